This design comes from an exercise in tuning for small area on the open sky130 flow, not from production work. Function was checked by simulation only, so behaviour that the tests miss may differ from the original. Runs are listed by start time; runs that overlapped did not see each other's results, and the first one shown may already differ from the original design. Not every run is shown, and edits may drop behaviour that the tests do not exercise. The flow treats the clock pin as an ideal source, which a real chip does not have. Power is estimated from default activity; no workload was simulated.

File: design/flow/config.mk
export PLATFORM = sky130hd
export DESIGN_NAME = project_top_milestone_3
export DESIGN_NICKNAME = project_top_milestone_3
export VERILOG_FILES = /design/flow/design.v
export SDC_FILE = /design/flow/constraint.sdc
export NUM_CORES = 4
export LEC_CHECK = 0
export CAP_MARGIN = 20
export CORE_MARGIN = 2
export CORE_UTILIZATION = 40
export SLEW_MARGIN = 20
File: design/flow/constraint.sdc
create_clock -name core_clock -period 20.0 [get_ports {clk}]
set_input_delay 4.0000 -clock core_clock [delete_from_list [all_inputs] [get_ports {clk}]]
set_output_delay 4.0000 -clock core_clock [all_outputs]
set_load 0.01 [all_outputs]
File: design/flow/design.v
module vgaSync(clk, rst, hsync, vsync, video_on, p_tick, pixel_x, pixel_y);
input clk, rst;
output hsync, vsync, video_on, p_tick;
output [9:0] pixel_x, pixel_y;
parameter HD = 640;  
parameter HF = 48;  
parameter HB = 16;  
parameter HR = 96;  
parameter VD = 480;  
parameter VF = 10;  
parameter VB = 33;  
parameter VR = 2;  
reg mod2;
wire mod2Next;
reg [9:0] h_count, h_countNext;
reg [9:0] v_count, v_countNext;
reg v_sync, h_sync;
wire v_syncNext, h_syncNext;
wire h_end, v_end, pixel_tick;
always @(posedge clk) begin
		mod2 <= mod2Next;
		v_count <= v_countNext;
		h_count <= h_countNext;
		v_sync <= v_syncNext;
		h_sync <= h_syncNext;
end
assign mod2Next = rst ? 0 : ~mod2;
assign pixel_tick = mod2;
assign h_end = (h_count == (HD+HF+HB+HR-1));
assign v_end = (v_count == (VD+VF+VB+VR-1));
always @(*) begin
	h_countNext = h_count;
	if(rst)
		h_countNext = 0;
	else if(pixel_tick)  
		if(h_end)
			h_countNext = 0;
		else
			h_countNext = h_count + 1;
end
always @(*) begin
	v_countNext = v_count;
	if(rst)
		v_countNext = 0;
	else if(pixel_tick & h_end)
		if(v_end)
			v_countNext = 0;
		else
			v_countNext = v_count + 1;
end
assign h_syncNext = rst ? 0 : (h_count >= (HD+HB) && h_count <= (HD+HB+HR-1));
assign v_syncNext = rst ? 0 : (v_count >= (VD+VB) && v_count <= (VD+VB+VR-1));
assign video_on = (h_count < HD) && (v_count < VD);
assign hsync = h_sync;
assign vsync = v_sync;
assign p_tick = mod2;
assign pixel_x = h_count;
assign pixel_y = v_count;
endmodule
module pixelGeneration(clk, rst, push, pixel_x, pixel_y, video_on, rgb);
input clk, rst;
input [2:0] push;
input [9:0] pixel_x, pixel_y;
input video_on;
output reg [2:0] rgb;
wire ball_on, border_circle, handle_on ,refr_tick;
reg handle_pixel;
localparam MAX_X = 640;
localparam MAX_Y = 480;
localparam ROD_L = 16;
localparam BALL_RADIUS = 16;
localparam BIG_BALL_RADIUS = 27;
localparam BALL_VEL = 5;
reg [1:0] state, stateNext;
wire [17:0] expanded_x, expanded_y;
wire [9:0] ball_x_left, ball_x_right, ball_y_top, ball_y_bottom;
reg [9:0] ball_y_cent, ball_y_cent_next, diffX, diffY;
reg [9:0] ball_x_cent, ball_x_cent_next;
reg direction_y, direction_x, direction_yNext, direction_xNext;
reg [1:0] quadrant, quadrant_next;
reg [7:0] angle, angle_next;
wire [7:0] tan;
LUT_TAN lut(angle, tan);
always @(posedge clk) begin
	if(rst) begin
		ball_y_cent <= 240;
		ball_x_cent <= 320;
		direction_y <= 0;  
		direction_x <= 0;  
		quadrant <= 0;
		angle <= 0;
		state <= 0;
	end
	else begin
		ball_y_cent <= ball_y_cent_next;
		ball_x_cent <= ball_x_cent_next;
		direction_y <= direction_yNext;
		direction_x <= direction_xNext;
		quadrant <= quadrant_next;
		angle <= angle_next;
		state <= stateNext;
	end
end
assign refr_tick = (pixel_y == 481) && (pixel_x == 0);
assign ball_y_top = ball_y_cent - BALL_RADIUS + 1;
assign ball_x_left = ball_x_cent - BALL_RADIUS + 1;
assign ball_y_bottom = ball_y_cent + BALL_RADIUS - 1;
assign ball_x_right = ball_x_cent + BALL_RADIUS - 1;
always @(*) begin
	rgb = 3'b000;
	if(video_on) begin
		if(handle_on)
			rgb = 3'b000;
		else begin 
			if(ball_on)
				rgb = 3'b011;
			else	
				rgb = 3'b110;
		end
	end
end
assign ball_on = ((BALL_RADIUS * BALL_RADIUS) > ((pixel_x - ball_x_cent)*(pixel_x - ball_x_cent))
									+ ((pixel_y - ball_y_cent)*(pixel_y - ball_y_cent)));
assign border_circle = ((BIG_BALL_RADIUS * BIG_BALL_RADIUS) > ((pixel_x - ball_x_cent)*(pixel_x - ball_x_cent))
									+ ((pixel_y - ball_y_cent)*(pixel_y - ball_y_cent))); 									
assign handle_on = handle_pixel && border_circle;
assign expanded_x = diffX*tan;  
assign expanded_y = diffY*tan;  
always @(*) begin
	ball_y_cent_next = ball_y_cent;
	ball_x_cent_next = ball_x_cent;
	direction_xNext = direction_x;
	direction_yNext = direction_y;
	quadrant_next = quadrant;
	angle_next = angle;
	stateNext = state;
	handle_pixel = 1'b0;
	diffX = 10'd0;
	diffY = 10'd0;
	if(ball_x_right >= (MAX_X-8))
		direction_xNext = 1;  
	else if (0 >= ball_x_left)
		direction_xNext = 0;  
	if (ball_y_bottom >= MAX_Y)
		direction_yNext = 0;  
	else if (5 >= ball_y_top)
		direction_yNext = 1;  
	if(refr_tick) begin		
		if (push[0] && (~direction_x)) begin
			ball_x_cent_next = ball_x_cent + BALL_VEL;  
		end 
		else if (push[0] && (direction_x)) begin
			if(ball_x_left < BALL_VEL) begin
				ball_x_cent_next = BALL_RADIUS - 1 ;  
			end
			else begin  
				ball_x_cent_next = ball_x_cent - BALL_VEL; 
			end
		end
		else if (push[1] && (direction_y)) begin
			ball_y_cent_next = ball_y_cent + BALL_VEL;  
		end
		else if (push[1] && (~direction_y)) begin
			ball_y_cent_next = ball_y_cent - BALL_VEL;  
		end
		if(push[2]) begin
			if(state == 0)begin
				if(angle < 23)
					angle_next = angle + 1;
				else
					stateNext = state + 1;
			end
			else if(state == 1) begin		
				if(angle > 0)
					angle_next = angle - 1;
				else begin
					stateNext = state + 1;
					quadrant_next = quadrant + 1;
				end
			end
			else if(state == 2)begin
				if(angle < 23)
					angle_next = angle + 1;
				else
					stateNext = state + 1;
			end
			else if(state == 3) begin		
				if(angle > 0)
					angle_next = angle - 1;
				else begin
					stateNext = state + 1;
					quadrant_next = quadrant + 1;
				end
			end
		end
	end	 
	case(quadrant)
		0:begin 
			diffX = pixel_x-ball_x_cent;
			diffY = ball_y_cent-pixel_y;
			if ((state == 0) || (state == 3)) begin	
				handle_pixel =
					(expanded_x[17:7]-1 == diffY)
				|| (expanded_x[17:7] == diffY)
				|| (expanded_x[17:7]+1 == diffY);
			end
			else if ((state == 1) || (state == 2))begin
				handle_pixel =
					(expanded_y[17:7]-1 == diffX)
				|| (expanded_y[17:7] == diffX)
				|| (expanded_y[17:7]+1 == diffX);
			end
		end
		1:begin
			diffX = ball_x_cent-pixel_x;
			diffY = ball_y_cent-pixel_y;
			if ((state == 0) || (state == 3)) begin	
				handle_pixel =
					(expanded_x[17:7]-1 == diffY)
				|| (expanded_x[17:7] == diffY)
				|| (expanded_x[17:7]+1 == diffY);
			end
			else if ((state == 1) || (state == 2))begin
				handle_pixel =
					(expanded_y[17:7]-1 == diffX)
				|| (expanded_y[17:7] == diffX)
				|| (expanded_y[17:7]+1 == diffX);
			end
		end
		2:begin
			diffX = ball_x_cent-pixel_x;
			diffY = pixel_y-ball_y_cent;
			if ((state == 0) || (state == 3)) begin	
				handle_pixel =
					(expanded_x[17:7]-1 == diffY)
				|| (expanded_x[17:7] == diffY)
				|| (expanded_x[17:7]+1 == diffY);
			end
			else if ((state == 1) || (state == 2))begin
				handle_pixel =
					(expanded_y[17:7]-1 == diffX)
				|| (expanded_y[17:7] == diffX)
				|| (expanded_y[17:7]+1 == diffX);
			end	
		end
		3:begin
			diffX = pixel_x-ball_x_cent;
			diffY = pixel_y-ball_y_cent;
			if ((state == 0) || (state == 3)) begin	
				handle_pixel =
					(expanded_x[17:7]-1 == diffY)
				|| (expanded_x[17:7] == diffY)
				|| (expanded_x[17:7]+1 == diffY);
			end
			else if ((state == 1) || (state == 2))begin
				handle_pixel =
					(expanded_y[17:7]-1 == diffX)
				|| (expanded_y[17:7] == diffX)
				|| (expanded_y[17:7]+1 == diffX);
			end	
		end
	endcase
	if(refr_tick) begin		
		if (push[0] && (~direction_x)) begin
			ball_x_cent_next = ball_x_cent + BALL_VEL;  
		end 
		else if (push[0] && (direction_x)) begin
			if(ball_x_left < BALL_VEL) begin
				ball_x_cent_next = BALL_RADIUS - 1 ;  
			end
			else begin  
				ball_x_cent_next = ball_x_cent - BALL_VEL; 
			end
		end
		else if (push[1] && (direction_y)) begin
			ball_y_cent_next = ball_y_cent + BALL_VEL;  
		end
		else if (push[1] && (~direction_y)) begin
			ball_y_cent_next = ball_y_cent - BALL_VEL;  
		end
	end
end
endmodule
module LUT_TAN (angle, tan_scale);
input [7:0] angle;
output reg [7:0] tan_scale;
always @(*)
   case(angle)
       0: tan_scale = 4;   
       1: tan_scale = 7;   
       2: tan_scale = 11;   
       3: tan_scale = 14;  
       4: tan_scale = 18;  
       5: tan_scale = 21;  
       6: tan_scale = 25;  
       7: tan_scale = 29;  
       8: tan_scale = 33;   
       9: tan_scale = 36;   
       10: tan_scale = 40;   
       11: tan_scale = 45;   
       12: tan_scale = 49;   
       13: tan_scale = 53;   
       14: tan_scale = 58;   
       15: tan_scale = 63;   
       16: tan_scale = 67;   
       17: tan_scale = 73;   
       18: tan_scale = 78;   
       19: tan_scale = 84;   
       20: tan_scale = 90;   
       21: tan_scale = 97;   
       22: tan_scale = 100;  
       default: tan_scale = 100; 
    endcase
endmodule
module project_top_milestone_3(clk, rst, push, hsync, vsync, rgb);
input clk, rst;
input [2:0] push; 
output hsync, vsync;
output [2:0] rgb;
wire video_on;
wire [9:0] pixel_x, pixel_y;
vgaSync vgaSync(.clk(clk), .rst(rst), .hsync(hsync), .vsync(vsync), .video_on(video_on), .p_tick(), .pixel_x(pixel_x), .pixel_y(pixel_y));
pixelGeneration pixelGeneration(.clk(clk), .rst(rst), .push(push), .pixel_x(pixel_x), .pixel_y(pixel_y), .video_on(video_on), .rgb(rgb));
endmodule
File: design/flow/run.sh
#!/bin/bash
# synth_recipe.tcl (not shown) runs the flow's synth.tcl, then flattens the netlist and writes it again
# the make line also repeats each setting of config.mk as NAME=value (left out here)
make -C /OpenROAD-flow-scripts/flow DESIGN_CONFIG=/design/flow/config.mk WORK_HOME=/design/flow/orfs CLKGATE_MAP_FILE= SYNTH_SCRIPT=/design/flow/synth_recipe.tcl finish
==> impl_metrics.ini, run 1 <==
[route]
routedWlPerCell_um = 17.9
vias = 23535
drt_pre_antenna_iters = 5
vias_per_cell = 5.11
first_iter_violations = 1455
drc = 0
drtAntennaViolNets = 0
drt-total-wl_um = 82500

[place]
portBuffers = 9
dp_slack_ns = 2.91
place_hpwl_um = 71500
gp_congestion = 0.954
place_area_um2 = 32600

[clocking]
postCtsResizedCells = 0
htreeDepth = 3
path_clk_slew_ns = 0.06
clkLatencyLatePin_ns = 0.34
numCtsBuffers = 9
cts_hold_buf = 0
cts_sinks = 64
post_cts.repair.setup_buffers = 0
cts_tree = yes
root_buffer = clkbuf_16
clk_path_buf_depth = 2

[yosys]
synthArstFlopShare_pct = 0
seq_area_frac_synth_pct = 4.10
synth_top_family_by_area = adder cells
synth_compound_area_share_pct = 10.4
dominantRegCellSynth = dfxtp_1
yosysWarnings = 3
synth_fa_ha_area_share_pct = 53.0
synth-xor-area-share_pct = 6.67
synth_nets = 4569
synth_seq_cells = 64
syn_avg_cell_area_um2 = 8.70
synth_edf_count = 0
yosysUniqueCellTypes = 102
syn-cell-area_um2 = 31300
syn_inst = 3593
muxShareOfSynthArea_pct = 0.973
synth_simple_gate_area_share_pct = 13.3

[worst_setup_path]
critical-path-slowest-cell = o21ai_0
crit_fanout = 13
startpoint_type = flip-flop
cp_common_cell = fa_1
cp.arrival_ns = 13.32
max_stage_delay_ns = 0.84
timing_worst_setup_path_type = reg -> out
worst_ep_required_time_ns = 16.00
end_kind = primary output

[die]
fp.dieH_um = 284
core-area_um2 = 77500
io_pins = 10
fp.dieW_um = 284
start_util_pct = 40.3
num_rows = 102
die-area_um2 = 80400

[run_status]
status = complete, no violations

[global_route]
grt.overflow.total = 0
grt_pass1_vias = 24092
grt_start_max_net_pins = 37
track_usage_pct = 20.8
antenna_found_initial = 0
grt_pass1_wl_um = 134000

[timing]
rsz0062_at_grt = no
final_hold_viol_count = 0
worst_pin_slew_ns = 1.18
setup-violations-final = 0
maxSlewViolCount = 0
fin_setup_tns_ns = 0
slew_headroom_pct = 21.1
setup_slack_ns = 2.68
fmax_mhz = 57.7
period_needed_ns = 17.32
period_share_pct = 86.6
finClkSkew_ns = 0.00921

[hold_path]
hp-class = reg -> reg

[finish]
nets = 4538
area_growth_pct = 5.34
fin_util_pct = 42.5
drive_above_1_share_pct = 3.73
fin_area_um2 = 32900

[job]
cap_violations = 0
## worst paths after layout
path	endpoint	cells past startpoint	slack, ns	start
setup / recovery	rgb[2]	41	2.68	vgaSync.v_count[0]
hold reg to reg	pixelGeneration.angle[7]	2	0.49	pixelGeneration.angle[7]
hold / removal	pixelGeneration.angle[7]	2	0.49	pixelGeneration.angle[7]
setup reg to reg	flip-flop	14	16.28	vgaSync.v_count[5]
## layer usage
metal	vias up	wire length [um]	GRT usage, %
met5	-	0	0
met4	0	997	2.94
met3	51	4280	2.55
met2	511	37800	33.8
met1	11713	39400	30.5
li1	11260	-	-
## kinds of logic (layout without fill, tap and decap cells)
| kind of cell | after synthesis | count (layout) |
|---|---|---|
| fa+ha+maj | 971 | 971 |
| buf+inv | 952 | 925 |
| simple gates | 859 | 859 |
| compound gates | 484 | 484 |
| xor+xnor | 233 | 233 |
| flops | 64 | 64 |
| mux | 30 | 30 |
| other cells | 0 | 1 |
## synth_stat cells, drive strengths merged (6+ instances only)
master   instances  area [um^2]
nand3           49          245
xor2            45          402
xnor2          186         1640
ha             382         4780
nor2           350         1310
dfxtp           64         1280
a21oi          143          719
inv            856         3210
nor2b           21          131
o31ai           16          134
a2111oi         13          140
buf             18          103
nand4           28          181
o22ai            9         56.3
fa             589        11800
nor4            28          188
o31a             6         52.6
a31oi           25          156
or4              8         63.8
or3             21          136
o21a            24          180
o21bai          11         82.6
nand2b          29          181
and3            24          150
and4             7         61.3
nand2          158          593
o211ai          25          193
nor3            49          262
clkbuf          73          274
mux2i           27          270
a21boi           6         45.0
nor3b           10         75.1
or2             34          215
o21ai           85          425
a211oi          26          220
and2            21          136
a21o            34          255
nand3b           7         52.6
## worst max-delay path: cells and delay by family, from the launching register on
kind                     cells  cell delay (ns)
buffers and inverters       11             2.28
flip-flops                   1             0.41
AND/OR/NAND/NOR              7             1.34
adder cells (fa/ha/maj)     13             6.13
AO/OA/AOI/OAI               10             2.79
## layout make-up
cell class	count	area (um^2)
antenna	1	2.50
clock buffer	12	256
clock inverter	3	65.1
fill	7711	44500
inverter	861	3230
multi-input combinational	2577	26400
sequential	64	1280
tap	1040	1300
timing repair buffer	49	390
## cells in the final DEF, fill, tap and decap left out, types with 32 or more instances in the layout
cell | synthesis | final
xnor2_1 | 185 | 184
ha_1 | 382 | 382
buf_4 | 1 | 40
a21oi_1 | 142 | 141
nor3_1 | 47 | 47
o21ai_0 | 84 | 84
inv_1 | 852 | 852
xor2_1 | 44 | 43
or2_2 | 32 | 32
fa_1 | 589 | 589
dfxtp_1 | 64 | 64
nor2_1 | 350 | 350
a21o_1 | 34 | 34
nand3_1 | 49 | 49
nand2_1 | 158 | 157
## through the flow
| stage | hold WS, ns | std cells |
|---|---|---|
| final | 0.494 | 4607 |
| after global routing | 0.519 | 4606 |
| after CTS | 0.500 | 4606 |
| after detailed placement | 0.493 | 4591 |
| after global placement | 0.475 | 4591 |
| after floorplan | 0.459 | 3593 |
Power of run 1 is not shown: the default activity estimate is doubtful for this run.
==> run 2: changes to the inputs <==
==> design/flow/design.v (replaced) <==
module vgaSync(clk, rst, hsync, vsync, video_on, pix_adv, line_adv, pixel_x, pixel_y);
input clk, rst;
output hsync, vsync, video_on, pix_adv, line_adv;
output [9:0] pixel_x, pixel_y;
reg [10:0] hc;
reg [9:0] vc;
wire [11:0] hcy;
wire [10:0] hinc;
assign hcy[0] = 1'b1;
wire [10:0] vcy;
wire [9:0] vinc;
genvar i;
generate
	for (i = 0; i < 11; i = i + 1) begin : h_inc
		assign hinc[i] = hc[i] ^ hcy[i];
		assign hcy[i + 1] = hc[i] & hcy[i];
	end
	for (i = 0; i < 10; i = i + 1) begin : v_inc
		assign vinc[i] = vc[i] ^ vcy[i];
		assign vcy[i + 1] = vc[i] & vcy[i];
	end
endgenerate
assign line_adv = hcy[11];
assign vcy[0] = line_adv;
assign pix_adv = hc[0];
wire h_jump = hc[10] & ~hc[9] & hcy[8];
wire v_jump = ~vc[9] & vc[8] & vc[7] & vc[6] & vcy[5];
always @(posedge clk) begin
	if (rst) begin
		hc <= 11'd0;
		vc <= 10'd0;
	end else begin
		hc <= h_jump ? 11'd1728 : hinc;
		vc <= v_jump ? 10'd979 : vinc;
	end
end
assign hsync = (hc >= 11'd1761) && (hc <= 11'd1952);
wire line_start = (hc == 11'd0);
assign vsync = (vc == 10'd1013) || (!line_start && vc == 10'd1012) || (line_start && vc == 10'd1014);
assign video_on = ~(hc[10] & hc[9]) & ~vc[9];
assign pixel_x = hc[10:1];
assign pixel_y = vc;
endmodule
module pixelGeneration(clk, rst, push, pixel_x, pixel_y, pix_adv, line_adv, video_on, rgb);
input clk, rst;
input [2:0] push;
input [9:0] pixel_x, pixel_y;
input pix_adv, line_adv, video_on;
output [2:0] rgb;
reg [9:0] kx;
reg [8:0] ly;
reg dir_x, dir_y;        
reg [4:0] k;
reg [2:0] sq;            
reg [11:0] acc;
genvar i;
wire refr_tick = (pixel_y == 10'd980) && (pixel_x == 10'd0);
wire at_right  = ~|kx[9:6] & ~(kx[5] & kx[4] & kx[3]);    
wire at_left   = kx[9] & kx[7] & kx[4];                   
wire at_bottom = ~|ly[8:4];                               
wire at_top    = ly[8] & ly[7] & ly[6] & (ly[4] | ly[3]);  
wire mx = refr_tick & push[0] & ~(dir_x & at_left);
wire my = refr_tick & ~push[0] & push[1];
wire [9:0] dkx = {{7{mx & ~dir_x}}, mx & dir_x, mx & ~dir_x, mx};
wire [8:0] dly = {{6{my & dir_y}}, my & ~dir_y, my & dir_y, my};
wire [10:0] kcy;
wire [9:0] ksum;
wire [9:0] lcy;
wire [8:0] lsum;
assign kcy[0] = 1'b0;
assign lcy[0] = 1'b0;
generate
	for (i = 0; i < 10; i = i + 1) begin : k_add
		assign ksum[i] = kx[i] ^ dkx[i] ^ kcy[i];
		assign kcy[i + 1] = (kx[i] & dkx[i]) | (kx[i] & kcy[i]) | (dkx[i] & kcy[i]);
	end
	for (i = 0; i < 9; i = i + 1) begin : l_add
		assign lsum[i] = ly[i] ^ dly[i] ^ lcy[i];
		assign lcy[i + 1] = (ly[i] & dly[i]) | (ly[i] & lcy[i]) | (dly[i] & lcy[i]);
	end
endgenerate
wire ma = refr_tick & push[2];
wire k_wrap = k[4] & k[2] & k[1] & k[0];      
wire [5:0] kacy;
wire [4:0] kinc;
assign kacy[0] = ma;
wire [3:0] scy;
wire [2:0] sinc;
assign scy[0] = ma & k_wrap;
generate
	for (i = 0; i < 5; i = i + 1) begin : a_inc
		assign kinc[i] = k[i] ^ kacy[i];
		assign kacy[i + 1] = k[i] & kacy[i];
	end
	for (i = 0; i < 3; i = i + 1) begin : s_inc
		assign sinc[i] = sq[i] ^ scy[i];
		assign scy[i + 1] = sq[i] & scy[i];
	end
endgenerate
always @(posedge clk) begin
	if (rst) begin
		kx <= 10'd352;
		ly <= 9'd240;
		dir_x <= 1'b0;
		dir_y <= 1'b0;
		k <= 5'd0;
		sq <= 3'd0;
	end else begin
		kx <= ksum;
		ly <= lsum;
		dir_x <= at_right | (dir_x & ~at_left);
		dir_y <= ~at_bottom & (at_top | dir_y);
		k <= (ma & k_wrap) ? 5'd0 : kinc;
		sq <= sinc;
	end
end
wire s0 = sq[0];
wire [1:0] quadrant = sq[2:1];
wire [9:0] t, s;
wire [10:0] tcy, scy2;
assign tcy[0] = 1'b0;
assign scy2[0] = 1'b0;
wire [9:0] lyx = {1'b0, ly};
generate
	for (i = 0; i < 10; i = i + 1) begin : t_add
		assign t[i] = pixel_x[i] ^ kx[i] ^ tcy[i];
		assign tcy[i + 1] = (pixel_x[i] & kx[i]) | (pixel_x[i] & tcy[i]) | (kx[i] & tcy[i]);
		assign s[i] = pixel_y[i] ^ lyx[i] ^ scy2[i];
		assign scy2[i + 1] = (pixel_y[i] & lyx[i]) | (pixel_y[i] & scy2[i]) | (lyx[i] & scy2[i]);
	end
endgenerate
wire wt = (t[9:6] == 4'd10);
wire ws = (s[9:6] == 4'd7);
wire [4:0] a = t[5] ? t[4:0] : 5'd0 - t[4:0];
wire [4:0] b = s[5] ? s[4:0] : 5'd0 - s[4:0];
wire in_win = wt & ws & (|t[5:0]) & (|s[5:0]);
wire ball_in, border_in;
circleTest circleTest(.a(a), .b(b), .ball_on(ball_in), .border(border_in));
wire ball_on = in_win & ball_in;
wire border = in_win & border_in;
wire [6:0] tan;
tanLut tanLut(.s0(s0), .k(k), .tan(tan));
wire u_pos = ~(quadrant[0] ^ quadrant[1]);    
wire v_pos = quadrant[1];                     
wire ok_u = u_pos ? t[5] : (~t[5] | ~|t[4:0]);
wire ok_v = v_pos ? s[5] : (~s[5] | ~|s[4:0]);
wire xmode = ~(quadrant[0] ^ s0);             
wire d_pos = xmode ? u_pos : v_pos;
wire d_win = xmode ? wt : ws;
wire d_hi = xmode ? t[5] : s[5];
wire d_en = xmode ? pix_adv : line_adv;
wire d_step = d_win & (~d_pos | d_hi);
wire d_add = d_en & d_step;
wire d_load = d_en & ~d_step;
wire [6:0] dtan = tan & {7{d_add}};
wire [12:0] acy;
wire [11:0] asum;
assign acy[0] = 1'b0;
generate
	for (i = 0; i < 12; i = i + 1) begin : acc_add
		if (i < 7) begin : full
			assign asum[i] = acc[i] ^ dtan[i] ^ acy[i];
			assign acy[i + 1] = (acc[i] & dtan[i]) | (acc[i] & acy[i]) | (dtan[i] & acy[i]);
		end else begin : half
			assign asum[i] = acc[i] ^ acy[i];
			assign acy[i + 1] = acc[i] & acy[i];
		end
	end
endgenerate
wire [11:0] d_hold = d_pos ? 12'd0 : {~tan, 5'b11111};
always @(posedge clk)
	acc <= d_load ? d_hold : asum;
wire [4:0] r = xmode ? b : a;
wire [4:0] rn = r ^ {5{d_pos}};               
wire [5:0] ncy;
wire [4:0] diff;
assign ncy[0] = 1'b1;
generate
	for (i = 0; i < 5; i = i + 1) begin : n_sub
		assign diff[i] = acc[7 + i] ^ rn[i] ^ ncy[i];
		assign ncy[i + 1] = (acc[7 + i] & rn[i]) | (acc[7 + i] & ncy[i]) | (rn[i] & ncy[i]);
	end
endgenerate
wire near = ~|diff[4:1] | (&diff);
wire handle_on = border & ok_u & ok_v & near;
assign rgb = video_on ? (handle_on ? 3'b000 : (ball_on ? 3'b011 : 3'b110)) : 3'b000;
endmodule
module circleTest(a, b, ball_on, border);
input [4:0] a, b;
output ball_on, border;
function [1023:0] disc;
	input integer rr;
	integer i;
	begin
		for (i = 0; i < 1024; i = i + 1)
			disc[i] = ((i / 32) * (i / 32) + (i % 32) * (i % 32)) < rr;
	end
endfunction
localparam [1023:0] BALL = disc(16 * 16);
localparam [1023:0] BORDER = disc(27 * 27);
assign ball_on = BALL[{a, b}];
assign border = BORDER[{a, b}];
endmodule
module tanLut(s0, k, tan);
input s0;
input [4:0] k;
output [6:0] tan;
function [447:0] table_of;
	input dummy;
	integer j, ang;
	reg [6:0] v;
	begin
		table_of = 448'd0;
		for (j = 0; j < 64; j = j + 1) begin
			ang = (j >= 32) ? 23 - (j % 32) : (j % 32);
			case (ang)
				0: v = 4;   1: v = 7;   2: v = 11;  3: v = 14;  4: v = 18;  5: v = 21;
				6: v = 25;  7: v = 29;  8: v = 33;  9: v = 36;  10: v = 40; 11: v = 45;
				12: v = 49; 13: v = 53; 14: v = 58; 15: v = 63; 16: v = 67; 17: v = 73;
				18: v = 78; 19: v = 84; 20: v = 90; 21: v = 97; default: v = 100;
			endcase
			table_of[j * 7 +: 7] = v;
		end
	end
endfunction
localparam [447:0] TAN = table_of(1'b0);
assign tan = TAN[{s0, k} * 7 +: 7];
endmodule
module project_top_milestone_3(clk, rst, push, hsync, vsync, rgb);
input clk, rst;
input [2:0] push;
output hsync, vsync;
output [2:0] rgb;
wire video_on, pix_adv, line_adv;
wire [9:0] pixel_x, pixel_y;
vgaSync vgaSync(.clk(clk), .rst(rst), .hsync(hsync), .vsync(vsync), .video_on(video_on),
                .pix_adv(pix_adv), .line_adv(line_adv), .pixel_x(pixel_x), .pixel_y(pixel_y));
pixelGeneration pixelGeneration(.clk(clk), .rst(rst), .push(push), .pixel_x(pixel_x),
                .pixel_y(pixel_y), .pix_adv(pix_adv), .line_adv(line_adv), .video_on(video_on),
                .rgb(rgb));
endmodule
==> impl_metrics.ini, run 2 <==
[worst_setup_path]
worst_ep_required_time_ns = 16.00
timing_worst_setup_path_type = reg -> out
cp.arrival_ns = 7.55
end_kind = primary output
startpoint_type = flip-flop
crit_fanout = 17

[timing]
maxSlewViolCount = 0
period_needed_ns = 11.55
slew_headroom_pct = 34.7
fin_setup_tns_ns = 0
final_hold_viol_count = 0
rsz0062_at_grt = no
setup-violations-final = 0
finClkSkew_ns = 0.00669
period_share_pct = 57.7
fmax_mhz = 86.6
worst_pin_slew_ns = 0.976

[clocking]
cts_tree = yes
postCtsResizedCells = 0
clkLatencyLatePin_ns = 0.34
cts_hold_buf = 0
post_cts.repair.setup_buffers = 0
path_clk_slew_ns = 0.05
cts_sinks = 62
root_buffer = clkbuf_16
numCtsBuffers = 9
htreeDepth = 3
clk_path_buf_depth = 2

[place]
dp.cells = 715
place_area_um2 = 5170
place_hpwl_um = 7800
portBuffers = 9
gp_congestion = 0.894

[yosys]
dominantRegCellSynth = dfxtp_1
synth_nets = 654
synth_area_leaders = dfxtp_1, fa_1, ha_1
yosysTopAreaCellShare_pct = 25.0
yosysUniqueCellTypes = 61
yosys-top-cells-count = dfxtp_1, nor2_1, inv_1
syn-cell-area_um2 = 4970
yosysMostFrequentCell = dfxtp_1
synth_edf_count = 0
synth_area_leader_cell = dfxtp_1
syn_inst = 562
synth_seq_cells = 62
syn_avg_cell_area_um2 = 8.85
yosysWarnings = 2
seq_area_frac_synth_pct = 25.0
synthArstFlopShare_pct = 0

[die]
fp.dieW_um = 115
start_util_pct = 41.2
fp.dieH_um = 115
die-area_um2 = 13300
core-area_um2 = 12100
io_pins = 10
num_rows = 40

[route]
routedWlPerCell_um = 14.0
first_iter_violations = 238
vias_per_cell = 5.02
vias = 3670
drc = 0
drt-total-wl_um = 10200
drtAntennaViolNets = 0
drt_pre_antenna_iters = 4

[finish]
layout_common_cells = dfxtp_1, nor2_1, inv_1, ha_1
n_antenna_cell = 0
nets = 650
fin_area_um2 = 5500
drive_above_1_share_pct = 5.51
fin_util_pct = 45.6
fin_cells = 731
largestRegisters = pixelGeneration.acc x12, vgaSync.hc x11
area_growth_pct = 10.5
top_register = pixelGeneration.acc
largest_reg_flops = 12
final_common_cell = dfxtp_1

[global_route]
grt_pass1_wl_um = 17600
grt_pass1_vias = 3744
grt.overflow.total = 0
antenna_found_initial = 0
grt_start_max_net_pins = 41
track_usage_pct = 17.2

[hold_path]
hp-class = reg -> reg

[power]
p_per_area_nw_per_um2 = 55.8
p_total_mw = 0.307
ir_worst_vdd_mv = 0.0560
p_leak_nw = 2.25

[job]
cap_violations = 0

[run_status]
status = complete, no violations
## run 2: changes by cell type in the layout (fill, tap and decap cells not counted), sizes merged, moves of 38 or more
cell   delta
xnor2   -165
ha      -335
a21oi   -114
inv     -800
nand2   -118
fa      -549
nand3    -41
xor2     -38
o21ai    -63
nor2    -293
buf      -39
## run 2: final cells by class
class                   instances  area [um^2]
well taps                     168          210
clock inverters                 4         70.1
flip-flops and latches         62         1240
repair buffers                 10         97.6
fillers                      1179         6570
multi-input cells             419         3420
inverters                      56          210
clock buffers                  12          246
## run 2: cells by family after synthesis
logic type | Yosys count | share of synthesized area, %
multiplexers | 7 | 1.99
flip-flops | 62 | 25.0
AND/OR/NAND/NOR | 201 | 20.6
adder cells (fa/ha/maj) | 87 | 27.9
XOR/XNOR | 30 | 5.86
AO/OA/AOI/OAI | 94 | 12.3
buffers and inverters | 81 | 6.42
## run 2: worst max-delay path: stages (launching register included)
cell,delay (ns)
dfxtp_1,0.38
ha_1,0.16
inv_1,0.05
fa_1,0.45
fa_1,0.47
fa_1,0.47
fa_1,0.47
fa_1,0.87
nand2_1,0.14
o21ai_0,0.19
mux2i_1,0.15
xnor2_1,0.19
fa_1,0.48
fa_1,0.44
fa_1,0.42
xnor2_1,0.18
xnor3_1,0.25
and3_1,0.16
or3_1,0.32
a211oi_2,0.18
o211ai_1,0.14
and3b_1,0.20
clkdlybuf4s50_1,0.47
## run 2: path summary, 6_finish.rpt
kind | slack (ns) | from | endpoint | depth (start not counted)
max reg2reg | 10.92 | vgaSync.vc[0] | pixelGeneration.acc[10] | 31
min | 0.51 | pixelGeneration.dir_x | pixelGeneration.dir_x | 2
min reg2reg | 0.51 | pixelGeneration.dir_x | pixelGeneration.dir_x | 2
max | 8.45 | vgaSync.hc[1] | rgb[2] | 22
## run 2: layer usage
metal	GRT usage (%)	part of all wire [%]
met3	4.24	2.6
met1	20.8	45
met2	29.0	49
met4	7.47	2.9
met5	0	0
## run 2: report_power, final
part	total [mW]	leakage (nW)	switching (mW)	internal (mW)
combinational	0.0124	1.60	0.00742	0.00493
sequential	0.126	0.501	0.00102	0.125
clock	0.169	0.157	0.0569	0.112
total	0.307	2.25	0.0654	0.242
## run 2: metrics by stage
step	hold slack, ns	worst slack, ns
global placement	0.481	8.95
global route	0.530	7.98
CTS	0.507	8.38
finish	0.507	8.45
detailed placement	0.499	8.78
floorplan	0.466	9.54
==> run 3: changes to the inputs <==
--- a/design/flow/design.v
+++ b/design/flow/design.v
@@ -50,8 +50,9 @@
 reg [9:0] kx;
 reg [8:0] ly;
 reg dir_x, dir_y;        
-reg [4:0] k;
-reg [2:0] sq;            
+reg [4:0] angle;
+reg s0;                  
+reg [1:0] quadrant;
 reg [11:0] acc;
 genvar i;
 wire refr_tick = (pixel_y == 10'd980) && (pixel_x == 10'd0);
@@ -80,42 +81,39 @@
 	end
 endgenerate
 wire ma = refr_tick & push[2];
-wire k_wrap = k[4] & k[2] & k[1] & k[0];      
-wire [5:0] kacy;
-wire [4:0] kinc;
-assign kacy[0] = ma;
-wire [3:0] scy;
-wire [2:0] sinc;
-assign scy[0] = ma & k_wrap;
-generate
-	for (i = 0; i < 5; i = i + 1) begin : a_inc
-		assign kinc[i] = k[i] ^ kacy[i];
-		assign kacy[i + 1] = k[i] & kacy[i];
-	end
-	for (i = 0; i < 3; i = i + 1) begin : s_inc
-		assign sinc[i] = sq[i] ^ scy[i];
-		assign scy[i + 1] = sq[i] & scy[i];
-	end
-endgenerate
+wire a_end = s0 ? ~|angle : (angle[4] & angle[2] & angle[1] & angle[0]);
+wire ma_step = ma & ~a_end;
+wire ma_turn = ma & a_end;
+wire [4:0] dang = {{4{ma_step & s0}}, ma_step};
+wire [5:0] angcy;
+wire [4:0] anginc;
+assign angcy[0] = 1'b0;
+generate
+	for (i = 0; i < 5; i = i + 1) begin : a_add
+		assign anginc[i] = angle[i] ^ dang[i] ^ angcy[i];
+		assign angcy[i + 1] = (angle[i] & dang[i]) | (angle[i] & angcy[i]) | (dang[i] & angcy[i]);
+	end
+endgenerate
+wire q_step = ma_turn & s0;
 always @(posedge clk) begin
 	if (rst) begin
 		kx <= 10'd352;
 		ly <= 9'd240;
 		dir_x <= 1'b0;
 		dir_y <= 1'b0;
-		k <= 5'd0;
-		sq <= 3'd0;
+		angle <= 5'd0;
+		s0 <= 1'b0;
+		quadrant <= 2'd0;
 	end else begin
 		kx <= ksum;
 		ly <= lsum;
 		dir_x <= at_right | (dir_x & ~at_left);
 		dir_y <= ~at_bottom & (at_top | dir_y);
-		k <= (ma & k_wrap) ? 5'd0 : kinc;
-		sq <= sinc;
+		angle <= anginc;
+		s0 <= s0 ^ ma_turn;
+		quadrant <= {quadrant[1] ^ (quadrant[0] & q_step), quadrant[0] ^ q_step};
 	end
 end
-wire s0 = sq[0];
-wire [1:0] quadrant = sq[2:1];
 wire [9:0] t, s;
 wire [10:0] tcy, scy2;
 assign tcy[0] = 1'b0;
@@ -139,7 +137,7 @@
 wire ball_on = in_win & ball_in;
 wire border = in_win & border_in;
 wire [6:0] tan;
-tanLut tanLut(.s0(s0), .k(k), .tan(tan));
+tanLut tanLut(.angle(angle), .tan(tan));
 wire u_pos = ~(quadrant[0] ^ quadrant[1]);    
 wire v_pos = quadrant[1];                     
 wire ok_u = u_pos ? t[5] : (~t[5] | ~|t[4:0]);
@@ -201,30 +199,15 @@
 assign ball_on = BALL[{a, b}];
 assign border = BORDER[{a, b}];
 endmodule
-module tanLut(s0, k, tan);
-input s0;
-input [4:0] k;
+module tanLut(angle, tan);
+input [4:0] angle;
 output [6:0] tan;
-function [447:0] table_of;
-	input dummy;
-	integer j, ang;
-	reg [6:0] v;
-	begin
-		table_of = 448'd0;
-		for (j = 0; j < 64; j = j + 1) begin
-			ang = (j >= 32) ? 23 - (j % 32) : (j % 32);
-			case (ang)
-				0: v = 4;   1: v = 7;   2: v = 11;  3: v = 14;  4: v = 18;  5: v = 21;
-				6: v = 25;  7: v = 29;  8: v = 33;  9: v = 36;  10: v = 40; 11: v = 45;
-				12: v = 49; 13: v = 53; 14: v = 58; 15: v = 63; 16: v = 67; 17: v = 73;
-				18: v = 78; 19: v = 84; 20: v = 90; 21: v = 97; default: v = 100;
-			endcase
-			table_of[j * 7 +: 7] = v;
-		end
-	end
-endfunction
-localparam [447:0] TAN = table_of(1'b0);
-assign tan = TAN[{s0, k} * 7 +: 7];
+localparam [223:0] TAN = {
+	7'd63,  7'd58,  7'd53,  7'd49,  7'd45,  7'd40,  7'd36,  7'd33,
+	7'd100, 7'd100, 7'd97,  7'd90,  7'd84,  7'd78,  7'd73,  7'd67,
+	7'd63,  7'd58,  7'd53,  7'd49,  7'd45,  7'd40,  7'd36,  7'd33,
+	7'd29,  7'd25,  7'd21,  7'd18,  7'd14,  7'd11,  7'd7,   7'd4};
+assign tan = TAN[angle * 7 +: 7];
 endmodule
 module project_top_milestone_3(clk, rst, push, hsync, vsync, rgb);
 input clk, rst;
==> impl_metrics.ini, run 3 <==
[run_status]
status = complete, no violations

[route]
routedWlPerCell_um = 13.5
first_iter_violations = 104
vias_per_cell = 5.10
drc = 0
drtAntennaViolNets = 0
drt-total-wl_um = 8850
drt_pre_antenna_iters = 5
vias = 3355

[power]
p_total_mw = 0.309
p_per_area_nw_per_um2 = 60.2
pwr-share-comb_pct = 3.2
ir_worst_vdd_mv = 0.0296
internal_power_mw = 0.247
p_seq_share_pct = 40.5
p_clk_share_pct = 56.3
swShare_pct = 20.0
p_leak_nw = 2.18
power_switching_mw = 0.0619

[yosys]
dominantRegCellSynth = dfxtp_1
synth_nets = 596
synth_seq_cells = 62
yosysMostFrequentCell = dfxtp_1
synth_area_leaders = dfxtp_1, fa_1, ha_1
yosysWarnings = 2
yosys-top-cells-count = dfxtp_1, inv_1, nor2_1
synth_area_leader_cell = dfxtp_1
seq_area_frac_synth_pct = 27.1
syn_inst = 506
synthArstFlopShare_pct = 0
synth_edf_count = 0
syn_avg_cell_area_um2 = 9.06
yosysTopAreaCellShare_pct = 27.1
syn-cell-area_um2 = 4580
yosysUniqueCellTypes = 53

[die]
fp.dieH_um = 111
io_pins = 10
num_rows = 39
die-area_um2 = 12300
start_util_pct = 40.5
core-area_um2 = 11300
fp.dieW_um = 111

[clocking]
postCtsResizedCells = 0
clk_path_buf_depth = 2
root_buffer = clkbuf_16
post_cts.repair.setup_buffers = 0
cts_sinks = 62
clkLatencyLatePin_ns = 0.33
path_clk_slew_ns = 0.05
numCtsBuffers = 9
htreeDepth = 3
cts_tree = yes
cts_hold_buf = 0

[global_route]
grt.overflow.total = 0
grt_pass1_wl_um = 15700
grt_pass1_vias = 3384
track_usage_pct = 15.6
grt_start_max_net_pins = 44
antenna_found_initial = 0

[finish]
drive_above_1_share_pct = 5.83
largestRegisters = pixelGeneration.acc x12, vgaSync.hc x11
top_register = pixelGeneration.acc
area_growth_pct = 12.1
n_antenna_cell = 0
final_common_cell = dfxtp_1
layout_common_cells = dfxtp_1, inv_1, nor2_1, fa_1, ha_1
fillers = 1078
nets = 600
fin_util_pct = 45.4
largest_reg_flops = 12

[worst_setup_path]
end_kind = primary output
cp.arrival_ns = 7.27
cp_common_cell = fa_1
max_stage_delay_ns = 0.86
worst_ep_required_time_ns = 16.00
crit_fanout = 16
reg2reg_depth = 32
path_cells = ha_1, inv_1, fa_1, fa_1, fa_1, fa_1, fa_1, nor2_1, a21oi_1, mux2i_1, xor2_1, fa_1, fa_1, fa_1, xor2_1, xnor2_1, xnor2_1, mux2i_1, o41ai_2, a21oi_1, clkdlybuf4s50_1
startpoint_type = flip-flop
timing_worst_setup_path_type = reg -> out
critical-path-slowest-cell = fa_1

[hold_path]
hold_depth = 1
hp-class = reg -> reg

[timing]
worst_pin_slew_ns = 0.948
finClkSkew_ns = 0.00407
fmax_mhz = 88.8
final_hold_viol_count = 0
rsz0062_at_grt = no
maxSlewViolCount = 0
setup-violations-final = 0
fin_setup_tns_ns = 0
period_needed_ns = 11.27
slew_headroom_pct = 36.6
period_share_pct = 56.3

[job]
cap_violations = 0

[place]
gp_congestion = 0.828
portBuffers = 9
place_hpwl_um = 6890
-- run 3: final cells by class --
cell class	instances	area [um^2]	area share, %
Clock buffer	13	270	5.26
Inverter	57	214	4.17
Multi-Input combinational cell	368	3050	59.5
Clock inverter	3	65.1	1.27
Sequential cell	62	1240	24.2
Timing Repair Buffer	12	113	2.19
Tap cell	143	179	3.48
-- run 3: metal layers --
metal	vias to the layer above	wire, um	GRT usage [%]
met5	-	0	0
met4	0	170	6.26
met1	1583	4290	20.9
li1	1692	-	-
met2	67	4040	24.7
met3	13	348	3.55
-- run 3: worst paths after layout --
path | to | from | slack [ns]
min | vgaSync.hc[0] | vgaSync.hc[0] | 0.50
max | rgb[0] | vgaSync.vc[0] | 8.73
min reg2reg | vgaSync.hc[0] | vgaSync.hc[0] | 0.50
max reg2reg | pixelGeneration.acc[11] | vgaSync.vc[0] | 11.05
-- run 3: power groups by stage --
stage               Sequential [mW]  Clock (mW)  Combinational (mW)
floorplan                     0.127           0             0.00734
global placement              0.128           0             0.00985
detailed placement            0.128           0             0.00992
CTS                           0.125       0.179              0.0100
global route                  0.125       0.184              0.0115
finish                        0.125       0.174             0.00992
-- run 3: worst max-delay path, delay by kind of cell, from the launching register on --
| kind | cells | cell delay, ns |
|---|---|---|
| multiplexers | 2 | 0.24 |
| XOR/XNOR | 4 | 0.70 |
| AO/OA/AOI/OAI | 3 | 0.79 |
| buffers and inverters | 2 | 0.55 |
| adder cells (fa/ha/maj) | 9 | 4.15 |
| AND/OR/NAND/NOR | 1 | 0.14 |
| flip-flops | 1 | 0.35 |
-- run 3: logic make-up after synthesis --
kind of cell               synth area share, %
xor gates and xnor gates                  5.35
buffers and inverters                     6.25
DFF                                       27.1
and+or+nand+nor                           18.8
muxes                                     1.31
AOI/OAI and AO/OA                         10.9
adders and majority gates                 30.3
-- run 3: metrics by stage --
| stage | hold WS (ns) | worst slack (ns) | std cells | instance area, um^2 |
|---|---|---|---|---|
| floorplan | 0.456 | 9.99 | 506 | 4580 |
| global placement | 0.477 | 9.24 | 641 | 4790 |
| detailed placement | 0.491 | 9.05 | 641 | 4790 |
| CTS | 0.499 | 8.68 | 657 | 5130 |
| global route | 0.532 | 8.35 | 658 | 5140 |
| finish | 0.501 | 8.73 | 658 | 5140 |
==> run 4: changes to the inputs <==
--- a/design/flow/config.mk
+++ b/design/flow/config.mk
@@ -8,4 +8,7 @@
 export CAP_MARGIN = 20
 export CORE_MARGIN = 2
 export CORE_UTILIZATION = 40
+export CTS_BUF_LIST = sky130_fd_sc_hd__clkbuf_8
+export CTS_CLUSTER_DIAMETER = 200
+export CTS_CLUSTER_SIZE = 32
 export SLEW_MARGIN = 20
==> impl_metrics.ini, run 4 <==
[run_status]
status = complete, no violations

[route]
first_iter_violations = 97
vias_per_cell = 5.03
vias = 3305
drtAntennaViolNets = 0
drc = 0
routedWlPerCell_um = 13.5
drt-total-wl_um = 8860
drt_pre_antenna_iters = 4

[worst_setup_path]
r2r_setup_slack_ns = 11.04
path_cells = ha_1, inv_1, fa_1, fa_1, fa_1, fa_1, fa_1, nor2_1, a21oi_1, mux2i_1, xor2_1, fa_1, fa_1, fa_1, xor2_1, xnor2_1, xnor2_1, mux2i_1, o41ai_2, a21oi_1, clkdlybuf4s50_1
crit_fanout = 16
worst_r2r_endpoint = pixelGeneration.acc[11]
worst_ep_required_time_ns = 16.00
max_stage_delay_ns = 0.86
reg2reg_depth = 32
startpoint_type = flip-flop
timing_worst_setup_path_type = reg -> out
end_kind = primary output
cp_common_cell = fa_1
critical-path-slowest-cell = fa_1
rr_startpoint = vgaSync.vc[0]
cp.arrival_ns = 7.29

[job]
cap_violations = 0

[clocking]
htreeDepth = 3
clk_path_buf_depth = 2
clkLatencyLatePin_ns = 0.35
cts_tree = yes
post_cts.repair.setup_buffers = 0
cts_hold_buf = 0
root_buffer = clkbuf_8
postCtsResizedCells = 0
cts_sinks = 62
path_clk_slew_ns = 0.07
numCtsBuffers = 9

[timing]
period_share_pct = 56.4
final_hold_viol_count = 0
period_needed_ns = 11.29
fmax_mhz = 88.6
rsz0062_at_grt = no
worst_pin_slew_ns = 0.941
maxSlewViolCount = 0
setup_slack_ns = 8.71
slew_headroom_pct = 37.1
fin_setup_tns_ns = 0
setup-violations-final = 0
finClkSkew_ns = 0.00925

[global_route]
grt_pass1_wl_um = 15600
grt.overflow.total = 0
antenna_found_initial = 0
grt_start_max_net_pins = 44
grt_pass1_vias = 3404
track_usage_pct = 15.7

[yosys]
synth-xor-area-share_pct = 5.35
synth_compound_area_share_pct = 10.9
yosysWarnings = 2
synth_fa_ha_area_share_pct = 30.3
synth_area_leaders = dfxtp_1, fa_1, ha_1
syn_inst = 506
seq_area_frac_synth_pct = 27.1
synth_nets = 596
yosysUniqueCellTypes = 53
yosys-top-cells-count = dfxtp_1, inv_1, nor2_1
synth_simple_gate_area_share_pct = 18.8
synthArstFlopShare_pct = 0
syn_avg_cell_area_um2 = 9.06
yosysMostFrequentCell = dfxtp_1
dominantRegCellSynth = dfxtp_1
synth_top_family_by_area = adder cells
yosysTopAreaCellShare_pct = 27.1
muxShareOfSynthArea_pct = 1.31
synth_area_leader_cell = dfxtp_1
syn-cell-area_um2 = 4580
synth_seq_cells = 62
synth_edf_count = 0

[place]
place_hpwl_um = 6890
portBuffers = 9
dp_slack_ns = 9.05
dp.cells = 641
gp_congestion = 0.828

[finish]
fin_cells = 657
largest_reg_flops = 12
layout_common_cells = dfxtp_1, inv_1, nor2_1, fa_1, ha_1
fillers = 1090
largestRegisters = pixelGeneration.acc x12, vgaSync.hc x11
area_growth_pct = 9.78
drive_above_1_share_pct = 5.84
top_register = pixelGeneration.acc
n_antenna_cell = 0
final_common_cell = dfxtp_1
nets = 599

[die]
start_util_pct = 40.5
fp.dieW_um = 111
io_pins = 10
die-area_um2 = 12300
core-area_um2 = 11300
fp.dieH_um = 111
num_rows = 39

[hold_path]
worstHoldStart = vgaSync.hc[0]
hold_depth = 1
hp-class = reg -> reg
holdPathEnd = vgaSync.hc[0]

[power]
p_leak_nw = 2.14
p_per_area_nw_per_um2 = 52.7
ir_worst_vdd_mv = 0.0330
p_total_mw = 0.265
[run 4: changes by cell type in the layout (fill, tap and decap cells not counted)]
cell and change:
clkbuf_8 +9, inv_1 +1, buf_4 -1, nor2_1 -1, nor2_2 +1, clkbuf_1 -1
clkbuf_16 -9
[run 4: power breakdown]
part           internal (mW)  total (mW)  switching, mW
registers              0.124       0.125       0.000856
clock network         0.0797       0.130         0.0505
logic                0.00384     0.00989        0.00605
[run 4: critical path, delay by kind of cell, from the launching register on]
family	cells	cell delay (ns)
adders and majority gates	9	4.15
AOI/OAI and AO/OA	3	0.78
xor gates and xnor gates	4	0.70
buffers and inverters	2	0.55
DFF	1	0.36
muxes	2	0.25
and+or+nand+nor	1	0.14
[run 4: area by class of cell]
class / instances / area [um^2] / area share [%]
inverters: 57 / 214 / 4.25
flip-flops and latches: 62 / 1240 / 24.7
repair buffers: 11 / 105 / 2.09
clock inverters: 4 / 68.8 / 1.37
well taps: 143 / 179 / 3.56
multi-input cells: 368 / 3060 / 60.8
clock buffers: 12 / 165 / 3.28
[run 4: cells by family after synthesis]
logic type | after synthesis
compound gates | 78
xor+xnor | 28
fa+ha+maj | 85
buf+inv | 76
flops | 62
mux | 6
simple gates | 171
[run 4: per-layer routing]
layer / global-route usage [%] / routed length [um] / up-vias
li1: - / - / 1686
met1: 20.8 / 4330 / 1558
met2: 24.5 / 4000 / 49
met3: 3.61 / 327 / 12
met4: 7.08 / 195 / 0
met5: 0 / 0 / -
[run 4: how the worst max path moves through the flow]
stage | start | end | slack (ns) | depth (start not counted)
finish | vgaSync.vc[0] | rgb[0] | 8.71 | 21
global route | vgaSync.vc[0] | rgb[0] | 8.32 | 21
CTS | vgaSync.vc[0] | rgb[0] | 8.65 | 21
detailed placement | vgaSync.vc[0] | rgb[0] | 9.05 | 21
global placement | vgaSync.vc[0] | rgb[0] | 9.24 | 21
floorplan | vgaSync.vc[0] | rgb[0] | 9.99 | 20
[run 4: per-stage QoR]
stage / cell area (um^2) / hold WS [ns] / utilization (%)
CTS: 5030 / 0.501 / 44.4
global placement: 4790 / 0.477 / 42.3
detailed placement: 4790 / 0.491 / 42.3
floorplan: 4580 / 0.456 / -
global route: 5030 / 0.532 / 44.4
finish: 5030 / 0.503 / 44.4
==> run 5: changes to the inputs <==
--- a/design/flow/config.mk
+++ b/design/flow/config.mk
@@ -8,7 +8,7 @@
 export CAP_MARGIN = 20
 export CORE_MARGIN = 2
 export CORE_UTILIZATION = 40
-export CTS_BUF_LIST = sky130_fd_sc_hd__clkbuf_8
+export CTS_BUF_LIST = sky130_fd_sc_hd__clkbuf_4
 export CTS_CLUSTER_DIAMETER = 200
-export CTS_CLUSTER_SIZE = 32
+export CTS_CLUSTER_SIZE = 30
 export SLEW_MARGIN = 20
==> impl_metrics.ini, run 5 <==
[clocking]
postCtsResizedCells = 0
cts_sinks = 62
htreeDepth = 3
clk_path_buf_depth = 2
cts_tree = yes
numCtsBuffers = 9
cts_hold_buf = 0
clkLatencyLatePin_ns = 0.42
post_cts.repair.setup_buffers = 0
path_clk_slew_ns = 0.10
root_buffer = clkbuf_4

[finish]
layout_common_cells = dfxtp_1, inv_1, nor2_1, fa_1, ha_1
nets = 600
largestRegisters = pixelGeneration.acc x12, vgaSync.hc x11
final_common_cell = dfxtp_1
largest_reg_flops = 12
area_growth_pct = 8.14
drive_above_1_share_pct = 5.44
top_register = pixelGeneration.acc

[timing]
period_share_pct = 57.0
whs_ns = 0.507
fmax_mhz = 87.8
maxSlewViolCount = 0
setup_slack_ns = 8.61
worst_pin_slew_ns = 0.952
period_needed_ns = 11.39
finClkSkew_ns = 0.0149
fin_setup_tns_ns = 0
slew_headroom_pct = 36.3
final_hold_viol_count = 0
rsz0062_at_grt = no
setup-violations-final = 0

[route]
routedWlPerCell_um = 13.4
vias = 3340
drt-total-wl_um = 8840
first_iter_violations = 110
drc = 0
vias_per_cell = 5.07
drtAntennaViolNets = 0
drt_pre_antenna_iters = 5

[hold_path]
hold_depth = 1
hp-class = reg -> reg

[power]
p_leak_nw = 2.10
ir_worst_vdd_mv = 0.0279
p_per_area_nw_per_um2 = 47.0

[job]
cap_violations = 0

[global_route]
grt_start_max_net_pins = 44
grt_pass1_wl_um = 15600
grt.overflow.total = 0
track_usage_pct = 15.6
grt_pass1_vias = 3394
antenna_found_initial = 1

[yosys]
yosysTopAreaCellShare_pct = 27.1
synth_area_leader_cell = dfxtp_1
synthArstFlopShare_pct = 0
syn_inst = 506
yosysMostFrequentCell = dfxtp_1
yosysUniqueCellTypes = 53
synth_nets = 596
yosys-top-cells-count = dfxtp_1, inv_1, nor2_1
synth_edf_count = 0
seq_area_frac_synth_pct = 27.1
syn-cell-area_um2 = 4580
synth_seq_cells = 62
syn_avg_cell_area_um2 = 9.06
yosysWarnings = 2
synth_area_leaders = dfxtp_1, fa_1, ha_1
dominantRegCellSynth = dfxtp_1

[place]
gp_congestion = 0.828
portBuffers = 9
dp_slack_ns = 9.05
place_hpwl_um = 6890

[run_status]
status = complete, no violations

[worst_setup_path]
worst_ep_required_time_ns = 16.00
crit_fanout = 16
timing_worst_setup_path_type = reg -> out
end_kind = primary output
startpoint_type = flip-flop
cp.arrival_ns = 7.39
reg2reg_depth = 32

[die]
io_pins = 10
fp.dieW_um = 111
fp.dieH_um = 111
die-area_um2 = 12300
num_rows = 39
start_util_pct = 40.5
core-area_um2 = 11300
[run 5: cell families after synthesis]
family / count (synthesis) / synth area share [%]
simple gates: 171 / 18.8
fa+ha+maj: 85 / 30.3
compound gates: 78 / 10.9
buf+inv: 76 / 6.25
flops: 62 / 27.1
xor+xnor: 28 / 5.35
mux: 6 / 1.31
[run 5: final timing paths]
path	startpoint	end	slack (ns)
max	vgaSync.vc[0]	rgb[0]	8.61
min	vgaSync.hc[0]	vgaSync.hc[0]	0.51
max reg2reg	vgaSync.vc[0]	pixelGeneration.acc[11]	11.03
min reg2reg	vgaSync.hc[0]	vgaSync.hc[0]	0.51
[run 5: worst max-delay path, cell delays in order (launching register included)]
cell and delay, ns:
dfxtp_1 0.37, ha_1 0.16, inv_1 0.06, fa_1 0.44, fa_1 0.46, fa_1 0.46, fa_1 0.46, fa_1 0.87
nor2_1 0.14, a21oi_1 0.27, mux2i_1 0.14, xor2_1 0.20, fa_1 0.46, fa_1 0.43, fa_1 0.42, xor2_1 0.17
xnor2_1 0.18, xnor2_1 0.15, mux2i_1 0.11, o41ai_2 0.40, a21oi_1 0.12, clkdlybuf4s50_1 0.49
[run 5: layout make-up]
class	count	area (um^2)
diodes	1	2.50
fillers	1107	6370
flip-flops and latches	62	1240
inverters	57	214
repair buffers	12	113
clock inverters	6	76.3
clock buffers	10	75.1
multi-input cells	368	3050
well taps	143	179
[run 5: routing by layer]
metal	wire (um)	vias up	GRT usage, %	share of wire (%)
li1	-	1693	-	-
met1	4390	1574	20.8	50
met2	4010	60	24.6	45
met3	298	13	3.28	3.4
met4	145	0	6.34	1.6
met5	0	-	0	0
[run 5: through the flow]
stage,cell area (um^2),total power [mW],utilization (%),std cells
6_report,4950,0.233,43.8,659
5_1_grt,4950,0.244,43.8,659
3_3_place_gp,4790,0.137,42.3,641
2_1_floorplan,4580,0.135,-,506
4_1_cts,4940,0.236,43.7,657
3_5_place_dp,4790,0.138,42.3,641
[run 5: report_power, final]
group          switching [mW]  internal (mW)  total (mW)
sequential           0.000855          0.124       0.125
combinational         0.00608        0.00384     0.00993
clock                  0.0472         0.0507      0.0979
==> run 6: changes to the inputs <==
--- a/design/flow/config.mk
+++ b/design/flow/config.mk
@@ -8,7 +8,6 @@
 export CAP_MARGIN = 20
 export CORE_MARGIN = 2
 export CORE_UTILIZATION = 40
-export CTS_BUF_LIST = sky130_fd_sc_hd__clkbuf_4
-export CTS_CLUSTER_DIAMETER = 200
-export CTS_CLUSTER_SIZE = 30
+export CTS_BUF_LIST = sky130_fd_sc_hd__clkbuf_4 sky130_fd_sc_hd__clkbuf_8
+export CTS_CLUSTER_SIZE = 20
 export SLEW_MARGIN = 20
==> impl_metrics.ini, run 6 <==
[route]
routedWlPerCell_um = 13.5
drt-total-wl_um = 8860
vias_per_cell = 5.03
vias = 3305
first_iter_violations = 97
drc = 0
drtAntennaViolNets = 0
drt_pre_antenna_iters = 4

[yosys]
syn_avg_cell_area_um2 = 9.06
yosys-top-cells-count = dfxtp_1, inv_1, nor2_1
seq_area_frac_synth_pct = 27.1
yosysWarnings = 2
syn_inst = 506
synth_area_leaders = dfxtp_1, fa_1, ha_1
yosysTopAreaCellShare_pct = 27.1
yosysUniqueCellTypes = 53
syn-cell-area_um2 = 4580
synthArstFlopShare_pct = 0
synth_nets = 596
synth_edf_count = 0
yosysMostFrequentCell = dfxtp_1
dominantRegCellSynth = dfxtp_1
synth_area_leader_cell = dfxtp_1
synth_seq_cells = 62

[die]
num_rows = 39
start_util_pct = 40.5
io_pins = 10
core-area_um2 = 11300
fp.dieH_um = 111
fp.dieW_um = 111
die-area_um2 = 12300

[global_route]
track_usage_pct = 15.7
antenna_found_initial = 0
grt_start_max_net_pins = 44
grt_pass1_vias = 3404
grt_pass1_wl_um = 15600
grt.overflow.total = 0

[finish]
ff_latch_area_um2 = 1240
drive_above_1_share_pct = 6.03
largest_reg_flops = 12
top_register = pixelGeneration.acc
nets = 599
fin_cells = 657
multi_input_area_um2 = 3060
area_growth_pct = 9.86
layout_common_cells = dfxtp_1, inv_1, nor2_1, fa_1, ha_1
fillers = 1090
final_common_cell = dfxtp_1
n_antenna_cell = 0
largestRegisters = pixelGeneration.acc x12, vgaSync.hc x11

[timing]
final_hold_viol_count = 0
period_needed_ns = 11.29
rsz0062_at_grt = no
whs_ns = 0.503
fin_setup_tns_ns = 0
setup_slack_ns = 8.71
fmax_mhz = 88.6
setup-violations-final = 0
maxSlewViolCount = 0
period_share_pct = 56.4
worst_pin_slew_ns = 0.941
slew_headroom_pct = 37.1
finClkSkew_ns = 0.00903

[clocking]
root_buffer = clkbuf_8
path_clk_slew_ns = 0.07
postCtsResizedCells = 0
post_cts.repair.setup_buffers = 0
numCtsBuffers = 9
cts_tree = yes
clkLatencyLatePin_ns = 0.35
htreeDepth = 3
clk_path_buf_depth = 2
cts_sinks = 62
cts_hold_buf = 0

[worst_setup_path]
cp.arrival_ns = 7.29
crit_fanout = 16
timing_worst_setup_path_type = reg -> out
end_kind = primary output
cp_common_cell = fa_1
startpoint_type = flip-flop
critical-path-slowest-cell = fa_1
worst_ep_required_time_ns = 16.00
max_stage_delay_ns = 0.86
path_cells = ha_1, inv_1, fa_1, fa_1, fa_1, fa_1, fa_1, nor2_1, a21oi_1, mux2i_1, xor2_1, fa_1, fa_1, fa_1, xor2_1, xnor2_1, xnor2_1, mux2i_1, o41ai_2, a21oi_1, clkdlybuf4s50_1

[job]
cap_violations = 0

[power]
internal_power_mw = 0.210
swShare_pct = 21.5
p_seq_share_pct = 46.8
power_switching_mw = 0.0574
ir_worst_vdd_mv = 0.0330
pwr-share-comb_pct = 3.7
p_clk_share_pct = 49.5
p_per_area_nw_per_um2 = 53.0
p_leak_nw = 2.14

[place]
place_hpwl_um = 6890
gp_congestion = 0.828
dp.cells = 641
portBuffers = 9
dp_slack_ns = 9.05

[run_status]
status = complete, no violations

[hold_path]
hp-class = reg -> reg
==> run 6: worst paths after layout <==
check	start	end	slack, ns	cells after the start
worst max-delay path	vgaSync.vc[0]	rgb[0]	8.71	21
worst max register to register	vgaSync.vc[0]	pixelGeneration.acc[11]	11.04	32
worst min-delay path	vgaSync.hc[0]	vgaSync.hc[0]	0.50	1
worst min register to register	vgaSync.hc[0]	vgaSync.hc[0]	0.50	1
==> run 6: cells by family after synthesis <==
kind of cell,after synthesis,synth area share [%]
buffers and inverters,76,6.25
and+or+nand+nor,171,18.8
AOI/OAI and AO/OA,78,10.9
DFF,62,27.1
xor gates and xnor gates,28,5.35
muxes,6,1.31
adders and majority gates,85,30.3
==> run 6: routing by layer <==
metal  GRT usage (%)  share of wire, %
met2            24.5                45
met5               0                 0
met1            20.8                49
met3            3.61               3.7
met4            7.08               2.2
==> run 6: stage by stage <==
step / power, mW / util (%) / area, um^2
floorplan: 0.135 / - / 4580
global placement: 0.137 / 42.3 / 4790
detailed placement: 0.138 / 42.3 / 4790
CTS: 0.271 / 44.4 / 5030
global route: 0.278 / 44.5 / 5030
finish: 0.267 / 44.5 / 5030
==> run 6: area by class of cell <==
| type | instances | share of cell area, % |
|---|---|---|
| clock buffers | 13 | 3.43 |
| clock inverters | 3 | 1.29 |
| inverters | 57 | 4.25 |
| multi-input cells | 368 | 60.7 |
| flip-flops and latches | 62 | 24.7 |
| well taps | 143 | 3.55 |
| repair buffers | 11 | 2.09 |
==> run 6: critical path, delay by kind of cell (launching register included) <==
kind	cells	cell delay, ns
XOR/XNOR	4	0.70
adder cells (fa/ha/maj)	9	4.15
AO/OA/AOI/OAI	3	0.78
buffers and inverters	2	0.55
multiplexers	2	0.25
flip-flops	1	0.36
AND/OR/NAND/NOR	1	0.14
==> run 6: power groups by stage <==
stage          Clock (mW)  Combinational, mW  Sequential, mW
2_1_floorplan           0            0.00734           0.127
3_3_place_gp            0            0.00985           0.128
3_5_place_dp            0            0.00992           0.128
4_1_cts             0.136             0.0100           0.125
5_1_grt             0.141             0.0115           0.125
6_report            0.132            0.00989           0.125
==> run 7: changes to the inputs <==
--- a/design/flow/config.mk
+++ b/design/flow/config.mk
@@ -8,6 +8,5 @@
 export CAP_MARGIN = 20
 export CORE_MARGIN = 2
 export CORE_UTILIZATION = 40
-export CTS_BUF_LIST = sky130_fd_sc_hd__clkbuf_4 sky130_fd_sc_hd__clkbuf_8
-export CTS_CLUSTER_SIZE = 20
+export CTS_BUF_LIST = sky130_fd_sc_hd__clkbuf_4
 export SLEW_MARGIN = 20
==> impl_metrics.ini, run 7 <==
[run_status]
status = complete, no violations

[timing]
final_hold_viol_count = 0
fin_setup_tns_ns = 0
fmax_mhz = 87.8
worst_pin_slew_ns = 0.952
slew_headroom_pct = 36.3
maxSlewViolCount = 0
finClkSkew_ns = 0.0149
period_share_pct = 57.0
whs_ns = 0.507
period_needed_ns = 11.39
rsz0062_at_grt = no
setup-violations-final = 0

[yosys]
yosysUniqueCellTypes = 53
synth_seq_cells = 62
synth_top_family_by_area = adder cells
syn-cell-area_um2 = 4580
synth_nets = 596
synth_compound_area_share_pct = 10.9
syn_inst = 506
yosys-top-cells-count = dfxtp_1, inv_1, nor2_1
synth_simple_gate_area_share_pct = 18.8
synth_area_leaders = dfxtp_1, fa_1, ha_1
yosysMostFrequentCell = dfxtp_1
yosysWarnings = 2
synth_fa_ha_area_share_pct = 30.3
synth_area_leader_cell = dfxtp_1
synth-xor-area-share_pct = 5.35
dominantRegCellSynth = dfxtp_1
muxShareOfSynthArea_pct = 1.31
seq_area_frac_synth_pct = 27.1
yosysTopAreaCellShare_pct = 27.1
synthArstFlopShare_pct = 0
syn_avg_cell_area_um2 = 9.06
synth_edf_count = 0

[route]
met1_length_um = 4390
routedWlPerCell_um = 13.4
drtAntennaViolNets = 0
drc = 0
top_layer = met4
drt_pre_antenna_iters = 5
vias_per_cell = 5.07
wl_met2_um = 4010
vias = 3340
drt-total-wl_um = 8840
wl_met3_um = 298
first_iter_violations = 110

[finish]
final_common_cell = dfxtp_1
largest_reg_flops = 12
multi_input_area_um2 = 3050
top_register = pixelGeneration.acc
fin_area_um2 = 4950
nets = 600
drive_above_1_share_pct = 5.44
ff_latch_area_um2 = 1240
largestRegisters = pixelGeneration.acc x12, vgaSync.hc x11
fillers = 1107
area_growth_pct = 8.14
layout_common_cells = dfxtp_1, inv_1, nor2_1, fa_1, ha_1

[die]
start_util_pct = 40.5
fp.dieH_um = 111
io_pins = 10
fp.dieW_um = 111
core-area_um2 = 11300
die-area_um2 = 12300
num_rows = 39

[clocking]
clk_path_buf_depth = 2
postCtsResizedCells = 0
cts_tree = yes
cts_sinks = 62
clkLatencyLatePin_ns = 0.42
root_buffer = clkbuf_4
numCtsBuffers = 9
cts_hold_buf = 0
path_clk_slew_ns = 0.10
htreeDepth = 3
post_cts.repair.setup_buffers = 0

[worst_setup_path]
max_stage_delay_ns = 0.87
cp_common_cell = fa_1
crit_fanout = 16
startpoint_type = flip-flop
end_kind = primary output
path_cells = ha_1, inv_1, fa_1, fa_1, fa_1, fa_1, fa_1, nor2_1, a21oi_1, mux2i_1, xor2_1, fa_1, fa_1, fa_1, xor2_1, xnor2_1, xnor2_1, mux2i_1, o41ai_2, a21oi_1, clkdlybuf4s50_1
timing_worst_setup_path_type = reg -> out
worst_ep_required_time_ns = 16.00
critical-path-slowest-cell = fa_1
cp.arrival_ns = 7.39

[power]
p_total_mw = 0.233
p_leak_nw = 2.10
p_per_area_nw_per_um2 = 47.0
ir_worst_vdd_mv = 0.0279

[place]
portBuffers = 9
place_area_um2 = 4790
place_hpwl_um = 6890
gp_congestion = 0.828

[global_route]
grt.overflow.total = 0
grt_start_max_net_pins = 44
antenna_found_initial = 1
track_usage_pct = 15.6
grt_pass1_wl_um = 15600
grt_pass1_vias = 3394

[hold_path]
hp-class = reg -> reg

[job]
cap_violations = 0
-- run 7: cell counts after synthesis --
Identical to the previous run, type by type.
-- run 7: power by group --
part | internal [mW] | switching, mW
registers | 0.124 | 0.000855
logic | 0.00384 | 0.00608
clock network | 0.0507 | 0.0472
-- run 7: worst max-delay path, delay by kind of cell (launching register included) --
| family | cells | cell delay (ns) |
|---|---|---|
| DFF | 1 | 0.37 |
| buffers and inverters | 2 | 0.55 |
| muxes | 2 | 0.25 |
| adders and majority gates | 9 | 4.16 |
| and+or+nand+nor | 1 | 0.14 |
| AOI/OAI and AO/OA | 3 | 0.79 |
| xor gates and xnor gates | 4 | 0.70 |
-- run 7: layer usage --
| metal | up-vias | GRT usage, % |
|---|---|---|
| met2 | 60 | 24.6 |
| met5 | - | 0 |
| met3 | 13 | 3.28 |
| li1 | 1693 | - |
| met4 | 0 | 6.34 |
| met1 | 1574 | 20.8 |
-- run 7: logic make-up (layout without fill, tap and decap cells) --
| logic type | Yosys count | after routing |
|---|---|---|
| multiplexers | 6 | 6 |
| other | 0 | 1 |
| buffers and inverters | 76 | 85 |
| AND/OR/NAND/NOR | 171 | 171 |
| XOR/XNOR | 28 | 28 |
| adder cells (fa/ha/maj) | 85 | 85 |
| flip-flops | 62 | 62 |
| AO/OA/AOI/OAI | 78 | 78 |
-- run 7: path summary, 6_finish.rpt --
kind,end,cells after the start,startpoint,slack (ns)
setup / recovery,rgb[0],21,vgaSync.vc[0],8.61
setup reg to reg,pixelGeneration.acc[11],32,vgaSync.vc[0],11.03
hold / removal,vgaSync.hc[0],1,vgaSync.hc[0],0.51
hold reg to reg,vgaSync.hc[0],1,vgaSync.hc[0],0.51
-- run 7: area by class of cell --
class	instances	area share, %
diodes	1	0.0505
clock buffers	10	1.52
clock inverters	6	1.54
inverters	57	4.32
multi-input cells	368	61.6
flip-flops and latches	62	25.1
well taps	143	3.61
repair buffers	12	2.27
-- run 7: through the flow --
step / instances / util [%] / setup WS [ns]
3_5_place_dp: 641 / 42.3 / 9.05
3_3_place_gp: 641 / 42.3 / 9.24
6_report: 659 / 43.8 / 8.61
2_1_floorplan: 506 / - / 9.99
5_1_grt: 659 / 43.8 / 8.22
4_1_cts: 657 / 43.7 / 8.55
==> run 8: changes to the inputs <==
==> design/flow/flow/run.sh (new file) <==
#!/bin/bash
# Layout flow: the standard flow (standard.sh), with three changes:
#  - after the standard synthesis, the combinational logic is re-mapped by ABC
#    with an area-oriented script (flip-flops, adders and tie cells are kept as
#    synthesized), and the result is proven equivalent to the standard netlist;
#  - the port buffers are buf_1 cells;
#  - clock tree synthesis uses clkbuf_4 buffers and inserts no dummy loads.
# Each tool's output goes to a log file of its own in this folder.
set -euo pipefail
HERE=$(cd "$(dirname "$0")" && pwd)
WD=$(pwd)
LIB=$FLOW_HOME/platforms/$FLOW_PLATFORM/lib/sky130_fd_sc_hd__tt_025C_1v80.lib
RES=$WD/orfs/results/$FLOW_PLATFORM/project_top_milestone_3/base

bash standard.sh synth > "$WD/1_synth_standard.log" 2>&1
cp "$RES/1_2_yosys.v" "$WD/synth_standard.v"

bash "$HERE/reopt.sh" "$WD/synth_standard.v" "$WD/synth_reopt.v" "$LIB" "$WD/reopt" > "$WD/2_reopt.log" 2>&1
(cd "$WD/reopt" && bash "$HERE/equiv.sh" "$WD/synth_standard.v" "$WD/synth_reopt.v" "$LIB") > "$WD/3_equiv.log" 2>&1

cp "$WD/synth_reopt.v" "$RES/1_2_yosys.v"
rm -f "$RES/1_synth.odb" "$RES/1_synth.sdc"

export BUFFER_PORTS_ARGS="-buffer_cell sky130_fd_sc_hd__buf_1"
export CTS_ARGS="-sink_clustering_enable -repair_clock_nets -buf_list sky130_fd_sc_hd__clkbuf_4 -dont_use_dummy_load"
bash standard.sh finish > "$WD/4_layout.log" 2>&1
==> design/flow/flow/equiv.sh (new file) <==
#!/bin/bash
# equiv.sh GOLD_NETLIST GATE_NETLIST LIB : proves the two mapped netlists equivalent
# (flip-flops paired by name), reading the cells from the liberty file.
set -euo pipefail
cat > equiv.ys <<EOY
read_liberty -ignore_miss_func $3
read_verilog $1
rename $FLOW_TOP gold
read_verilog $2
rename $FLOW_TOP gate
hierarchy -check
flatten gold gate
opt_clean
equiv_make gold gate equiv
hierarchy -top equiv
equiv_simple -seq 2
equiv_induct
equiv_status -assert
EOY
yosys -s equiv.ys
==> design/flow/flow/gen_cells.py (new file) <==
#!/usr/bin/env python3
# Writes Verilog models of the liberty's cells for re-mapping a netlist:
# single-output combinational cells as logic, every other cell as an empty blackbox.
import re, sys
lib = open(sys.argv[1]).read()
comb, boxes = [], []
for body in re.split(r'\n\s*cell\s*\(', lib)[1:]:
    name = re.match(r'\s*"?(\w+)"?', body).group(1)
    pins = []
    for m in re.finditer(r'\n\s*pin\s*\(\s*"?(\w+)"?\s*\)\s*\{', body):
        seg = body[m.end():m.end() + 6000]
        d = re.search(r'direction\s*:\s*"?(\w+)"?', seg).group(1)
        head = seg.split('timing')[0].split('internal_power')[0]
        f = re.search(r'function\s*:\s*"([^"]*)"', head)
        if m.group(1) not in [p[0] for p in pins]:
            pins.append((m.group(1), d, f.group(1) if f else None))
    ins = [p for p, d, f in pins if d == 'input']
    outs = [(p, f) for p, d, f in pins if d == 'output']
    seq = re.search(r'\b(ff|latch|statetable)\s*\(', body) is not None
    ports = ins + [p for p, _ in outs]
    if not ports:
        continue
    if not seq and len(outs) == 1 and outs[0][1]:
        o, f = outs[0]
        e = f.replace('!', '~').replace('+', '|').replace('*', '&')
        e = re.sub(r'(\w)\s+(?=[\w(~])', r'\1 & ', e)
        e = re.sub(r'\)\s+(?=[\w(~])', r') & ', e)
        comb.append('module %s(%s);\n%s output %s;\n assign %s = %s;\nendmodule\n' % (
            name, ', '.join(ports), ''.join(' input %s;\n' % p for p in ins), o, o, e))
    else:
        decl = ''.join(' input %s;\n' % p for p in ins) + ''.join(' output %s;\n' % p for p, _ in outs)
        decl += ''.join(' inout %s;\n' % p for p, d, f in pins if d == 'inout')
        allp = ports + [p for p, d, f in pins if d == 'inout']
        boxes.append('(* blackbox *)\nmodule %s(%s);\n%sendmodule\n' % (name, ', '.join(allp), decl))
open(sys.argv[2], 'w').write(''.join(comb))
open(sys.argv[3], 'w').write(''.join(boxes))
==> design/flow/flow/reopt.abc (new file) <==
strash
&get -n
&st
&dch -f
&nf -R 1000
&put
mfs2 -a
strash
&get -n
&dch -f
&nf -R 1000
&put
topo
==> design/flow/flow/reopt.sh (new file) <==
#!/bin/bash
# reopt.sh IN_NETLIST OUT_NETLIST LIB WORKDIR
# Re-maps the combinational logic of a mapped netlist with ABC; flip-flops and
# multi-output cells (full/half adders, tie cells) are kept as they are.
set -euo pipefail
IN=$1; OUT=$2; LIB=$3; W=$4
HERE=$(cd "$(dirname "$0")" && pwd)
mkdir -p "$W"
python3 "$HERE/gen_cells.py" "$LIB" "$W/comb.v" "$W/boxes.v"
DU=""
for c in $(python3 - "$LIB" <<'PY'
import re, sys
names = re.findall(r'\n\s*cell\s*\(\s*"?(\w+)"?', open(sys.argv[1]).read())
bad = re.compile(r'lpflow|probe|clkbuf|clkinv|clkdly|dlygate|dlymetal|dlxb|dlxt|dlrt|_16$|_12$|_8$|buf_6|conb|einv|ebuf|bufbuf|bufinv|fill|tap|decap|diode|macro')
print(' '.join(n for n in names if bad.search(n)))
PY
); do DU="$DU -dont_use $c"; done
cat > "$W/reopt.ys" <<EOY
read_verilog $W/comb.v
read_verilog $W/boxes.v
read_verilog $IN
hierarchy -top $FLOW_TOP
flatten
techmap
opt -purge
abc -liberty $LIB $DU -script $HERE/reopt.abc
read_liberty -lib -ignore_redef $LIB
opt_clean -purge
hilomap -singleton -hicell sky130_fd_sc_hd__conb_1 HI -locell sky130_fd_sc_hd__conb_1 LO
insbuf -buf sky130_fd_sc_hd__buf_1 A X
splitnets
opt_clean -purge
check -assert -mapped
tee -o $W/reopt_stat.txt stat -liberty $LIB
write_verilog -noattr -nohex -nodec $OUT
EOY
yosys -s "$W/reopt.ys"
==> design/flow/standard.sh (new file) <==
#!/bin/bash
# synth_recipe.tcl (not shown) runs the flow's synth.tcl, then flattens the netlist and writes it again
# the make line also repeats each setting of config.mk as NAME=value (left out here)
make -C /OpenROAD-flow-scripts/flow DESIGN_CONFIG=/design/flow/config.mk WORK_HOME=/design/flow/orfs CLKGATE_MAP_FILE= SYNTH_SCRIPT=/design/flow/synth_recipe.tcl "${@:-finish}"
removed: design/flow/run.sh
==> impl_metrics.ini, run 8 <==
[run_status]
status = complete, no violations

[route]
drc = 0
vias = 3184
drtAntennaViolNets = 0
vias_per_cell = 5.05
first_iter_violations = 138
routedWlPerCell_um = 13.3
drt-total-wl_um = 8360
drt_pre_antenna_iters = 4

[finish]
area_growth_pct = 6.08
largest_reg_flops = 12
top_register = pixelGeneration.acc
drive_above_1_share_pct = 2.04
layout_common_cells = dfxtp_1, inv_1, nor2_1, fa_1, ha_1
largestRegisters = pixelGeneration.acc x12, vgaSync.hc x11
final_common_cell = dfxtp_1
nets = 582
n_antenna_cell = 0
fin_util_pct = 43.3
fin_area_um2 = 4650

[die]
fp.dieW_um = 109
fp.dieH_um = 109
die-area_um2 = 11800
core-area_um2 = 10700
start_util_pct = 40.8
io_pins = 10
num_rows = 38

[worst_setup_path]
rr_startpoint = vgaSync.vc[0]
startpoint_type = flip-flop
worst_ep_required_time_ns = 16.00
r2r_setup_slack_ns = 10.99
worst_r2r_endpoint = pixelGeneration.acc[11]
cp.arrival_ns = 7.15
reg2reg_depth = 31
end_kind = primary output
crit_fanout = 9
timing_worst_setup_path_type = reg -> out

[power]
p_per_area_nw_per_um2 = 41.8
ir_worst_vdd_mv = 0.0263
p_leak_nw = 1.93
p_total_mw = 0.194

[place]
gp_congestion = 0.848
portBuffers = 9
place_area_um2 = 4580
place_hpwl_um = 6680

[yosys]
yosysWarnings = 2
syn_inst = 475
synth_nets = 565
syn_avg_cell_area_um2 = 9.23
syn-cell-area_um2 = 4390

[clocking]
post_cts.repair.setup_buffers = 0
cts_hold_buf = 0
clk_path_buf_depth = 2
cts_sinks = 62
postCtsResizedCells = 0
cts_tree = yes
numCtsBuffers = 9
root_buffer = clkbuf_4
htreeDepth = 3
clkLatencyLatePin_ns = 0.42
path_clk_slew_ns = 0.09

[timing]
whs_ns = 0.507
fmax_mhz = 89.6
worst_pin_slew_ns = 1.03
maxSlewViolCount = 0
rsz0062_at_grt = no
slew_headroom_pct = 31.2
period_share_pct = 55.8
final_hold_viol_count = 0
fin_setup_tns_ns = 0
period_needed_ns = 11.15
setup-violations-final = 0
finClkSkew_ns = 0.0402

[hold_path]
holdPathEnd = pixelGeneration.dir_x
hold_depth = 2
hp-class = reg -> reg
worstHoldStart = pixelGeneration.dir_x

[global_route]
grt.overflow.total = 0
antenna_found_initial = 0
grt_start_max_net_pins = 46
use_met1_pct = 21.2
gr-max-usage-layer = met2
grt_pass1_wl_um = 14900
grt_util_met2_pct = 26.5
grt_pass1_vias = 3271
track_usage_pct = 16.1
met3_usage_pct = 3.23

[job]
cap_violations = 0
==> run 8: area by class of cell <==
cell class	count	area [um^2]
Multi-Input combinational cell	353	2920
Clock buffer	9	67.6
Timing Repair Buffer	9	35.0
Sequential cell	62	1240
Inverter	57	214
Tap cell	140	175
Fill cell	1099	6090
==> run 8: per-stage QoR <==
stage,std cells,worst slack [ns]
floorplan,475,9.80
CTS,630,8.84
finish,630,8.85
global route,630,8.37
global placement,621,9.48
detailed placement,621,9.27
==> run 8: worst max path at each step <==
stage | slack, ns | cells past startpoint | start | end
floorplan | 9.80 | 22 | vgaSync.hc[1] | rgb[0]
global placement | 9.48 | 22 | vgaSync.hc[1] | rgb[0]
detailed placement | 9.27 | 22 | vgaSync.hc[1] | rgb[0]
CTS | 8.84 | 22 | vgaSync.hc[1] | rgb[0]
global route | 8.37 | 22 | vgaSync.hc[1] | rgb[0]
finish | 8.85 | 22 | vgaSync.hc[1] | rgb[0]
==> run 8: power breakdown <==
part           switching (mW)  internal [mW]  leakage, nW
logic                 0.00557        0.00255         1.39
registers            0.000681          0.124        0.500
clock network          0.0409         0.0209       0.0414
==> run 8: critical path, stage by stage (launching register included) <==
cell and delay [ns]:
dfxtp_1 0.44, ha_1 0.19, inv_1 0.06, fa_1 0.44, fa_1 0.46, fa_1 0.46
fa_1 0.46, fa_1 0.61, o21ai_0 0.50, mux2i_1 0.18, xnor2_1 0.19, fa_1 0.45
fa_1 0.43, fa_1 0.41, xnor2_1 0.15, xnor2_1 0.14, xnor2_1 0.22, o31a_1 0.16
nor3_1 0.05, o21ai_0 0.10, a21oi_1 0.12, nor4_1 0.32, buf_1 0.19
==> run 8: per-layer routing <==
| layer | vias to the layer above | part of all wire (%) |
|---|---|---|
| met5 | - | 0 |
| li1 | 1624 | - |
| met1 | 1518 | 50 |
| met3 | 9 | 2.2 |
| met4 | 0 | 1.3 |
| met2 | 33 | 47 |
==> run 9: changes to the inputs <==
--- a/design/flow/flow/run.sh
+++ b/design/flow/flow/run.sh
@@ -4,7 +4,8 @@
 #    with an area-oriented script (flip-flops, adders and tie cells are kept as
 #    synthesized), and the result is proven equivalent to the standard netlist;
 #  - the port buffers are buf_1 cells;
-#  - clock tree synthesis uses clkbuf_4 buffers and inserts no dummy loads.
+#  - clock tree synthesis uses clkbuf_4 buffers and inserts no dummy loads; clock
+#    buffers whose sinks see a slow clock edge are then upsized to clkbuf_8.
 # Each tool's output goes to a log file of its own in this folder.
 set -euo pipefail
 HERE=$(cd "$(dirname "$0")" && pwd)
@@ -22,5 +23,6 @@
 rm -f "$RES/1_synth.odb" "$RES/1_synth.sdc"
 
 export BUFFER_PORTS_ARGS="-buffer_cell sky130_fd_sc_hd__buf_1"
+export POST_CTS_TCL="$HERE/post_cts.tcl"
 export CTS_ARGS="-sink_clustering_enable -repair_clock_nets -buf_list sky130_fd_sc_hd__clkbuf_4 -dont_use_dummy_load"
 bash standard.sh finish > "$WD/4_layout.log" 2>&1
==> design/flow/flow/post_cts.tcl (new file) <==
# Upsize clock buffers whose sinks see a slow clock edge, then re-legalize.
estimate_parasitics -placement
set changed 0
foreach inst [get_cells -hierarchical clkbuf_*] {
  set name [get_full_name $inst]
  set ref [get_property $inst ref_name]
  if { $ref != "sky130_fd_sc_hd__clkbuf_4" } { continue }
  set worst 0
  foreach pin [get_pins -of_objects [get_nets -of_objects [get_pins $name/X]]] {
    if { [get_property $pin direction] == "input" } {
      set s [get_property $pin slew_max]
      if { $s > $worst } { set worst $s }
    }
  }
  if { $worst > 0.095 } {
    puts "upsizing $name (worst sink slew $worst)"
    replace_cell $name sky130_fd_sc_hd__clkbuf_8
    incr changed
  }
}
if { $changed > 0 } {
  detailed_placement
  check_placement -verbose
  estimate_parasitics -placement
}
--- a/design/flow/config.mk
+++ b/design/flow/config.mk
@@ -7,6 +7,6 @@
 export LEC_CHECK = 0
 export CAP_MARGIN = 20
 export CORE_MARGIN = 2
-export CORE_UTILIZATION = 40
+export CORE_UTILIZATION = 60
 export CTS_BUF_LIST = sky130_fd_sc_hd__clkbuf_4
 export SLEW_MARGIN = 20
==> impl_metrics.ini, run 9 <==
[place]
dp_slack_ns = 9.31
place_area_um2 = 4530
portBuffers = 9
place_hpwl_um = 6540
dp.cells = 580
gp_congestion = 0.902

[route]
vias = 3220
first_iter_violations = 190
routedWlPerCell_um = 14.2
drc = 0
drt-total-wl_um = 8350
drt_pre_antenna_iters = 4
drtAntennaViolNets = 0
vias_per_cell = 5.47

[yosys]
syn-cell-area_um2 = 4390
syn_avg_cell_area_um2 = 9.23
syn_inst = 475
yosysWarnings = 2
synth_nets = 565

[clocking]
path_clk_slew_ns = 0.07
cts_sinks = 62
clkLatencyLatePin_ns = 0.34
cts_tree = yes

[timing]
worst_pin_slew_ns = 0.930
final_hold_viol_count = 0
setup_slack_ns = 8.97
fin_setup_tns_ns = 0
slew_headroom_pct = 37.8
rsz0062_at_grt = no
finClkSkew_ns = 0.0233
fmax_mhz = 90.7
period_share_pct = 55.1
period_needed_ns = 11.03
maxSlewViolCount = 0
whs_ns = 0.504
setup-violations-final = 0

[run_status]
status = complete, no violations

[global_route]
grt_pass1_vias = 3034
track_usage_pct = 23.6
antenna_found_initial = 0
grt_pass1_wl_um = 14300
grt.overflow.total = 0
grt_start_max_net_pins = 46

[worst_setup_path]
path_cells = ha_1, inv_1, fa_1, fa_1, fa_1, fa_1, fa_1, o21ai_0, mux2i_1, xnor2_1, fa_1, fa_1, fa_1, xnor2_1, xnor2_1, xnor2_1, o31a_1, nor3_1, o21ai_0, a21oi_1, nor4_1, buf_1
timing_worst_setup_path_type = reg -> out
startpoint_type = flip-flop
path_delay_family = adder cells
crit_fanout = 9
r2r_setup_slack_ns = 11.15
rr_startpoint = vgaSync.vc[0]
cp_common_cell = fa_1
path_buf_inv = 2
cp.arrival_ns = 7.03
worst_r2r_endpoint = pixelGeneration.acc[11]
max_stage_delay_ns = 0.62
critical-path-slowest-cell = fa_1
reg2reg_depth = 31
end_kind = primary output
worst_ep_required_time_ns = 16.00

[finish]
largestRegisters = pixelGeneration.acc x12, vgaSync.hc x11
fin_area_um2 = 4630
final_common_cell = dfxtp_1
largest_reg_flops = 12
drive_above_1_share_pct = 2.04
fillers = 611
top_register = pixelGeneration.acc
fin_cells = 589
ff_latch_area_um2 = 1240
n_antenna_cell = 0
layout_common_cells = dfxtp_1, inv_1, nor2_1, fa_1, ha_1
area_growth_pct = 5.62
nets = 582
multi_input_area_um2 = 2920

[die]
fp.dieH_um = 89.5
core-area_um2 = 7180
num_rows = 31
fp.dieW_um = 89.5
start_util_pct = 61.1
io_pins = 10
die-area_um2 = 8010

[job]
cap_violations = 0

[hold_path]
hp-class = reg -> reg
hold_depth = 2
worstHoldStart = pixelGeneration.dir_x
holdPathEnd = pixelGeneration.dir_x

[power]
p_leak_nw = 1.94
p_per_area_nw_per_um2 = 44.5
ir_worst_vdd_mv = 0.0355
## run 9: tightest hold or removal path: stages, from the launching register on
cell,delay (ns)
dfxtp_1,0.32
nand2_1,0.08
a21oi_1,0.06
## run 9: worst max path at each step
stage | endpoint | cells past startpoint | slack (ns) | from
global placement | rgb[0] | 22 | 9.52 | vgaSync.hc[1]
global route | rgb[0] | 22 | 8.43 | vgaSync.hc[1]
floorplan | rgb[0] | 22 | 9.80 | vgaSync.hc[1]
finish | rgb[0] | 22 | 8.97 | vgaSync.hc[1]
detailed placement | rgb[0] | 22 | 9.31 | vgaSync.hc[1]
## run 9: area by class of cell
type | instances | share of cell area (%)
Multi-Input combinational cell | 353 | 63.0
Sequential cell | 62 | 26.8
Inverter | 57 | 4.62
Tap cell | 99 | 2.67
Clock buffer | 9 | 2.13
Timing Repair Buffer | 9 | 0.756
## run 9: per-stage QoR
step / util [%] / total power, mW
2_1_floorplan: - / 0.132
3_3_place_gp: 63.2 / 0.135
3_5_place_dp: 63.2 / 0.135
5_1_grt: 64.6 / 0.215
6_report: 64.6 / 0.206
## run 9: routing by layer
metal	vias to the layer above	GRT usage (%)	share of wire, %
met5	-	0	0
met4	0	6.92	1.5
met3	11	4.89	3.1
met2	44	37.2	46
met1	1552	32.9	49
li1	1613	-	-
## run 9: power by group
group	internal, mW	leakage (nW)	switching, mW
Clock	0.0317	0.0544	0.0416
Combinational	0.00257	1.39	0.00557
Sequential	0.124	0.500	0.000649
==> run 10: changes to the inputs <==
--- a/design/flow/config.mk
+++ b/design/flow/config.mk
@@ -7,6 +7,6 @@
 export LEC_CHECK = 0
 export CAP_MARGIN = 20
 export CORE_MARGIN = 2
-export CORE_UTILIZATION = 60
+export CORE_UTILIZATION = 75
 export CTS_BUF_LIST = sky130_fd_sc_hd__clkbuf_4
 export SLEW_MARGIN = 20
==> impl_metrics.ini, run 10 <==
[finish]
area_growth_pct = 4.56
largest_reg_flops = 12
final_common_cell = dfxtp_1
top_register = pixelGeneration.acc
drive_above_1_share_pct = 2.04
n_antenna_cell = 0
largestRegisters = pixelGeneration.acc x12, vgaSync.hc x11
nets = 582
fillers = 363
layout_common_cells = dfxtp_1, inv_1, nor2_1, fa_1, ha_1

[yosys]
syn-cell-area_um2 = 4390
syn_avg_cell_area_um2 = 9.23
syn_inst = 475
synth_nets = 565
yosysWarnings = 2

[die]
io_pins = 10
die-area_um2 = 6470
fp.dieH_um = 80.5
start_util_pct = 78.7
num_rows = 27
core-area_um2 = 5570
fp.dieW_um = 80.5

[clocking]
path_clk_slew_ns = 0.09
cts_sinks = 62
cts_tree = yes
clkLatencyLatePin_ns = 0.35

[place]
dp_slack_ns = 9.29
place_hpwl_um = 7130
portBuffers = 9
gp_congestion = 0.941

[timing]
maxSlewViolCount = 0
whs_ns = 0.506
finClkSkew_ns = 0.0352
slew_headroom_pct = 35.2
fmax_mhz = 90.2
fin_setup_tns_ns = 0
setup-violations-final = 0
rsz0062_at_grt = no
setup_slack_ns = 8.91
period_share_pct = 55.4
period_needed_ns = 11.09
worst_pin_slew_ns = 0.970
final_hold_viol_count = 0

[route]
vias = 3319
routedWlPerCell_um = 16.1
first_iter_violations = 167
vias_per_cell = 5.91
drtAntennaViolNets = 0
drt-total-wl_um = 9070
drt_pre_antenna_iters = 6
drc = 0

[global_route]
use_met1_pct = 39.4
grt_pass1_wl_um = 15400
grt_util_met2_pct = 54.6
grt_pass1_vias = 3378
grt_start_max_net_pins = 46
met3_usage_pct = 4.72
antenna_found_initial = 0
track_usage_pct = 31.3
grt.overflow.total = 0
gr-max-usage-layer = met2

[job]
cap_violations = 0

[power]
p_per_area_nw_per_um2 = 44.3
p_total_mw = 0.203
ir_worst_vdd_mv = 0.0397
p_leak_nw = 1.94

[worst_setup_path]
worst_ep_required_time_ns = 16.00
timing_worst_setup_path_type = reg -> out
end_kind = primary output
startpoint_type = flip-flop
cp.arrival_ns = 7.09
crit_fanout = 9

[run_status]
status = complete, no violations

[hold_path]
hp-class = reg -> reg
run 10: area by class of cell:
type	instances	area (um^2)	share of cell area, %
multi-input cells	353	2920	63.7
flip-flops and latches	62	1240	27.1
inverters	57	214	4.67
well taps	72	90.1	1.96
clock buffers	9	86.3	1.88
repair buffers	9	35.0	0.764
run 10: final timing paths:
| kind | start | end | slack (ns) | cells past startpoint |
|---|---|---|---|---|
| max | vgaSync.hc[1] | rgb[0] | 8.91 | 22 |
| min | vgaSync.hc[0] | vgaSync.hc[0] | 0.51 | 1 |
| max reg2reg | vgaSync.vc[0] | pixelGeneration.acc[11] | 10.86 | 31 |
| min reg2reg | vgaSync.hc[0] | vgaSync.hc[0] | 0.51 | 1 |
run 10: critical path, stage by stage, from the launching register on:
cell	delay (ns)
dfxtp_1	0.42
ha_1	0.18
inv_1	0.05
fa_1	0.45
fa_1	0.46
fa_1	0.47
fa_1	0.46
fa_1	0.63
o21ai_0	0.50
mux2i_1	0.19
xnor2_1	0.19
fa_1	0.47
fa_1	0.44
fa_1	0.43
xnor2_1	0.19
xnor2_1	0.10
xnor2_1	0.23
o31a_1	0.16
nor3_1	0.04
o21ai_0	0.10
a21oi_1	0.12
nor4_1	0.29
buf_1	0.18
run 10: metrics by stage:
stage	area [um^2]	utilization (%)	cells
finish	4590	82.3	562
global route	4590	82.3	562
detailed placement	4500	80.7	553
global placement	4500	80.7	553
floorplan	4390	-	475
run 10: where the power goes:
| part | switching (mW) | internal (mW) | leakage (nW) |
|---|---|---|---|
| Combinational | 0.00574 | 0.00263 | 1.39 |
| Clock | 0.0428 | 0.0275 | 0.0492 |
| Sequential | 0.000612 | 0.124 | 0.500 |
run 10: routing by layer:
layer / vias up / routed length, um
met5: - / 0
met4: 0 / 194
met3: 21 / 414
met2: 81 / 4440
met1: 1597 / 4020
li1: 1620 / -
==> run 11: changes to the inputs <==
--- a/design/flow/config.mk
+++ b/design/flow/config.mk
@@ -7,6 +7,6 @@
 export LEC_CHECK = 0
 export CAP_MARGIN = 20
 export CORE_MARGIN = 2
-export CORE_UTILIZATION = 75
+export CORE_UTILIZATION = 40
 export CTS_BUF_LIST = sky130_fd_sc_hd__clkbuf_4
 export SLEW_MARGIN = 20
==> impl_metrics.ini, run 11 <==
[run_status]
status = complete, no violations

[place]
gp_congestion = 0.848
dp_slack_ns = 9.27
place_hpwl_um = 6680
portBuffers = 9

[finish]
final_common_cell = dfxtp_1
nets = 582
n_antenna_cell = 0
top_register = pixelGeneration.acc
layout_common_cells = dfxtp_1, inv_1, nor2_1, fa_1, ha_1
largest_reg_flops = 12
largestRegisters = pixelGeneration.acc x12, vgaSync.hc x11
drive_above_1_share_pct = 2.04
area_growth_pct = 6.51

[route]
first_iter_violations = 109
drt-total-wl_um = 8380
drtAntennaViolNets = 0
vias_per_cell = 5.05
drt_pre_antenna_iters = 4
routedWlPerCell_um = 13.3
vias = 3181
drc = 0

[worst_setup_path]
worst_r2r_endpoint = pixelGeneration.acc[11]
cp_common_cell = fa_1
cp.arrival_ns = 7.12
crit_fanout = 9
worst_ep_required_time_ns = 16.00
path_buf_inv = 2
reg2reg_depth = 31
max_stage_delay_ns = 0.62
timing_worst_setup_path_type = reg -> out
r2r_setup_slack_ns = 11.00
critical-path-slowest-cell = fa_1
path_cells = ha_1, inv_1, fa_1, fa_1, fa_1, fa_1, fa_1, o21ai_0, mux2i_1, xnor2_1, fa_1, fa_1, fa_1, xnor2_1, xnor2_1, xnor2_1, o31a_1, nor3_1, o21ai_0, a21oi_1, nor4_1, buf_1
rr_startpoint = vgaSync.vc[0]
path_delay_family = adder cells
end_kind = primary output
startpoint_type = flip-flop

[hold_path]
hold_depth = 2
holdPathEnd = pixelGeneration.dir_x
worstHoldStart = pixelGeneration.dir_x
hp-class = reg -> reg

[global_route]
antenna_found_initial = 0
grt_start_max_net_pins = 46
grt_pass1_wl_um = 15000
grt.overflow.total = 0
grt_pass1_vias = 3281
track_usage_pct = 16.1

[die]
core-area_um2 = 10700
die-area_um2 = 11800
io_pins = 10
fp.dieH_um = 109
num_rows = 38
fp.dieW_um = 109
start_util_pct = 40.8

[clocking]
cts_sinks = 62
cts_tree = yes
clkLatencyLatePin_ns = 0.35
path_clk_slew_ns = 0.09

[timing]
setup_slack_ns = 8.88
whs_ns = 0.506
period_needed_ns = 11.12
fin_setup_tns_ns = 0
setup-violations-final = 0
maxSlewViolCount = 0
worst_pin_slew_ns = 1.03
slew_headroom_pct = 31.1
period_share_pct = 55.6
finClkSkew_ns = 0.0199
rsz0062_at_grt = no
final_hold_viol_count = 0
fmax_mhz = 90.0

[power]
p_leak_nw = 1.94
p_total_mw = 0.202
p_per_area_nw_per_um2 = 43.2
ir_worst_vdd_mv = 0.0186

[yosys]
yosysWarnings = 2
synth_nets = 565
syn_inst = 475
syn-cell-area_um2 = 4390
syn_avg_cell_area_um2 = 9.23

[job]
cap_violations = 0
## run 11: cell counts in the layout (fill, tap and decap cells not counted)
Identical to the previous run, type by type.
## run 11: worst register-to-register path, delay by kind of cell (launching register included)
kind | cells | cell delay [ns]
XOR/XNOR | 2 | 0.28
AND/OR/NAND/NOR | 4 | 0.58
flip-flops | 1 | 0.38
AO/OA/AOI/OAI | 2 | 0.22
buffers and inverters | 3 | 0.20
adder cells (fa/ha/maj) | 20 | 7.23
## run 11: how the worst max path moves through the flow
stage               endpoint  cells past startpoint  slack [ns]          start
floorplan             rgb[0]                     22        9.80  vgaSync.hc[1]
global placement      rgb[0]                     22        9.48  vgaSync.hc[1]
detailed placement    rgb[0]                     22        9.27  vgaSync.hc[1]
global route          rgb[0]                     22        8.43  vgaSync.hc[1]
finish                rgb[0]                     22        8.88  vgaSync.hc[1]
## run 11: layout make-up
class                   instances  area, um^2
inverters                      57         214
fillers                      1101        6070
flip-flops and latches         62        1240
repair buffers                  9        35.0
well taps                     140         175
clock buffers                   9        86.3
multi-input cells             353        2920
## run 11: where the power goes
| part | total [mW] | switching (mW) | internal (mW) |
|---|---|---|---|
| sequential | 0.125 | 0.000681 | 0.124 |
| clock | 0.0692 | 0.0417 | 0.0275 |
| combinational | 0.00811 | 0.00556 | 0.00254 |
## run 11: layer usage
layer,wire (um),part of all wire [%],global-route usage [%],vias to the layer above
met5,0,0,0,-
met4,157,1.9,6.41,0
met3,153,1.8,2.69,14
met2,3880,46,26.5,31
met1,4180,50,21.2,1516
li1,-,-,-,1620
## run 11: per-stage QoR
stage	util, %	std cells	instance area, um^2
after floorplan	-	475	4390
after detailed placement	42.7	621	4580
after global placement	42.7	621	4580
after global routing	43.5	630	4670
final	43.5	630	4670
==> run 12: changes to the inputs <==
==> design/flow/flow/run.sh (replaced) <==
#!/bin/bash
# Layout flow: the standard flow (standard.sh), with these changes:
#  - after the standard synthesis, the combinational logic is re-mapped by ABC
#    with area-oriented scripts; flip-flops, adders and tie cells stay as
#    synthesized. Full adders whose inputs mostly come through inverters are
#    turned to the opposite polarity (a full adder is self-dual) before the
#    last re-mapping. The smaller of two re-mappings is kept, and it is proven
#    equivalent to the standard netlist;
#  - the port buffers are buf_1 cells;
#  - clock tree synthesis uses clkbuf_4 buffers and inserts no dummy loads; clock
#    buffers whose sinks see a slow clock edge are then upsized to clkbuf_8.
# Each tool's output goes to a log file of its own in this folder.
set -euo pipefail
HERE=$(cd "$(dirname "$0")" && pwd)
WD=$(pwd)
LIB=$FLOW_HOME/platforms/$FLOW_PLATFORM/lib/sky130_fd_sc_hd__tt_025C_1v80.lib
RES=$WD/orfs/results/$FLOW_PLATFORM/project_top_milestone_3/base

bash standard.sh synth > "$WD/1_synth_standard.log" 2>&1
cp "$RES/1_2_yosys.v" "$WD/synth_standard.v"

bash "$HERE/reopt.sh" "$WD/synth_standard.v" "$WD/synth_reopt1.v" "$LIB" "$WD/reopt1" "$HERE/reopt_fast.abc" > "$WD/2_reopt1.log" 2>&1
python3 "$HERE/fa_polarity.py" "$WD/synth_reopt1.v" "$WD/synth_fapol.v" > "$WD/3_fa_polarity.log" 2>&1
bash "$HERE/reopt.sh" "$WD/synth_fapol.v" "$WD/synth_reopt_fast.v" "$LIB" "$WD/reopt_fast" "$HERE/reopt_fast.abc" > "$WD/4_reopt_fast.log" 2>&1
bash "$HERE/reopt.sh" "$WD/synth_fapol.v" "$WD/synth_reopt_deep.v" "$LIB" "$WD/reopt_deep" "$HERE/reopt_deep.abc" > "$WD/5_reopt_deep.log" 2>&1

area() { grep "Chip area" "$1" | awk '{print $NF}'; }
best="$WD/synth_reopt_fast.v"
if awk -v a="$(area "$WD/reopt_deep/reopt_stat.txt")" -v b="$(area "$WD/reopt_fast/reopt_stat.txt")" 'BEGIN { exit !(a < b) }'; then
  best="$WD/synth_reopt_deep.v"
fi
cp "$best" "$WD/synth_final.v"
(cd "$WD/reopt1" && bash "$HERE/equiv.sh" "$WD/synth_standard.v" "$WD/synth_final.v" "$LIB") > "$WD/6_equiv.log" 2>&1

cp "$WD/synth_final.v" "$RES/1_2_yosys.v"
rm -f "$RES/1_synth.odb" "$RES/1_synth.sdc"

export BUFFER_PORTS_ARGS="-buffer_cell sky130_fd_sc_hd__buf_1"
export POST_CTS_TCL="$HERE/post_cts.tcl"
export CTS_ARGS="-sink_clustering_enable -repair_clock_nets -buf_list sky130_fd_sc_hd__clkbuf_4 -dont_use_dummy_load"
bash standard.sh finish > "$WD/7_layout.log" 2>&1
--- a/design/flow/flow/equiv.sh
+++ b/design/flow/flow/equiv.sh
@@ -10,7 +10,8 @@
 rename $FLOW_TOP gate
 hierarchy -check
 flatten gold gate
-opt_clean
+rename -hide w:_*
+opt_clean -purge
 equiv_make gold gate equiv
 hierarchy -top equiv
 equiv_simple -seq 2
==> design/flow/flow/fa_polarity.py (new file) <==
#!/usr/bin/env python3
# fa_polarity.py IN.v OUT.v : flips full adders to the opposite polarity where that
# saves inverters. A full adder is self-dual, FA(~a,~b,~c) = ~FA(a,b,c), so a cell
# whose inputs mostly come through inverters can take the uninverted signals and
# hand out complemented sums and carries instead.
import re, sys
from collections import defaultdict

src = open(sys.argv[1]).read()
cell_re = re.compile(r'^(\s*)(sky130_fd_sc_hd__\w+)\s+(\\\S+|\w+)\s*\((.*?)\);\n', re.S | re.M)
pin_re = re.compile(r'\.(\w+)\(\s*(\\\S+ |[\w\[\]]+)\s*\)')

cells = {}
order = []
for m in cell_re.finditer(src):
    typ, name, body = m.group(2), m.group(3), m.group(4)
    pins = {p: n.strip() for p, n in pin_re.findall(body)}
    cells[name] = [typ, pins]
    order.append(name)
head = src[:cell_re.search(src).start()]
tail_start = src.rindex('endmodule')

OUTS = {'Y', 'X', 'Q', 'SUM', 'COUT', 'HI', 'LO'}
def is_inv(t): return re.match(r'sky130_fd_sc_hd__(clk)?inv_\d+$', t) is not None
def is_fa(t): return t == 'sky130_fd_sc_hd__fa_1' or re.match(r'sky130_fd_sc_hd__fa_\d+$', t)

def index():
    drv, loads = {}, defaultdict(list)
    for n, (t, pins) in cells.items():
        for p, net in pins.items():
            if p in OUTS: drv[net] = (n, p)
            else: loads[net].append((n, p))
    return drv, loads

ports = set()
for m in re.finditer(r'^\s*(input|output)\s+(\[[^\]]*\]\s*)?(.*?);', head, re.M):
    for x in m.group(3).split(','):
        ports.add(x.strip())
def is_port(net):
    return net.split('[')[0].strip() in ports or net in ports

newid = [0]
def fresh():
    newid[0] += 1
    return '_fapol_%d_' % newid[0]

def inv_driver(net, drv):
    d = drv.get(net)
    if d and is_inv(cells[d[0]][0]): return d[0]
    return None

def complement_of(x, drv, loads):
    # an existing net holding ~x, if any
    i = inv_driver(x, drv)
    if i and i in cells: return cells[i][1]['A']
    for n, p in loads.get(x, []):
        if n in cells and is_inv(cells[n][0]): return cells[n][1]['Y']
    return None

def delta(f, drv, loads):
    t, pins = cells[f]
    d = 0
    for p in ('A', 'B', 'CIN'):
        x = pins[p]
        i = inv_driver(x, drv)
        if i:
            if len(loads[x]) == 1 and not is_port(x): d -= 1
        elif complement_of(x, drv, loads) is None:
            d += 1
    for p in ('SUM', 'COUT'):
        n = pins.get(p)
        if n is None or is_port(n): 
            if n is not None and is_port(n): d += 1
            continue
        ls = loads.get(n, [])
        if not ls: continue
        invs = [l for l in ls if is_inv(cells[l[0]][0])]
        d -= len(invs)
        if len(invs) < len(ls): d += 1
    return d

def flip(f, drv, loads):
    t, pins = cells[f]
    newpins = dict(pins)
    for p in ('A', 'B', 'CIN'):
        x = pins[p]
        i = inv_driver(x, drv)
        if i:
            newpins[p] = cells[i][1]['A']
            if len(loads[x]) == 1 and not is_port(x):
                del cells[i]
        else:
            c = complement_of(x, drv, loads)
            if c is None:
                c = fresh()
                cells[fresh()] = ['sky130_fd_sc_hd__inv_1', {'A': x, 'Y': c}]
            newpins[p] = c
    drv, loads = index()
    for p in ('SUM', 'COUT'):
        n = pins.get(p)
        if n is None: continue
        ls = [l for l in loads.get(n, []) if l[0] != f]
        nn = fresh()
        newpins[p] = nn
        keep_n = is_port(n) or any(not is_inv(cells[l[0]][0]) for l in ls)
        for ln, lp in ls:
            if is_inv(cells[ln][0]):
                y = cells[ln][1]['Y']
                if is_port(y):
                    # keep the port driven: buffer it from the new net
                    cells[ln] = ['sky130_fd_sc_hd__buf_1', {'A': nn, 'X': y}]
                else:
                    del cells[ln]
                    for n2, (t2, p2) in cells.items():
                        for q, v in p2.items():
                            if v == y and q not in OUTS: p2[q] = nn
        if keep_n:
            cells[fresh()] = ['sky130_fd_sc_hd__inv_1', {'A': nn, 'Y': n}]
    cells[f] = [t, newpins]

import copy
def cost():
    return sum(1 for t, p in cells.values() if is_inv(t) or t == 'sky130_fd_sc_hd__buf_1')

def chains():
    drv, loads = index()
    fas = [n for n in cells if is_fa(cells[n][0])]
    parent = {f: f for f in fas}
    def find(x):
        while parent[x] != x:
            parent[x] = parent[parent[x]]
            x = parent[x]
        return x
    for f in fas:
        n = cells[f][1].get('COUT')
        targets = list(loads.get(n, []))
        for ln, lp in list(targets):
            if is_inv(cells[ln][0]):
                targets += loads.get(cells[ln][1]['Y'], [])
        for ln, lp in targets:
            if ln in parent:
                parent[find(ln)] = find(f)
    groups = defaultdict(list)
    for f in fas: groups[find(f)].append(f)
    return list(groups.values())

nflip = 0
for g in chains():
    saved = copy.deepcopy(cells)
    before = cost()
    for f in g:
        drv, loads = index()
        flip(f, drv, loads)
    if cost() < before:
        nflip += len(g)
    else:
        cells.clear(); cells.update(saved)

changed = True
while changed:
    changed = False
    drv, loads = index()
    for f in list(cells):
        if f in cells and is_fa(cells[f][0]):
            if delta(f, drv, loads) < 0:
                flip(f, drv, loads)
                nflip += 1
                changed = True
                drv, loads = index()

# emit
new_wires = sorted({v for t, p in cells.values() for v in p.values() if v.startswith('_fapol_')})
out = [head]
out.extend('  wire %s;\n' % w for w in new_wires)
mid_start = cell_re.search(src).start()
# keep any non-cell statements (assigns) that sit between the cells
rest = cell_re.sub('', src[mid_start:tail_start])
out.append(rest)
for n, (t, pins) in cells.items():
    out.append('  %s %s (\n%s\n  );\n' % (t, n, ',\n'.join('    .%s(%s%s)' % (p, v, ' ' if v.startswith('\\') else '') for p, v in pins.items())))
out.append('endmodule\n')
open(sys.argv[2], 'w').write(''.join(out))
sys.stderr.write('flipped %d full adders\n' % nflip)
--- a/design/flow/flow/reopt.sh
+++ b/design/flow/flow/reopt.sh
@@ -1,9 +1,9 @@
 #!/bin/bash
-# reopt.sh IN_NETLIST OUT_NETLIST LIB WORKDIR
+# reopt.sh IN_NETLIST OUT_NETLIST LIB WORKDIR ABC_SCRIPT
 # Re-maps the combinational logic of a mapped netlist with ABC; flip-flops and
 # multi-output cells (full/half adders, tie cells) are kept as they are.
 set -euo pipefail
-IN=$1; OUT=$2; LIB=$3; W=$4
+IN=$1; OUT=$2; LIB=$3; W=$4; SCRIPT=$5
 HERE=$(cd "$(dirname "$0")" && pwd)
 mkdir -p "$W"
 python3 "$HERE/gen_cells.py" "$LIB" "$W/comb.v" "$W/boxes.v"
@@ -16,14 +16,13 @@
 PY
 ); do DU="$DU -dont_use $c"; done
 cat > "$W/reopt.ys" <<EOY
-read_verilog $W/comb.v
 read_verilog $W/boxes.v
 read_verilog $IN
 hierarchy -top $FLOW_TOP
-flatten
+techmap -map $W/comb.v
 techmap
 opt -purge
-abc -liberty $LIB $DU -script $HERE/reopt.abc
+abc -liberty $LIB $DU -script $SCRIPT
 read_liberty -lib -ignore_redef $LIB
 opt_clean -purge
 hilomap -singleton -hicell sky130_fd_sc_hd__conb_1 HI -locell sky130_fd_sc_hd__conb_1 LO
==> design/flow/flow/reopt_deep.abc (new file) <==
strash
&get -n
&deepsyn -T 60
&put
strash
&get -n
&dch -f
&nf -R 1000
&put
mfs2 -a
strash
&get -n
&dch -f
&nf -R 1000
&put
mfs2 -a
strash
&get -n
&dch -f
&nf -R 1000
&put
topo
==> design/flow/flow/reopt_fast.abc (new file) <==
strash
&get -n
&st
&dch -f
&nf -R 1000
&put
mfs2 -a
strash
&get -n
&dch -f
&nf -R 1000
&put
topo
removed: design/flow/flow/reopt.abc
==> impl_metrics.ini, run 12 <==
[power]
ir_worst_vdd_mv = 0.0296
p_per_area_nw_per_um2 = 45.0
p_total_mw = 0.206
p_leak_nw = 1.98

[clocking]
cts_tree = yes
clkLatencyLatePin_ns = 0.35
path_clk_slew_ns = 0.09
cts_sinks = 62

[global_route]
grt.overflow.total = 0
grt_start_max_net_pins = 44
grt_pass1_vias = 3249
grt_pass1_wl_um = 15300
track_usage_pct = 16.9
antenna_found_initial = 0

[place]
dp.cells = 602
gp_congestion = 0.873
portBuffers = 9
place_hpwl_um = 6600

[worst_setup_path]
crit_fanout = 10
timing_worst_setup_path_type = reg -> out
path_buf_inv = 3
endpoint = rgb[0]
worst_ep_required_time_ns = 16.00
cp_common_cell = fa_1
cp.depth = 23
rr_startpoint = vgaSync.vc[0]
max_stage_delay_ns = 0.73
path_delay_family = adder cells
cp-startpoint = vgaSync.vc[0]
end_kind = primary output
worst_r2r_endpoint = pixelGeneration.acc[10]
reg2reg_depth = 28
r2r_setup_slack_ns = 10.85
startpoint_type = flip-flop
critical-path-slowest-cell = fa_1
cp.arrival_ns = 6.85
path_cells = ha_1, inv_1, fa_1, fa_1, fa_1, fa_1, fa_1, nor2_1, a21oi_1, a21oi_1, xnor2_1, fa_1, fa_1, fa_1, xnor2_1, xnor2_1, xnor2_1, o21ai_0, o2111ai_1, o21ai_0, inv_1, and3_1, buf_1

[finish]
final_common_cell = dfxtp_1
fin_cells = 611
largest_reg_flops = 12
largestRegisters = pixelGeneration.acc x12, vgaSync.hc x11
fillers = 1057
drive_above_1_share_pct = 2.32
nets = 567
layout_common_cells = dfxtp_1, nor2_1, fa_1, ha_1, inv_1
top_register = pixelGeneration.acc
n_antenna_cell = 0
area_growth_pct = 7.03

[timing]
finClkSkew_ns = 0.0288
slew_headroom_pct = 28.6
fmax_mhz = 92.2
period_needed_ns = 10.85
rsz0062_at_grt = no
maxSlewViolCount = 0
fin_setup_tns_ns = 0
period_share_pct = 54.2
final_hold_viol_count = 0
worst_pin_slew_ns = 1.06
setup-violations-final = 0

[die]
start_util_pct = 41.2
io_pins = 10
fp.dieW_um = 107
fp.dieH_um = 107
num_rows = 37
die-area_um2 = 11500
core-area_um2 = 10400

[route]
drc = 0
wl_met3_um = 233
drt_pre_antenna_iters = 5
top_layer = met4
routedWlPerCell_um = 13.7
vias = 3106
vias_per_cell = 5.08
drt-total-wl_um = 8350
met1_length_um = 3890
drtAntennaViolNets = 0
first_iter_violations = 99
wl_met2_um = 4110

[yosys]
syn_inst = 457
synth_nets = 547
yosysWarnings = 2
syn-cell-area_um2 = 4270
syn_avg_cell_area_um2 = 9.35

[job]
cap_violations = 0

[run_status]
status = complete, no violations

[hold_path]
hp-class = reg -> reg
-- run 12: per-stage QoR --
| step | worst slack, ns | utilization, % | hold slack (ns) | instance area, um^2 |
|---|---|---|---|---|
| floorplan | 9.97 | - | 0.476 | 4270 |
| global placement | 9.63 | 43.2 | 0.510 | 4480 |
| detailed placement | 9.55 | 43.2 | 0.522 | 4480 |
| global route | 8.75 | 44.1 | 0.570 | 4570 |
| finish | 9.15 | 44.1 | 0.541 | 4570 |
-- run 12: tightest hold or removal path: cells and delay by family (launching register included) --
family / cells / cell delay (ns)
flip-flops: 1 / 0.34
AND/OR/NAND/NOR: 1 / 0.10
AO/OA/AOI/OAI: 1 / 0.06
-- run 12: routing by layer --
| layer | vias up | track usage [%] |
|---|---|---|
| met5 | - | 0 |
| met4 | 0 | 4.49 |
| met3 | 13 | 4.18 |
| met2 | 34 | 28.9 |
| met1 | 1498 | 21.2 |
| li1 | 1561 | - |
-- run 12: worst min-delay path by stage --
stage | startpoint | endpoint | slack (ns) | depth (start not counted)
after floorplan | vgaSync.hc[0] | vgaSync.hc[0] | 0.48 | 1
after global placement | pixelGeneration.dir_x | pixelGeneration.dir_x | 0.51 | 2
after detailed placement | pixelGeneration.dir_x | pixelGeneration.dir_x | 0.52 | 2
after global routing | vgaSync.hc[0] | vgaSync.hc[0] | 0.57 | 1
final | pixelGeneration.dir_x | pixelGeneration.dir_x | 0.54 | 2
-- run 12: area by class of cell --
cell class / count / area (um^2) / area share [%]
Sequential cell: 62 / 1240 / 27.1
Multi-Input combinational cell: 356 / 2890 / 63.1
Inverter: 39 / 146 / 3.20
Timing Repair Buffer: 9 / 35.0 / 0.766
Clock buffer: 9 / 92.6 / 2.03
Tap cell: 136 / 170 / 3.72
-- run 12: where the power goes --
part           total [mW]  switching [mW]  internal [mW]  leakage [nW]
Sequential          0.125        0.000734          0.124         0.500
Combinational     0.00803         0.00548        0.00255          1.43
Clock              0.0731          0.0434         0.0296        0.0518
==> run 13: changes to the inputs <==
==> design/flow/flow/run.sh (replaced) <==
#!/bin/bash
# Layout flow: the standard flow (standard.sh), with these changes:
#  - after the standard synthesis, the combinational logic is re-mapped by ABC
#    with area-oriented scripts; flip-flops, adders and tie cells stay as
#    synthesized. Full adders whose inputs mostly come through inverters are
#    turned to the opposite polarity (a full adder is self-dual) between
#    re-mappings. The smallest netlist found is kept, and it is proven
#    equivalent to the standard netlist;
#  - the port buffers are buf_1 cells;
#  - clock tree synthesis uses clkbuf_4 buffers and inserts no dummy loads; clock
#    buffers whose sinks see a slow clock edge are then upsized to clkbuf_8.
# Each tool's output goes to a log file of its own in this folder.
set -euo pipefail
HERE=$(cd "$(dirname "$0")" && pwd)
WD=$(pwd)
LIB=$FLOW_HOME/platforms/$FLOW_PLATFORM/lib/sky130_fd_sc_hd__tt_025C_1v80.lib
RES=$WD/orfs/results/$FLOW_PLATFORM/project_top_milestone_3/base
mkdir -p "$WD/remap"
R=$WD/remap

area() { grep "Chip area" "$1/reopt_stat.txt" | awk '{print $NF}'; }
smaller() { awk -v a="$1" -v b="$2" 'BEGIN { exit !(a < b) }'; }

bash standard.sh synth > "$WD/1_synth_standard.log" 2>&1
cp "$RES/1_2_yosys.v" "$WD/synth_standard.v"

# first re-mapping, then full-adder polarity
bash "$HERE/reopt.sh" "$WD/synth_standard.v" "$R/r0.v" "$LIB" "$R/r0" "$HERE/reopt_fast.abc" > "$WD/2_remap_r0.log" 2>&1
python3 "$HERE/fa_polarity.py" "$R/r0.v" "$R/p0.v" > "$WD/3_fa_polarity_p0.log" 2>&1

# deep re-mappings with four seeds, in parallel
for s in 1 2 3 4; do
  sed "s/&deepsyn -T 60/\&deepsyn -T 60 -S $s/" "$HERE/reopt_deep.abc" > "$R/deep_$s.abc"
  bash "$HERE/reopt.sh" "$R/p0.v" "$R/d$s.v" "$LIB" "$R/d$s" "$R/deep_$s.abc" > "$WD/4_remap_deep_$s.log" 2>&1 &
done
wait
best=$R/r0.v; besta=$(area "$R/r0")
for s in 1 2 3 4; do
  if smaller "$(area "$R/d$s")" "$besta"; then best=$R/d$s.v; besta=$(area "$R/d$s"); fi
done

# alternate polarity and fast re-mapping from the best netlist
cur=$best
for i in 1 2 3 4; do
  python3 "$HERE/fa_polarity.py" "$cur" "$R/p$i.v" > "$WD/5_fa_polarity_p$i.log" 2>&1
  bash "$HERE/reopt.sh" "$R/p$i.v" "$R/i$i.v" "$LIB" "$R/i$i" "$HERE/reopt_fast.abc" > "$WD/6_remap_i$i.log" 2>&1
  if smaller "$(area "$R/i$i")" "$besta"; then best=$R/i$i.v; besta=$(area "$R/i$i"); fi
  cur=$R/i$i.v
done
echo "kept $best ($besta um2)" > "$WD/7_remap_choice.log"
cp "$best" "$WD/synth_final.v"
(cd "$R/r0" && bash "$HERE/equiv.sh" "$WD/synth_standard.v" "$WD/synth_final.v" "$LIB") > "$WD/8_equiv.log" 2>&1

cp "$WD/synth_final.v" "$RES/1_2_yosys.v"
rm -f "$RES/1_synth.odb" "$RES/1_synth.sdc"

export BUFFER_PORTS_ARGS="-buffer_cell sky130_fd_sc_hd__buf_1"
export POST_CTS_TCL="$HERE/post_cts.tcl"
export CTS_ARGS="-sink_clustering_enable -repair_clock_nets -buf_list sky130_fd_sc_hd__clkbuf_4 -dont_use_dummy_load"
bash standard.sh finish > "$WD/9_layout.log" 2>&1
==> impl_metrics.ini, run 13 <==
[finish]
fillers = 1028
final_common_cell = dfxtp_1
multi_input_area_um2 = 2870
layout_common_cells = dfxtp_1, nor2_1, fa_1, ha_1, nand2_1
largestRegisters = pixelGeneration.acc x12, vgaSync.hc x11
top_register = pixelGeneration.acc
drive_above_1_share_pct = 2.43
largest_reg_flops = 12
n_antenna_cell = 0
ff_latch_area_um2 = 1240
nets = 545
area_growth_pct = 7.29

[global_route]
grt_start_max_net_pins = 46
grt_pass1_vias = 3001
grt_pass1_wl_um = 14100
grt.overflow.total = 0
antenna_found_initial = 0
track_usage_pct = 15.8

[timing]
period_share_pct = 54.2
rsz0062_at_grt = no
worst_pin_slew_ns = 0.919
setup-violations-final = 0
maxSlewViolCount = 0
finClkSkew_ns = 0.0271
fmax_mhz = 92.3
slew_headroom_pct = 38.5
period_needed_ns = 10.84
fin_setup_tns_ns = 0
setup_slack_ns = 9.16
final_hold_viol_count = 0

[worst_setup_path]
rr_startpoint = pixelGeneration.ly[0]
timing_worst_setup_path_type = reg -> out
crit_fanout = 8
startpoint_type = flip-flop
end_kind = primary output
cp-startpoint = pixelGeneration.ly[0]
reg2reg_depth = 29
cp.arrival_ns = 6.84
worst_ep_required_time_ns = 16.00

[hold_path]
hold_depth = 1
hp-class = reg -> reg
worstHoldStart = vgaSync.hc[0]

[route]
drtAntennaViolNets = 0
drt_pre_antenna_iters = 4
routedWlPerCell_um = 13.5
vias = 3025
vias_per_cell = 5.14
drc = 0
drt-total-wl_um = 7980
first_iter_violations = 127

[power]
ir_worst_vdd_mv = 0.0210
p_per_area_nw_per_um2 = 45.6
p_leak_nw = 2.01
p_total_mw = 0.206

[clocking]
cts_sinks = 62
cts_tree = yes
path_clk_slew_ns = 0.07
clkLatencyLatePin_ns = 0.34

[place]
dp_slack_ns = 9.50
gp_congestion = 0.816
place_hpwl_um = 6360
portBuffers = 9

[job]
cap_violations = 0

[die]
core-area_um2 = 10300
die-area_um2 = 11400
start_util_pct = 40.9
io_pins = 10
fp.dieW_um = 107
num_rows = 37
fp.dieH_um = 107

[yosys]
syn-cell-area_um2 = 4210
synth_nets = 525
syn_inst = 435
syn_avg_cell_area_um2 = 9.67
yosysWarnings = 2

[run_status]
status = complete, no violations
run 13: final timing paths:
kind	end	slack [ns]
worst max-delay path	rgb[2]	9.16
worst min-delay path	vgaSync.hc[0]	0.50
worst max register to register	pixelGeneration.acc[11]	10.75
worst min register to register	vgaSync.hc[0]	0.50
run 13: per-stage QoR:
step | cells | utilization (%) | instance area (um^2) | hold WS [ns]
finish | 589 | 43.9 | 4510 | 0.502
detailed placement | 580 | 42.9 | 4410 | 0.491
floorplan | 435 | - | 4210 | 0.452
global placement | 580 | 42.9 | 4410 | 0.489
global route | 589 | 43.9 | 4510 | 0.532
run 13: layer usage:
layer | vias up | share of wire (%) | GRT usage (%)
met5 | - | 0 | 0
li1 | 1519 | - | -
met1 | 1433 | 48 | 21.5
met2 | 65 | 46 | 24.8
met4 | 0 | 1.6 | 5.57
met3 | 8 | 3.9 | 3.68
run 13: layout make-up:
type / instances / share of cell area, %
Multi-Input combinational cell: 347 / 63.6
Sequential cell: 62 / 27.5
Tap cell: 136 / 3.77
Clock buffer: 9 / 2.19
Inverter: 26 / 2.16
Timing Repair Buffer: 9 / 0.776
run 13: where the power goes:
group	switching, mW	total (mW)	internal, mW
Clock	0.0409	0.0726	0.0317
Combinational	0.00609	0.00872	0.00263
Sequential	0.000592	0.124	0.124
Total	0.0475	0.206	0.158
run 13: critical path, stage by stage, from the launching register on:
cell and delay [ns]:
dfxtp_1 0.32, ha_1 0.21, fa_1 0.46, fa_1 0.46
fa_1 0.47, fa_1 0.46, fa_1 0.73, mux2i_1 0.49
nor2_1 0.07, a21oi_1 0.17, xor2_1 0.11, fa_1 0.48
fa_1 0.43, fa_1 0.43, xor2_1 0.16, xnor2_1 0.14
xnor2_1 0.23, o21ai_0 0.12, o2111ai_1 0.12, o21ai_0 0.15
nor2b_1 0.14, buf_1 0.15
==> run 14: changes to the inputs <==
--- a/design/flow/flow/gen_cells.py
+++ b/design/flow/flow/gen_cells.py
@@ -1,6 +1,7 @@
 #!/usr/bin/env python3
 # Writes Verilog models of the liberty's cells for re-mapping a netlist:
-# single-output combinational cells as logic, every other cell as an empty blackbox.
+# combinational cells as logic (half adders included), every other cell (flip-flops,
+# full adders, tie cells, ...) as an empty blackbox.
 import re, sys
 lib = open(sys.argv[1]).read()
 comb, boxes = [], []
@@ -20,13 +21,16 @@
     ports = ins + [p for p, _ in outs]
     if not ports:
         continue
-    if not seq and len(outs) == 1 and outs[0][1]:
-        o, f = outs[0]
-        e = f.replace('!', '~').replace('+', '|').replace('*', '&')
-        e = re.sub(r'(\w)\s+(?=[\w(~])', r'\1 & ', e)
-        e = re.sub(r'\)\s+(?=[\w(~])', r') & ', e)
-        comb.append('module %s(%s);\n%s output %s;\n assign %s = %s;\nendmodule\n' % (
-            name, ', '.join(ports), ''.join(' input %s;\n' % p for p in ins), o, o, e))
+    keep = re.search(r'__(fa|fah\w*|conb)_\d+$', name) is not None
+    if not seq and not keep and outs and all(f for _, f in outs):
+        body_v = ''
+        for o, f in outs:
+            e = f.replace('!', '~').replace('+', '|').replace('*', '&')
+            e = re.sub(r'(\w)\s+(?=[\w(~])', r'\1 & ', e)
+            e = re.sub(r'\)\s+(?=[\w(~])', r') & ', e)
+            body_v += ' output %s;\n assign %s = %s;\n' % (o, o, e)
+        comb.append('module %s(%s);\n%s%sendmodule\n' % (
+            name, ', '.join(ports), ''.join(' input %s;\n' % p for p in ins), body_v))
     else:
         decl = ''.join(' input %s;\n' % p for p in ins) + ''.join(' output %s;\n' % p for p, _ in outs)
         decl += ''.join(' inout %s;\n' % p for p, d, f in pins if d == 'inout')
==> impl_metrics.ini, run 14 <==
[worst_setup_path]
worst_ep_required_time_ns = 16.00
startpoint_type = flip-flop
cp_common_cell = fa_1
end_kind = primary output
critical-path-slowest-cell = fa_1
crit_fanout = 8
path_cells = nand2_1, fa_1, fa_1, fa_1, fa_1, fa_1, nand2_1, xnor2_1, mux2i_1, xnor2_1, fa_1, fa_1, fa_1, xnor2_1, xnor2_1, xnor2_1, a21oi_1, nand4_1, o31ai_1, nor2_1, buf_1
timing_worst_setup_path_type = reg -> out
cp.arrival_ns = 7.05
max_stage_delay_ns = 0.71

[global_route]
grt_pass1_vias = 3146
grt.overflow.total = 0
antenna_found_initial = 0
grt_pass1_wl_um = 15000
grt_start_max_net_pins = 48
track_usage_pct = 17.0

[place]
dp_slack_ns = 9.29
place_hpwl_um = 6620
portBuffers = 9
gp_congestion = 0.986

[yosys]
syn_avg_cell_area_um2 = 8.84
syn-cell-area_um2 = 4070
yosysWarnings = 2
synth_nets = 508
syn_inst = 460

[route]
vias = 3226
drt-total-wl_um = 8590
first_iter_violations = 141
drtAntennaViolNets = 0
drt_pre_antenna_iters = 4
routedWlPerCell_um = 14.1
vias_per_cell = 5.28
drc = 0

[clocking]
cts_tree = yes
clkLatencyLatePin_ns = 0.34
path_clk_slew_ns = 0.07
cts_sinks = 62

[job]
cap_violations = 0

[finish]
largestRegisters = pixelGeneration.acc x12, vgaSync.hc x11
final_common_cell = dfxtp_1
top_register = pixelGeneration.acc
drive_above_1_share_pct = 2.09
nets = 528
n_antenna_cell = 0
area_growth_pct = 7.38
largest_reg_flops = 12
layout_common_cells = dfxtp_1, nand2_1, nor2_1, fa_1, xnor2_1
fin_util_pct = 44.5

[die]
io_pins = 10
fp.dieH_um = 105
fp.dieW_um = 105
start_util_pct = 41.4
num_rows = 36
die-area_um2 = 11000
core-area_um2 = 9820

[run_status]
status = complete, no violations

[timing]
setup_slack_ns = 8.95
worst_pin_slew_ns = 0.966
period_needed_ns = 11.05
maxSlewViolCount = 0
period_share_pct = 55.3
final_hold_viol_count = 0
slew_headroom_pct = 35.3
rsz0062_at_grt = no
whs_ns = 0.530
fmax_mhz = 90.5
fin_setup_tns_ns = 0
finClkSkew_ns = 0.0216
setup-violations-final = 0

[power]
p_per_area_nw_per_um2 = 47.4
ir_worst_vdd_mv = 0.0222
p_total_mw = 0.207
p_leak_nw = 1.70

[hold_path]
hp-class = reg -> reg
[run 14: final cells by class]
type	count	area (um^2)
sequential	62	1240
tap	133	166
timing repair buffer	9	35.0
multi-input combinational	367	2710
fill	1009	5450
clock buffer	9	98.8
inverter	31	116
[run 14: per-layer routing]
metal / global-route usage, % / vias to the layer above / routed length, um
li1: - / 1605 / -
met1: 24.0 / 1548 / 4270
met2: 25.4 / 58 / 3840
met3: 4.05 / 15 / 305
met4: 6.29 / 0 / 170
met5: 0 / - / 0
[run 14: stage by stage]
stage,instance area [um^2],cells
after floorplan,4070,460
after global placement,4270,602
after detailed placement,4270,602
after global routing,4370,611
final,4370,611
[run 14: final timing paths]
kind	startpoint	end	slack [ns]	cells past startpoint
setup / recovery	vgaSync.hc[1]	rgb[0]	8.95	21
hold reg to reg	vgaSync.hc[0]	vgaSync.hc[0]	0.53	1
hold / removal	vgaSync.hc[0]	vgaSync.hc[0]	0.53	1
setup reg to reg	vgaSync.vc[0]	pixelGeneration.acc[11]	11.23	26
[run 14: power by group]
part | internal, mW | leakage, nW | switching (mW) | total (mW)
Sequential | 0.124 | 0.500 | 0.000923 | 0.125
Clock | 0.0318 | 0.0544 | 0.0428 | 0.0746
Combinational | 0.00220 | 1.15 | 0.00520 | 0.00740
Total | 0.158 | 1.70 | 0.0490 | 0.207
[run 14: worst max-delay path: cells and delay by family, from the launching register on]
kind / cells / cell delay [ns]
flops: 1 / 0.48
mux: 1 / 0.19
buf+inv: 1 / 0.14
compound gates: 2 / 0.56
fa+ha+maj: 8 / 3.90
simple gates: 4 / 0.42
xor+xnor: 5 / 1.04
==> run 15: changes to the inputs <==
--- a/design/flow/flow/run.sh
+++ b/design/flow/flow/run.sh
@@ -1,8 +1,9 @@
 #!/bin/bash
 # Layout flow: the standard flow (standard.sh), with these changes:
 #  - after the standard synthesis, the combinational logic is re-mapped by ABC
-#    with area-oriented scripts; flip-flops, adders and tie cells stay as
-#    synthesized. Full adders whose inputs mostly come through inverters are
+#    with area-oriented scripts; flip-flops, full adders and tie cells stay as
+#    synthesized. Half adders are first kept too, and later dissolved into logic
+#    for ABC to re-map. Full adders whose inputs mostly come through inverters are
 #    turned to the opposite polarity (a full adder is self-dual) between
 #    re-mappings. The smallest netlist found is kept, and it is proven
 #    equivalent to the standard netlist;
@@ -17,6 +18,7 @@
 RES=$WD/orfs/results/$FLOW_PLATFORM/project_top_milestone_3/base
 mkdir -p "$WD/remap"
 R=$WD/remap
+KEEP_HA='__(fa|fah\w*|ha|conb)_\d+$'
 
 area() { grep "Chip area" "$1/reopt_stat.txt" | awk '{print $NF}'; }
 smaller() { awk -v a="$1" -v b="$2" 'BEGIN { exit !(a < b) }'; }
@@ -24,14 +26,14 @@
 bash standard.sh synth > "$WD/1_synth_standard.log" 2>&1
 cp "$RES/1_2_yosys.v" "$WD/synth_standard.v"
 
-# first re-mapping, then full-adder polarity
-bash "$HERE/reopt.sh" "$WD/synth_standard.v" "$R/r0.v" "$LIB" "$R/r0" "$HERE/reopt_fast.abc" > "$WD/2_remap_r0.log" 2>&1
+# first re-mapping (half adders kept), then full-adder polarity
+bash "$HERE/reopt.sh" "$WD/synth_standard.v" "$R/r0.v" "$LIB" "$R/r0" "$HERE/reopt_fast.abc" "$KEEP_HA" > "$WD/2_remap_r0.log" 2>&1
 python3 "$HERE/fa_polarity.py" "$R/r0.v" "$R/p0.v" > "$WD/3_fa_polarity_p0.log" 2>&1
 
 # deep re-mappings with four seeds, in parallel
 for s in 1 2 3 4; do
   sed "s/&deepsyn -T 60/\&deepsyn -T 60 -S $s/" "$HERE/reopt_deep.abc" > "$R/deep_$s.abc"
-  bash "$HERE/reopt.sh" "$R/p0.v" "$R/d$s.v" "$LIB" "$R/d$s" "$R/deep_$s.abc" > "$WD/4_remap_deep_$s.log" 2>&1 &
+  bash "$HERE/reopt.sh" "$R/p0.v" "$R/d$s.v" "$LIB" "$R/d$s" "$R/deep_$s.abc" "$KEEP_HA" > "$WD/4_remap_deep_$s.log" 2>&1 &
 done
 wait
 best=$R/r0.v; besta=$(area "$R/r0")
@@ -39,11 +41,14 @@
   if smaller "$(area "$R/d$s")" "$besta"; then best=$R/d$s.v; besta=$(area "$R/d$s"); fi
 done
 
-# alternate polarity and fast re-mapping from the best netlist
+# alternate polarity and fast re-mapping from the best netlist: four rounds with
+# the half adders kept, then six with them dissolved
 cur=$best
-for i in 1 2 3 4; do
+for i in 1 2 3 4 5 6 7 8 9 10; do
+  keep=$KEEP_HA
+  if [ "$i" -gt 4 ]; then keep='__(fa|fah\w*|conb)_\d+$'; fi
   python3 "$HERE/fa_polarity.py" "$cur" "$R/p$i.v" > "$WD/5_fa_polarity_p$i.log" 2>&1
-  bash "$HERE/reopt.sh" "$R/p$i.v" "$R/i$i.v" "$LIB" "$R/i$i" "$HERE/reopt_fast.abc" > "$WD/6_remap_i$i.log" 2>&1
+  bash "$HERE/reopt.sh" "$R/p$i.v" "$R/i$i.v" "$LIB" "$R/i$i" "$HERE/reopt_fast.abc" "$keep" > "$WD/6_remap_i$i.log" 2>&1
   if smaller "$(area "$R/i$i")" "$besta"; then best=$R/i$i.v; besta=$(area "$R/i$i"); fi
   cur=$R/i$i.v
 done
--- a/design/flow/flow/fa_polarity.py
+++ b/design/flow/flow/fa_polarity.py
@@ -39,7 +39,8 @@
 def is_port(net):
     return net.split('[')[0].strip() in ports or net in ports
 
-newid = [0]
+# new names continue after any the netlist already has from an earlier pass
+newid = [max([int(x) for x in re.findall(r'_fapol_(\d+)_', src)] + [0])]
 def fresh():
     newid[0] += 1
     return '_fapol_%d_' % newid[0]
--- a/design/flow/flow/gen_cells.py
+++ b/design/flow/flow/gen_cells.py
@@ -1,9 +1,11 @@
 #!/usr/bin/env python3
+# gen_cells.py LIB COMB.v BOXES.v [KEEP_REGEX]
 # Writes Verilog models of the liberty's cells for re-mapping a netlist:
-# combinational cells as logic (half adders included), every other cell (flip-flops,
-# full adders, tie cells, ...) as an empty blackbox.
+# combinational cells as logic, every other cell (flip-flops, cells matching
+# KEEP_REGEX, by default full adders and tie cells) as an empty blackbox.
 import re, sys
 lib = open(sys.argv[1]).read()
+keep_re = sys.argv[4] if len(sys.argv) > 4 else r'__(fa|fah\w*|conb)_\d+$'
 comb, boxes = [], []
 for body in re.split(r'\n\s*cell\s*\(', lib)[1:]:
     name = re.match(r'\s*"?(\w+)"?', body).group(1)
@@ -21,7 +23,7 @@
     ports = ins + [p for p, _ in outs]
     if not ports:
         continue
-    keep = re.search(r'__(fa|fah\w*|conb)_\d+$', name) is not None
+    keep = re.search(keep_re, name) is not None
     if not seq and not keep and outs and all(f for _, f in outs):
         body_v = ''
         for o, f in outs:
--- a/design/flow/flow/reopt.sh
+++ b/design/flow/flow/reopt.sh
@@ -1,12 +1,12 @@
 #!/bin/bash
-# reopt.sh IN_NETLIST OUT_NETLIST LIB WORKDIR ABC_SCRIPT
-# Re-maps the combinational logic of a mapped netlist with ABC; flip-flops and
-# multi-output cells (full/half adders, tie cells) are kept as they are.
+# reopt.sh IN_NETLIST OUT_NETLIST LIB WORKDIR ABC_SCRIPT [KEEP_REGEX]
+# Re-maps the combinational logic of a mapped netlist with ABC; flip-flops and the
+# cells matching KEEP_REGEX (by default full adders and tie cells) stay as they are.
 set -euo pipefail
-IN=$1; OUT=$2; LIB=$3; W=$4; SCRIPT=$5
+IN=$1; OUT=$2; LIB=$3; W=$4; SCRIPT=$5; KEEP=${6:-'__(fa|fah\w*|conb)_\d+$'}
 HERE=$(cd "$(dirname "$0")" && pwd)
 mkdir -p "$W"
-python3 "$HERE/gen_cells.py" "$LIB" "$W/comb.v" "$W/boxes.v"
+python3 "$HERE/gen_cells.py" "$LIB" "$W/comb.v" "$W/boxes.v" "$KEEP"
 DU=""
 for c in $(python3 - "$LIB" <<'PY'
 import re, sys
==> impl_metrics.ini, run 15 <==
[place]
portBuffers = 9
place_hpwl_um = 5990
gp_congestion = 0.892

[worst_setup_path]
cp-startpoint = vgaSync.vc[0]
cp.arrival_ns = 7.17
endpoint = rgb[0]
r2r_setup_slack_ns = 11.06
reg2reg_depth = 26
timing_worst_setup_path_type = reg -> out
rr_startpoint = vgaSync.vc[0]
end_kind = primary output
worst_r2r_endpoint = pixelGeneration.acc[11]
worst_ep_required_time_ns = 16.00
crit_fanout = 7
startpoint_type = flip-flop

[route]
routedWlPerCell_um = 13.3
vias_per_cell = 5.26
drt_pre_antenna_iters = 4
drtAntennaViolNets = 0
drt-total-wl_um = 7840
first_iter_violations = 117
vias = 3092
drc = 0

[yosys]
syn-cell-area_um2 = 3970
yosysWarnings = 2
syn_inst = 437
synth_nets = 485
syn_avg_cell_area_um2 = 9.07

[finish]
area_growth_pct = 7.64
nets = 505
final_common_cell = dfxtp_1
drive_above_1_share_pct = 2.42
n_antenna_cell = 0
fillers = 961
largest_reg_flops = 12
layout_common_cells = dfxtp_1, nor2_1, fa_1, nand2_1, nor3_1
largestRegisters = pixelGeneration.acc x12, vgaSync.hc x11
top_register = pixelGeneration.acc

[die]
num_rows = 36
die-area_um2 = 10700
io_pins = 10
fp.dieW_um = 104
fp.dieH_um = 104
start_util_pct = 40.9
core-area_um2 = 9680

[global_route]
grt.overflow.total = 0
grt_start_max_net_pins = 51
grt_pass1_vias = 2950
antenna_found_initial = 0
grt_pass1_wl_um = 14000
track_usage_pct = 16.0

[power]
p_clk_share_pct = 36.3
ir_worst_vdd_mv = 0.0282
swShare_pct = 23.4
internal_power_mw = 0.157
p_total_mw = 0.206
p_seq_share_pct = 60.6
power_switching_mw = 0.0481
pwr-share-comb_pct = 3.2
p_leak_nw = 1.65
p_per_area_nw_per_um2 = 48.2

[run_status]
status = complete, no violations

[timing]
worst_pin_slew_ns = 0.995
period_share_pct = 55.9
fmax_mhz = 89.5
rsz0062_at_grt = no
slew_headroom_pct = 33.7
setup-violations-final = 0
maxSlewViolCount = 0
finClkSkew_ns = 0.0250
period_needed_ns = 11.17
final_hold_viol_count = 0
fin_setup_tns_ns = 0

[hold_path]
hp-class = reg -> reg

[clocking]
path_clk_slew_ns = 0.07
cts_sinks = 62
cts_tree = yes
clkLatencyLatePin_ns = 0.35

[job]
cap_violations = 0
==> run 15: power by group through the flow <==
stage / combinational, mW / clock (mW) / sequential, mW
final: 0.00654 / 0.0745 / 0.124
after global routing: 0.00757 / 0.0814 / 0.125
after detailed placement: 0.00647 / 0 / 0.127
after global placement: 0.00653 / 0 / 0.127
after floorplan: 0.00383 / 0 / 0.127
==> run 15: worst max-delay path: stages, from the launching register on <==
cell	delay, ns
dfxtp_1	0.37
and2_0	0.21
fa_1	0.46
fa_1	0.46
fa_1	0.46
fa_1	0.46
fa_1	0.61
or3_1	0.44
xnor2_1	0.22
mux2_1	0.35
xnor2_1	0.16
fa_1	0.47
fa_1	0.42
fa_1	0.41
xor2_1	0.18
xnor2_1	0.14
xnor2_1	0.22
a41o_1	0.13
nand4_1	0.06
o21ai_0	0.35
nor3_1	0.11
buf_1	0.14
==> run 15: layer usage <==
layer / vias up / share of wire (%) / wire length [um] / GRT usage, %
met1: 1476 / 50 / 3890 / 21.9
met2: 52 / 45 / 3540 / 25.1
li1: 1554 / - / - / -
met3: 10 / 3.8 / 297 / 3.65
met5: - / 0 / 0 / 0
met4: 0 / 1.5 / 117 / 5.21
==> run 15: worst min-delay path by stage <==
stage	slack [ns]	cells after the start	start	end
2_1_floorplan	0.43	1	vgaSync.hc[0]	vgaSync.hc[0]
3_3_place_gp	0.46	1	vgaSync.hc[0]	vgaSync.hc[0]
3_5_place_dp	0.47	1	vgaSync.hc[0]	vgaSync.hc[0]
5_1_grt	0.50	1	vgaSync.hc[0]	vgaSync.hc[0]
6_report	0.48	1	vgaSync.hc[0]	vgaSync.hc[0]
==> run 15: final cells by class <==
class	count	area, um^2	share of cell area, %
flip-flops and latches	62	1240	29.1
clock buffers	9	98.8	2.32
multi-input cells	364	2690	62.9
well taps	133	166	3.90
repair buffers	9	35.0	0.821
inverters	11	41.3	0.967
==> run 15: through the flow <==
step           hold WS [ns]  setup slack [ns]  utilization [%]  std cells  cell area [um^2]
2_1_floorplan         0.430              9.58                -        437              3970
3_3_place_gp          0.455              9.34             43.0        579              4170
3_5_place_dp          0.465              9.14             43.0        579              4170
5_1_grt               0.504              8.37             44.1        588              4270
6_report              0.481              8.83             44.1        588              4270
==> run 16: changes to the inputs <==
--- a/design/flow/flow/run.sh
+++ b/design/flow/flow/run.sh
@@ -42,9 +42,9 @@
 done
 
 # alternate polarity and fast re-mapping from the best netlist: four rounds with
-# the half adders kept, then six with them dissolved
+# the half adders kept, then sixteen with them dissolved
 cur=$best
-for i in 1 2 3 4 5 6 7 8 9 10; do
+for i in $(seq 1 20); do
   keep=$KEEP_HA
   if [ "$i" -gt 4 ]; then keep='__(fa|fah\w*|conb)_\d+$'; fi
   python3 "$HERE/fa_polarity.py" "$cur" "$R/p$i.v" > "$WD/5_fa_polarity_p$i.log" 2>&1
==> impl_metrics.ini, run 16 <==
[run_status]
status = complete, no violations

[global_route]
track_usage_pct = 16.6
grt_pass1_vias = 2834
use_met1_pct = 21.8
grt_util_met2_pct = 26.5
grt.overflow.total = 0
gr-max-usage-layer = met2
grt_start_max_net_pins = 52
grt_pass1_wl_um = 13700
met3_usage_pct = 3.76
antenna_found_initial = 0

[worst_setup_path]
worst_r2r_endpoint = pixelGeneration.acc[11]
rr_startpoint = vgaSync.vc[0]
cp_common_cell = fa_1
startpoint_type = flip-flop
path_buf_inv = 2
crit_fanout = 6
path_cells = and2_0, fa_1, fa_1, fa_1, fa_1, fa_1, inv_1, nand2_1, xor2_1, mux2i_1, xnor2_1, fa_1, fa_1, fa_1, xor2_1, xnor2_1, xnor2_1, a41oi_1, nor4_1, nand3_1, nand3b_1, nor2_1, buf_1
max_stage_delay_ns = 0.65
timing_worst_setup_path_type = reg -> out
critical-path-slowest-cell = fa_1
r2r_setup_slack_ns = 11.14
cp.arrival_ns = 6.91
end_kind = primary output
worst_ep_required_time_ns = 16.00
path_delay_family = adder cells
reg2reg_depth = 26

[die]
die-area_um2 = 10700
start_util_pct = 40.8
fp.dieW_um = 103
fp.dieH_um = 103
io_pins = 10
num_rows = 36
core-area_um2 = 9680

[route]
routedWlPerCell_um = 13.9
drc = 0
vias_per_cell = 5.23
drt-total-wl_um = 8120
first_iter_violations = 111
drt_pre_antenna_iters = 5
drtAntennaViolNets = 0
vias = 3065

[timing]
setup-violations-final = 0
period_needed_ns = 10.91
rsz0062_at_grt = no
period_share_pct = 54.6
final_hold_viol_count = 0
maxSlewViolCount = 0
worst_pin_slew_ns = 0.992
fin_setup_tns_ns = 0
slew_headroom_pct = 33.8
fmax_mhz = 91.6
finClkSkew_ns = 0.0228

[job]
cap_violations = 0

[yosys]
syn_inst = 435
syn_avg_cell_area_um2 = 9.09
syn-cell-area_um2 = 3950
yosysWarnings = 2
synth_nets = 483

[power]
p_leak_nw = 1.70
ir_worst_vdd_mv = 0.0502
p_per_area_nw_per_um2 = 46.9

[clocking]
clkLatencyLatePin_ns = 0.33
path_clk_slew_ns = 0.08
cts_tree = yes
cts_sinks = 62

[finish]
area_growth_pct = 7.34
largest_reg_flops = 12
drive_above_1_share_pct = 2.43
n_antenna_cell = 0
final_common_cell = dfxtp_1
ff_latch_area_um2 = 1240
nets = 503
fin_area_um2 = 4240
layout_common_cells = dfxtp_1, nor2_1, fa_1, nand2_1, nor3_1
largestRegisters = pixelGeneration.acc x12, vgaSync.hc x11
fillers = 946
multi_input_area_um2 = 2650
top_register = pixelGeneration.acc

[place]
place_area_um2 = 4150
place_hpwl_um = 6290
gp_congestion = 0.921
portBuffers = 9

[hold_path]
hp-class = reg -> reg
worstHoldStart = vgaSync.hc[0]
holdPathEnd = vgaSync.hc[0]
hold_depth = 1
-- run 16: area by class of cell --
| cell class | count | share of cell area, % |
|---|---|---|
| clock buffers | 9 | 2.03 |
| multi-input cells | 356 | 62.5 |
| inverters | 17 | 1.50 |
| well taps | 133 | 3.92 |
| flip-flops and latches | 62 | 29.3 |
| repair buffers | 9 | 0.826 |
-- run 16: worst max-delay path by stage --
stage                  startpoint      to  slack [ns]  cells after the start
floorplan           vgaSync.vc[0]  rgb[2]        9.97                     22
global placement    vgaSync.vc[0]  rgb[2]        9.54                     23
detailed placement  vgaSync.vc[0]  rgb[2]        9.39                     23
global route        vgaSync.vc[0]  rgb[2]        8.60                     23
finish              vgaSync.vc[0]  rgb[2]        9.09                     23
-- run 16: report_power, final --
group          switching, mW  leakage (nW)  internal (mW)  total, mW
Combinational        0.00493          1.15        0.00198    0.00691
Clock                 0.0401        0.0492         0.0275     0.0676
Sequential          0.000698         0.500          0.124      0.124
Total                 0.0457          1.70          0.153      0.199
-- run 16: through the flow --
step                      cells  total power [mW]  util, %  hold slack, ns  setup slack, ns
after floorplan             435             0.131        -           0.441             9.97
after global placement      577             0.134     42.9           0.479             9.54
after detailed placement    577             0.134     42.9           0.483             9.39
after global routing        586             0.210     43.8           0.541             8.60
final                       586             0.199     43.8           0.505             9.09
-- run 16: routing by layer --
layer	vias to the layer above	routed length, um
met5	-	0
met4	0	155
met3	19	227
met2	59	4030
met1	1447	3710
li1	1540	-
-- run 16: worst reg2reg max path, delay by kind of cell, from the launching register on --
family                     cells  cell delay, ns
AOI/OAI and AO/OA              3            0.46
xor gates and xnor gates       2            0.28
adders and majority gates     14            6.30
DFF                            1            0.36
and+or+nand+nor                7            1.34
==> run 17: changes to the inputs <==
--- a/design/flow/flow/run.sh
+++ b/design/flow/flow/run.sh
@@ -5,6 +5,7 @@
 #    synthesized. Half adders are first kept too, and later dissolved into logic
 #    for ABC to re-map. Full adders whose inputs mostly come through inverters are
 #    turned to the opposite polarity (a full adder is self-dual) between
+#    re-mappings, along four chains of re-mappings that start from four deep
 #    re-mappings. The smallest netlist found is kept, and it is proven
 #    equivalent to the standard netlist;
 #  - the port buffers are buf_1 cells;
@@ -20,7 +21,14 @@
 R=$WD/remap
 KEEP_HA='__(fa|fah\w*|ha|conb)_\d+$'
 
-area() { grep "Chip area" "$1/reopt_stat.txt" | awk '{print $NF}'; }
+# area of a re-mapping, or a huge number if it did not finish
+area() {
+  if [ -s "$1.v" ] && grep -q "Chip area" "$1/reopt_stat.txt" 2>/dev/null; then
+    grep "Chip area" "$1/reopt_stat.txt" | awk '{print $NF}'
+  else
+    echo 1e12
+  fi
+}
 smaller() { awk -v a="$1" -v b="$2" 'BEGIN { exit !(a < b) }'; }
 
 bash standard.sh synth > "$WD/1_synth_standard.log" 2>&1
@@ -41,16 +49,24 @@
   if smaller "$(area "$R/d$s")" "$besta"; then best=$R/d$s.v; besta=$(area "$R/d$s"); fi
 done
 
-# alternate polarity and fast re-mapping from the best netlist: four rounds with
-# the half adders kept, then sixteen with them dissolved
-cur=$best
-for i in $(seq 1 20); do
-  keep=$KEEP_HA
-  if [ "$i" -gt 4 ]; then keep='__(fa|fah\w*|conb)_\d+$'; fi
-  python3 "$HERE/fa_polarity.py" "$cur" "$R/p$i.v" > "$WD/5_fa_polarity_p$i.log" 2>&1
-  bash "$HERE/reopt.sh" "$R/p$i.v" "$R/i$i.v" "$LIB" "$R/i$i" "$HERE/reopt_fast.abc" "$keep" > "$WD/6_remap_i$i.log" 2>&1
-  if smaller "$(area "$R/i$i")" "$besta"; then best=$R/i$i.v; besta=$(area "$R/i$i"); fi
-  cur=$R/i$i.v
+# from each deep re-mapping, in parallel: alternate polarity and fast re-mapping,
+# four rounds with the half adders kept, then sixteen with them dissolved
+chain() {
+  local s=$1 cur=$R/d$1.v keep i
+  for i in $(seq 1 20); do
+    keep=$KEEP_HA
+    if [ "$i" -gt 4 ]; then keep='__(fa|fah\w*|conb)_\d+$'; fi
+    python3 "$HERE/fa_polarity.py" "$cur" "$R/c${s}p$i.v" > "$WD/5_fa_polarity_c${s}p$i.log" 2>&1
+    bash "$HERE/reopt.sh" "$R/c${s}p$i.v" "$R/c${s}i$i.v" "$LIB" "$R/c${s}i$i" "$HERE/reopt_fast.abc" "$keep" > "$WD/6_remap_c${s}i$i.log" 2>&1
+    cur=$R/c${s}i$i.v
+  done
+}
+for s in 1 2 3 4; do chain $s & done
+wait
+for s in 1 2 3 4; do
+  for i in $(seq 1 20); do
+    if smaller "$(area "$R/c${s}i$i")" "$besta"; then best=$R/c${s}i$i.v; besta=$(area "$R/c${s}i$i"); fi
+  done
 done
 echo "kept $best ($besta um2)" > "$WD/7_remap_choice.log"
 cp "$best" "$WD/synth_final.v"
==> impl_metrics.ini, run 17 <==
[run_status]
status = complete, no violations

[finish]
n_antenna_cell = 0
drive_above_1_share_pct = 2.61
largest_reg_flops = 12
largestRegisters = pixelGeneration.acc x12, vgaSync.hc x11
top_register = pixelGeneration.acc
layout_common_cells = dfxtp_1, nor2_1, nand2_1, fa_1, a21oi_1
area_growth_pct = 7.71
final_common_cell = dfxtp_1
fillers = 1001
fin_cells = 593
nets = 510

[route]
first_iter_violations = 109
drtAntennaViolNets = 0
vias_per_cell = 5.24
drc = 0
routedWlPerCell_um = 13.7
vias = 3106
drt-total-wl_um = 8140
drt_pre_antenna_iters = 4

[global_route]
grt_pass1_wl_um = 13900
antenna_found_initial = 0
grt.overflow.total = 0
track_usage_pct = 16.9
grt_start_max_net_pins = 51
grt_pass1_vias = 2938

[yosys]
yosysWarnings = 2
syn_avg_cell_area_um2 = 8.94
syn_inst = 441
syn-cell-area_um2 = 3940
synth_nets = 489

[power]
ir_worst_vdd_mv = 0.0280
p_leak_nw = 1.66
p_total_mw = 0.201
p_per_area_nw_per_um2 = 47.4

[clocking]
path_clk_slew_ns = 0.09
clkLatencyLatePin_ns = 0.34
cts_tree = yes
cts_sinks = 62

[place]
gp_congestion = 0.934
dp_slack_ns = 9.62
place_hpwl_um = 6240
dp.cells = 584
portBuffers = 9

[timing]
period_needed_ns = 10.74
final_hold_viol_count = 0
setup-violations-final = 0
slew_headroom_pct = 49.8
maxSlewViolCount = 0
whs_ns = 0.496
rsz0062_at_grt = no
fmax_mhz = 93.1
period_share_pct = 53.7
worst_pin_slew_ns = 0.751
finClkSkew_ns = 0.0218
fin_setup_tns_ns = 0
setup_slack_ns = 9.26

[worst_setup_path]
crit_fanout = 7
path_cells = and2_0, fa_1, fa_1, fa_1, fa_1, fa_1, inv_1, nand2_1, xnor2_1, nor2_1, a21oi_1, xnor2_1, fa_1, fa_1, fa_1, xnor2_1, xnor2_1, xnor2_1, a32o_1, o21ai_0, nor2_1, buf_1
critical-path-slowest-cell = fa_1
worst_ep_required_time_ns = 16.00
end_kind = primary output
timing_worst_setup_path_type = reg -> out
startpoint_type = flip-flop
cp.arrival_ns = 6.74
cp_common_cell = fa_1
max_stage_delay_ns = 0.55

[die]
io_pins = 10
die-area_um2 = 10700
fp.dieW_um = 103
start_util_pct = 40.7
fp.dieH_um = 103
num_rows = 36
core-area_um2 = 9680

[job]
cap_violations = 0

[hold_path]
hp-class = reg -> reg
==> run 17: cell count changes in the layout (fill, tap and decap cells not counted), sizes merged, moves of 3 or more <==
cell,delta
o32ai,-3
nand3,-4
a21oi,+14
o21ai,+10
nor3,-7
nand2,+6
xor2,-4
nor4,-3
and2,-3
inv,-4
==> run 17: area by class of cell <==
class / instances / area [um^2] / area share [%]
clock buffers: 9 / 92.6 / 2.18
inverters: 13 / 48.8 / 1.15
multi-input cells: 366 / 2660 / 62.5
flip-flops and latches: 62 / 1240 / 29.2
well taps: 133 / 166 / 3.92
repair buffers: 10 / 42.5 / 1.00
==> run 17: path summary, 6_finish.rpt <==
path / start / to / slack, ns / cells past startpoint
setup / recovery: pixelGeneration.ly[0] / rgb[0] / 9.26 / 22
hold / removal: vgaSync.hc[0] / vgaSync.hc[0] / 0.50 / 1
setup reg to reg: pixelGeneration.ly[0] / pixelGeneration.acc[11] / 10.90 / 26
hold reg to reg: vgaSync.hc[0] / vgaSync.hc[0] / 0.50 / 1
==> run 17: power by group <==
group	total, mW	switching (mW)	internal (mW)
Combinational	0.00640	0.00455	0.00186
Sequential	0.124	0.000673	0.124
Clock	0.0705	0.0409	0.0296
==> run 17: critical path: cells and delay by family (launching register included) <==
family                     cells  cell delay [ns]
AOI/OAI and AO/OA              3             0.64
xor gates and xnor gates       5             1.01
adders and majority gates      8             3.71
buffers and inverters          2             0.26
DFF                            1             0.34
and+or+nand+nor                4             0.43
==> run 17: per-layer routing <==
layer | vias to the layer above | GRT usage, % | routed length [um]
met5 | - | 0 | 0
li1 | 1568 | - | -
met3 | 10 | 4.44 | 328
met1 | 1475 | 23.3 | 4060
met2 | 53 | 26.3 | 3650
met4 | 0 | 5.16 | 111
==> run 17: stage by stage <==
step           util, %  instance area (um^2)
2_1_floorplan        -                  3940
3_3_place_gp      42.9                  4150
3_5_place_dp      42.9                  4150
5_1_grt           43.9                  4250
6_report          43.9                  4250

-- re-timing with driven ports --
How much do the figures lean on ideal ports? The routed layouts below were timed once more, with nothing changed but the port constraints.
Step 1 sets driving cells, clkbuf_16 on the clock port and buf_2 on the other inputs (assumed; they add their load-dependent delay and slew).
Step 2 times the ports against the registers' clock, not the clock port: input delays grow and output delays shrink by t, the midpoint of the rising clock arrivals with the driver on.
Slacks: ideal ports / drivers / drivers and shift; pairs: ideal ports / drivers.
run	shift t [ns]	setup WS [ns]	hold WS [ns]	worst register clock-pin slew, ns	worst slew at a driven data input, ns
run 1	0.378	2.678 / 2.634 / 3.011	0.494 / 0.494 / 0.494	0.06 / 0.06	0.04
run 2	0.377	8.451 / 8.414 / 8.790	0.507 / 0.507 / 0.507	0.05 / 0.05	0.04
run 3	0.370	8.734 / 8.695 / 9.066	0.501 / 0.501 / 0.501	0.05 / 0.05	0.03
run 4	0.388	8.710 / 8.673 / 9.060	0.503 / 0.503 / 0.503	0.07 / 0.07	0.03
run 5	0.454	8.610 / 8.574 / 9.027	0.507 / 0.507 / 0.507	0.11 / 0.11	0.03
run 6	0.388	8.710 / 8.673 / 9.060	0.503 / 0.503 / 0.503	0.07 / 0.07	0.03
run 7	0.454	8.610 / 8.574 / 9.027	0.507 / 0.507 / 0.507	0.11 / 0.11	0.03
run 8	0.433	8.845 / 8.813 / 9.247	0.507 / 0.507 / 0.507	0.12 / 0.12	0.03
run 9	0.361	8.973 / 8.941 / 9.303	0.504 / 0.504 / 0.504	0.08 / 0.08	0.03
run 10	0.366	8.911 / 8.880 / 9.246	0.506 / 0.506 / 0.506	0.10 / 0.10	0.03
run 11	0.366	8.883 / 8.852 / 9.218	0.506 / 0.506 / 0.506	0.09 / 0.09	0.03
run 12	0.370	9.155 / 9.120 / 9.490	0.541 / 0.541 / 0.541	0.09 / 0.09	0.03
run 13	0.361	9.162 / 9.129 / 9.490	0.502 / 0.502 / 0.502	0.09 / 0.09	0.03
run 14	0.357	8.946 / 8.913 / 9.271	0.530 / 0.530 / 0.530	0.09 / 0.09	0.03
run 15	0.369	8.829 / 8.799 / 9.168	0.481 / 0.481 / 0.481	0.09 / 0.09	0.03
run 16	0.352	9.088 / 9.058 / 9.410	0.505 / 0.505 / 0.505	0.09 / 0.09	0.03
run 17	0.366	9.262 / 9.229 / 9.595	0.496 / 0.496 / 0.496	0.09 / 0.09	0.03
After both steps setup and hold are still met in every run listed.
